This is an optimization exercise on Yosys and OpenROAD, whose aim is small area and a short achievable clock period, not a production implementation.
At most, simulation tests tie the RTL to the original design; equivalence was not proved.
The runs stand in the order in which they began. Some may have run side by side, so a run need not build on the results above it, and the first need not be the original design.
Some runs may be left out. An edit can pass the tests and still lose a function that they never use.
Function not checked in runs 2 to 11, 13, 15 to 18, 22 to 27, 31, 32 and 35: the RTL went through the layout flow alone.

File: run.sh
#!/bin/bash
# synth_recipe.tcl (not shown) runs the flow's synth.tcl, then flattens the netlist and writes it again
# the make line also repeats each setting of config.mk as NAME=value (left out here)
make -C /OpenROAD-flow-scripts/flow DESIGN_CONFIG=/design/flow/config.mk WORK_HOME=/design/flow/orfs CLKGATE_MAP_FILE= SYNTH_SCRIPT=/design/flow/synth_recipe.tcl finish
File: config.mk
export PLATFORM = sky130hd
export DESIGN_NAME = I_PD
export DESIGN_NICKNAME = I_PD
export VERILOG_FILES = /design/flow/design.v
export SDC_FILE = /design/flow/constraint.sdc
export NUM_CORES = 4
export LEC_CHECK = 0
export CAP_MARGIN = 20
export CORE_MARGIN = 2
export CORE_UTILIZATION = 40
export PLACE_DENSITY = 0.6
export SLEW_MARGIN = 20
File: constraint.sdc
create_clock -name core_clock -period 20.0 [get_ports {clk}]
set_input_delay 4.0000 -clock core_clock [delete_from_list [all_inputs] [get_ports {clk}]]
set_output_delay 4.0000 -clock core_clock [all_outputs]
set_load 0.01 [all_outputs]
File: design.v
`timescale 1ns / 1ps
module Multiplicador #(parameter size=22, parameter sign=1)
	(
		input wire signed [size-1:0] A, B,
		output wire signed [size-1:0] Multi 
    );
reg signed[size*2-1:0] Multg;
always @ *
begin
	Multg=A*B;
	if (A=={size{1'b0}} | B=={size{1'b0}})
		Multg={(size*2){1'b0}};
	else
	begin
		if(A[size-1]==B[size-1]) 
		begin
			if(|Multg[size*2-1:size])
				Multg[size-1:0]={1'b0,{(size-1){1'b1}}};
		end
		else 
		begin
			if(~&Multg[size*2-1:size])
				Multg[size-1:0]={1'b1,{(size-1){1'b0}}};
		end
	end
end
assign Multi=Multg[size-1:0];
endmodule
`timescale 1ns / 1ps
module Sumador #(parameter size=22, parameter sign=1)
	(
		input wire signed [size-1:0] A,B,
		output wire signed [size-1:0] D
    );
reg signed [size-1:0] R;
always @ *
begin
	R=A+B;
	if(A[size-1]==1'b0 && B[size-1]==1'b0 && R[size-1]==1'b1) begin
		R={{sign{1'b0}},{(size-1){1'b1}}}; end
	else if (A[size-1]==1'b1 && B[size-1]==1'b1 && R[size-1]==1'b0) begin
		R={{sign{1'b1}},{(size-1){1'b0}}}; end
end
assign D=R;
endmodule
`timescale 1ns / 1ps
module Reg_n# (parameter size=19)
	(
		input wire [size-1:0] In,
		input wire rst, clk, EN,
		output wire [size-1:0] Out
    );
reg [size-1:0] Reg;
always @(posedge clk , posedge rst)
begin
	if (rst) begin      
		Reg <= {size{1'b0}};
	end
	else if (EN) begin     
		Reg <= In;
	end
end
assign Out=Reg;
endmodule
`timescale 1ns / 1ps
module Derivador #(parameter size=19)
	(
		input wire clk, rst, EN,
		input wire signed [size-1:0] yk,
		output wire signed [size-1:0] dk
    );
wire signed[size-1:0] NEG_yk;
wire signed[size-1:0] yk_yk1, yk1;
assign NEG_yk=-yk;
Reg_n #(size) Registro_yk1 (
    .In(NEG_yk), 
    .rst(rst), 
    .clk(clk), 
    .EN(EN), 
    .Out(yk1)
    );
Sumador #(size,1) Suma1
	(
		.A(yk),
		.B(yk1),
		.D(yk_yk1) 
    );
Multiplicador #(size,1) Mult_150 (
    .A(-19'sd150), 
    .B(yk_yk1), 
    .Multi(dk)
    );
endmodule
`timescale 1ns / 1ps
module Integrador #(parameter size=19)
	(
		input wire clk, rst, EN,
		input wire signed [size-1:0] yk, rk,
		output signed [size-1:0] ik
    );
wire signed [size-1:0] ek, ek_7, ik1;
wire signed[size-1:0] NEG_yk;
assign NEG_yk=-yk;
Sumador #(size,1) Error (
    .A(rk), 
    .B(NEG_yk), 
    .D(ek)
    );
Multiplicador #(size,1) Mult_7 (
    .A(19'd7), 
    .B(ek), 
    .Multi(ek_7)
    );
Sumador #(size,1) Suma_ik1 (
    .A(ek_7), 
    .B(ik1), 
    .D(ik)
    );
Reg_n #(size) Registro_ik1 (
    .In(ik), 
    .rst(rst), 
    .clk(clk), 
    .EN(EN), 
    .Out(ik1)
    );
endmodule
`timescale 1ns / 1ps
module Proporcional #(parameter size=13) 
	(
		input wire signed[size-1:0] yk,
		output wire signed[size-1:0] pk
    );
Multiplicador #(size,1) Mult_18 (
    .A(-19'sd18), 
    .B(yk), 
    .Multi(pk)
    );
endmodule
`timescale 1ns / 1ps
module I_PD #(parameter size=19) 
	(
		input wire clk, rst, EN,
		input wire signed [size-1:0] yk, rk,
		output wire signed[size-1:0] pidk
    );
wire signed[size-1:0] dk, ik, pk, ik_pk,Cpidk;
Derivador #(size) Derivador_k (
    .clk(clk), 
    .rst(rst), 
    .EN(EN), 
    .yk(yk), 
    .dk(dk)
    );
Integrador #(size) Integrador_k (
    .clk(clk), 
    .rst(rst), 
    .EN(EN), 
    .yk(yk), 
    .rk(rk), 
    .ik(ik)
    );
Proporcional #(size) Proporcional_k (
    .yk(yk), 
    .pk(pk)
    );
Sumador #(size,1) Restador_ik_pk (
    .A(dk), 
    .B(pk), 
    .D(ik_pk)
    );
Sumador #(size,1) Restador_pidk (
    .A(ik_pk), 
    .B(ik), 
    .D(Cpidk)
    );
Reg_n #(size) Registro_salida (
    .In(Cpidk), 
    .rst(rst), 
    .clk(clk), 
    .EN(EN), 
    .Out(pidk)
    );
endmodule
==> results of run 1 <==
==> layer usage <==
metal  vias up  GRT usage (%)  routed length, µm
met1      6498           27.0              19300
li1       6925              -                  -
met3        72           1.73               1200
met5         -              0                 43
met4         6           7.14               1290
met2       242           35.5              19700
==> area by class of cell <==
type / instances / area (µm²) / share of cell area (%)
tap: 525 / 657 / 3.72
multi-input combinational: 1579 / 13600 / 76.8
inverter: 277 / 1040 / 5.88
antenna: 3 / 7.51 / 0.0425
timing repair buffer: 67 / 646 / 3.65
sequential: 57 / 1430 / 8.07
clock buffer: 10 / 239 / 1.35
clock inverter: 6 / 90.1 / 0.510
==> cell usage after synthesis (all sizes together) (14+ instances only) <==
cell    number  area [µm²]
a31oi       26         169
o21bai      20         161
mux2        23         259
fa         114        2280
nand3       40         200
a21o        58         435
o211ai      14         110
inv        277        1040
xor2        50         438
nor2       105         394
xnor2       83         727
nand2      121         470
nor4        19         165
ha         310        3880
a21oi      149         764
o21a        30         226
dfrtp       57        1430
nand2b      21         131
clkbuf      34         128
and3        16         100
nor3        59         295
o21ai      110         551
a211oi      40         325
nor2b       20         125
==> flip-flops by register name (all words and copies together) (netlist names) <==
| signal | count |
|---|---|
| Derivador_k.Registro_yk1.Reg | 19 |
| Integrador_k.Registro_ik1.Reg | 19 |
| Registro_salida.Reg | 19 |
==> cells by family after synthesis <==
family                     count (synthesis)
buffers and inverters                    323
muxes                                     31
DFF                                       57
AOI/OAI and AO/OA                        532
and+or+nand+nor                          459
xor gates and xnor gates                 133
adders and majority gates                424
==> worst min-delay path, delay by kind of cell, from the launching register on <==
| kind | cells | cell delay [ps] |
|---|---|---|
| buffers and inverters | 1 | 50 |
| DFF | 1 | 370 |
| AOI/OAI and AO/OA | 1 | 60 |
==> worst min-delay path by stage <==
stage | from | slack [ps] | end
floorplan | Integrador_k.Registro_ik1.Reg[17] | 470 | Integrador_k.Registro_ik1.Reg[17]
global placement | Integrador_k.Registro_ik1.Reg[17] | 500 | Integrador_k.Registro_ik1.Reg[17]
detailed placement | Derivador_k.Registro_yk1.Reg[2] | 520 | Derivador_k.Registro_yk1.Reg[2]
CTS | Registro_salida.Reg[1] | 530 | Registro_salida.Reg[1]
global route | Registro_salida.Reg[1] | 540 | Registro_salida.Reg[1]
finish | Registro_salida.Reg[1] | 520 | Registro_salida.Reg[1]
==> placed cells by master, fill, tap and decap left out, types with 29 or more instances in the layout <==
master and n:
ha_1 310, inv_1 273, a21oi_1 146, nand2_1 120, fa_1 114, nor2_1 105
o21ai_0 97, xnor2_1 83, nor3_1 59, a21o_1 58, clkdlybuf4s50_1 58, dfrtp_1 57
xor2_1 50, nand3_1 40, a211oi_1 35, o21a_1 29
==> stage by stage <==
step	instance area [µm²]	instances	setup WS [ps]	hold WS (ps)	util, %
4_1_cts	17700	2521	1190	525	44.3
6_report	17700	2524	1520	521	44.3
3_5_place_dp	17300	2505	833	515	43.4
3_3_place_gp	17300	2505	1200	505	43.4
5_1_grt	17700	2522	128	540	44.3
2_1_floorplan	16200	1959	3550	474	-
==> results.tsv, run 1 <==
metric	value	unit
area_growth	8.78	%
antenna_found_initial	6	
clock-root-buffer	clkbuf_16	
synth-edff-count	0	
pin_count	60	
gp_congestion	0.920	
rows	73	
setup-violations-final	0	
overflow	0	
initial_core_util	40.7	%
synthAdderAreaFrac	37.9	%
slew_headroom	43.0	%
via_count	13700	
vias_per_cell	5.44	
grt_max_degree	78	
required	20190	ps
critical_path.max_stage_delay	610	ps
tightest_slew	856	ps
cp-startpoint	yk[1]	
synth_ff_type	dfrtp_1	
track_usage	20.6	%
start_kind	input pin	
cp_common_cell	ha_1	
synth.avg_cell_area	8.29	µm²
clkLatencyLatePin	350	ps
cp_max_fo	20	
cts_resized	0	
ctsHoldBuffers	0	
worstHoldPathCells	2	
postRouteAntennaNets	0	
die_w	206	µm
r2r_cells	50	
grt_pass1_vias	14100	
finalClockSkew	14.2	ps
final_hold_viol_count	0	
finalCritPeriodShare	92.4	%
final_max_slew_viol_count	0	
fmax	54.1	MHz
fin_setup_tns	0	ps
yosysWarnings	3	
coreArea	39900	µm²
die_h	206	µm
port_buffers	59	
drive_above_1_share	4.51	%
path_buf_inv	6	
path_depth	59	
cts_tree	done	
crit_arrival	18680	ps
crit_family	compound AO/OA/AOI/OAI gates	
syn-num-nets	2424	
clk_pin_slew	60	ps
finalCriticalPeriod	18480	ps
worst_setup_path_end_kind	register	
synth_mux_area_share	2.16	%
r2r-end	Registro_salida.Reg[16]	
dieArea	42300	µm²
grt_pass1_wl	70500	µm
firstDrtPassIters	6	
crit_type	input pin to register	
synth_seq_cells	57	
clock-sinks	57	
cts_setup_buffers	0	
cap_violations	0	
dp_hpwl	35800	µm
r2r_start	Derivador_k.Registro_yk1.Reg[0]	
detail_route.wl_per_cell	16.4	µm
wl	41500	µm
synth_simple_gate_area_share	14.3	%
syn_area	16200	µm²
ctsLongestPathBuffers	2	
nNetsFinal	2456	
hold_class	register to register	
endpoint	Registro_salida.Reg[16]	
yosysSeqAreaShare	8.78	%
drc	0	
syn_inst	1959	
synthXorXnorAreaFrac	7.17	%
synth_top_family_by_area	adder cells	
synth_compound_area_share	22.0	%
cts_made_buffers	9	
rsz0062_at_grt	false	
reg2reg_slack	5910	ps
status	no timing/DRC/antenna violations	
num-fill-cells	3952	
drtIter0Drc	575	
synth_cell_types	89	
cp_slowest_cell	a2111oi_4	
synthArstFlopShare	100	%
htree_levels	3	
Power of run 1 is left out: the tool's default activity adds up to more than one toggle a clock period on the data nets, which glitch-free logic cannot reach.
==> inputs of run 2 (changes only) <==
==> design.v (replaced) <==
`timescale 1ns / 1ps
module IPD_core
	(
		input wire [18:0] yk, rk, yk1, ik1,
		output wire [18:0] n_yk1, n_ik1, n_pidk
    );
localparam [18:0] MAX = 19'h3FFFF;
localparam [18:0] MIN = 19'h40000;
function [18:0] sat_add(input [18:0] a, input [18:0] b);
	reg [19:0] s;
	begin
		s = {a[18], a} + {b[18], b};
		sat_add = (s[19] != s[18]) ? (s[19] ? MIN : MAX) : s[18:0];
	end
endfunction
wire [18:0] neg_yk = -yk;
wire signed [19:0] t = $signed({yk[18], yk}) + $signed({yk1[18], yk1});
wire [18:0] t19 = t[18:0];
wire [18:0] d_w = (t19 << 1) - (t19 << 3) - (t19 << 4) - (t19 << 7);
wire [18:0] dk = (t >= 20'sd3496) ? MIN : (t <= -20'sd3496) ? MAX : d_w;
wire signed [18:0] ys = yk;
wire [18:0] p_w = -((yk << 4) + (yk << 1));
wire [18:0] pk = (ys >= 19'sd29128) ? MIN : (ys <= -19'sd29128) ? MAX : p_w;
wire signed [19:0] e = $signed({rk[18], rk}) + $signed({neg_yk[18], neg_yk});
wire [18:0] e19 = e[18:0];
wire [18:0] m_w = (e19 << 3) - e19;
wire [18:0] m7 = (e >= 20'sd74899) ? MAX : (e <= -20'sd74899) ? MIN : m_w;
wire [18:0] ik = sat_add(m7, ik1);
assign n_yk1 = neg_yk;
assign n_ik1 = ik;
assign n_pidk = sat_add(sat_add(dk, pk), ik);
endmodule
module I_PD #(parameter size=19)
	(
		input wire clk, rst, EN,
		input wire signed [size-1:0] yk, rk,
		output reg signed [size-1:0] pidk
    );
reg [18:0] yk1, ik1;
wire [18:0] n_yk1, n_ik1, n_pidk;
IPD_core core (.yk(yk), .rk(rk), .yk1(yk1), .ik1(ik1),
	.n_yk1(n_yk1), .n_ik1(n_ik1), .n_pidk(n_pidk));
always @(posedge clk or posedge rst)
begin
	if (rst) begin
		yk1 <= 19'd0;
		ik1 <= 19'd0;
		pidk <= 19'd0;
	end
	else if (EN) begin
		yk1 <= n_yk1;
		ik1 <= n_ik1;
		pidk <= n_pidk;
	end
end
endmodule
==> run 2 against run 1 <==
Count of clock-buffer cells in the layout unchanged; register-to-register slack better by 3700 ps; final area down 30%; critical path depth shrank 17; first-iteration DRC count grew 4.2%; area after synthesis is 32% lower; non-clock buffer count is the same; critical path type unchanged; largest cell class unchanged.
==> results.tsv, run 2 <==
metric	value	unit
ctsHoldBuffers	0	
synth_ff_type	dfrtp_1	
track_usage	21.6	%
finalCriticalPeriod	15600	ps
stdcell_count	1772	
ctsLongestPathBuffers	2	
rsz0062_at_grt	false	
antenna_found_initial	0	
layout_common_cells	ha_1, inv_1, a21oi_1, xnor2_1, o21ai_0	
cts_made_buffers	9	
drive_above_1_share	5.38	%
finalCritPeriodShare	78.0	%
coreArea	27000	µm²
drc	0	
syn-num-nets	1628	
overflow	0	
dieArea	28900	µm²
fin_setup_tns	0	ps
critical_path.max_stage_delay	610	ps
cts_setup_buffers	0	
clkLatencyLatePin	350	ps
final_hold_viol_count	0	
die_w	170	µm
syn_area	11000	µm²
vias_per_cell	5.70	
worst_setup_path_end_kind	register	
grt_max_degree	71	
clock-sinks	57	
mostFrequentLayoutCell	ha_1	
yosysSeqAreaShare	12.9	%
numPlacedInstances	1757	
start_kind	input pin	
hold_class	register to register	
cts_tree	done	
synth-edff-count	0	
synth_most_common_cell	ha_1	
wl	30600	µm
synth_cell_types	76	
required	20190	ps
pin_count	60	
crit_type	input pin to register	
status	no timing/DRC/antenna violations	
via_count	10100	
initial_core_util	40.9	%
port_buffers	59	
fmax	64.1	MHz
synthTopCellsByCount	ha_1, inv_1, a21oi_1	
synth_seq_cells	57	
cp_max_fo	20	
synth_top_cell_by_area	ha_1	
postRouteAntennaNets	0	
clk_pin_slew	60	ps
detail_route.wl_per_cell	17.3	µm
crit_family	compound AO/OA/AOI/OAI gates	
dp_hpwl	25000	µm
crit_arrival	15800	ps
grt_pass1_wl	50500	µm
clock-root-buffer	clkbuf_16	
yosysWarnings	2	
cap_violations	0	
area_growth	11.3	%
final_max_slew_viol_count	0	
nNetsFinal	1677	
gp_congestion	0.910	
rows	60	
top_regs	ik1: 19 flops, pidk: 19 flops, yk1: 19 flops	
grt_pass1_vias	9962	
ys_top_cells_by_area	ha_1, dfrtp_1, xnor2_1	
cp_slowest_cell	nand3_1	
drtIter0Drc	599	
syn_inst	1378	
synth.avg_cell_area	8.01	µm²
die_h	170	µm
firstDrtPassIters	5	
slew_headroom	42.1	%
path_buf_inv	3	
synthArstFlopShare	100	%
cts_resized	0	
finalClockSkew	8.55	ps
tightest_slew	869	ps
htree_levels	3	
setup-violations-final	0	
yosysTopAreaCellShare	21.4	%
antenna_cells	0	
[run 2: cell families after synthesis]
group	synth area share (%)
AO/OA/AOI/OAI	28.4
XOR/XNOR	11.2
adder cells (fa/ha/maj)	25.2
buffers and inverters	6.06
flip-flops	12.9
multiplexers	3.55
AND/OR/NAND/NOR	12.6
[run 2: metrics by stage]
step	cell area [µm²]	utilization (%)	setup slack, ps	hold slack [ps]
4_1_cts	12300	45.5	4410	493
2_1_floorplan	11000	-	6790	485
6_report	12300	45.5	4400	492
3_3_place_gp	12000	44.3	4480	472
3_5_place_dp	12000	44.3	4180	475
5_1_grt	12300	45.5	3320	512
[run 2: layer usage]
metal  wire length [µm]  track usage (%)  vias up
met4                457             4.91        0
met5                  0                0        -
met2              14200             36.5      180
li1                   -                -     5116
met3               1070             2.88       31
met1              14900             29.3     4769
[run 2: area by class of cell]
| class | instances | area (µm²) |
|---|---|---|
| multi-input combinational | 1150 | 8950 |
| sequential | 57 | 1430 |
| inverter | 142 | 533 |
| clock buffer | 10 | 229 |
| tap | 341 | 427 |
| timing repair buffer | 67 | 646 |
| clock inverter | 5 | 81.3 |
| fill | 2747 | 14700 |
[run 2: final timing paths]
kind,from,endpoint,slack (ps),depth (start not counted)
min,pidk[1],pidk[1],490,1
max in group asynchronous,rst,yk1[6],15290,3
min reg2reg,pidk[1],pidk[1],490,1
max reg2reg,yk1[0],pidk[17],9570,39
max,yk[1],pidk[17],4400,42
min in group asynchronous,rst,ik1[10],4200,3
Power of run 2 is left out for the same reason.
==> inputs of run 3 (changes only) <==
--- a/config.mk
+++ b/config.mk
@@ -7,2 +7,3 @@
 export LEC_CHECK = 0
+export ABC_CLOCK_PERIOD_IN_PS = 2000
 export CAP_MARGIN = 20
==> run 3 against run 2 <==
Die area unchanged; first-iteration DRC count unchanged; critical path depth unchanged; synthesized cell count unchanged; sequential share of layout area unchanged; worst setup slack unchanged; fmax unchanged; via count unchanged; final area unchanged; count of clock-buffer cells in the layout unchanged.
==> results.tsv, run 3 <==
metric	value	unit
finalCriticalPeriod	15600	ps
grt_max_degree	71	
pin_count	60	
nNetsFinal	1677	
rsz0062_at_grt	false	
port_buffers	59	
ctsLongestPathBuffers	2	
fin_setup_tns	0	ps
final_max_slew_viol_count	0	
dp_hpwl	25000	µm
hold_class	register to register	
worst_setup_path_end_kind	register	
synth_cell_types	76	
detail_route.wl_per_cell	17.3	µm
synth_seq_cells	57	
postRouteAntennaNets	0	
area_growth	11.3	%
setup-violations-final	0	
coreArea	27000	µm²
rows	60	
crit_type	input pin to register	
cts_made_buffers	9	
fmax	64.1	MHz
dr_wl_met2	14200	µm
via_count	10100	
routed.top_layer	met4	
met1_length	14900	µm
ys_top_cells_by_area	ha_1, dfrtp_1, xnor2_1	
top_regs	ik1: 19 flops, pidk: 19 flops, yk1: 19 flops	
cp_max_fo	20	
cts_resized	0	
synth_ff_type	dfrtp_1	
yosysSeqAreaShare	12.9	%
crit_family	compound AO/OA/AOI/OAI gates	
crit_arrival	15800	ps
antenna_cells	0	
start_kind	input pin	
path_buf_inv	3	
syn-num-nets	1628	
synth-edff-count	0	
htree_levels	3	
clock-sinks	57	
finalCritPeriodShare	78.0	%
synth.avg_cell_area	8.01	µm²
yosysTopAreaCellShare	21.4	%
slew_headroom	42.1	%
required	20190	ps
overflow	0	
reg2reg_slack	9570	ps
synthTopCellsByCount	ha_1, inv_1, a21oi_1	
critical_path.max_stage_delay	610	ps
final_hold_viol_count	0	
grt_pass1_wl	50500	µm
clk_pin_slew	60	ps
pre_cts_slack	4180	ps
yosysWarnings	2	
synth_top_cell_by_area	ha_1	
drtIter0Drc	599	
syn_area	11000	µm²
synthArstFlopShare	100	%
grt_pass1_vias	9962	
drc	0	
drive_above_1_share	5.38	%
clkLatencyLatePin	350	ps
cts_tree	done	
wl_met3	1070	µm
firstDrtPassIters	5	
mostFrequentLayoutCell	ha_1	
gp_congestion	0.910	
ctsHoldBuffers	0	
cp_slowest_cell	nand3_1	
layout_common_cells	ha_1, inv_1, a21oi_1, xnor2_1, o21ai_0	
die_w	170	µm
clock-root-buffer	clkbuf_16	
dieArea	28900	µm²
cap_violations	0	
synth_most_common_cell	ha_1	
fin_ws	4400	ps
antenna_found_initial	0	
wl	30600	µm
die_h	170	µm
initial_core_util	40.9	%
cts_setup_buffers	0	
tightest_slew	869	ps
track_usage	21.6	%
syn_inst	1378	
finalClockSkew	8.55	ps
status	no timing/DRC/antenna violations	
vias_per_cell	5.70	
[run 3: final timing paths]
check	cells past startpoint	from	end
worst max-delay path	42	yk[1]	pidk[17]
worst min-delay path	1	pidk[1]	pidk[1]
worst max register to register	39	yk1[0]	pidk[17]
worst min register to register	1	pidk[1]	pidk[1]
max in group asynchronous	3	rst	yk1[6]
min in group asynchronous	3	rst	ik1[10]
[run 3: cell type report]
class                      instances  area [µm²]
multi-input combinational       1150        8950
inverter                         142         533
sequential                        57        1430
timing repair buffer              67         646
tap                              341         427
clock inverter                     5        81.3
clock buffer                      10         229
fill                            2747       14700
[run 3: cell families after synthesis]
group                      count (synthesis)  synth area share [%]
adders and majority gates                211                  25.2
buffers and inverters                    171                  6.06
muxes                                     35                  3.55
AOI/OAI and AO/OA                        476                  28.4
and+or+nand+nor                          287                  12.6
DFF                                       57                  12.9
xor gates and xnor gates                 141                  11.2
[run 3: stage by stage]
| stage | std cells | utilization (%) | hold slack [ps] | area [µm²] |
|---|---|---|---|---|
| after global routing | 1772 | 45.5 | 512 | 12300 |
| final | 1772 | 45.5 | 492 | 12300 |
| after global placement | 1757 | 44.3 | 472 | 12000 |
| after detailed placement | 1757 | 44.3 | 475 | 12000 |
| after CTS | 1772 | 45.5 | 493 | 12300 |
| after floorplan | 1378 | - | 485 | 11000 |
[run 3: routing by layer]
layer  up-vias  global-route usage [%]
met5         -                       0
met1      4769                    29.3
li1       5116                       -
met4         0                    4.91
met2       180                    36.5
met3        31                    2.88
Power of run 3 is left out for the same reason.
==> inputs of run 4 (changes only) <==
--- a/config.mk
+++ b/config.mk
@@ -7,3 +7,3 @@
 export LEC_CHECK = 0
-export ABC_CLOCK_PERIOD_IN_PS = 2000
+export ABC_CLOCK_PERIOD_IN_PS = 5000
 export CAP_MARGIN = 20
==> run 4 against run 3 <==
Sequential share of layout area did not move; still clean; register-to-register slack hardly changed; critical path type unchanged; final area unchanged; sequential cell count unchanged; critical path depth is the same; critical endpoint unchanged; worst hold slack unchanged; first-iteration DRC count did not move; non-clock buffer count stayed put; synthesized cell count is the same.
==> results.tsv, run 4 <==
metric	value	unit
status	no timing/DRC/antenna violations	
synth.avg_cell_area	8.01	µm²
drc	0	
synth_seq_cells	57	
required	20190	ps
fin_setup_tns	0	ps
wl	30600	µm
coreArea	27000	µm²
layout_common_cells	ha_1, inv_1, a21oi_1, xnor2_1, o21ai_0	
firstDrtPassIters	5	
fmax	64.1	MHz
nNetsFinal	1677	
cp_max_fo	20	
cap_violations	0	
top_regs	ik1: 19 flops, pidk: 19 flops, yk1: 19 flops	
synth_top_cell_by_area	ha_1	
setup-violations-final	0	
clkLatencyLatePin	350	ps
port_buffers	59	
yosysSeqAreaShare	12.9	%
synthAdderAreaFrac	25.2	%
htree_levels	3	
postRouteAntennaNets	0	
clock-sinks	57	
worst_setup_path_end_kind	register	
finalCritPeriodShare	78.0	%
dieArea	28900	µm²
synth_most_common_cell	ha_1	
syn_inst	1378	
cts_tree	done	
cts_resized	0	
track_usage	21.6	%
die_w	170	µm
via_count	10100	
critical_path.max_stage_delay	610	ps
vias_per_cell	5.70	
antenna_found_initial	0	
yosysWarnings	2	
rows	60	
start_kind	input pin	
final_hold_viol_count	0	
grt_pass1_vias	9962	
synth_compound_area_share	28.4	%
synth_simple_gate_area_share	12.6	%
holdWs	492	ps
detail_route.wl_per_cell	17.3	µm
drive_above_1_share	5.38	%
synth_mux_area_share	3.55	%
yosysTopAreaCellShare	21.4	%
fin_ws	4400	ps
antenna_cells	0	
slew_headroom	42.1	%
synth_cell_types	76	
pin_count	60	
synthArstFlopShare	100	%
ys_top_cells_by_area	ha_1, dfrtp_1, xnor2_1	
grt_max_degree	71	
dp_hpwl	25000	µm
gp_congestion	0.910	
final_max_slew_viol_count	0	
hold_class	register to register	
overflow	0	
tightest_slew	869	ps
clock-root-buffer	clkbuf_16	
area_growth	11.3	%
synth-edff-count	0	
rsz0062_at_grt	false	
grt_pass1_wl	50500	µm
synth_top_family_by_area	compound AO/OA/AOI/OAI gates	
pre_cts_slack	4180	ps
drtIter0Drc	599	
synthTopCellsByCount	ha_1, inv_1, a21oi_1	
finalCriticalPeriod	15600	ps
cp_slowest_cell	nand3_1	
finalClockSkew	8.55	ps
cts_setup_buffers	0	
syn_area	11000	µm²
ctsHoldBuffers	0	
synth_ff_type	dfrtp_1	
ctsLongestPathBuffers	2	
initial_core_util	40.9	%
crit_type	input pin to register	
crit_arrival	15800	ps
die_h	170	µm
clk_pin_slew	60	ps
syn-num-nets	1628	
cts_made_buffers	9	
mostFrequentLayoutCell	ha_1	
synthXorXnorAreaFrac	11.2	%
[run 4: cell type report]
cell class / count / area (µm²)
sequential: 57 / 1430
timing repair buffer: 67 / 646
tap: 341 / 427
fill: 2747 / 14700
clock buffer: 10 / 229
clock inverter: 5 / 81.3
inverter: 142 / 533
multi-input combinational: 1150 / 8950
[run 4: path summary, 6_finish.rpt]
| path | depth (start not counted) | slack, ps | endpoint | from |
|---|---|---|---|---|
| max | 42 | 4400 | pidk[17] | yk[1] |
| min | 1 | 490 | pidk[1] | pidk[1] |
| max reg2reg | 39 | 9570 | pidk[17] | yk1[0] |
| min reg2reg | 1 | 490 | pidk[1] | pidk[1] |
| max in group asynchronous | 3 | 15290 | yk1[6] | rst |
| min in group asynchronous | 3 | 4200 | ik1[10] | rst |
[run 4: stage by stage]
step	std cells	util (%)	instance area (µm²)
6_report	1772	45.5	12300
5_1_grt	1772	45.5	12300
4_1_cts	1772	45.5	12300
3_5_place_dp	1757	44.3	12000
3_3_place_gp	1757	44.3	12000
2_1_floorplan	1378	-	11000
[run 4: cells by family after synthesis]
group           after synthesis
mux                          35
buf+inv                     171
fa+ha+maj                   211
xor+xnor                    141
compound gates              476
flops                        57
simple gates                287
[run 4: worst max-delay path, delay by kind of cell]
kind	cells	cell delay, ps
and+or+nand+nor	7	2260
xor gates and xnor gates	2	370
AOI/OAI and AO/OA	24	6330
adders and majority gates	6	1980
buffers and inverters	3	860
[run 4: layer usage]
metal | vias up | routed length [µm] | share of wire, % | GRT usage, %
met2 | 180 | 14200 | 46 | 36.5
met1 | 4769 | 14900 | 49 | 29.3
met5 | - | 0 | 0 | 0
met3 | 31 | 1070 | 3.5 | 2.88
met4 | 0 | 457 | 1.5 | 4.91
li1 | 5116 | - | - | -
Power of run 4 is left out for the same reason.
==> inputs of run 5 (changes only) <==
--- a/config.mk
+++ b/config.mk
@@ -7,3 +7,3 @@
 export LEC_CHECK = 0
-export ABC_CLOCK_PERIOD_IN_PS = 5000
+export ABC_AREA = 1
 export CAP_MARGIN = 20
==> run 5 against run 4 <==
Routed wire length increased by 26%; global-route usage grew 1.8 points; critical path depth increased by 9; critical path type unchanged; via count grew 31%; sequential cell count unchanged; non-clock buffer count shrank 4.
==> results.tsv, run 5 <==
metric	value	unit
hold_class	register to register	
syn_area	12800	µm²
overflow	0	
via_count	13200	
dp_hpwl	32800	µm
htree_levels	3	
synth_top_cell_by_area	ha_1	
wl	38700	µm
grt_pass1_vias	12700	
synth-edff-count	0	
firstDrtPassIters	6	
critical_path.max_stage_delay	600	ps
cp_common_cell	inv_1	
top_regs	ik1: 19 flops, pidk: 19 flops, yk1: 19 flops	
dieArea	33600	µm²
worst_setup_path_end_kind	register	
cts_setup_buffers	0	
gp_congestion	0.903	
cts_made_buffers	9	
crit_type	input pin to register	
synthArstFlopShare	100	%
synth.avg_cell_area	6.23	µm²
mostFrequentLayoutCell	nand2_1	
drtIter0Drc	881	
slew_headroom	37.4	%
fmax	71.8	MHz
cts_tree	done	
detail_route.wl_per_cell	15.4	µm
yosysWarnings	2	
tightest_slew	934	ps
nNetsFinal	2360	
cts_resized	0	
rows	65	
antenna_found_initial	1	
track_usage	23.4	%
finalCriticalPeriod	13930	ps
synth_ff_type	dfrtp_1	
ys_top_cells_by_area	ha_1, nand2_1, dfrtp_1	
initial_core_util	40.7	%
clkLatencyLatePin	350	ps
setup-violations-final	0	
synth_seq_cells	57	
syn_inst	2061	
yosysTopAreaCellShare	18.4	%
crit_arrival	14170	ps
fin_setup_tns	0	ps
required	20240	ps
die_w	183	µm
final_max_slew_viol_count	0	
coreArea	31600	µm²
clock-sinks	57	
grt_max_degree	58	
clock-root-buffer	clkbuf_16	
yosysSeqAreaShare	11.1	%
grt_pass1_wl	64100	µm
postRouteAntennaNets	0	
cp_slowest_cell	a21oi_2	
ctsLongestPathBuffers	2	
cp_max_fo	17	
finalCritPeriodShare	69.6	%
rsz0062_at_grt	false	
start_kind	input pin	
status	no timing/DRC/antenna violations	
area_growth	10.2	%
synthTopCellsByCount	nand2_1, inv_1, ha_1	
pin_count	60	
syn-num-nets	2311	
finalClockSkew	11.2	ps
port_buffers	59	
drc	0	
die_h	183	µm
drive_above_1_share	4.92	%
synth_cell_types	58	
clk_pin_slew	60	ps
cap_violations	0	
synth_most_common_cell	nand2_1	
final_hold_viol_count	0	
layout_common_cells	nand2_1, inv_1, ha_1, a21oi_1, nor2_1	
ctsHoldBuffers	0	
vias_per_cell	5.26	
-- run 5: cell count changes after synthesis, moves of 30 or more --
cell	previous run	this run
nand2_1	66	558
a21oi_1	137	178
nand3_1	26	116
a21o_1	57	6
mux2_2	33	0
o21a_1	39	4
o21ai_0	81	111
xor2_1	39	73
xnor2_1	102	37
nor2_1	74	141
inv_1	139	317
-- run 5: worst paths after layout --
| path | depth (start not counted) | endpoint | slack, ps | from |
|---|---|---|---|---|
| setup reg to reg | 48 | pidk[12] | 10600 | yk1[0] |
| max in group asynchronous | 3 | pidk[2] | 15240 | rst |
| hold reg to reg | 2 | yk1[2] | 470 | yk1[2] |
| min in group asynchronous | 3 | ik1[18] | 4230 | rst |
| setup / recovery | 51 | pidk[1] | 6070 | yk[0] |
| hold / removal | 2 | yk1[2] | 470 | yk1[2] |
-- run 5: metal layers --
metal	global-route usage, %	vias to the layer above	part of all wire, %
met4	4.67	0	1.3
met1	33.3	6073	50
met5	0	-	0
met3	2.20	41	4.5
li1	-	6835	-
met2	38.6	296	45
-- run 5: logic make-up (layout without fill, tap and decap cells) --
kind of cell	count (synthesis)	after routing	share of synthesized area, %
simple gates	957	957	32.2
buf+inv	350	404	10.7
other cells	0	1	0
fa+ha+maj	209	209	21.5
compound gates	372	372	16.1
flops	57	57	11.1
xor+xnor	116	116	8.35
-- run 5: cell type report --
| type | count | area (µm²) |
|---|---|---|
| Fill cell | 3428 | 17400 |
| Multi-Input combinational cell | 1654 | 10100 |
| Sequential cell | 57 | 1430 |
| Inverter | 325 | 1220 |
| Timing Repair Buffer | 63 | 621 |
| Tap cell | 402 | 503 |
| Clock buffer | 9 | 225 |
| Clock inverter | 7 | 103 |
| Antenna cell | 1 | 2.50 |
-- run 5: critical path: cells and delay by family --
kind	cells	cell delay, ps
AND/OR/NAND/NOR	23	3540
XOR/XNOR	4	910
buffers and inverters	9	1400
AO/OA/AOI/OAI	9	2010
adder cells (fa/ha/maj)	6	2290
-- run 5: metrics by stage --
stage	hold WS, ps	utilization (%)	instance area [µm²]	setup slack [ps]	instances
6_report	474	44.9	14200	6070	2518
5_1_grt	508	44.8	14200	5010	2517
4_1_cts	478	44.8	14200	6160	2517
3_5_place_dp	465	43.8	13800	5860	2501
3_3_place_gp	461	43.8	13800	5550	2501
2_1_floorplan	446	-	12800	8440	2061
Power of run 5 is left out for the same reason.
==> inputs of run 6 (changes only) <==
==> design.v (replaced) <==
`timescale 1ns / 1ps
module IPD_core
	(
		input wire [18:0] yk, rk,
		input wire [18:0] yp,       
		input wire [18:0] ik1,
		output wire [18:0] n_ik1, n_pidk
    );
localparam [18:0] MAX = 19'h3FFFF;
localparam [18:0] MIN = 19'h40000;
function [18:0] clamp20(input [19:0] s);
	clamp20 = (s[19] != s[18]) ? (s[19] ? MIN : MAX) : s[18:0];
endfunction
function [39:0] csa(input [19:0] a, input [19:0] b, input [19:0] c);
	csa = {((a & b) | (a & c) | (b & c)) << 1, a ^ b ^ c};
endfunction
wire ypmin = (yp == MIN);
wire ymin = (yk == MIN);
wire [19:0] t0 = {yk[18], yk} - {yp[18], yp};
wire [19:0] t = {t0[19] ^ ypmin, t0[18:0]};
wire signed [19:0] ts = t;
wire d_min = ts >= 20'sd3496;       
wire d_max = ts <= -20'sd3496;      
wire dsat = d_min | d_max;
wire d_wrap = (ts >= 20'sd1748) | (ts <= -20'sd1748);
wire [39:0] l1 = csa(~(t << 7), ~(t << 4), ~(t << 3));
wire [39:0] l2 = csa(l1[19:0], l1[39:20], t << 1);
wire [19:0] ds = dsat ? 20'd0 : l2[19:0];
wire [19:0] dc = dsat ? 20'd0 : l2[39:20];
wire signed [18:0] ys = yk;
wire p_min = ys >= 19'sd29128;      
wire p_max = ys <= -19'sd29128;     
wire psat = p_min | p_max;
wire p_wrap = (ys >= 19'sd14564) | (ys <= -19'sd14564);
wire [19:0] yc = psat ? 20'h20000 : {yk[18], yk};
wire [19:0] kd = d_min ? 20'hC0000 : d_max ? 20'h3FFFF : 20'd3;
wire [19:0] pr = kd - (yc << 4) - (yc << 1) - {19'd0, p_max};
wire [39:0] l3 = csa(ds, dc, pr);
wire [19:0] v = l3[19:0] + l3[39:20];
wire par_a = (dsat ? 1'b0 : d_wrap) ^ (psat ? p_max : p_wrap);
wire [18:0] a = clamp20({v[19] ^ par_a, v[18:0]});
wire [19:0] e0 = {rk[18], rk} - {yk[18], yk};
wire [19:0] e = {e0[19] ^ ymin, e0[18:0]};
wire signed [19:0] es = e;
wire m_max = es >= 20'sd74899;
wire m_min = es <= -20'sd74899;
wire msat = m_max | m_min;
wire m_wrap = (es >= 20'sd37450) | (es <= -20'sd37450);
wire [19:0] ec = msat ? 20'h40000 : e;
wire [19:0] q = (ec << 3) - ec + {ik1[18], ik1} - {19'd0, m_max};
wire par_q = msat ? m_max : m_wrap;
wire [18:0] ik = clamp20({q[19] ^ par_q, q[18:0]});
assign n_ik1 = ik;
assign n_pidk = clamp20({a[18], a} + {ik[18], ik});
endmodule
module I_PD #(parameter size=19)
	(
		input wire clk, rst, EN,
		input wire signed [size-1:0] yk, rk,
		output reg signed [size-1:0] pidk
    );
reg [18:0] yp, ik1;
wire [18:0] n_ik1, n_pidk;
IPD_core core (.yk(yk), .rk(rk), .yp(yp), .ik1(ik1),
	.n_ik1(n_ik1), .n_pidk(n_pidk));
always @(posedge clk or posedge rst)
begin
	if (rst) begin
		yp <= 19'd0;
		ik1 <= 19'd0;
		pidk <= 19'd0;
	end
	else if (EN) begin
		yp <= yk;
		ik1 <= n_ik1;
		pidk <= n_pidk;
	end
end
endmodule
--- a/config.mk
+++ b/config.mk
@@ -7,3 +7,2 @@
 export LEC_CHECK = 0
-export ABC_AREA = 1
 export CAP_MARGIN = 20
==> run 6 against run 5 <==
Fmax down 21%; critical path depth up 3; global-route usage decreased by 2.7 points; synthesized cell count fell by 30%; worst setup slack worse by 3800 ps; largest cell class unchanged.
==> results.tsv, run 6 <==
metric	value	unit
status	no timing/DRC/antenna violations	
start_kind	input pin	
synth_top_cell_by_area	ha_1	
wl	31200	µm
final_max_slew_viol_count	0	
reg2reg_slack	6640	ps
port_buffers	59	
detail_route.wl_per_cell	16.6	µm
vias_per_cell	5.35	
die_h	174	µm
synthTopCellsByCount	inv_1, ha_1, nand2_1	
cts_made_buffers	9	
clock-root-buffer	clkbuf_16	
postRouteAntennaNets	0	
r2r_cells	50	
clk_pin_slew	50	ps
grt_pass1_wl	50500	µm
area_growth	10.9	%
fin_setup_tns	0	ps
via_count	10100	
slew_headroom	31.8	%
hold-path-endpoint	pidk[3]	
worst_setup_path_end_kind	register	
grt_max_degree	81	
rows	62	
path_depth	54	
die_w	174	µm
track_usage	20.7	%
gp_congestion	0.936	
syn-num-nets	1728	
tightest_slew	1020	ps
ys_top_cells_by_area	ha_1, fa_1, dfrtp_1	
syn_area	11600	µm²
ctsHoldBuffers	0	
antenna_cells	0	
synth-edff-count	0	
fmax	56.5	MHz
synth_cell_types	81	
coreArea	28600	µm²
cp_slowest_cell	or2_1	
final_hold_viol_count	0	
layout_common_cells	inv_1, ha_1, nand2_1, nor2_1	
syn_inst	1451	
synth_seq_cells	57	
synthArstFlopShare	100	%
clock-sinks	57	
yosysWarnings	2	
crit_family	compound AO/OA/AOI/OAI gates	
path_buf_inv	6	
r2r_start	yp[0]	
finalCritPeriodShare	88.5	%
mostFrequentLayoutCell	inv_1	
top_regs	ik1: 19 flops, pidk: 19 flops, yp: 19 flops	
synth.avg_cell_area	8.01	µm²
yosysTopAreaCellShare	16.9	%
cts_resized	0	
clkLatencyLatePin	340	ps
hold_class	register to register	
nNetsFinal	1771	
overflow	0	
dieArea	30400	µm²
grt_pass1_vias	9679	
drc	0	
firstDrtPassIters	5	
crit_arrival	17890	ps
rsz0062_at_grt	false	
pin_count	60	
drtIter0Drc	623	
cap_violations	0	
drive_above_1_share	4.87	%
htree_levels	3	
yosysSeqAreaShare	12.3	%
min-delay-start	pidk[3]	
antenna_found_initial	0	
r2r-end	pidk[15]	
synth_ff_type	dfrtp_1	
setup-violations-final	0	
worstHoldPathCells	1	
finalClockSkew	7.67	ps
initial_core_util	40.6	%
ctsLongestPathBuffers	2	
crit_type	input pin to register	
cp_max_fo	34	
cts_setup_buffers	0	
dp_hpwl	26500	µm
critical_path.max_stage_delay	830	ps
cts_tree	done	
required	20190	ps
synth_most_common_cell	inv_1	
finalCriticalPeriod	17700	ps
==> run 6: cell count changes after synthesis, sizes merged, moves of 36 or more <==
cell / previous run / this run
inv: 324 / 227
nor2: 157 / 102
a21oi: 182 / 83
xor2: 78 / 34
nand3: 125 / 21
fa: 20 / 79
nand2: 586 / 113
o21ai: 121 / 85
==> run 6: metal layers <==
metal | wire length (µm) | share of wire [%] | track usage (%) | vias up
met5 | 0 | 0 | 0 | -
met3 | 811 | 2.6 | 1.57 | 49
met4 | 1190 | 3.8 | 7.91 | 0
met2 | 14600 | 47 | 33.9 | 201
li1 | - | - | - | 5074
met1 | 14600 | 47 | 28.4 | 4748
==> run 6: worst max path at each step <==
stage,from,endpoint,slack (ps)
6_report,yk[4],pidk[15],2300
5_1_grt,yk[4],pidk[15],780
4_1_cts,yk[4],pidk[15],2220
3_5_place_dp,yk[4],pidk[15],1900
3_3_place_gp,yk[4],pidk[15],2070
2_1_floorplan,yk[0],pidk[10],4570
==> run 6: area by class of cell <==
cell class                 instances  area, µm²
clock buffer                       9        225
clock inverter                     7       70.1
fill                            2859      15700
inverter                         228        857
multi-input combinational       1132       9190
sequential                        57       1430
tap                              384        480
timing repair buffer              66        638
==> run 6: logic make-up (layout without fill, tap and decap cells) <==
logic type | after synthesis | after routing | share of synthesized area (%)
multiplexers | 5 | 5 | 0.463
adder cells (fa/ha/maj) | 257 | 257 | 32.5
XOR/XNOR | 106 | 106 | 8.41
AND/OR/NAND/NOR | 402 | 402 | 16.7
flip-flops | 57 | 57 | 12.3
buffers and inverters | 262 | 310 | 8.66
AO/OA/AOI/OAI | 362 | 362 | 21.0
==> run 6: metrics by stage <==
stage / instances / setup slack, ps / area (µm²) / utilization [%] / hold WS [ps]
2_1_floorplan: 1451 / 4570 / 11600 / - / 481
3_3_place_gp: 1867 / 2070 / 12600 / 44.0 / 471
3_5_place_dp: 1867 / 1900 / 12600 / 44.0 / 478
4_1_cts: 1883 / 2220 / 12900 / 45.0 / 492
5_1_grt: 1883 / 780 / 12900 / 45.0 / 515
6_report: 1883 / 2300 / 12900 / 45.0 / 489
==> run 6: worst reg2reg max path: cells and delay by family, from the launching register on <==
kind / cells / cell delay [ps]
flops: 1 / 380
xor+xnor: 5 / 1930
compound gates: 27 / 6640
simple gates: 6 / 920
buf+inv: 4 / 400
fa+ha+maj: 8 / 2940
Power of run 6 is left out for the same reason.
==> inputs of run 7 (changes only) <==
--- a/config.mk
+++ b/config.mk
@@ -7,3 +7,3 @@
 export LEC_CHECK = 0
-export CAP_MARGIN = 20
+export CAP_MARGIN = 80
 export CORE_MARGIN = 2
@@ -11,2 +11,2 @@
 export PLACE_DENSITY = 0.6
-export SLEW_MARGIN = 20
+export SLEW_MARGIN = 80
==> run 7 against run 6 <==
Still clean on timing, DRC and antenna; via count up 2.8%; sequential cell count unchanged; non-clock buffer count up 57; fmax down 0.83%; register-to-register slack worse by 1000 ps; worst setup slack worse by 150 ps; die area unchanged; worst hold slack worse by 7.6 ps; critical path type unchanged; critical endpoint is now pidk[6].
==> results.tsv, run 7 <==
metric	value	unit
status	no timing/DRC/antenna violations	
antenna_cells	0	
cts_resized	0	
wl	32700	µm
numPlacedInstances	1916	
cp-startpoint	yk[0]	
synth_top_cell_by_area	ha_1	
rsz0062_at_grt	false	
die_h	174	µm
min-delay-start	pidk[4]	
syn_inst	1451	
path_buf_inv	17	
postRouteAntennaNets	0	
yosysSeqAreaShare	12.3	%
cp_max_fo	9	
grt_max_degree	36	
crit_family	compound AO/OA/AOI/OAI gates	
cts_made_buffers	9	
clock-sinks	57	
final_hold_viol_count	0	
ys_top_cells_by_area	ha_1, fa_1, dfrtp_1	
rows	62	
synth_most_common_cell	inv_1	
layout_common_cells	inv_1, ha_1, nand2_1, nor2_1, fa_1	
num-fill-cells	2680	
cp_slowest_cell	clkdlybuf4s50_1	
hold_class	register to register	
synth_ff_type	dfrtp_1	
ctsLongestPathBuffers	2	
detail_route.wl_per_cell	16.8	µm
drtIter0Drc	620	
cap_violations	0	
vias_per_cell	5.34	
critical_path.max_stage_delay	590	ps
final_max_slew_viol_count	0	
synth-edff-count	0	
crit_type	input pin to register	
via_count	10400	
die_w	174	µm
mostFrequentLayoutCell	inv_1	
reg2reg_slack	5630	ps
worst_setup_path_end_kind	register	
multi_input_area	10500	µm²
synthArstFlopShare	100	%
nNetsFinal	1828	
htree_levels	3	
grt_pass1_vias	10200	
clock-root-buffer	clkbuf_16	
yosysTopAreaCellShare	16.9	%
drc	0	
firstDrtPassIters	5	
synth_seq_cells	57	
gp_congestion	0.936	
top_regs	ik1: 19 flops, pidk: 19 flops, yp: 19 flops	
syn-num-nets	1728	
clkLatencyLatePin	340	ps
finalClockSkew	6.44	ps
area_growth	24.8	%
crit_arrival	18070	ps
dieArea	30400	µm²
overflow	0	
synth_cell_types	81	
stdcell_count	1940	
slew_headroom	79.6	%
r2r_start	yp[0]	
clk_pin_slew	60	ps
cts_tree	done	
cts_setup_buffers	0	
synth.avg_cell_area	8.01	µm²
synthTopCellsByCount	inv_1, ha_1, nand2_1	
fmax	56.0	MHz
antenna_found_initial	0	
initial_core_util	40.6	%
grt_pass1_wl	52200	µm
syn_area	11600	µm²
port_buffers	59	
track_usage	21.3	%
setup-violations-final	0	
fin_setup_tns	0	ps
tightest_slew	307	ps
drive_above_1_share	18.0	%
regArea	1430	µm²
coreArea	28600	µm²
required	20230	ps
pin_count	60	
ctsHoldBuffers	0	
dp_hpwl	27700	µm
start_kind	input pin	
finalCriticalPeriod	17840	ps
finalCritPeriodShare	89.2	%
cp_common_cell	buf_2	
yosysWarnings	2	
run 7: cell count changes in the layout (fill, tap and decap cells not counted), moves of 15 or more:
| cell | before | now |
|---|---|---|
| a21oi_1 | 83 | 65 |
| a21oi_2 | 0 | 17 |
| buf_1 | 0 | 18 |
| buf_2 | 1 | 32 |
| ha_1 | 157 | 141 |
| ha_2 | 0 | 16 |
| o21ai_0 | 83 | 66 |
| xnor2_1 | 67 | 43 |
| xnor2_2 | 4 | 22 |
| xor2_1 | 34 | 19 |
run 7: cell type report:
cell class / count / area share, %
sequential: 57 / 9.84
clock buffer: 10 / 1.65
multi-input combinational: 1132 / 72.1
clock inverter: 6 / 0.293
inverter: 228 / 5.93
tap: 384 / 3.31
timing repair buffer: 123 / 6.87
run 7: final timing paths:
check,to,depth (start not counted)
setup / recovery,pidk[6],64
hold / removal,pidk[4],2
setup reg to reg,pidk[6],62
hold reg to reg,pidk[4],2
max in group asynchronous,ik1[17],4
min in group asynchronous,pidk[13],3
run 7: tightest hold or removal path: stages, from the launching register on:
cell,delay [ps]
dfrtp_1,340
nand2_1,50
o21ai_0,60
run 7: logic make-up (layout without fill, tap and decap cells):
group / Yosys count / in the layout / share of synthesized area, %
muxes: 5 / 5 / 0.463
DFF: 57 / 57 / 12.3
xor gates and xnor gates: 106 / 106 / 8.41
buffers and inverters: 262 / 367 / 8.66
AOI/OAI and AO/OA: 362 / 362 / 21.0
adders and majority gates: 257 / 257 / 32.5
and+or+nand+nor: 402 / 402 / 16.7
run 7: through the flow:
stage          util, %  hold slack (ps)  cell area (µm²)  setup slack (ps)
3_3_place_gp      44.0              471            12600              2070
3_5_place_dp      48.0              473            13700              1860
6_report          50.6              482            14500              2160
4_1_cts           49.0              487            14000              2140
2_1_floorplan        -              481            11600              4570
5_1_grt           50.6              506            14500              1420
run 7: routing by layer:
layer	wire length [µm]	track usage (%)
met1	14900	28.4
met2	15600	35.7
met3	883	1.75
met4	1270	8.75
met5	0	0
Power of run 7 is left out for the same reason.
==> inputs of run 8 (changes only) <==
--- a/config.mk
+++ b/config.mk
@@ -11,2 +11,3 @@
 export PLACE_DENSITY = 0.6
+export SETUP_SLACK_MARGIN = 5
 export SLEW_MARGIN = 80
==> run 8 against run 7 <==
Still clean on timing, DRC and antenna; global-route usage shrank 0.33 points; die area is the same; critical path depth shrank 3; final cell count grew 3.5%; via count grew 5.5%; worst hold slack gained 3.9 ps; count of clock-buffer cells in the layout shrank 1; first-iteration DRC count grew 21%; highest routed layer unchanged.
==> results.tsv, run 8 <==
metric	value	unit
grt_pass1_vias	10600	
ys_top_cells_by_area	ha_1, fa_1, dfrtp_1	
yosysTopAreaCellShare	16.9	%
initial_core_util	40.6	%
cp_common_cell	xnor2_2	
syn_area	11600	µm²
area_growth	33.2	%
synth_most_common_cell	inv_1	
synth_cell_types	81	
finalClockSkew	6.39	ps
critical_path.max_stage_delay	520	ps
postRouteAntennaNets	0	
detail_route.wl_per_cell	16.5	µm
pin_count	60	
cts_tree	done	
final_hold_viol_count	0	
grt_max_degree	40	
crit_arrival	14890	ps
synth-edff-count	0	
die_w	174	µm
dp_hpwl	25900	µm
synth_seq_cells	57	
hold_class	register to register	
top_regs	ik1: 19 flops, pidk: 19 flops, yp: 19 flops	
finalCriticalPeriod	14660	ps
rows	62	
yosysWarnings	2	
syn_inst	1451	
tightest_slew	319	ps
coreArea	28600	µm²
clk_pin_slew	60	ps
crit_type	input pin to register	
die_h	174	µm
port_buffers	59	
drive_above_1_share	25.3	%
antenna_found_initial	0	
final_max_slew_viol_count	0	
htree_levels	3	
firstDrtPassIters	5	
slew_headroom	78.6	%
start_kind	input pin	
layout_common_cells	inv_1, ha_1, nand2_1, nor2_1, fa_1	
min-delay-start	pidk[13]	
multi_input_area	10800	µm²
worst_setup_path_end_kind	register	
via_count	10900	
status	no timing/DRC/antenna violations	
gp_congestion	0.898	
finalCritPeriodShare	73.3	%
clkLatencyLatePin	350	ps
cp_slowest_cell	fa_1	
grt_pass1_wl	52200	µm
antenna_cells	0	
synth_ff_type	dfrtp_1	
dieArea	30400	µm²
num-fill-cells	2552	
drtIter0Drc	750	
nNetsFinal	1896	
cts_made_buffers	9	
track_usage	21.0	%
clock-sinks	57	
synthTopCellsByCount	inv_1, ha_1, nand2_1	
yosysSeqAreaShare	12.3	%
mostFrequentLayoutCell	inv_1	
cp_max_fo	7	
ctsLongestPathBuffers	2	
fmax	68.2	MHz
fin_setup_tns	0	ps
setup-violations-final	0	
cap_violations	0	
overflow	0	
rsz0062_at_grt	true	
synth.avg_cell_area	8.01	µm²
vias_per_cell	5.44	
synthArstFlopShare	100	%
cp-startpoint	yk[0]	
syn-num-nets	1728	
regArea	1430	µm²
synth_top_cell_by_area	ha_1	
clock-root-buffer	clkbuf_16	
r2r_start	yp[3]	
wl	33100	µm
drc	0	
required	20240	ps
==> run 8: timing repair <==
item                       CTS  global route
setup buffers               27            42
cloned                       0             1
hold buffers                 0             0
pin swaps                   25            74
setup endpoints to repair   19            19
resized for setup           59           129
==> run 8: layout make-up <==
type	instances	share of cell area, %
clock buffer	9	1.46
clock inverter	6	0.598
inverter	228	5.71
multi-input combinational	1132	69.6
sequential	57	9.22
tap	384	3.11
timing repair buffer	191	10.3
==> run 8: worst paths after layout <==
kind / slack (ps) / cells past startpoint / end
min in group asynchronous: 3940 / 3 / pidk[13]
worst min register to register: 490 / 1 / pidk[13]
worst min-delay path: 490 / 1 / pidk[13]
max in group asynchronous: 15500 / 5 / yp[14]
worst max-delay path: 5340 / 61 / pidk[6]
worst max register to register: 8660 / 60 / pidk[6]
==> run 8: logic make-up (layout without fill, tap and decap cells) <==
kind of cell    after synthesis  count (layout)  synth area share (%)
buf+inv                     262             434                  8.66
xor+xnor                    106             106                  8.41
compound gates              362             362                  21.0
fa+ha+maj                   257             257                  32.5
mux                           5               5                 0.463
flops                        57              57                  12.3
simple gates                402             402                  16.7
==> run 8: per-layer routing <==
metal / GRT usage, % / share of wire, % / up-vias
met1: 27.2 / 44 / 5348
met5: 0 / 0 / -
met2: 35.7 / 50 / 219
met4: 6.23 / 2.0 / 0
met3: 3.72 / 4.4 / 48
li1: - / - / 5307
==> run 8: metrics by stage <==
stage	cell area [µm²]	instances	util, %	setup WS (ps)	hold slack (ps)
2_1_floorplan	11600	1451	-	5050	481
3_3_place_gp	12600	1866	44.0	2720	476
3_5_place_dp	13700	1916	47.8	2770	477
4_1_cts	14400	1958	50.3	5000	491
5_1_grt	15500	2007	54.1	4850	506
6_report	15500	2007	54.1	5340	485
==> run 8: worst max-delay path, delay by kind of cell <==
family / cells / cell delay (ps)
xor+xnor: 8 / 1350
simple gates: 6 / 770
buf+inv: 12 / 1270
fa+ha+maj: 9 / 2700
mux: 1 / 260
compound gates: 25 / 4530
Power of run 8 is left out for the same reason.
==> inputs of run 9 (changes only) <==
--- a/design.v
+++ b/design.v
@@ -6,3 +6,3 @@
 		input wire [18:0] ik1,
-		output wire [18:0] n_ik1, n_pidk
+		output wire [18:0] n_ik1, n_a
     );
@@ -53,3 +53,3 @@
 assign n_ik1 = ik;
-assign n_pidk = clamp20({a[18], a} + {ik[18], ik});
+assign n_a = a;
 endmodule
@@ -59,8 +59,10 @@
 		input wire signed [size-1:0] yk, rk,
-		output reg signed [size-1:0] pidk
+		output wire signed [size-1:0] pidk
     );
-reg [18:0] yp, ik1;
-wire [18:0] n_ik1, n_pidk;
+reg [18:0] yp, ik1, a1;
+wire [18:0] n_ik1, n_a;
+wire [19:0] sum = {a1[18], a1} + {ik1[18], ik1};
 IPD_core core (.yk(yk), .rk(rk), .yp(yp), .ik1(ik1),
-	.n_ik1(n_ik1), .n_pidk(n_pidk));
+	.n_ik1(n_ik1), .n_a(n_a));
+assign pidk = (sum[19] != sum[18]) ? {sum[19], {18{~sum[19]}}} : sum[18:0];
 always @(posedge clk or posedge rst)
@@ -70,3 +72,3 @@
 		ik1 <= 19'd0;
-		pidk <= 19'd0;
+		a1 <= 19'd0;
 	end
@@ -75,3 +77,3 @@
 		ik1 <= n_ik1;
-		pidk <= n_pidk;
+		a1 <= n_a;
 	end
--- a/config.mk
+++ b/config.mk
@@ -7,3 +7,3 @@
 export LEC_CHECK = 0
-export CAP_MARGIN = 80
+export CAP_MARGIN = 20
 export CORE_MARGIN = 2
@@ -11,3 +11,2 @@
 export PLACE_DENSITY = 0.6
-export SETUP_SLACK_MARGIN = 5
-export SLEW_MARGIN = 80
+export SLEW_MARGIN = 20
==> run 9 against run 8 <==
Final cell count down 4.3%; core utilization down 9.4 points; first-iteration DRC count down 6.0%; count of clock-buffer cells in the layout up 1; largest cell class unchanged; via count down 3.1%.
==> results.tsv, run 9 <==
metric	value	unit
detail_route.wl_per_cell	16.7	µm
min-delay-start	a1[18]	
finalCriticalPeriod	13610	ps
layout_common_cells	inv_1, ha_1, a21oi_1, o21ai_0, nand2_1	
pin_count	60	
clock-root-buffer	clkbuf_16	
crit_arrival	13790	ps
grt_max_degree	90	
grt.busiest_layer	met2	
num-fill-cells	3045	
met2_usage	34.3	%
area_growth	10.4	%
synthArstFlopShare	100	%
postRouteAntennaNets	0	
mostFrequentLayoutCell	inv_1	
coreArea	29500	µm²
cp_common_cell	inv_1	
critical_path.max_stage_delay	540	ps
ys_top_cells_by_area	ha_1, fa_1, dfrtp_1	
required	20180	ps
ctsHoldBuffers	0	
antenna_cells	0	
ctsLongestPathBuffers	2	
syn_inst	1485	
hold_class	register to register	
synth_top_cell_by_area	ha_1	
rsz0062_at_grt	false	
cts_tree	done	
synth_ff_type	dfrtp_1	
cap_violations	0	
via_count	10600	
gp_congestion	0.917	
firstDrtPassIters	5	
clk_pin_slew	60	ps
antenna_found_initial	0	
cp_max_fo	28	
dp_hpwl	27100	µm
yosysSeqAreaShare	12.0	%
cts_made_buffers	9	
final_max_slew_viol_count	0	
vias_per_cell	5.51	
status	no timing/DRC/antenna violations	
setup-violations-final	0	
grt_use_met3	2.30	%
nNetsFinal	1800	
syn-num-nets	1760	
fmax	73.5	MHz
die_w	177	µm
synth-edff-count	0	
fin_setup_tns	0	ps
grtUsageMet1	29.0	%
cp_slowest_cell	clkdlybuf4s50_1	
dieArea	31200	µm²
tightest_slew	962	ps
finalCritPeriodShare	68.0	%
r2r_start	yp[0]	
grt_pass1_wl	52100	µm
drc	0	
synth_seq_cells	57	
track_usage	20.8	%
yosysTopAreaCellShare	16.3	%
htree_levels	3	
cts_setup_buffers	0	
grt_pass1_vias	10200	
drtIter0Drc	705	
top_regs	a1: 19 flops, ik1: 19 flops, yp: 19 flops	
synth_cell_types	82	
drive_above_1_share	4.71	%
cp-startpoint	yk[0]	
port_buffers	59	
die_h	177	µm
finalClockSkew	9.01	ps
crit_type	input pin to register	
worst_setup_path_end_kind	register	
initial_core_util	40.5	%
slew_headroom	35.9	%
synthTopCellsByCount	inv_1, ha_1, a21oi_1	
synth.avg_cell_area	8.04	µm²
clkLatencyLatePin	340	ps
clock-sinks	57	
final_hold_viol_count	0	
start_kind	input pin	
rows	63	
cts_resized	0	
synth_most_common_cell	inv_1	
wl	32100	µm
yosysWarnings	2	
overflow	0	
syn_area	11900	µm²
[run 9: final cells by class]
cell class | instances | area [µm²] | share of cell area (%)
clock inverter | 6 | 42.5 | 0.323
multi-input combinational | 1148 | 9430 | 71.6
timing repair buffer | 65 | 631 | 4.79
tap | 390 | 488 | 3.71
inverter | 244 | 916 | 6.95
sequential | 57 | 1430 | 10.8
clock buffer | 10 | 239 | 1.81
[run 9: metrics by stage]
stage          hold slack [ps]  cells  instance area, µm²  worst slack, ps  utilization, %
2_1_floorplan              499   1485               11900             7520               -
3_3_place_gp               516   1904               12900             6360            43.7
3_5_place_dp               527   1904               12900             6120            43.7
4_1_cts                    538   1920               13200             6440            44.7
5_1_grt                    563   1920               13200             5600            44.7
6_report                   534   1920               13200             6390            44.7
[run 9: cells by family after synthesis]
| family | synth area share, % |
|---|---|
| and+or+nand+nor | 16.4 |
| DFF | 12.0 |
| xor gates and xnor gates | 7.25 |
| adders and majority gates | 31.1 |
| buffers and inverters | 9.04 |
| AOI/OAI and AO/OA | 22.2 |
| muxes | 2.06 |
[run 9: path summary, 6_finish.rpt]
kind / slack (ps) / depth (start not counted) / to
max in group asynchronous: 15260 / 3 / yp[9]
min in group asynchronous: 4210 / 3 / ik1[9]
max: 6390 / 44 / a1[16]
max reg2reg: 10300 / 42 / a1[16]
min reg2reg: 530 / 2 / a1[18]
min: 530 / 2 / a1[18]
[run 9: worst max-delay path, delay by kind of cell]
family	cells	cell delay [ps]
AOI/OAI and AO/OA	22	4660
xor gates and xnor gates	4	1060
buffers and inverters	7	1320
adders and majority gates	6	1980
and+or+nand+nor	5	770
[run 9: per-layer routing]
metal	share of wire (%)	wire length, µm
met5	0	0
met2	46	14800
met3	4.8	1550
met4	1.9	625
met1	47	15100
Power of run 9 is not shown: the default activity estimate is doubtful for this run.
==> inputs of run 10 (changes only) <==
--- a/design.v
+++ b/design.v
@@ -26,5 +26,5 @@
 wire [39:0] l1 = csa(~(t << 7), ~(t << 4), ~(t << 3));
-wire [39:0] l2 = csa(l1[19:0], l1[39:20], t << 1);
-wire [19:0] ds = dsat ? 20'd0 : l2[19:0];
-wire [19:0] dc = dsat ? 20'd0 : l2[39:20];
+wire [39:0] l2 = csa(l1[19:0], {l1[39:21], 1'b1}, {t[18:0], 1'b1});
+wire [19:0] ds = d_min ? 20'hC0000 : d_max ? 20'h3FFFF : l2[19:0];
+wire [19:0] dc = dsat ? 20'd0 : {l2[39:21], 1'b1};
 wire signed [18:0] ys = yk;
@@ -35,6 +35,5 @@
 wire [19:0] yc = psat ? 20'h20000 : {yk[18], yk};
-wire [19:0] kd = d_min ? 20'hC0000 : d_max ? 20'h3FFFF : 20'd3;
-wire [19:0] pr = kd - (yc << 4) - (yc << 1) - {19'd0, p_max};
-wire [39:0] l3 = csa(ds, dc, pr);
-wire [19:0] v = l3[19:0] + l3[39:20];
+wire [19:0] m18 = (yc << 4) + (yc << 1);
+wire [39:0] l3 = csa(ds, dc, ~m18);
+wire [19:0] v = l3[19:0] + {l3[39:21], ~p_max};
 wire par_a = (dsat ? 1'b0 : d_wrap) ^ (psat ? p_max : p_wrap);
@@ -49,3 +48,4 @@
 wire [19:0] ec = msat ? 20'h40000 : e;
-wire [19:0] q = (ec << 3) - ec + {ik1[18], ik1} - {19'd0, m_max};
+wire [39:0] lq = csa(ec << 3, ~ec, {ik1[18], ik1});
+wire [19:0] q = lq[19:0] + {lq[39:21], ~m_max};
 wire par_q = msat ? m_max : m_wrap;
@@ -54,2 +54,10 @@
 assign n_a = a;
+endmodule
+module IPD_out
+	(
+		input wire [18:0] a1, ik1,
+		output wire [18:0] pidk
+    );
+wire [19:0] sum = {a1[18], a1} + {ik1[18], ik1};
+assign pidk = (sum[19] != sum[18]) ? {sum[19], {18{~sum[19]}}} : sum[18:0];
 endmodule
@@ -63,6 +71,5 @@
 wire [18:0] n_ik1, n_a;
-wire [19:0] sum = {a1[18], a1} + {ik1[18], ik1};
 IPD_core core (.yk(yk), .rk(rk), .yp(yp), .ik1(ik1),
 	.n_ik1(n_ik1), .n_a(n_a));
-assign pidk = (sum[19] != sum[18]) ? {sum[19], {18{~sum[19]}}} : sum[18:0];
+IPD_out out (.a1(a1), .ik1(ik1), .pidk(pidk));
 always @(posedge clk or posedge rst)
==> run 10 against run 9 <==
Still clean; sequential share of layout area is 1.1 points higher; fmax rose by 8.7%; final area decreased by 9.0%; critical path depth decreased by 7; sequential cell count unchanged; count of clock-buffer cells in the layout up 2; worst setup slack better by 1100 ps; synthesized cell count decreased by 7.9%; first-iteration DRC count grew 7.1%; critical endpoint unchanged; highest routed layer unchanged.
==> results.tsv, run 10 <==
metric	value	unit
via_count	9929	
synth_ff_type	dfrtp_1	
ctsHoldBuffers	0	
clk_pin_slew	60	ps
top_regs	a1: 19 flops, ik1: 19 flops, yp: 19 flops	
synth_top_cell_by_area	ha_1	
die_w	168	µm
setup-violations-final	0	
cts_tree	done	
cap_violations	0	
fmax	79.9	MHz
cp_slowest_cell	a211oi_4	
reg2reg_slack	11550	ps
finalCriticalPeriod	12520	ps
cts_setup_buffers	0	
hold_class	register to register	
wl	31000	µm
track_usage	22.4	%
synthTopCellsByCount	inv_1, ha_1, a21oi_1	
ys_top_cells_by_area	ha_1, dfrtp_1, fa_1	
cp_max_fo	24	
crit_type	input pin to register	
pin_count	60	
worst_setup_path_end_kind	register	
synth.avg_cell_area	7.86	µm²
grt_pass1_wl	51100	µm
synth_most_common_cell	inv_1	
antenna_found_initial	1	
overflow	0	
r2r_start	yp[1]	
syn-num-nets	1595	
htree_levels	3	
rsz0062_at_grt	false	
synth_seq_cells	57	
postRouteAntennaNets	0	
tightest_slew	960	ps
firstDrtPassIters	5	
clkLatencyLatePin	350	ps
rows	60	
endpoint	a1[16]	
final_hold_viol_count	0	
yosysWarnings	2	
cts_made_buffers	9	
cp_common_cell	o21ai_0	
grt_max_degree	72	
synthArstFlopShare	100	%
initial_core_util	40.4	%
finalClockSkew	11.2	ps
yosysTopAreaCellShare	14.1	%
slew_headroom	35.8	%
area_growth	11.5	%
clock-sinks	57	
syn_inst	1368	
synth-edff-count	0	
coreArea	26700	µm²
drc	0	
vias_per_cell	5.64	
min-delay-start	a1[14]	
critical_path.max_stage_delay	800	ps
nNetsFinal	1640	
finalCritPeriodShare	62.6	%
synth_cell_types	90	
die_h	168	µm
r2r_cells	32	
final_max_slew_viol_count	0	
grt_pass1_vias	9668	
fin_setup_tns	0	ps
required	20260	ps
port_buffers	59	
syn_area	10800	µm²
dp_hpwl	25500	µm
layout_common_cells	inv_1, ha_1, a21oi_1, nand2_1, nor2_1	
clock-root-buffer	clkbuf_16	
drive_above_1_share	4.23	%
yosysSeqAreaShare	13.3	%
cts_resized	0	
ctsLongestPathBuffers	2	
r2r-end	a1[16]	
final_util	45.0	%
gp_congestion	0.930	
status	no timing/DRC/antenna violations	
start_kind	input pin	
crit_arrival	12780	ps
num-fill-cells	2627	
detail_route.wl_per_cell	17.6	µm
drtIter0Drc	755	
dieArea	28200	µm²
cp-startpoint	yk[1]	
mostFrequentLayoutCell	inv_1	
==> run 10: cell count changes after synthesis, moves of 16 or more <==
cell	previous run	this run
a21oi_1	96	112
a21o_1	44	24
mux2i_1	20	3
maj3_1	19	1
ha_1	155	121
and2_1	6	23
inv_1	243	195
nand2b_1	38	22
==> run 10: metrics by stage <==
| stage | hold slack (ps) | std cells | cell area (µm²) | setup slack [ps] |
|---|---|---|---|---|
| floorplan | 461 | 1368 | 10800 | 9360 |
| global placement | 493 | 1743 | 11700 | 7170 |
| detailed placement | 494 | 1743 | 11700 | 7140 |
| CTS | 511 | 1759 | 12000 | 7470 |
| global route | 533 | 1759 | 12000 | 6690 |
| finish | 506 | 1760 | 12000 | 7480 |
==> run 10: worst min path at each step <==
stage	end	slack, ps	cells after the start
6_report	a1[14]	510	1
4_1_cts	a1[6]	510	1
2_1_floorplan	a1[0]	460	1
3_5_place_dp	a1[6]	490	1
5_1_grt	a1[16]	530	1
3_3_place_gp	a1[6]	490	1
==> run 10: final cells by class <==
type / instances / area, µm² / area share [%]
multi-input combinational: 1083 / 8450 / 70.5
sequential: 57 / 1430 / 11.9
inverter: 196 / 736 / 6.14
timing repair buffer: 66 / 638 / 5.32
tap: 341 / 427 / 3.56
clock buffer: 12 / 256 / 2.14
clock inverter: 4 / 51.3 / 0.428
antenna: 1 / 2.50 / 0.0209
==> run 10: per-layer routing <==
metal / wire length [µm] / part of all wire (%) / GRT usage, %
met5: 0 / 0 / 0
met4: 587 / 1.9 / 5.48
met3: 1220 / 3.9 / 2.84
met2: 14600 / 47 / 37.9
met1: 14500 / 47 / 30.3
==> run 10: cell families (layout without fill, tap and decap cells) <==
group                    count (synthesis)  after routing  share of synthesized area, %
AO/OA/AOI/OAI                          430            430                          27.0
AND/OR/NAND/NOR                        375            375                          17.6
buffers and inverters                  228            278                          8.21
adder cells (fa/ha/maj)                187            187                          26.3
XOR/XNOR                                85             85                          7.06
flip-flops                              57             57                          13.3
multiplexers                             6              6                         0.593
other                                    0              1                             0
==> run 10: worst max-delay path, delay by kind of cell <==
family	cells	cell delay, ps
buf+inv	4	870
xor+xnor	2	280
simple gates	8	1200
fa+ha+maj	4	1340
compound gates	19	5050
Power of run 10 is not shown: the default activity estimate is doubtful for this run.
==> inputs of run 11 (changes only) <==
--- a/design.v
+++ b/design.v
@@ -1 +1,29 @@
+`timescale 1ns / 1ps
+module addbk #(parameter W = 20)
+	(
+		input wire [W-1:0] a, b,
+		input wire cin,
+		output wire [W-1:0] s
+    );
+localparam L = $clog2(W);
+reg [W-1:0] g, p;
+integer k, i;
+always @* begin
+	p = a ^ b;
+	g = (a & b) | {{(W-1){1'b0}}, p[0] & cin};
+	for (k = 0; k < L; k = k + 1) begin
+		for (i = (2 << k) - 1; i < W; i = i + (2 << k)) begin
+			g[i] = g[i] | (p[i] & g[i - (1 << k)]);
+			p[i] = p[i] & p[i - (1 << k)];
+		end
+	end
+	for (k = L - 2; k >= 0; k = k - 1) begin
+		for (i = 3 * (1 << k) - 1; i < W; i = i + (2 << k)) begin
+			g[i] = g[i] | (p[i] & g[i - (1 << k)]);
+			p[i] = p[i] & p[i - (1 << k)];
+		end
+	end
+end
+assign s = a ^ b ^ {g[W-2:0], cin};
+endmodule
 `timescale 1ns / 1ps
@@ -6,3 +34,4 @@
 		input wire [18:0] ik1,
-		output wire [18:0] n_ik1, n_a
+		output wire [18:0] n_ik1,
+		output wire [19:0] n_a
     );
@@ -18,3 +47,4 @@
 wire ymin = (yk == MIN);
-wire [19:0] t0 = {yk[18], yk} - {yp[18], yp};
+wire [19:0] t0;
+addbk #(20) add_t (.a({yk[18], yk}), .b(~{yp[18], yp}), .cin(1'b1), .s(t0));
 wire [19:0] t = {t0[19] ^ ypmin, t0[18:0]};
@@ -35,8 +65,10 @@
 wire [19:0] yc = psat ? 20'h20000 : {yk[18], yk};
-wire [19:0] m18 = (yc << 4) + (yc << 1);
-wire [39:0] l3 = csa(ds, dc, ~m18);
-wire [19:0] v = l3[19:0] + {l3[39:21], ~p_max};
+wire [39:0] l3 = csa(ds, dc, ~(yc << 4));
+wire [39:0] l4 = csa(l3[19:0], {l3[39:21], 1'b1}, ~(yc << 1));
+wire [19:0] v;
+addbk #(20) add_v (.a(l4[19:0]), .b({l4[39:21], 1'b0}), .cin(~p_max), .s(v));
 wire par_a = (dsat ? 1'b0 : d_wrap) ^ (psat ? p_max : p_wrap);
-wire [18:0] a = clamp20({v[19] ^ par_a, v[18:0]});
-wire [19:0] e0 = {rk[18], rk} - {yk[18], yk};
+wire [19:0] a = {v[19] ^ par_a, v[18:0]};    
+wire [19:0] e0;
+addbk #(20) add_e (.a({rk[18], rk}), .b(~{yk[18], yk}), .cin(1'b1), .s(e0));
 wire [19:0] e = {e0[19] ^ ymin, e0[18:0]};
@@ -49,3 +81,4 @@
 wire [39:0] lq = csa(ec << 3, ~ec, {ik1[18], ik1});
-wire [19:0] q = lq[19:0] + {lq[39:21], ~m_max};
+wire [19:0] q;
+addbk #(20) add_q (.a(lq[19:0]), .b({lq[39:21], 1'b0}), .cin(~m_max), .s(q));
 wire par_q = msat ? m_max : m_wrap;
@@ -57,6 +90,11 @@
 	(
-		input wire [18:0] a1, ik1,
+		input wire [19:0] a1,      
+		input wire [18:0] ik1,
 		output wire [18:0] pidk
     );
-wire [19:0] sum = {a1[18], a1} + {ik1[18], ik1};
+localparam [18:0] MAX = 19'h3FFFF;
+localparam [18:0] MIN = 19'h40000;
+wire [18:0] a = (a1[19] != a1[18]) ? (a1[19] ? MIN : MAX) : a1[18:0];
+wire [19:0] sum;
+addbk #(20) add_o (.a({a[18], a}), .b({ik1[18], ik1}), .cin(1'b0), .s(sum));
 assign pidk = (sum[19] != sum[18]) ? {sum[19], {18{~sum[19]}}} : sum[18:0];
@@ -69,4 +107,6 @@
     );
-reg [18:0] yp, ik1, a1;
-wire [18:0] n_ik1, n_a;
+reg [18:0] yp, ik1;
+reg [19:0] a1;
+wire [18:0] n_ik1;
+wire [19:0] n_a;
 IPD_core core (.yk(yk), .rk(rk), .yp(yp), .ik1(ik1),
@@ -79,3 +119,3 @@
 		ik1 <= 19'd0;
-		a1 <= 19'd0;
+		a1 <= 20'd0;
 	end
==> run 11 against run 10 <==
Critical path type unchanged; clock skew grew 2.0 ps; via count down 16%; die area decreased by 4.5%; worst hold slack better by 9.7 ps; highest routed layer unchanged; critical path depth grew 1.
==> results.tsv, run 11 <==
metric	value	unit
status	no timing/DRC/antenna violations	
synth_compound_area_share	14.3	%
grt_pass1_wl	44200	µm
dieArea	27000	µm²
stdcell_count	1546	
cts_setup_buffers	0	
cp-startpoint	yk[0]	
clk_pin_slew	50	ps
yosysTopAreaCellShare	23.8	%
final_util	45.5	%
reg2reg_slack	10520	ps
detail_route.wl_per_cell	17.6	µm
yosysSeqAreaShare	14.1	%
dr_wl_met2	13200	µm
clock-root-buffer	clkbuf_16	
area_growth	11.6	%
dp_hpwl	22400	µm
drc	0	
cp_common_cell	inv_1	
synth.avg_cell_area	8.71	µm²
overflow	0	
synthArstFlopShare	100	%
final_hold_viol_count	0	
final_max_slew_viol_count	0	
syn-num-nets	1445	
synth_top_family_by_area	adder cells	
required	20200	ps
ys_top_cells_by_area	fa_1, dfrtp_1, ha_1	
r2r-end	a1[19]	
synth_ff_type	dfrtp_1	
mostFrequentLayoutCell	inv_1	
crit_type	input pin to register	
cts_resized	0	
setup-violations-final	0	
clkLatencyLatePin	340	ps
postRouteAntennaNets	0	
largest_reg_flops	20	
r2r_cells	36	
syn_inst	1178	
cts_tree	done	
synthXorXnorAreaFrac	5.24	%
yosysWarnings	3	
hold_class	register to register	
routed.top_layer	met4	
largest_register	a1	
tightest_slew	930	ps
pin_count	60	
fmax	74.4	MHz
wl_met3	1150	µm
grt_max_degree	123	
coreArea	25200	µm²
layout_common_cells	inv_1, fa_1, ha_1, nand2_1, nor2_1	
r2r_start	yp[0]	
die_h	164	µm
nNetsFinal	1478	
finalCritPeriodShare	67.2	%
cp_max_fo	23	
finalCriticalPeriod	13450	ps
initial_core_util	40.7	%
synthTopCellsByCount	inv_1, fa_1, ha_1	
die_w	164	µm
worstHoldPathCells	1	
synth_mux_area_share	1.95	%
ctsLongestPathBuffers	2	
drive_above_1_share	5.26	%
synth_cell_types	65	
rsz0062_at_grt	false	
gp_congestion	0.868	
grt_pass1_vias	8311	
fin_setup_tns	0	ps
endpoint	a1[19]	
critical_path.max_stage_delay	790	ps
ctsHoldBuffers	0	
top_regs	a1: 20 flops, ik1: 19 flops, yp: 19 flops	
antenna_found_initial	0	
synthAdderAreaFrac	38.4	%
port_buffers	59	
cp_slowest_cell	a311oi_1	
rows	58	
track_usage	21.0	%
met1_length	12400	µm
cap_violations	0	
synth_most_common_cell	inv_1	
cts_made_buffers	9	
via_count	8311	
syn_area	10300	µm²
synth_simple_gate_area_share	17.6	%
synth_top_cell_by_area	fa_1	
drtIter0Drc	597	
crit_arrival	13650	ps
htree_levels	3	
numPlacedInstances	1530	
start_kind	input pin	
finalClockSkew	13.2	ps
wl	27200	µm
firstDrtPassIters	5	
synth_seq_cells	58	
slew_headroom	38.0	%
synth-edff-count	0	
vias_per_cell	5.38	
clock-sinks	58	
antenna_cells	0	
worst_setup_path_end_kind	register	
-- run 11: cell count changes in the layout (fill, tap and decap cells not counted), moves of 17 or more --
cell	delta
a21oi_1	-69
maj3_1	+19
xnor2_1	-21
fa_1	+57
ha_1	-17
-- run 11: final cells by class --
type | count | area (µm²)
tap | 330 | 413
multi-input combinational | 898 | 7950
sequential | 58 | 1450
fill | 2445 | 13700
clock inverter | 4 | 73.8
inverter | 181 | 679
timing repair buffer | 63 | 622
clock buffer | 12 | 256
-- run 11: critical path, delay by kind of cell --
family	cells	cell delay [ps]
buffers and inverters	7	1830
XOR/XNOR	2	620
adder cells (fa/ha/maj)	7	2330
AND/OR/NAND/NOR	6	1070
AO/OA/AOI/OAI	16	3770
-- run 11: logic make-up after synthesis --
kind of cell,count (synthesis)
AOI/OAI and AO/OA,219
xor gates and xnor gates,55
adders and majority gates,246
buffers and inverters,222
DFF,58
muxes,18
and+or+nand+nor,360
-- run 11: worst min path at each step --
stage	startpoint	to	slack [ps]
final	a1[11]	a1[11]	520
after global routing	a1[11]	a1[11]	530
after floorplan	a1[5]	a1[5]	480
after CTS	a1[11]	a1[11]	510
after detailed placement	a1[11]	a1[11]	500
after global placement	a1[11]	a1[11]	490
-- run 11: routing by layer --
layer | vias to the layer above | global-route usage, %
li1 | 4022 | -
met1 | 4046 | 28.9
met2 | 208 | 35.3
met3 | 35 | 2.78
met4 | 0 | 4.55
met5 | - | 0
-- run 11: through the flow --
step	hold WS, ps	setup slack, ps	area (µm²)
floorplan	481	8440	10300
global placement	494	6570	11100
detailed placement	501	6260	11100
CTS	515	6560	11400
global route	528	5580	11400
finish	515	6550	11400
Power of run 11 is not shown: the default activity estimate is doubtful for this run.
==> inputs of run 12 (changes only) <==
--- a/design.v
+++ b/design.v
@@ -1,29 +1 @@
-`timescale 1ns / 1ps
-module addbk #(parameter W = 20)
-	(
-		input wire [W-1:0] a, b,
-		input wire cin,
-		output wire [W-1:0] s
-    );
-localparam L = $clog2(W);
-reg [W-1:0] g, p;
-integer k, i;
-always @* begin
-	p = a ^ b;
-	g = (a & b) | {{(W-1){1'b0}}, p[0] & cin};
-	for (k = 0; k < L; k = k + 1) begin
-		for (i = (2 << k) - 1; i < W; i = i + (2 << k)) begin
-			g[i] = g[i] | (p[i] & g[i - (1 << k)]);
-			p[i] = p[i] & p[i - (1 << k)];
-		end
-	end
-	for (k = L - 2; k >= 0; k = k - 1) begin
-		for (i = 3 * (1 << k) - 1; i < W; i = i + (2 << k)) begin
-			g[i] = g[i] | (p[i] & g[i - (1 << k)]);
-			p[i] = p[i] & p[i - (1 << k)];
-		end
-	end
-end
-assign s = a ^ b ^ {g[W-2:0], cin};
-endmodule
 `timescale 1ns / 1ps
@@ -47,4 +19,3 @@
 wire ymin = (yk == MIN);
-wire [19:0] t0;
-addbk #(20) add_t (.a({yk[18], yk}), .b(~{yp[18], yp}), .cin(1'b1), .s(t0));
+wire [19:0] t0 = {yk[18], yk} - {yp[18], yp};
 wire [19:0] t = {t0[19] ^ ypmin, t0[18:0]};
@@ -67,8 +38,6 @@
 wire [39:0] l4 = csa(l3[19:0], {l3[39:21], 1'b1}, ~(yc << 1));
-wire [19:0] v;
-addbk #(20) add_v (.a(l4[19:0]), .b({l4[39:21], 1'b0}), .cin(~p_max), .s(v));
+wire [19:0] v = l4[19:0] + {l4[39:21], ~p_max};
 wire par_a = (dsat ? 1'b0 : d_wrap) ^ (psat ? p_max : p_wrap);
 wire [19:0] a = {v[19] ^ par_a, v[18:0]};    
-wire [19:0] e0;
-addbk #(20) add_e (.a({rk[18], rk}), .b(~{yk[18], yk}), .cin(1'b1), .s(e0));
+wire [19:0] e0 = {rk[18], rk} - {yk[18], yk};
 wire [19:0] e = {e0[19] ^ ymin, e0[18:0]};
@@ -81,4 +50,3 @@
 wire [39:0] lq = csa(ec << 3, ~ec, {ik1[18], ik1});
-wire [19:0] q;
-addbk #(20) add_q (.a(lq[19:0]), .b({lq[39:21], 1'b0}), .cin(~m_max), .s(q));
+wire [19:0] q = lq[19:0] + {lq[39:21], ~m_max};
 wire par_q = msat ? m_max : m_wrap;
@@ -97,4 +65,3 @@
 wire [18:0] a = (a1[19] != a1[18]) ? (a1[19] ? MIN : MAX) : a1[18:0];
-wire [19:0] sum;
-addbk #(20) add_o (.a({a[18], a}), .b({ik1[18], ik1}), .cin(1'b0), .s(sum));
+wire [19:0] sum = {a[18], a} + {ik1[18], ik1};
 assign pidk = (sum[19] != sum[18]) ? {sum[19], {18{~sum[19]}}} : sum[18:0];
==> run 12 against run 11 <==
Still clean; critical path depth shrank 7; register-to-register slack gained 1500 ps; non-clock buffer count grew 2.
==> results.tsv, run 12 <==
metric	value	unit
status	no timing/DRC/antenna violations	
drc	0	
die_w	170	µm
min-delay-start	a1[6]	
clk_pin_slew	60	ps
synth_seq_cells	58	
syn_area	11000	µm²
pin_count	60	
r2r_start	yp[0]	
rsz0062_at_grt	false	
yosysTopAreaCellShare	14.3	%
initial_core_util	40.9	%
reg2reg_slack	11980	ps
synth.avg_cell_area	7.90	µm²
tightest_slew	930	ps
htree_levels	3	
crit_family	simple AND/OR/NAND/NOR gates	
vias_per_cell	5.48	
final_max_slew_viol_count	0	
start_kind	input pin	
mostFrequentLayoutCell	inv_1	
num-fill-cells	2737	
cp_max_fo	22	
grt_pass1_vias	9583	
r2r_cells	29	
fmax	83.7	MHz
nNetsFinal	1663	
syn_inst	1398	
synth-edff-count	0	
wl	30000	µm
port_buffers	59	
syn-num-nets	1628	
grt_pass1_wl	49300	µm
finalCriticalPeriod	11950	ps
cp_slowest_cell	nor2b_1	
yosysSeqAreaShare	13.1	%
finalCritPeriodShare	59.7	%
worst_setup_path_end_kind	register	
coreArea	27000	µm²
layout_common_cells	inv_1, nor2_1, ha_1, nand2_1, a21oi_1	
ys_top_cells_by_area	fa_1, dfrtp_1, ha_1	
yosysWarnings	2	
crit_type	input pin to register	
crit_arrival	12160	ps
synth_top_cell_by_area	fa_1	
die_h	170	µm
regArea	1450	µm²
antenna_found_initial	2	
top_regs	a1: 20 flops, ik1: 19 flops, yp: 19 flops	
hold-path-endpoint	a1[6]	
placed_area	11900	µm²
gp_congestion	0.906	
via_count	9759	
postRouteAntennaNets	0	
cts_setup_buffers	0	
cts_made_buffers	9	
synthTopCellsByCount	inv_1, nor2_1, ha_1	
r2r-end	a1[19]	
multi_input_area	8640	µm²
fin_setup_tns	0	ps
firstDrtPassIters	5	
synth_ff_type	dfrtp_1	
cts_tree	done	
detail_route.wl_per_cell	16.8	µm
ctsHoldBuffers	0	
critical_path.max_stage_delay	670	ps
hold_class	register to register	
synth_cell_types	87	
ctsLongestPathBuffers	2	
final_cell_area	12200	µm²
clkLatencyLatePin	350	ps
worstHoldPathCells	2	
largest_reg_flops	20	
cts_resized	0	
finalClockSkew	7.80	ps
track_usage	21.4	%
required	20210	ps
overflow	0	
synthArstFlopShare	100	%
grt_max_degree	81	
path_buf_inv	5	
area_growth	10.8	%
largest_register	a1	
slew_headroom	37.4	%
setup-violations-final	0	
dieArea	28900	µm²
rows	60	
clock-sinks	58	
drtIter0Drc	614	
synth_most_common_cell	inv_1	
dp_hpwl	25100	µm
cap_violations	0	
final_hold_viol_count	0	
clock-root-buffer	clkbuf_16	
drive_above_1_share	6.40	%
==> run 12: cells by family after synthesis <==
family | count (synthesis) | share of synthesized area (%)
compound gates | 345 | 21.0
flops | 58 | 13.1
mux | 31 | 3.31
buf+inv | 254 | 8.86
fa+ha+maj | 205 | 28.3
simple gates | 425 | 18.8
xor+xnor | 80 | 6.61
==> run 12: through the flow <==
stage	hold slack, ps	instances	setup slack [ps]	utilization [%]
finish	507	1780	8050	45.3
floorplan	447	1398	9250	-
detailed placement	481	1763	7750	44.1
CTS	503	1779	8070	45.2
global placement	476	1763	7820	44.1
global route	520	1779	7350	45.2
==> run 12: tightest hold or removal path, stage by stage, from the launching register on <==
cell     delay (ps)
dfrtp_1         350
nand2_1          70
o31ai_1          60
==> run 12: how the worst max path moves through the flow <==
stage                     slack [ps]  cells after the start   from  endpoint
after detailed placement        7750                     31  yk[0]    a1[19]
after CTS                       8070                     31  yk[0]    a1[19]
after global routing            7350                     31  yk[0]    a1[19]
final                           8050                     31  yk[0]    a1[19]
after floorplan                 9250                     31  rk[0]    ik1[2]
after global placement          7820                     31  yk[0]    a1[19]
==> run 12: final cells by class <==
cell class / count / area share (%)
clock inverters: 6 / 0.338
multi-input cells: 1086 / 70.6
inverters: 213 / 6.54
flip-flops and latches: 58 / 11.9
repair buffers: 65 / 5.16
clock buffers: 10 / 1.95
well taps: 341 / 3.49
diodes: 1 / 0.0205
==> run 12: per-layer routing <==
layer  track usage [%]  part of all wire, %  vias up
met5                 0                0.043        -
met4              7.17                  2.8        2
met3              2.84                  3.6       48
met2              35.9                   47      217
met1              28.4                   47     4581
li1                  -                    -     4911
Power of run 12 is not shown: the default activity estimate is doubtful for this run.
==> inputs of run 13 (changes only) <==
--- a/design.v
+++ b/design.v
@@ -5,5 +5,5 @@
 		input wire [18:0] yp,       
-		input wire [18:0] ik1,
-		output wire [18:0] n_ik1,
-		output wire [19:0] n_a
+		input wire [18:0] ik1,      
+		output wire [19:0] n_vs, n_vc,    
+		output wire [19:0] n_qs, n_qc     
     );
@@ -11,5 +11,2 @@
 localparam [18:0] MIN = 19'h40000;
-function [18:0] clamp20(input [19:0] s);
-	clamp20 = (s[19] != s[18]) ? (s[19] ? MIN : MAX) : s[18:0];
-endfunction
 function [39:0] csa(input [19:0] a, input [19:0] b, input [19:0] c);
@@ -38,5 +35,5 @@
 wire [39:0] l4 = csa(l3[19:0], {l3[39:21], 1'b1}, ~(yc << 1));
-wire [19:0] v = l4[19:0] + {l4[39:21], ~p_max};
 wire par_a = (dsat ? 1'b0 : d_wrap) ^ (psat ? p_max : p_wrap);
-wire [19:0] a = {v[19] ^ par_a, v[18:0]};    
+assign n_vs = {l4[19] ^ par_a, l4[18:0]};
+assign n_vc = {l4[39:21], ~p_max};
 wire [19:0] e0 = {rk[18], rk} - {yk[18], yk};
@@ -50,19 +47,13 @@
 wire [39:0] lq = csa(ec << 3, ~ec, {ik1[18], ik1});
-wire [19:0] q = lq[19:0] + {lq[39:21], ~m_max};
 wire par_q = msat ? m_max : m_wrap;
-wire [18:0] ik = clamp20({q[19] ^ par_q, q[18:0]});
-assign n_ik1 = ik;
-assign n_a = a;
+assign n_qs = {lq[19] ^ par_q, lq[18:0]};
+assign n_qc = {lq[39:21], ~m_max};
 endmodule
-module IPD_out
+module IPD_clamp
 	(
-		input wire [19:0] a1,      
-		input wire [18:0] ik1,
-		output wire [18:0] pidk
+		input wire [19:0] s, c,
+		output wire [18:0] y
     );
-localparam [18:0] MAX = 19'h3FFFF;
-localparam [18:0] MIN = 19'h40000;
-wire [18:0] a = (a1[19] != a1[18]) ? (a1[19] ? MIN : MAX) : a1[18:0];
-wire [19:0] sum = {a[18], a} + {ik1[18], ik1};
-assign pidk = (sum[19] != sum[18]) ? {sum[19], {18{~sum[19]}}} : sum[18:0];
+wire [19:0] r = s + c;
+assign y = (r[19] != r[18]) ? {r[19], {18{~r[19]}}} : r[18:0];
 endmodule
@@ -74,9 +65,11 @@
     );
-reg [18:0] yp, ik1;
-reg [19:0] a1;
-wire [18:0] n_ik1;
-wire [19:0] n_a;
+reg [18:0] yp;
+reg [19:0] vs, vc, qs, qc;
+wire [19:0] n_vs, n_vc, n_qs, n_qc;
+wire [18:0] a1, ik1;
+IPD_clamp clamp_a (.s(vs), .c(vc), .y(a1));
+IPD_clamp clamp_i (.s(qs), .c(qc), .y(ik1));
 IPD_core core (.yk(yk), .rk(rk), .yp(yp), .ik1(ik1),
-	.n_ik1(n_ik1), .n_a(n_a));
-IPD_out out (.a1(a1), .ik1(ik1), .pidk(pidk));
+	.n_vs(n_vs), .n_vc(n_vc), .n_qs(n_qs), .n_qc(n_qc));
+IPD_clamp clamp_o (.s({a1[18], a1}), .c({ik1[18], ik1}), .y(pidk));
 always @(posedge clk or posedge rst)
@@ -85,4 +78,6 @@
 		yp <= 19'd0;
-		ik1 <= 19'd0;
-		a1 <= 20'd0;
+		vs <= 20'd0;
+		vc <= 20'd0;
+		qs <= 20'd0;
+		qc <= 20'd0;
 	end
@@ -90,4 +85,6 @@
 		yp <= yk;
-		ik1 <= n_ik1;
-		a1 <= n_a;
+		vs <= n_vs;
+		vc <= n_vc;
+		qs <= n_qs;
+		qc <= n_qc;
 	end
==> run 13 against run 12 <==
First-iteration DRC count is 13% higher; core utilization down 0.58 points; via count rose by 1.1%; clock skew up 6.1 ps; routed wire length is 4.5% higher; still clean on timing, DRC and antenna; area after synthesis is 7.8% higher; count of clock-buffer cells in the layout shrank 1; global-route usage fell by 0.57 points; final area increased by 7.7%; worst setup slack improved by 110 ps.
==> results.tsv, run 13 <==
metric	value	unit
fin_setup_tns	0	ps
antenna_found_initial	0	
die_h	177	µm
crit_type	register to output pin	
grt_pass1_wl	51100	µm
coreArea	29500	µm²
crit_family	compound AO/OA/AOI/OAI gates	
cts_made_buffers	9	
syn-num-nets	1579	
path_depth	27	
cts_setup_buffers	0	
final_util	44.7	%
syn_inst	1348	
synthArstFlopShare	100	%
fmax	84.5	MHz
clock-root-buffer	clkbuf_16	
yosysTopAreaCellShare	20.8	%
dp_hpwl	25700	µm
drive_above_1_share	9.35	%
ctsLongestPathBuffers	2	
wl	31300	µm
nNetsFinal	1617	
worstHoldPathCells	1	
crit_arrival	7840	ps
dieArea	31200	µm²
gp_congestion	0.912	
r2r_cells	16	
synth_seq_cells	99	
ctsHoldBuffers	0	
synth_most_common_cell	inv_1	
pin_count	60	
grt_max_degree	77	
initial_core_util	40.4	%
cp_max_fo	20	
yosysSeqAreaShare	20.8	%
setup-violations-final	0	
synth-edff-count	0	
cts_resized	0	
finalClockSkew	13.9	ps
syn_area	11900	µm²
rsz0062_at_grt	false	
cap_violations	0	
clock-sinks	99	
cp_common_cell	a21oi_1	
rows	63	
synth.avg_cell_area	8.83	µm²
htree_levels	3	
finalCritPeriodShare	59.2	%
postRouteAntennaNets	0	
detail_route.wl_per_cell	17.6	µm
synth_cell_types	85	
worst_setup_path_end_kind	output pin	
antenna_cells	0	
overflow	0	
drc	0	
via_count	9867	
clkLatencyLatePin	360	ps
port_buffers	59	
die_w	177	µm
vias_per_cell	5.54	
required	16000	ps
tightest_slew	1100	ps
critical_path.max_stage_delay	700	ps
cts_tree	done	
final_max_slew_viol_count	0	
status	no timing/DRC/antenna violations	
grt_pass1_vias	9609	
yosysWarnings	2	
track_usage	20.8	%
drtIter0Drc	691	
synth_top_cell_by_area	dfrtp_1	
final_hold_viol_count	0	
cp_slowest_cell	nor2_1	
firstDrtPassIters	5	
slew_headroom	26.7	%
start_kind	register	
hold_class	register to register	
path_buf_inv	2	
finalCriticalPeriod	11840	ps
mostFrequentLayoutCell	inv_1	
clk_pin_slew	80	ps
layout_common_cells	inv_1, nand2_1, a21oi_1, ha_1, dfrtp_1	
synthTopCellsByCount	inv_1, nand2_1, a21oi_1	
ys_top_cells_by_area	dfrtp_1, fa_1, ha_1	
area_growth	10.6	%
synth_ff_type	dfrtp_1	
run 13: area by class of cell:
class | count | area (µm²)
Tap cell | 390 | 488
Inverter | 139 | 524
Clock inverter | 7 | 62.6
Sequential cell | 99 | 2480
Multi-Input combinational cell | 1073 | 8770
Clock buffer | 9 | 225
Fill cell | 2940 | 16300
Timing Repair Buffer | 64 | 626
run 13: worst paths after layout:
kind | from | end | slack [ps]
min reg2reg | vs[8] | vs[8] | 510
max | qc[1] | pidk[13] | 8160
max reg2reg | yp[0] | vs[16] | 13900
max in group asynchronous | rst | vs[5] | 14720
min in group asynchronous | rst | qs[13] | 4030
min | vs[8] | vs[8] | 510
run 13: cell families (layout without fill, tap and decap cells):
group,count (synthesis),after routing,share of synthesized area (%)
adder cells (fa/ha/maj),196,196,25.5
buffers and inverters,176,219,5.66
AO/OA/AOI/OAI,352,352,19.4
flip-flops,99,99,20.8
XOR/XNOR,89,89,6.61
multiplexers,83,83,7.78
AND/OR/NAND/NOR,353,353,14.3
run 13: per-stage QoR:
step                      std cells  hold slack (ps)  instance area [µm²]  setup WS [ps]
final                          1781              514                13200           8160
after global routing           1781              530                13200           7440
after CTS                      1781              519                13200           8190
after detailed placement       1765              502                12900           8650
after global placement         1765              493                12900           8900
after floorplan                1348              481                11900          10190
run 13: per-layer routing:
| metal | part of all wire [%] | vias to the layer above | global-route usage (%) |
|---|---|---|---|
| li1 | - | 4769 | - |
| met1 | 50 | 4825 | 31.4 |
| met2 | 44 | 255 | 31.8 |
| met3 | 5.5 | 18 | 3.51 |
| met4 | 0.88 | 0 | 3.00 |
| met5 | 0 | - | 0 |
Power of run 13 is not shown: default switching activity piles up to over one toggle a cycle in this logic, so the estimate is an artifact.
==> inputs of run 14 (changes only) <==
==> design.v: back to that of run 12 <==
==> flow/run.sh (new file) <==
#!/bin/bash
# Standard ORFS layout, except that the port buffers are buf_2 cells
# instead of the delay cells buffer_ports picks by default.
set -euo pipefail
export BUFFER_PORTS_ARGS="-buffer_cell sky130_fd_sc_hd__buf_2"
bash standard.sh finish > standard_flow.log 2>&1
==> standard.sh (new file) <==
#!/bin/bash
# synth_recipe.tcl (not shown) runs the flow's synth.tcl, then flattens the netlist and writes it again
# the make line also repeats each setting of config.mk as NAME=value (left out here)
make -C /OpenROAD-flow-scripts/flow DESIGN_CONFIG=/design/flow/config.mk WORK_HOME=/design/flow/orfs CLKGATE_MAP_FILE= SYNTH_SCRIPT=/design/flow/synth_recipe.tcl "${@:-finish}"
removed: run.sh
==> run 14 against run 13 <==
Core utilization fell by 0.33 points; first-iteration DRC count fell by 8.4%; die area fell by 7.1%.
==> results.tsv, run 14 <==
metric	value	unit
status	no timing/DRC/antenna violations	
setup-violations-final	0	
r2r_cells	29	
dp_hpwl	24900	µm
nNetsFinal	1664	
clkLatencyLatePin	340	ps
antenna_cells	0	
cp_max_fo	22	
wl	29900	µm
grt_pass1_vias	9420	
grt_pass1_wl	48600	µm
crit_arrival	11810	ps
pin_count	60	
cts_resized	0	
worstHoldPathCells	2	
gp_congestion	0.946	
tightest_slew	1070	ps
area_growth	8.53	%
cp_slowest_cell	nor2b_1	
cap_violations	0	
yosysTopAreaCellShare	14.3	%
numPlacedInstances	1763	
drive_above_1_share	10.4	%
port_buffers	59	
synthTopCellsByCount	inv_1, nor2_1, ha_1	
crit_type	input pin to register	
cts_tree	done	
final_max_slew_viol_count	0	
htree_levels	3	
critical_path.max_stage_delay	660	ps
finalCriticalPeriod	11600	ps
synth_seq_cells	58	
dieArea	28900	µm²
firstDrtPassIters	5	
yosysWarnings	2	
coreArea	27000	µm²
clk_pin_slew	60	ps
drtIter0Drc	633	
crit_family	simple AND/OR/NAND/NOR gates	
mostFrequentLayoutCell	inv_1	
largest_register	a1	
postRouteAntennaNets	0	
ctsHoldBuffers	0	
vias_per_cell	5.52	
cts_made_buffers	9	
path_buf_inv	5	
hold-path-endpoint	a1[4]	
layout_common_cells	inv_1, nor2_1, ha_1, nand2_1, a21oi_1	
initial_core_util	40.9	%
track_usage	21.0	%
overflow	0	
synth_cell_types	87	
hold_class	register to register	
start_kind	input pin	
reg2reg_slack	11810	ps
synthArstFlopShare	100	%
synth-edff-count	0	
finalCritPeriodShare	58.0	%
synth_ff_type	dfrtp_1	
worst_setup_path_end_kind	register	
final_hold_viol_count	0	
synth_top_cell_by_area	fa_1	
rsz0062_at_grt	false	
detail_route.wl_per_cell	16.8	µm
fin_setup_tns	0	ps
finalClockSkew	14.2	ps
cts_setup_buffers	0	
clock-root-buffer	clkbuf_16	
syn_area	11000	µm²
syn_inst	1398	
holdWs	497	ps
via_count	9833	
top_regs	a1: 20 flops, ik1: 19 flops, yp: 19 flops	
grt_max_degree	81	
rows	60	
synth_most_common_cell	inv_1	
min-delay-start	a1[4]	
slew_headroom	28.4	%
r2r-end	a1[19]	
clock-sinks	58	
syn-num-nets	1628	
required	20210	ps
yosysSeqAreaShare	13.1	%
synth.avg_cell_area	7.90	µm²
ctsLongestPathBuffers	2	
stdcell_count	1780	
drc	0	
antenna_found_initial	4	
r2r_start	yp[1]	
ys_top_cells_by_area	fa_1, dfrtp_1, ha_1	
largest_reg_flops	20	
cp-startpoint	yk[0]	
die_h	170	µm
die_w	170	µm
fmax	86.2	MHz
[run 14: kinds of logic (layout without fill, tap and decap cells)]
logic type                 after synthesis  in the layout  share of synthesized area, %
AOI/OAI and AO/OA                      345            345                          21.0
DFF                                     58             58                          13.1
adders and majority gates              205            205                          28.3
and+or+nand+nor                        425            425                          18.8
xor gates and xnor gates                80             80                          6.61
muxes                                   31             31                          3.31
buffers and inverters                  254            295                          8.86
[run 14: metrics by stage]
step / util [%] / setup WS, ps / cell area, µm²
2_1_floorplan: - / 9250 / 11000
3_3_place_gp: 43.1 / 8110 / 11600
3_5_place_dp: 43.1 / 8070 / 11600
4_1_cts: 44.3 / 8410 / 12000
5_1_grt: 44.3 / 7680 / 12000
6_report: 44.3 / 8400 / 12000
[run 14: worst max-delay path by stage]
stage / slack [ps] / depth (start not counted) / end
after global routing: 7680 / 32 / a1[18]
after detailed placement: 8070 / 31 / a1[19]
final: 8400 / 31 / a1[19]
after floorplan: 9250 / 31 / ik1[2]
after global placement: 8110 / 31 / a1[19]
after CTS: 8410 / 31 / a1[19]
[run 14: area by class of cell]
cell class	count	area, µm²
inverters	213	800
fillers	2780	15000
flip-flops and latches	58	1450
repair buffers	66	352
clock buffers	12	256
clock inverters	4	73.8
multi-input cells	1086	8620
well taps	341	427
[run 14: tightest hold or removal path: cells and delay by family, from the launching register on]
family,cells,cell delay (ps)
AOI/OAI and AO/OA,1,50
DFF,1,350
and+or+nand+nor,1,60
[run 14: layer usage]
metal  global-route usage, %  vias to the layer above  routed length [µm]
li1                        -                     4909                   -
met1                    28.2                     4630               14000
met2                    35.3                      231               14000
met3                    2.51                       55                1160
met4                    6.13                        8                 669
met5                       0                        -                  52
Power of run 14 is left out for the same reason.
==> inputs of run 15 (changes only) <==
--- a/design.v
+++ b/design.v
@@ -5,5 +5,5 @@
 		input wire [18:0] yp,       
-		input wire [18:0] ik1,
-		output wire [18:0] n_ik1,
-		output wire [19:0] n_a
+		input wire [18:0] ik1,      
+		output wire [19:0] n_vs, n_vc,    
+		output wire [19:0] n_qs, n_qc     
     );
@@ -11,5 +11,2 @@
 localparam [18:0] MIN = 19'h40000;
-function [18:0] clamp20(input [19:0] s);
-	clamp20 = (s[19] != s[18]) ? (s[19] ? MIN : MAX) : s[18:0];
-endfunction
 function [39:0] csa(input [19:0] a, input [19:0] b, input [19:0] c);
@@ -38,5 +35,5 @@
 wire [39:0] l4 = csa(l3[19:0], {l3[39:21], 1'b1}, ~(yc << 1));
-wire [19:0] v = l4[19:0] + {l4[39:21], ~p_max};
 wire par_a = (dsat ? 1'b0 : d_wrap) ^ (psat ? p_max : p_wrap);
-wire [19:0] a = {v[19] ^ par_a, v[18:0]};    
+assign n_vs = {l4[19] ^ par_a, l4[18:0]};
+assign n_vc = {l4[39:21], ~p_max};
 wire [19:0] e0 = {rk[18], rk} - {yk[18], yk};
@@ -50,7 +47,5 @@
 wire [39:0] lq = csa(ec << 3, ~ec, {ik1[18], ik1});
-wire [19:0] q = lq[19:0] + {lq[39:21], ~m_max};
 wire par_q = msat ? m_max : m_wrap;
-wire [18:0] ik = clamp20({q[19] ^ par_q, q[18:0]});
-assign n_ik1 = ik;
-assign n_a = a;
+assign n_qs = {lq[19] ^ par_q, lq[18:0]};
+assign n_qc = {lq[39:21], ~m_max};
 endmodule
@@ -58,4 +53,4 @@
 	(
-		input wire [19:0] a1,      
-		input wire [18:0] ik1,
+		input wire [19:0] vs, vc, qs, qc,
+		output wire [18:0] ik1,
 		output wire [18:0] pidk
@@ -64,5 +59,22 @@
 localparam [18:0] MIN = 19'h40000;
-wire [18:0] a = (a1[19] != a1[18]) ? (a1[19] ? MIN : MAX) : a1[18:0];
-wire [19:0] sum = {a[18], a} + {ik1[18], ik1};
-assign pidk = (sum[19] != sum[18]) ? {sum[19], {18{~sum[19]}}} : sum[18:0];
+function [18:0] clamp20(input [19:0] s);
+	clamp20 = (s[19] != s[18]) ? (s[19] ? MIN : MAX) : s[18:0];
+endfunction
+function [39:0] csa(input [19:0] a, input [19:0] b, input [19:0] c);
+	csa = {((a & b) | (a & c) | (b & c)) << 1, a ^ b ^ c};
+endfunction
+wire [19:0] vr = vs + vc;
+wire [19:0] qr = qs + qc;
+wire ova = vr[19] ^ vr[18];
+wire ovi = qr[19] ^ qr[18];
+wire [18:0] a = clamp20(vr);
+assign ik1 = clamp20(qr);
+wire [39:0] l1 = csa(vs, vc, qs);
+wire [39:0] l2 = csa(l1[19:0], l1[39:20], qc);
+wire [19:0] sr = l2[19:0] + l2[39:20];
+wire s_max = ova ? ~vr[19] : ~qr[19];
+wire [18:0] x = ova ? ik1 : a;
+wire [18:0] x_dec = {1'b0, x[17:0]} + 19'h7FFFF;    
+wire [18:0] o_sat = s_max ? (x[18] ? x_dec : MAX) : (x[18] ? MIN : {1'b1, x[17:0]});
+assign pidk = (ova | ovi) ? o_sat : clamp20(sr);
 endmodule
@@ -74,9 +86,9 @@
     );
-reg [18:0] yp, ik1;
-reg [19:0] a1;
-wire [18:0] n_ik1;
-wire [19:0] n_a;
+reg [18:0] yp;
+reg [19:0] vs, vc, qs, qc;
+wire [19:0] n_vs, n_vc, n_qs, n_qc;
+wire [18:0] ik1;
+IPD_out out (.vs(vs), .vc(vc), .qs(qs), .qc(qc), .ik1(ik1), .pidk(pidk));
 IPD_core core (.yk(yk), .rk(rk), .yp(yp), .ik1(ik1),
-	.n_ik1(n_ik1), .n_a(n_a));
-IPD_out out (.a1(a1), .ik1(ik1), .pidk(pidk));
+	.n_vs(n_vs), .n_vc(n_vc), .n_qs(n_qs), .n_qc(n_qc));
 always @(posedge clk or posedge rst)
@@ -85,4 +97,6 @@
 		yp <= 19'd0;
-		ik1 <= 19'd0;
-		a1 <= 20'd0;
+		vs <= 20'd0;
+		vc <= 20'd0;
+		qs <= 20'd0;
+		qc <= 20'd0;
 	end
@@ -90,4 +104,6 @@
 		yp <= yk;
-		ik1 <= n_ik1;
-		a1 <= n_a;
+		vs <= n_vs;
+		vc <= n_vc;
+		qs <= n_qs;
+		qc <= n_qc;
 	end
==> run 15 against run 14 <==
Critical path depth is 14 lower; worst hold slack better by 45 ps; via count is 39% higher; die area is 33% higher; routed wire length is 59% higher; final cell count is 27% higher; register-to-register slack better by 2000 ps; final area is 32% higher.
==> results.tsv, run 15 <==
metric	value	unit
drtIter0Drc	1145	
synth_top_cell_by_area	dfrtp_1	
hold_class	register to register	
track_usage	25.2	%
synth_compound_area_share	24.2	%
synth_cell_types	99	
syn_inst	1758	
status	no timing/DRC/antenna violations	
htree_levels	3	
grt_pass1_vias	13300	
clk_pin_slew	100	ps
ys_top_cells_by_area	dfrtp_1, fa_1, ha_1	
regArea	2480	µm²
cts_tree	done	
syn_area	14800	µm²
slew_headroom	37.8	%
detail_route.wl_per_cell	21.0	µm
rows	70	
vias_per_cell	6.06	
grt_pass1_wl	75900	µm
ctsHoldBuffers	0	
syn-num-nets	2028	
finalClockSkew	25.5	ps
drive_above_1_share	10.1	%
coreArea	36500	µm²
synth_simple_gate_area_share	18.1	%
final_hold_viol_count	0	
fmax	99.1	MHz
clock-sinks	99	
worst_setup_path_end_kind	output pin	
cts_made_buffers	9	
cp_max_fo	13	
tightest_slew	927	ps
synthAdderAreaFrac	26.4	%
firstDrtPassIters	5	
overflow	0	
synth_mux_area_share	4.42	%
synth_most_common_cell	nand2_1	
synth_ff_type	dfrtp_1	
crit_arrival	6090	ps
finalCritPeriodShare	50.4	%
dp_hpwl	39400	µm
die_w	196	µm
synth_seq_cells	99	
yosysWarnings	3	
synthTopCellsByCount	nand2_1, inv_1, fa_1	
via_count	13700	
setup-violations-final	0	
final_max_slew_viol_count	0	
synth_top_family_by_area	adder cells	
yosysTopAreaCellShare	16.8	%
rsz0062_at_grt	false	
finalCriticalPeriod	10090	ps
wl	47500	µm
cts_setup_buffers	0	
synth.avg_cell_area	8.40	µm²
gp_congestion	0.922	
layout_common_cells	nand2_1, inv_1, fa_1, o21ai_0, nor2_1	
grt_max_degree	69	
ctsLongestPathBuffers	2	
postRouteAntennaNets	0	
start_kind	register	
antenna_found_initial	1	
synthXorXnorAreaFrac	4.62	%
initial_core_util	40.4	%
port_buffers	59	
multi_input_area	11500	µm²
pin_count	60	
required	16000	ps
cts_resized	0	
yosysSeqAreaShare	16.8	%
dieArea	38500	µm²
area_growth	7.39	%
drc	0	
crit_type	register to output pin	
die_h	196	µm
clock-root-buffer	clkbuf_16	
num-fill-cells	3686	
mostFrequentLayoutCell	nand2_1	
fin_setup_tns	0	ps
synthArstFlopShare	100	%
cap_violations	0	
nNetsFinal	2054	
synth-edff-count	0	
clkLatencyLatePin	390	ps
## run 15: worst max-delay path: stages (launching register included)
cell,delay [ps]
dfrtp_1,460
fa_1,520
fa_1,520
ha_1,160
inv_1,50
fa_1,370
nor2b_1,150
o21ai_0,110
a21o_1,230
a211o_1,410
a211o_1,310
nor4bb_1,150
a311oi_1,750
nand2_1,360
nand2_1,450
o21ai_0,160
nor3_1,310
buf_2,210
## run 15: logic make-up (layout without fill, tap and decap cells)
| group | after synthesis | after routing |
|---|---|---|
| other | 0 | 1 |
| buffers and inverters | 211 | 242 |
| AO/OA/AOI/OAI | 521 | 521 |
| flip-flops | 99 | 99 |
| adder cells (fa/ha/maj) | 245 | 245 |
| multiplexers | 59 | 59 |
| AND/OR/NAND/NOR | 546 | 546 |
| XOR/XNOR | 77 | 77 |
## run 15: worst paths after layout
path                       slack [ps]  endpoint  cells past startpoint  startpoint
hold reg to reg                   540    qc[19]                      2      qc[19]
min in group asynchronous        3660    qs[17]                      2         rst
hold / removal                    540    qc[19]                      2      qc[19]
setup reg to reg                13850     vs[6]                     18       yp[0]
setup / recovery                 9910  pidk[15]                     17       qs[1]
max in group asynchronous       15100     yp[0]                      3         rst
## run 15: routing by layer
metal / GRT usage [%] / up-vias / part of all wire [%]
li1: - / 6392 / -
met1: 35.6 / 6732 / 46
met2: 40.7 / 490 / 45
met3: 3.66 / 63 / 6.2
met4: 6.20 / 0 / 2.1
met5: 0 / - / 0
## run 15: stage by stage
stage | setup slack [ps] | std cells | utilization (%) | cell area [µm²] | hold WS, ps
after detailed placement | 9740 | 2241 | 42.5 | 15500 | 525
after CTS | 9960 | 2257 | 43.4 | 15900 | 544
after floorplan | 11250 | 1758 | - | 14800 | 473
after global placement | 10040 | 2241 | 42.5 | 15500 | 504
final | 9910 | 2258 | 43.4 | 15900 | 542
after global routing | 9600 | 2258 | 43.4 | 15900 | 580
## run 15: cell type report
class                      count  area share, %
inverter                     155           3.69
antenna                        1         0.0158
sequential                    99           15.6
multi-input combinational   1448           72.5
timing repair buffer          71           2.45
clock inverter                 7          0.592
clock buffer                   9           1.42
tap                          468           3.69
Power of run 15 is left out for the same reason.
==> inputs of run 16 (changes only) <==
==> design.v (replaced) <==
`timescale 1ns / 1ps
module addbk #(parameter W = 20)
	(
		input wire [W-1:0] a, b,
		input wire cin,
		output wire [W-1:0] s
    );
localparam L = $clog2(W);
reg [W-1:0] g, p;
integer k, i;
always @* begin
	p = a ^ b;
	g = (a & b) | {{(W-1){1'b0}}, p[0] & cin};
	for (k = 0; k < L; k = k + 1) begin
		for (i = (2 << k) - 1; i < W; i = i + (2 << k)) begin
			g[i] = g[i] | (p[i] & g[i - (1 << k)]);
			p[i] = p[i] & p[i - (1 << k)];
		end
	end
	for (k = L - 2; k >= 0; k = k - 1) begin
		for (i = 3 * (1 << k) - 1; i < W; i = i + (2 << k)) begin
			g[i] = g[i] | (p[i] & g[i - (1 << k)]);
			p[i] = p[i] & p[i - (1 << k)];
		end
	end
end
assign s = a ^ b ^ {g[W-2:0], cin};
endmodule
`timescale 1ns / 1ps
module IPD_core
	(
		input wire [18:0] yk, rk,
		input wire [18:0] yp,       
		input wire [18:0] ik1,
		output wire [18:0] n_ik1,
		output wire [19:0] n_a
    );
localparam [18:0] MAX = 19'h3FFFF;
localparam [18:0] MIN = 19'h40000;
function [18:0] clamp20(input [19:0] s);
	clamp20 = (s[19] != s[18]) ? (s[19] ? MIN : MAX) : s[18:0];
endfunction
function [39:0] csa(input [19:0] a, input [19:0] b, input [19:0] c);
	csa = {((a & b) | (a & c) | (b & c)) << 1, a ^ b ^ c};
endfunction
wire ypmin = (yp == MIN);
wire ymin = (yk == MIN);
wire [19:0] t0 = {yk[18], yk} - {yp[18], yp};
wire [19:0] t = {t0[19] ^ ypmin, t0[18:0]};
wire signed [19:0] ts = t;
wire d_min = ts >= 20'sd3496;       
wire d_max = ts <= -20'sd3496;      
wire dsat = d_min | d_max;
wire d_wrap = (ts >= 20'sd1748) | (ts <= -20'sd1748);
wire [39:0] l1 = csa(~(t << 7), ~(t << 4), ~(t << 3));
wire [39:0] l2 = csa(l1[19:0], {l1[39:21], 1'b1}, {t[18:0], 1'b1});
wire [19:0] ds = d_min ? 20'hC0000 : d_max ? 20'h3FFFF : l2[19:0];
wire [19:0] dc = dsat ? 20'd0 : {l2[39:21], 1'b1};
wire signed [18:0] ys = yk;
wire p_min = ys >= 19'sd29128;      
wire p_max = ys <= -19'sd29128;     
wire psat = p_min | p_max;
wire p_wrap = (ys >= 19'sd14564) | (ys <= -19'sd14564);
wire [19:0] yw = {yk[18], yk};
wire [19:0] p18;
addbk #(20) add_p (.a(~(yw << 4)), .b(~(yw << 1)), .cin(1'b1), .s(p18));
wire [19:0] pm1 = p_min ? 20'hBFFFF : p_max ? 20'hBFFFE : p18;
wire [39:0] l3 = csa(ds, dc, pm1);
wire [19:0] v = l3[19:0] + {l3[39:21], 1'b1};
wire par_a = (dsat ? 1'b0 : d_wrap) ^ (psat ? p_max : p_wrap);
wire [19:0] a = {v[19] ^ par_a, v[18:0]};    
wire [19:0] e0 = {rk[18], rk} - {yk[18], yk};
wire [19:0] e = {e0[19] ^ ymin, e0[18:0]};
wire signed [19:0] es = e;
wire m_max = es >= 20'sd74899;
wire m_min = es <= -20'sd74899;
wire msat = m_max | m_min;
wire m_wrap = (es >= 20'sd37450) | (es <= -20'sd37450);
wire [39:0] lq = csa(e << 3, ~e, {ik1[18], ik1});
wire [19:0] q = lq[19:0] + {lq[39:21], 1'b1};
wire [18:0] ik_w = clamp20({q[19] ^ m_wrap, q[18:0]});
wire [18:0] ik1_dec = {1'b0, ik1[17:0]} + 19'h7FFFF;
wire [18:0] ik_max = ik1[18] ? ik1_dec : MAX;
wire [18:0] ik_min = ik1[18] ? MIN : {1'b1, ik1[17:0]};
wire [18:0] ik = m_max ? ik_max : m_min ? ik_min : ik_w;
assign n_ik1 = ik;
assign n_a = a;
endmodule
module IPD_out
	(
		input wire [19:0] a1,      
		input wire [18:0] ik1,
		output wire [18:0] pidk
    );
localparam [18:0] MAX = 19'h3FFFF;
localparam [18:0] MIN = 19'h40000;
wire [18:0] a = (a1[19] != a1[18]) ? (a1[19] ? MIN : MAX) : a1[18:0];
wire [19:0] sum;
addbk #(20) add_o (.a({a[18], a}), .b({ik1[18], ik1}), .cin(1'b0), .s(sum));
assign pidk = (sum[19] != sum[18]) ? {sum[19], {18{~sum[19]}}} : sum[18:0];
endmodule
module I_PD #(parameter size=19)
	(
		input wire clk, rst, EN,
		input wire signed [size-1:0] yk, rk,
		output wire signed [size-1:0] pidk
    );
reg [18:0] yp, ik1;
reg [19:0] a1;
wire [18:0] n_ik1;
wire [19:0] n_a;
IPD_core core (.yk(yk), .rk(rk), .yp(yp), .ik1(ik1),
	.n_ik1(n_ik1), .n_a(n_a));
IPD_out out (.a1(a1), .ik1(ik1), .pidk(pidk));
always @(posedge clk or posedge rst)
begin
	if (rst) begin
		yp <= 19'd0;
		ik1 <= 19'd0;
		a1 <= 20'd0;
	end
	else if (EN) begin
		yp <= yk;
		ik1 <= n_ik1;
		a1 <= n_a;
	end
end
endmodule
==> run 16 against run 15 <==
Global-route usage down 3.0 points; register-to-register slack worse by 1800 ps; fmax down 11%; non-clock buffer count down 8; critical path depth up 12; count of clock-buffer cells in the layout up 2; largest cell class unchanged.
==> results.tsv, run 16 <==
metric	value	unit
syn_inst	1387	
setup-violations-final	0	
wl	31600	µm
pin_count	60	
ys_top_cells_by_area	fa_1, ha_1, dfrtp_1	
detail_route.wl_per_cell	17.6	µm
ctsLongestPathBuffers	2	
die_h	172	µm
port_buffers	59	
fmax	88.2	MHz
synth_ff_type	dfrtp_1	
rows	61	
clk_pin_slew	60	ps
synth_compound_area_share	24.3	%
track_usage	22.2	%
hold_class	register to register	
synthTopCellsByCount	inv_1, ha_1, nand2_1	
finalCritPeriodShare	56.7	%
overflow	0	
synth_seq_cells	58	
finalClockSkew	9.06	ps
firstDrtPassIters	5	
die_w	172	µm
cap_violations	0	
largest_register	a1	
grt_pass1_vias	9552	
synth_cell_types	95	
layout_common_cells	inv_1, ha_1, nand2_1, a21oi_1, fa_1	
gp_congestion	0.933	
drtIter0Drc	668	
crit_type	input pin to register	
grt_pass1_wl	51500	µm
synth_top_cell_by_area	fa_1	
slew_headroom	29.3	%
finalCriticalPeriod	11330	ps
grtUsageMet1	32.8	%
yosysTopAreaCellShare	14.5	%
dp_hpwl	26100	µm
via_count	10000	
synthArstFlopShare	100	%
crit_arrival	11550	ps
start_kind	input pin	
cts_tree	done	
postRouteAntennaNets	0	
largest_reg_flops	20	
syn_area	11300	µm²
grt.busiest_layer	met2	
vias_per_cell	5.56	
synth_mux_area_share	1.95	%
status	no timing/DRC/antenna violations	
grt_use_met3	3.43	%
yosysWarnings	3	
antenna_found_initial	0	
clock-sinks	58	
nNetsFinal	1661	
yosysSeqAreaShare	12.8	%
worst_setup_path_end_kind	register	
rsz0062_at_grt	false	
synth_most_common_cell	inv_1	
tightest_slew	1060	ps
cts_resized	0	
holdWs	515	ps
ctsHoldBuffers	0	
cts_made_buffers	9	
syn-num-nets	1629	
final_max_slew_viol_count	0	
dieArea	29600	µm²
fin_setup_tns	0	ps
antenna_cells	0	
mostFrequentLayoutCell	inv_1	
htree_levels	3	
clock-root-buffer	clkbuf_16	
required	20220	ps
synth_simple_gate_area_share	17.5	%
critical_path.max_stage_delay	680	ps
cts_setup_buffers	0	
synthAdderAreaFrac	29.5	%
synthXorXnorAreaFrac	6.18	%
top_regs	a1: 20 flops, ik1: 19 flops, yp: 19 flops	
area_growth	8.25	%
final_hold_viol_count	0	
cp_common_cell	a21oi_1	
num-fill-cells	2836	
cp_slowest_cell	and2b_1	
synth.avg_cell_area	8.14	µm²
synth-edff-count	0	
cp_max_fo	23	
grt_max_degree	67	
drc	0	
initial_core_util	40.7	%
met2_usage	34.2	%
synth_top_family_by_area	adder cells	
coreArea	27800	µm²
clkLatencyLatePin	340	ps
drive_above_1_share	9.84	%
-- run 16: per-layer routing --
layer | up-vias | wire (µm)
met1 | 4761 | 15600
met4 | 0 | 527
met2 | 295 | 13600
met5 | - | 0
met3 | 29 | 1850
li1 | 4929 | -
-- run 16: worst max-delay path, delay by kind of cell --
family,cells,cell delay (ps)
AO/OA/AOI/OAI,14,3090
buffers and inverters,3,510
AND/OR/NAND/NOR,5,1600
XOR/XNOR,2,640
multiplexers,1,260
adder cells (fa/ha/maj),4,1440
-- run 16: path summary, 6_finish.rpt --
kind,startpoint,endpoint,slack [ps],cells after the start
max reg2reg,yp[1],a1[16],12080,28
min,a1[7],a1[7],510,1
max in group asynchronous,rst,yp[8],15560,3
max,yk[0],a1[16],8670,29
min in group asynchronous,rst,ik1[15],3890,3
min reg2reg,a1[7],a1[7],510,1
-- run 16: logic make-up after synthesis --
kind of cell,after synthesis
other cells,1
buf+inv,230
xor+xnor,78
compound gates,396
fa+ha+maj,221
mux,20
simple gates,383
flops,58
-- run 16: per-stage QoR --
step / std cells / area [µm²] / utilization [%] / setup WS [ps]
after global placement: 1786 / 11900 / 42.9 / 8570
final: 1801 / 12200 / 44.0 / 8670
after floorplan: 1387 / 11300 / - / 9490
after detailed placement: 1786 / 11900 / 42.9 / 8360
after CTS: 1801 / 12200 / 44.0 / 8670
after global routing: 1801 / 12200 / 44.0 / 8070
-- run 16: area by class of cell --
class,count,area (µm²),area share (%)
Clock inverter,4,51.3,0.419
Timing Repair Buffer,63,325,2.66
Tap cell,378,473,3.87
Multi-Input combinational cell,1099,8970,73.3
Inverter,188,706,5.77
Sequential cell,58,1450,11.9
Clock buffer,11,253,2.07
Power of run 16 is not shown: the default activity estimate is doubtful for this run.
==> inputs of run 17 (changes only) <==
--- a/design.v
+++ b/design.v
@@ -1,29 +1 @@
-`timescale 1ns / 1ps
-module addbk #(parameter W = 20)
-	(
-		input wire [W-1:0] a, b,
-		input wire cin,
-		output wire [W-1:0] s
-    );
-localparam L = $clog2(W);
-reg [W-1:0] g, p;
-integer k, i;
-always @* begin
-	p = a ^ b;
-	g = (a & b) | {{(W-1){1'b0}}, p[0] & cin};
-	for (k = 0; k < L; k = k + 1) begin
-		for (i = (2 << k) - 1; i < W; i = i + (2 << k)) begin
-			g[i] = g[i] | (p[i] & g[i - (1 << k)]);
-			p[i] = p[i] & p[i - (1 << k)];
-		end
-	end
-	for (k = L - 2; k >= 0; k = k - 1) begin
-		for (i = 3 * (1 << k) - 1; i < W; i = i + (2 << k)) begin
-			g[i] = g[i] | (p[i] & g[i - (1 << k)]);
-			p[i] = p[i] & p[i - (1 << k)];
-		end
-	end
-end
-assign s = a ^ b ^ {g[W-2:0], cin};
-endmodule
 `timescale 1ns / 1ps
@@ -64,5 +36,4 @@
 wire [19:0] yw = {yk[18], yk};
-wire [19:0] p18;
-addbk #(20) add_p (.a(~(yw << 4)), .b(~(yw << 1)), .cin(1'b1), .s(p18));
-wire [19:0] pm1 = p_min ? 20'hBFFFF : p_max ? 20'hBFFFE : p18;
+wire [19:0] p18 = (yw << 4) + (yw << 1);
+wire [19:0] pm1 = p_min ? 20'hBFFFF : p_max ? 20'hBFFFE : ~p18;
 wire [39:0] l3 = csa(ds, dc, pm1);
@@ -97,4 +68,3 @@
 wire [18:0] a = (a1[19] != a1[18]) ? (a1[19] ? MIN : MAX) : a1[18:0];
-wire [19:0] sum;
-addbk #(20) add_o (.a({a[18], a}), .b({ik1[18], ik1}), .cin(1'b0), .s(sum));
+wire [19:0] sum = {a[18], a} + {ik1[18], ik1};
 assign pidk = (sum[19] != sum[18]) ? {sum[19], {18{~sum[19]}}} : sum[18:0];
--- a/config.mk
+++ b/config.mk
@@ -9,4 +9,4 @@
 export CORE_MARGIN = 2
-export CORE_UTILIZATION = 40
-export PLACE_DENSITY = 0.6
+export CORE_UTILIZATION = 70
+export PLACE_DENSITY = 0.8
 export SLEW_MARGIN = 20
==> run 17 against run 16 <==
Register-to-register slack lost 140 ps; worst hold slack lost 1.8 ps; critical path depth grew 1; sequential share of layout area grew 0.26 points; largest cell class unchanged; highest routed layer unchanged.
==> results.tsv, run 17 <==
metric	value	unit
required	20220	ps
syn_inst	1383	
synth_compound_area_share	25.5	%
wl	30200	µm
grt_max_degree	64	
start_kind	input pin	
largest_reg_flops	20	
synth_mux_area_share	1.94	%
die_h	130	µm
crit_family	compound AO/OA/AOI/OAI gates	
synthArstFlopShare	100	%
endpoint	a1[16]	
fin_setup_tns	0	ps
clk_pin_slew	50	ps
placed_area	11700	µm²
routed.top_layer	met4	
ctsLongestPathBuffers	2	
mostFrequentLayoutCell	inv_1	
rows	46	
setup-violations-final	0	
rsz0062_at_grt	false	
worst_setup_path_end_kind	register	
area_growth	7.05	%
cp-startpoint	yk[2]	
crit_arrival	11700	ps
pin_count	60	
fmax	87.2	MHz
detail_route.wl_per_cell	18.3	µm
synth_cell_types	94	
antenna_cells	0	
r2r-end	a1[16]	
r2r_start	yp[1]	
overflow	0	
syn_area	11200	µm²
die_w	130	µm
cp_slowest_cell	nor2b_1	
cts_resized	0	
cap_violations	0	
path_depth	30	
tightest_slew	987	ps
clkLatencyLatePin	340	ps
synth_top_cell_by_area	ha_1	
dieArea	17000	µm²
finalClockSkew	4.91	ps
finalCriticalPeriod	11470	ps
finalCritPeriodShare	57.4	%
cts_tree	done	
layout_common_cells	inv_1, ha_1, a21oi_1, nand2_1, nor2_1	
via_count	10400	
final_hold_viol_count	0	
final_cell_area	12000	µm²
reg2reg_slack	11940	ps
antenna_found_initial	0	
synth_most_common_cell	inv_1	
dr_wl_met2	13800	µm
dp_hpwl	24300	µm
synth.avg_cell_area	8.08	µm²
multi_input_area	8900	µm²
hold_class	register to register	
yosysTopAreaCellShare	13.7	%
synth-edff-count	0	
num-fill-cells	1262	
final_max_slew_viol_count	0	
fin_ws	8530	ps
drc	0	
track_usage	36.6	%
yosysWarnings	2	
synthTopCellsByCount	inv_1, ha_1, a21oi_1	
grt_pass1_wl	48600	µm
clock-sinks	58	
htree_levels	3	
synth_ff_type	dfrtp_1	
nNetsFinal	1654	
cp_max_fo	22	
drtIter0Drc	919	
crit_type	input pin to register	
postRouteAntennaNets	0	
synthAdderAreaFrac	26.8	%
initial_core_util	70.9	%
path_buf_inv	4	
final_util	75.9	%
critical_path.max_stage_delay	840	ps
met1_length	13400	µm
synth_seq_cells	58	
largest_register	a1	
wl_met3	2380	µm
yosysSeqAreaShare	13.0	%
drive_above_1_share	9.79	%
regArea	1450	µm²
gp_congestion	0.996	
top_regs	a1: 20 flops, ik1: 19 flops, yp: 19 flops	
grt_pass1_vias	9799	
cts_made_buffers	9	
port_buffers	59	
vias_per_cell	6.34	
synthXorXnorAreaFrac	7.79	%
ys_top_cells_by_area	ha_1, dfrtp_1, fa_1	
status	no timing/DRC/antenna violations	
clock-root-buffer	clkbuf_16	
syn-num-nets	1612	
slew_headroom	34.1	%
synth_top_family_by_area	adder cells	
synth_simple_gate_area_share	17.6	%
ctsHoldBuffers	0	
coreArea	15800	µm²
r2r_cells	30	
firstDrtPassIters	5	
pre_cts_slack	8310	ps
cts_setup_buffers	0	
## run 17: cell count changes in the layout (fill, tap and decap cells not counted), sizes merged, moves of 15 or more
cell	delta
a21oi	+22
and2	-15
fa	-16
nand2	-15
o2bb2ai	+15
or3	+17
xnor2	+22
## run 17: layout make-up
| cell class | count | share of cell area, % |
|---|---|---|
| clock inverters | 4 | 0.418 |
| repair buffers | 66 | 2.91 |
| well taps | 216 | 2.26 |
| inverters | 182 | 5.71 |
| clock buffers | 12 | 2.14 |
| flip-flops and latches | 58 | 12.1 |
| multi-input cells | 1108 | 74.4 |
## run 17: worst min path at each step
stage	startpoint	to	slack, ps	depth (start not counted)
3_3_place_gp	a1[7]	a1[7]	500	1
3_5_place_dp	a1[10]	a1[10]	510	1
5_1_grt	a1[7]	a1[7]	540	1
6_report	a1[10]	a1[10]	510	1
4_1_cts	a1[10]	a1[10]	520	1
2_1_floorplan	a1[17]	a1[17]	470	2
## run 17: logic make-up (layout without fill, tap and decap cells)
logic type                 Yosys count  in the layout
muxes                               19             19
DFF                                 58             58
AOI/OAI and AO/OA                  412            412
adders and majority gates          203            203
and+or+nand+nor                    380            380
xor gates and xnor gates            94             94
buffers and inverters              217            264
## run 17: metal layers
layer  vias up  track usage (%)
met5         -                0
met4         0             10.6
met3        51             5.74
met2       418             58.9
met1      4958             51.2
li1       5002                -
## run 17: stage by stage
step	hold slack (ps)	cells
final	513	1646
after global routing	543	1646
after CTS	517	1646
after detailed placement	505	1630
after global placement	500	1630
after floorplan	472	1383
Power of run 17 is not shown: the default activity estimate is doubtful for this run.
==> inputs of run 18 (changes only) <==
--- a/config.mk
+++ b/config.mk
@@ -9,4 +9,4 @@
 export CORE_MARGIN = 2
-export CORE_UTILIZATION = 70
-export PLACE_DENSITY = 0.8
+export CORE_UTILIZATION = 40
+export PLACE_DENSITY = 0.6
 export SLEW_MARGIN = 20
==> run 18 against run 17 <==
Sequential cell count unchanged; final cell count is 10% higher; synthesized cell count unchanged; non-clock buffer count grew 2; final area up 2.2%; worst setup slack better by 140 ps; routed wire length increased by 5.1%; worst hold slack gained 1.4 ps; core utilization fell by 32 points; clock skew increased by 9.7 ps; critical path type unchanged.
==> results.tsv, run 18 <==
metric	value	unit
nNetsFinal	1656	
detail_route.wl_per_cell	17.5	µm
tightest_slew	1010	ps
yosysSeqAreaShare	13.0	%
synth_ff_type	dfrtp_1	
rows	61	
cp_max_fo	22	
hold_class	register to register	
track_usage	22.2	%
pin_count	60	
grt_pass1_wl	51400	µm
largest_reg_flops	20	
worst_setup_path_end_kind	register	
r2r_start	yp[1]	
crit_arrival	11540	ps
synth_top_cell_by_area	ha_1	
drive_above_1_share	9.92	%
area_growth	9.37	%
status	no timing/DRC/antenna violations	
cts_setup_buffers	0	
die_w	171	µm
finalCriticalPeriod	11330	ps
syn_inst	1383	
final_util	44.2	%
grt_pass1_vias	9665	
cap_violations	0	
final_hold_viol_count	0	
ctsLongestPathBuffers	2	
clock-root-buffer	clkbuf_16	
cts_resized	0	
via_count	10000	
clk_pin_slew	70	ps
fmax	88.3	MHz
hold-path-endpoint	a1[3]	
antenna_cells	0	
syn_area	11200	µm²
drtIter0Drc	770	
yosysTopAreaCellShare	13.7	%
setup-violations-final	0	
grt_max_degree	64	
crit_type	input pin to register	
finalClockSkew	14.6	ps
synth-edff-count	0	
largest_register	a1	
clock-sinks	58	
dp_hpwl	26000	µm
numPlacedInstances	1794	
synthArstFlopShare	100	%
coreArea	27600	µm²
required	20220	ps
final_max_slew_viol_count	0	
firstDrtPassIters	5	
synth_cell_types	94	
htree_levels	3	
antenna_found_initial	0	
r2r_cells	30	
port_buffers	59	
wl	31700	µm
synth_most_common_cell	inv_1	
finalCritPeriodShare	56.6	%
ys_top_cells_by_area	ha_1, dfrtp_1, fa_1	
final_cell_area	12200	µm²
die_h	171	µm
dieArea	29300	µm²
clkLatencyLatePin	340	ps
postRouteAntennaNets	0	
syn-num-nets	1612	
layout_common_cells	inv_1, ha_1, a21oi_1, nand2_1, nor2_1	
top_regs	a1: 20 flops, ik1: 19 flops, yp: 19 flops	
synth.avg_cell_area	8.08	µm²
vias_per_cell	5.54	
rsz0062_at_grt	false	
gp_congestion	0.949	
synthTopCellsByCount	inv_1, ha_1, a21oi_1	
fin_setup_tns	0	ps
ctsHoldBuffers	0	
slew_headroom	32.1	%
start_kind	input pin	
placed_area	11900	µm²
synth_seq_cells	58	
drc	0	
stdcell_count	1810	
cts_made_buffers	9	
yosysWarnings	2	
mostFrequentLayoutCell	inv_1	
reg2reg_slack	12120	ps
min-delay-start	a1[3]	
r2r-end	a1[16]	
overflow	0	
initial_core_util	40.4	%
worstHoldPathCells	1	
cts_tree	done	
run 18: layout make-up:
| type | instances | area (µm²) |
|---|---|---|
| flip-flops and latches | 58 | 1450 |
| fillers | 2810 | 15400 |
| well taps | 378 | 473 |
| clock buffers | 9 | 225 |
| clock inverters | 7 | 125 |
| multi-input cells | 1108 | 8900 |
| inverters | 182 | 683 |
| repair buffers | 68 | 363 |
run 18: layer usage:
metal  up-vias  routed length [µm]  global-route usage (%)
met5         -                   0                       0
met4         0                 462                    5.01
met3        24                1400                    2.52
met2       259               14400                    36.4
met1      4737               15500                    31.3
li1       5008                   -                       -
run 18: cells by family after synthesis:
kind of cell | synth area share (%)
xor+xnor | 7.79
fa+ha+maj | 26.8
simple gates | 17.6
compound gates | 25.5
buf+inv | 7.36
flops | 13.0
mux | 1.94
run 18: worst max-delay path: stages:
cell and delay [ps]:
buf_2 160, inv_1 80, ha_1 220, fa_1 400
nand2b_1 180, a211o_1 330, a221oi_1 820, a211o_1 230
a211oi_1 70, o41a_2 680, nor2b_1 860, inv_1 240
fa_1 590, inv_1 40, ha_1 340, a21o_1 180
a21oi_1 210, o21bai_1 90, a21oi_1 230, o21bai_1 90
a21oi_1 220, nor2b_1 80, o21a_1 180, o41a_1 360
nand4_1 140, nand3b_1 100, xor2_1 150, mux2_2 260
run 18: per-stage QoR:
stage                     hold slack, ps  setup slack, ps
after global placement               498             8600
after CTS                            518             8700
final                                514             8670
after detailed placement             503             8370
after floorplan                      472             9620
after global routing                 529             8030
run 18: worst max-delay path by stage:
stage                     startpoint     end  slack [ps]
after global routing           yk[2]  a1[14]        8030
after detailed placement       yk[2]  a1[16]        8370
after floorplan                yk[0]  a1[14]        9620
after global placement         yk[2]  a1[14]        8600
after CTS                      yk[2]  a1[16]        8700
final                          yk[0]  a1[16]        8670
Power of run 18 is not shown: the default activity estimate is doubtful for this run.
==> inputs of run 19 (changes only) <==
--- a/design.v
+++ b/design.v
@@ -35,5 +35,4 @@
 wire p_wrap = (ys >= 19'sd14564) | (ys <= -19'sd14564);
-wire [19:0] yw = {yk[18], yk};
-wire [19:0] p18 = (yw << 4) + (yw << 1);
-wire [19:0] pm1 = p_min ? 20'hBFFFF : p_max ? 20'hBFFFE : ~p18;
+wire [19:0] yc = psat ? 20'h20000 : {yk[18], yk};
+wire [19:0] pm1 = ~(yc << 4) + ~(yc << 1) + {19'd0, ~p_max};
 wire [39:0] l3 = csa(ds, dc, pm1);
==> run 19 against run 18 <==
Highest routed layer unchanged; area after synthesis is 1.1% higher; core utilization hardly changed; sequential share of layout area is 0.058 points lower; final cell count is 3.6% higher; critical endpoint is now a1[18].
==> results.tsv, run 19 <==
metric	value	unit
finalCriticalPeriod	10910	ps
crit_type	input pin to register	
vias_per_cell	5.57	
ctsHoldBuffers	0	
initial_core_util	40.7	%
clk_pin_slew	50	ps
port_buffers	59	
dp_hpwl	26200	µm
dieArea	29600	µm²
antenna_found_initial	0	
antenna_cells	0	
rsz0062_at_grt	false	
critical_path.max_stage_delay	560	ps
synth-edff-count	0	
cp_slowest_cell	a31o_2	
mostFrequentLayoutCell	inv_1	
drc	0	
synth_mux_area_share	2.33	%
crit_arrival	11100	ps
die_h	172	µm
htree_levels	3	
tightest_slew	945	ps
setup-violations-final	0	
cp_common_cell	o21ai_0	
synth_ff_type	dfrtp_1	
synth_most_common_cell	inv_1	
yosysTopAreaCellShare	13.5	%
worst_setup_path_end_kind	register	
synth_cell_types	95	
finalCritPeriodShare	54.5	%
start_kind	input pin	
yosysWarnings	2	
final_hold_viol_count	0	
synth_compound_area_share	24.9	%
synth_top_cell_by_area	ha_1	
clock-sinks	58	
fin_setup_tns	0	ps
slew_headroom	36.8	%
nNetsFinal	1721	
synth_simple_gate_area_share	19.7	%
clock-root-buffer	clkbuf_16	
cts_made_buffers	9	
largest_reg_flops	20	
syn_inst	1450	
rows	61	
grt_pass1_vias	9657	
clkLatencyLatePin	350	ps
via_count	10400	
multi_input_area	8980	µm²
grt_pass1_wl	51600	µm
coreArea	27800	µm²
ctsLongestPathBuffers	2	
crit_family	compound AO/OA/AOI/OAI gates	
final_max_slew_viol_count	0	
gp_congestion	0.904	
firstDrtPassIters	5	
top_regs	a1: 20 flops, ik1: 19 flops, yp: 19 flops	
synthXorXnorAreaFrac	7.05	%
syn_area	11300	µm²
synth_seq_cells	58	
finalClockSkew	11.8	ps
overflow	0	
track_usage	22.1	%
area_growth	8.75	%
status	no timing/DRC/antenna violations	
synthArstFlopShare	100	%
hold_class	register to register	
detail_route.wl_per_cell	17.3	µm
synth.avg_cell_area	7.79	µm²
path_buf_inv	3	
met2_usage	34.3	%
cts_setup_buffers	0	
fmax	91.7	MHz
grt_max_degree	73	
yosysSeqAreaShare	12.9	%
cap_violations	0	
grt.busiest_layer	met2	
synth_top_family_by_area	adder cells	
drtIter0Drc	707	
largest_register	a1	
required	20200	ps
grt_use_met3	2.86	%
cts_tree	done	
die_w	172	µm
drive_above_1_share	9.62	%
synthAdderAreaFrac	25.5	%
cts_resized	0	
layout_common_cells	inv_1, nand2_1, ha_1, nor2_1, a21oi_1	
postRouteAntennaNets	0	
num-fill-cells	2866	
grtUsageMet1	31.9	%
ys_top_cells_by_area	ha_1, dfrtp_1, fa_1	
regArea	1450	µm²
wl	32400	µm
syn-num-nets	1679	
cp_max_fo	31	
synthTopCellsByCount	inv_1, nand2_1, ha_1	
pin_count	60	
## run 19: per-layer routing
metal  vias to the layer above  routed length [µm]
met5                         -                   0
met4                         0                 709
met3                        36                1680
met2                       300               14300
met1                      4886               15700
li1                       5214                   -
## run 19: through the flow
step                setup slack, ps  area (µm²)  std cells  hold WS (ps)  utilization [%]
floorplan                     10130       11300       1450           481                -
global placement               8740       12000       1859           493             43.1
detailed placement             8690       12000       1859           500             43.1
CTS                            9060       12300       1875           514             44.2
global route                   8500       12300       1875           531             44.2
finish                         9090       12300       1875           510             44.2
## run 19: cells by family (layout without fill, tap and decap cells)
group / count (synthesis) / after routing
simple gates: 449 / 449
mux: 24 / 24
xor+xnor: 86 / 86
buf+inv: 229 / 276
compound gates: 413 / 413
fa+ha+maj: 191 / 191
flops: 58 / 58
## run 19: worst paths after layout
kind	startpoint	end	slack [ps]	cells past startpoint
setup / recovery	yk[2]	a1[18]	9090	29
hold / removal	a1[12]	a1[12]	510	1
setup reg to reg	yp[2]	a1[18]	12550	29
hold reg to reg	a1[12]	a1[12]	510	1
max in group asynchronous	rst	yp[15]	15590	3
min in group asynchronous	rst	ik1[5]	3890	3
## run 19: final cells by class
class	count	area share, %
Tap cell	378	3.85
Clock buffer	10	1.95
Timing Repair Buffer	66	2.83
Clock inverter	6	0.530
Sequential cell	58	11.8
Multi-Input combinational cell	1163	73.1
Inverter	194	5.93
## run 19: worst reg2reg max path: cells and delay by family, from the launching register on
| family | cells | cell delay (ps) |
|---|---|---|
| mux | 1 | 110 |
| flops | 1 | 380 |
| simple gates | 4 | 740 |
| compound gates | 15 | 3340 |
| fa+ha+maj | 4 | 1320 |
| xor+xnor | 2 | 760 |
| buf+inv | 3 | 640 |
Power of run 19 is not shown: the default activity estimate is doubtful for this run.
==> inputs of run 20 (changes only) <==
--- a/config.mk
+++ b/config.mk
@@ -7,2 +7,3 @@
 export LEC_CHECK = 0
+export ABC_AREA = 1
 export CAP_MARGIN = 20
==> run 20 against run 19 <==
Fmax increased by 8.0%; worst setup slack improved by 800 ps; via count increased by 20%; area after synthesis increased by 10%; critical path type unchanged; critical endpoint is now a1[14].
==> results.tsv, run 20 <==
metric	value	unit
path_buf_inv	7	
cts_tree	done	
drc	0	
clk_pin_slew	50	ps
final_max_slew_viol_count	0	
finalClockSkew	11.9	ps
htree_levels	3	
worstHoldPathCells	2	
synthTopCellsByCount	nand2_1, inv_1, nor2_1	
drtIter0Drc	908	
area_growth	7.76	%
num-fill-cells	3363	
cts_setup_buffers	0	
dieArea	32500	µm²
largest_register	a1	
crit_family	simple AND/OR/NAND/NOR gates	
grt_pass1_vias	11900	
rows	64	
track_usage	22.3	%
mostFrequentLayoutCell	nand2_1	
finalCritPeriodShare	50.5	%
critical_path.max_stage_delay	590	ps
fin_setup_tns	0	ps
yosysWarnings	2	
syn_inst	2003	
crit_arrival	10310	ps
detail_route.wl_per_cell	14.9	µm
nNetsFinal	2275	
ys_top_cells_by_area	nand2_1, ha_1, dfrtp_1	
start_kind	input pin	
overflow	0	
r2r_start	yp[0]	
rsz0062_at_grt	false	
antenna_cells	0	
die_h	180	µm
syn-num-nets	2232	
postRouteAntennaNets	0	
port_buffers	59	
grt_use_met3	2.47	%
clock-root-buffer	clkbuf_16	
worst_setup_path_end_kind	register	
grt.busiest_layer	met2	
pin_count	60	
dp_hpwl	30700	µm
wl	36400	µm
multi_input_area	9430	µm²
synth-edff-count	0	
cp_common_cell	nand2_1	
hold-path-endpoint	a1[3]	
slew_headroom	45.8	%
grtUsageMet1	30.8	%
ctsHoldBuffers	0	
ctsLongestPathBuffers	2	
status	no timing/DRC/antenna violations	
crit_type	input pin to register	
finalCriticalPeriod	10100	ps
final_hold_viol_count	0	
vias_per_cell	5.13	
yosysTopAreaCellShare	15.4	%
grt_pass1_wl	59600	µm
cap_violations	0	
hold_class	register to register	
synth_cell_types	59	
cp_slowest_cell	xor2_1	
top_regs	a1: 20 flops, ik1: 19 flops, yp: 19 flops	
largest_reg_flops	20	
setup-violations-final	0	
tightest_slew	813	ps
yosysSeqAreaShare	11.7	%
cp_max_fo	20	
reg2reg_slack	13420	ps
synthArstFlopShare	100	%
clock-sinks	58	
antenna_found_initial	2	
layout_common_cells	nand2_1, inv_1, nor2_1, a21oi_1, ha_1	
cts_resized	0	
coreArea	30600	µm²
die_w	180	µm
cts_made_buffers	9	
grt_max_degree	63	
clkLatencyLatePin	350	ps
synth_top_cell_by_area	nand2_1	
required	20210	ps
min-delay-start	a1[3]	
r2r-end	a1[14]	
fmax	99.0	MHz
syn_area	12400	µm²
synth_ff_type	dfrtp_1	
synth.avg_cell_area	6.20	µm²
initial_core_util	40.6	%
drive_above_1_share	7.61	%
gp_congestion	0.963	
via_count	12600	
r2r_cells	32	
met2_usage	38.2	%
synth_most_common_cell	nand2_1	
firstDrtPassIters	5	
holdWs	483	ps
regArea	1450	µm²
synth_seq_cells	58	
[run 20: cells by family (layout without fill, tap and decap cells)]
| kind of cell | Yosys count | in the layout | share of synthesized area [%] |
|---|---|---|---|
| and+or+nand+nor | 967 | 967 | 33.5 |
| buffers and inverters | 399 | 447 | 12.5 |
| xor gates and xnor gates | 54 | 54 | 4.32 |
| AOI/OAI and AO/OA | 337 | 337 | 15.1 |
| adders and majority gates | 188 | 188 | 22.9 |
| DFF | 58 | 58 | 11.7 |
[run 20: final cells by class]
type	count	share of cell area, %
flip-flops and latches	58	10.8
repair buffers	62	2.37
clock buffers	12	1.92
inverters	369	10.4
clock inverters	4	0.374
well taps	396	3.70
multi-input cells	1546	70.4
[run 20: per-stage QoR]
| stage | instances | util, % | instance area, µm² | setup slack (ps) |
|---|---|---|---|---|
| 6_report | 2447 | 43.8 | 13400 | 9900 |
| 5_1_grt | 2447 | 43.8 | 13400 | 9190 |
| 4_1_cts | 2447 | 43.8 | 13400 | 9880 |
| 3_5_place_dp | 2431 | 42.8 | 13100 | 9530 |
| 3_3_place_gp | 2431 | 42.8 | 13100 | 9780 |
| 2_1_floorplan | 2003 | - | 12400 | 10930 |
[run 20: metal layers]
| layer | up-vias | part of all wire [%] |
|---|---|---|
| met5 | - | 0.055 |
| met4 | 4 | 1.1 |
| met3 | 38 | 3.9 |
| met2 | 263 | 47 |
| met1 | 5766 | 48 |
| li1 | 6482 | - |
[run 20: worst max path at each step]
stage / from / end / cells after the start
final: yk[0] / a1[14] / 34
after floorplan: yk[0] / a1[14] / 35
after detailed placement: yk[0] / a1[14] / 34
after CTS: yk[0] / a1[14] / 34
after global routing: yk[0] / a1[14] / 34
after global placement: yk[0] / a1[14] / 34
[run 20: tightest hold or removal path, stage by stage, from the launching register on]
cell     delay, ps
dfrtp_1        330
nand2_1         50
o21ai_0         60
Power of run 20 is not shown: the default activity estimate is doubtful for this run.
==> inputs of run 21 (changes only) <==
--- a/design.v
+++ b/design.v
@@ -74,7 +74,6 @@
 		input wire signed [size-1:0] yk, rk,
-		output wire signed [size-1:0] pidk
+		output reg signed [size-1:0] pidk
     );
 reg [18:0] yp, ik1;
-reg [19:0] a1;
-wire [18:0] n_ik1;
+wire [18:0] n_ik1, n_pidk;
 wire [19:0] n_a;
@@ -82,3 +81,3 @@
 	.n_ik1(n_ik1), .n_a(n_a));
-IPD_out out (.a1(a1), .ik1(ik1), .pidk(pidk));
+IPD_out out (.a1(n_a), .ik1(n_ik1), .pidk(n_pidk));
 always @(posedge clk or posedge rst)
@@ -88,3 +87,3 @@
 		ik1 <= 19'd0;
-		a1 <= 20'd0;
+		pidk <= 19'd0;
 	end
@@ -93,3 +92,3 @@
 		ik1 <= n_ik1;
-		a1 <= n_a;
+		pidk <= n_pidk;
 	end
--- a/config.mk
+++ b/config.mk
@@ -7,3 +7,2 @@
 export LEC_CHECK = 0
-export ABC_AREA = 1
 export CAP_MARGIN = 20
==> run 21 against run 20 <==
Sequential cell count is 1 lower; area after synthesis down 5.1%; worst hold slack better by 17 ps; non-clock buffer count is 8 higher; routed wire length down 4.7%; clock skew shrank 2.6 ps; global-route usage grew 0.36 points; critical path type unchanged; critical endpoint is now pidk[8]; largest cell class unchanged.
==> results.tsv, run 21 <==
metric	value	unit
status	no timing/DRC/antenna violations	
cts_resized	0	
nNetsFinal	1780	
synth_cell_types	99	
vias_per_cell	5.70	
final_max_slew_viol_count	0	
hold_class	register to register	
synthArstFlopShare	100	%
path_buf_inv	2	
final_hold_viol_count	0	
cp_max_fo	32	
rows	62	
ctsLongestPathBuffers	2	
crit_type	input pin to register	
die_w	176	µm
initial_core_util	40.8	%
top_regs	ik1: 19 flops, pidk: 19 flops, yp: 19 flops	
htree_levels	3	
synth.avg_cell_area	7.77	µm²
synth-edff-count	0	
layout_common_cells	inv_1, nand2_1, ha_1, o21ai_0, a21oi_1	
holdWs	500	ps
syn_area	11800	µm²
final_cell_area	12700	µm²
slew_headroom	30.8	%
finalClockSkew	9.30	ps
finalCritPeriodShare	76.0	%
cts_tree	done	
pin_count	60	
clock-root-buffer	clkbuf_16	
antenna_found_initial	2	
drive_above_1_share	10.0	%
dp_hpwl	28500	µm
cp_slowest_cell	o21bai_2	
clk_pin_slew	60	ps
cts_setup_buffers	0	
required	20230	ps
synth_most_common_cell	inv_1	
start_kind	input pin	
grt_pass1_vias	10800	
coreArea	28900	µm²
placed_area	12400	µm²
drtIter0Drc	572	
fmax	65.8	MHz
overflow	0	
area_growth	8.14	%
ys_top_cells_by_area	ha_1, dfrtp_1, fa_1	
crit_arrival	15430	ps
setup-violations-final	0	
clkLatencyLatePin	350	ps
gp_congestion	0.915	
clock-sinks	57	
via_count	11100	
drc	0	
wl	34700	µm
postRouteAntennaNets	0	
cts_made_buffers	9	
yosysSeqAreaShare	12.1	%
tightest_slew	1030	ps
fin_setup_tns	0	ps
yosysTopAreaCellShare	12.8	%
synthTopCellsByCount	inv_1, nand2_1, ha_1	
dieArea	30900	µm²
track_usage	22.7	%
cap_violations	0	
syn-num-nets	1745	
syn_inst	1517	
firstDrtPassIters	5	
worst_setup_path_end_kind	register	
ctsHoldBuffers	0	
synth_top_cell_by_area	ha_1	
yosysWarnings	2	
final_util	44.2	%
detail_route.wl_per_cell	17.9	µm
grt_pass1_wl	56100	µm
finalCriticalPeriod	15200	ps
rsz0062_at_grt	false	
mostFrequentLayoutCell	inv_1	
synth_seq_cells	57	
synth_ff_type	dfrtp_1	
die_h	176	µm
critical_path.max_stage_delay	760	ps
crit_family	compound AO/OA/AOI/OAI gates	
grt_max_degree	70	
port_buffers	59	
run 21: cell count changes in the layout (fill, tap and decap cells not counted), sizes merged, moves of 22 or more:
cell	previous run	this run
a21o	9	33
a21oi	179	99
inv	369	193
maj3	0	26
mux2	0	24
nand2	526	150
nand2b	0	23
nand3	110	31
nand4	33	11
nor2	226	79
nor2b	0	22
xnor2	18	53
run 21: layout make-up:
type,instances,area [µm²]
clock buffer,9,225
inverter,193,724
fill,3039,16100
timing repair buffer,70,378
tap,384,480
antenna,1,2.50
clock inverter,7,70.1
sequential,57,1430
multi-input combinational,1221,9440
run 21: stage by stage:
step	worst slack, ps	cells
5_1_grt	3680	1941
3_3_place_gp	4890	1925
4_1_cts	4870	1941
2_1_floorplan	6240	1517
3_5_place_dp	4560	1925
6_report	4800	1942
run 21: layer usage:
layer	vias to the layer above	GRT usage, %	part of all wire [%]
met5	-	0	0.037
li1	5445	-	-
met1	5259	30.6	46
met2	310	38.2	47
met3	59	2.84	4.7
met4	2	6.34	2.5
run 21: cells by family after synthesis:
kind of cell             after synthesis  share of synthesized area [%]
adder cells (fa/ha/maj)              213                           26.3
AO/OA/AOI/OAI                        442                           25.5
XOR/XNOR                              91                           7.01
multiplexers                          28                           2.63
flip-flops                            57                           12.1
AND/OR/NAND/NOR                      447                           18.6
buffers and inverters                239                           7.84
run 21: final timing paths:
kind                            to  cells past startpoint  startpoint  slack, ps
setup / recovery           pidk[8]                     44       yk[0]       4800
hold / removal             pidk[8]                      1     pidk[8]        500
setup reg to reg           pidk[8]                     42       yp[0]       8270
hold reg to reg            pidk[8]                      1     pidk[8]        500
max in group asynchronous   yp[12]                      3         rst      15600
min in group asynchronous   ik1[5]                      3         rst       3880
run 21: worst reg2reg max path: cells and delay by family (launching register included):
kind | cells | cell delay, ps
AO/OA/AOI/OAI | 26 | 6200
adder cells (fa/ha/maj) | 6 | 2150
AND/OR/NAND/NOR | 8 | 2050
XOR/XNOR | 1 | 530
flip-flops | 1 | 400
multiplexers | 1 | 270
Power of run 21 is not shown: default switching activity piles up to over one toggle a cycle in this logic, so the estimate is an artifact.
==> inputs of run 22 (changes only) <==
--- a/design.v
+++ b/design.v
@@ -28,4 +28,2 @@
 wire [39:0] l2 = csa(l1[19:0], {l1[39:21], 1'b1}, {t[18:0], 1'b1});
-wire [19:0] ds = d_min ? 20'hC0000 : d_max ? 20'h3FFFF : l2[19:0];
-wire [19:0] dc = dsat ? 20'd0 : {l2[39:21], 1'b1};
 wire signed [18:0] ys = yk;
@@ -35,8 +33,15 @@
 wire p_wrap = (ys >= 19'sd14564) | (ys <= -19'sd14564);
-wire [19:0] yc = psat ? 20'h20000 : {yk[18], yk};
-wire [19:0] pm1 = ~(yc << 4) + ~(yc << 1) + {19'd0, ~p_max};
-wire [39:0] l3 = csa(ds, dc, pm1);
+wire par_p = psat ? p_max : p_wrap;
+wire [19:0] yw = {yk[18], yk};
+wire [19:0] p18 = (yw << 4) + (yw << 1);
+wire [19:0] n18 = 20'd0 - p18;
+wire [19:0] pk0 = p_min ? 20'hC0000 : p_max ? 20'hBFFFF : n18;
+wire [19:0] pm1 = p_min ? 20'hBFFFF : p_max ? 20'hBFFFE : ~p18;
+wire [39:0] l3 = csa(l2[19:0], {l2[39:21], 1'b1}, pm1);
 wire [19:0] v = l3[19:0] + {l3[39:21], 1'b1};
-wire par_a = (dsat ? 1'b0 : d_wrap) ^ (psat ? p_max : p_wrap);
-wire [19:0] a = {v[19] ^ par_a, v[18:0]};    
+wire [19:0] a_w = {v[19] ^ d_wrap ^ par_p, v[18:0]};
+wire [19:0] pd = d_max ? pm1 : pk0;
+wire [1:0] pd_hi = pd[19:18] + 2'b11;
+wire [19:0] a_s = {pd_hi[1] ^ d_max ^ par_p, pd_hi[0], pd[17:0]};
+wire [19:0] a = dsat ? a_s : a_w;            
 wire [19:0] e0 = {rk[18], rk} - {yk[18], yk};
@@ -74,6 +79,7 @@
 		input wire signed [size-1:0] yk, rk,
-		output reg signed [size-1:0] pidk
+		output wire signed [size-1:0] pidk
     );
 reg [18:0] yp, ik1;
-wire [18:0] n_ik1, n_pidk;
+reg [19:0] a1;
+wire [18:0] n_ik1;
 wire [19:0] n_a;
@@ -81,3 +87,3 @@
 	.n_ik1(n_ik1), .n_a(n_a));
-IPD_out out (.a1(n_a), .ik1(n_ik1), .pidk(n_pidk));
+IPD_out out (.a1(a1), .ik1(ik1), .pidk(pidk));
 always @(posedge clk or posedge rst)
@@ -87,3 +93,3 @@
 		ik1 <= 19'd0;
-		pidk <= 19'd0;
+		a1 <= 20'd0;
 	end
@@ -92,3 +98,3 @@
 		ik1 <= n_ik1;
-		pidk <= n_pidk;
+		a1 <= n_a;
 	end
==> run 22 against run 21 <==
Highest routed layer is now met4; first-iteration DRC count grew 39%; final cell count grew 2.2%; routed wire length grew 0.54%; still clean; fmax grew 46%; worst setup slack gained 4800 ps; worst hold slack gained 17 ps; global-route usage grew 0.17 points; register-to-register slack gained 5300 ps.
==> results.tsv, run 22 <==
metric	value	unit
fin_setup_tns	0	ps
syn_inst	1563	
tightest_slew	1030	ps
final_max_slew_viol_count	0	
rsz0062_at_grt	false	
top_regs	a1: 20 flops, ik1: 19 flops, yp: 19 flops	
clk_pin_slew	60	ps
finalCriticalPeriod	10420	ps
syn_area	11800	µm²
slew_headroom	31.4	%
synthTopCellsByCount	inv_1, nor2_1, a21oi_1	
yosysSeqAreaShare	12.3	%
mostFrequentLayoutCell	inv_1	
synth.avg_cell_area	7.54	µm²
worst_setup_path_end_kind	register	
syn-num-nets	1789	
antenna_found_initial	0	
grt_pass1_vias	10600	
wl	34900	µm
coreArea	28900	µm²
drtIter0Drc	797	
ctsLongestPathBuffers	2	
crit_arrival	10700	ps
synth_top_cell_by_area	ha_1	
pin_count	60	
placed_area	12400	µm²
synth_seq_cells	58	
clkLatencyLatePin	350	ps
final_cell_area	12800	µm²
grt_pass1_wl	56500	µm
nNetsFinal	1821	
hold_class	register to register	
htree_levels	3	
yosysWarnings	2	
final_util	44.3	%
cp-startpoint	yk[1]	
layout_common_cells	inv_1, nor2_1, a21oi_1, ha_1, nand2_1	
synth_ff_type	dfrtp_1	
critical_path.max_stage_delay	640	ps
postRouteAntennaNets	0	
synth-edff-count	0	
r2r_start	yp[4]	
ctsHoldBuffers	0	
firstDrtPassIters	5	
port_buffers	59	
min-delay-start	a1[1]	
overflow	0	
required	20280	ps
yosysTopAreaCellShare	14.1	%
fmax	96.0	MHz
synthArstFlopShare	100	%
synth_most_common_cell	inv_1	
cts_tree	done	
drive_above_1_share	8.13	%
largest_register	a1	
crit_type	input pin to register	
antenna_cells	0	
initial_core_util	40.8	%
detail_route.wl_per_cell	17.6	µm
cap_violations	0	
setup-violations-final	0	
synth_cell_types	96	
start_kind	input pin	
dieArea	30800	µm²
drc	0	
crit_chain	buf_2, inv_1, fa_1, a21o_1, a21oi_2, o21ai_1, a211oi_1, nor3_1, nor2_1, fa_1, ha_1, or4_1, a211oi_1, nor4_1, nor2_1, o31ai_1, a211o_1, a31o_2, xor2_1, ha_1, or4b_1, mux2i_2, a221o_1	
ys_top_cells_by_area	ha_1, dfrtp_1, fa_1	
finalClockSkew	20.1	ps
status	no timing/DRC/antenna violations	
via_count	11400	
clock-root-buffer	clkbuf_16	
dp_hpwl	28300	µm
die_w	176	µm
grt_max_degree	85	
finalCritPeriodShare	52.1	%
clock-sinks	58	
gp_congestion	0.893	
die_h	176	µm
cts_setup_buffers	0	
cp_max_fo	14	
cts_made_buffers	9	
area_growth	8.53	%
cp_slowest_cell	mux2i_2	
vias_per_cell	5.75	
rows	62	
final_hold_viol_count	0	
cts_resized	0	
track_usage	22.8	%
largest_reg_flops	20	
[run 22: cell types whose count changed in the layout (fill, tap and decap cells not counted), sizes merged, moves of 18 or more]
cell and change:
a21oi +37, inv -22, mux2 -22, maj3 -20, o21ai -18, nor2 +87, nand2 -55
[run 22: area by class of cell]
type | instances | area, µm²
flip-flops and latches | 58 | 1450
fillers | 2996 | 16100
inverters | 172 | 646
repair buffers | 65 | 340
well taps | 384 | 480
clock buffers | 9 | 225
clock inverters | 7 | 125
multi-input cells | 1289 | 9520
[run 22: worst paths after layout]
check | endpoint | depth (start not counted) | slack [ps]
max in group asynchronous | yp[6] | 3 | 15600
min in group asynchronous | a1[9] | 3 | 3870
hold / removal | a1[1] | 2 | 520
hold reg to reg | a1[1] | 2 | 520
setup / recovery | ik1[3] | 23 | 9580
setup reg to reg | a1[19] | 23 | 13590
[run 22: per-stage QoR]
step	hold WS (ps)	setup WS, ps	std cells
floorplan	460	10240	1563
global placement	494	9480	1968
detailed placement	503	9300	1968
CTS	516	9640	1984
global route	538	9180	1984
finish	516	9580	1984
[run 22: kinds of logic after synthesis]
family                   share of synthesized area, %
AO/OA/AOI/OAI                                    25.4
multiplexers                                     1.18
AND/OR/NAND/NOR                                  22.0
adder cells (fa/ha/maj)                          23.5
buffers and inverters                            6.99
XOR/XNOR                                         8.64
flip-flops                                       12.3
[run 22: metal layers]
metal | GRT usage [%] | up-vias | wire (µm)
met1 | 34.6 | 5426 | 17900
met4 | 4.79 | 0 | 438
met5 | 0 | - | 0
met3 | 3.61 | 27 | 1820
met2 | 33.9 | 287 | 14700
li1 | - | 5670 | -
[run 22: critical path, delay by kind of cell]
kind | cells | cell delay, ps
and+or+nand+nor | 6 | 1810
AOI/OAI and AO/OA | 9 | 2040
muxes | 1 | 640
buffers and inverters | 2 | 380
adders and majority gates | 4 | 1640
xor gates and xnor gates | 1 | 160
Power of run 22 is not shown: the default activity estimate is doubtful for this run.
==> inputs of run 23 (changes only) <==
--- a/config.mk
+++ b/config.mk
@@ -7,2 +7,3 @@
 export LEC_CHECK = 0
+export ABC_AREA = 1
 export CAP_MARGIN = 20
==> run 23 against run 22 <==
Still clean; synthesized cell count increased by 44%; clock skew decreased by 9.9 ps; routed wire length increased by 28%; worst setup slack improved by 950 ps; via count increased by 27%; count of clock-buffer cells in the layout unchanged; area after synthesis increased by 13%; worst hold slack got worse by 12 ps; final cell count increased by 38%; critical path type unchanged.
==> results.tsv, run 23 <==
metric	value	unit
cp_common_cell	nand2_1	
detail_route.wl_per_cell	16.3	µm
grt_pass1_vias	14100	
synth.avg_cell_area	5.95	µm²
ys_top_cells_by_area	nand2_1, ha_1, dfrtp_1	
cp_max_fo	7	
largest_reg_flops	20	
grt_use_met3	2.03	%
yosysWarnings	2	
nNetsFinal	2513	
yosysTopAreaCellShare	17.3	%
area_growth	7.60	%
syn_area	13300	µm²
rsz0062_at_grt	false	
finalCritPeriodShare	47.3	%
synthTopCellsByCount	nand2_1, inv_1, nor2_1	
hold_class	register to register	
critical_path.max_stage_delay	480	ps
grt_pass1_wl	72800	µm
layout_common_cells	nand2_1, inv_1, nor2_1, a21oi_1, nand3_1	
ctsHoldBuffers	0	
synth_cell_types	57	
dp_hpwl	37100	µm
overflow	0	
drtIter0Drc	1033	
synth_top_cell_by_area	nand2_1	
grtUsageMet1	32.9	%
finalClockSkew	10.2	ps
clk_pin_slew	60	ps
setup-violations-final	0	
cts_setup_buffers	0	
coreArea	32700	µm²
cts_resized	0	
drc	0	
die_h	187	µm
htree_levels	3	
r2r-end	a1[19]	
mostFrequentLayoutCell	nand2_1	
crit_arrival	9700	ps
final_cell_area	14400	µm²
required	20240	ps
grt_max_degree	64	
vias_per_cell	5.32	
syn-num-nets	2469	
fin_setup_tns	0	ps
cp-startpoint	yk[0]	
finalCriticalPeriod	9460	ps
synth_most_common_cell	nand2_1	
firstDrtPassIters	8	
worst_setup_path_end_kind	register	
cts_made_buffers	9	
pin_count	60	
ctsLongestPathBuffers	2	
crit_type	input pin to register	
fmax	106	MHz
final_hold_viol_count	0	
cp_slowest_cell	fa_1	
synthArstFlopShare	100	%
synth_ff_type	dfrtp_1	
final_max_slew_viol_count	0	
r2r_start	yp[0]	
min-delay-start	a1[17]	
clock-sinks	58	
track_usage	25.7	%
syn_inst	2243	
final_util	43.9	%
synth-edff-count	0	
r2r_cells	32	
antenna_found_initial	0	
grt.busiest_layer	met2	
drive_above_1_share	7.33	%
dieArea	34800	µm²
postRouteAntennaNets	0	
cap_violations	0	
port_buffers	59	
worstHoldPathCells	2	
tightest_slew	1080	ps
wl	44600	µm
cts_tree	done	
rows	66	
via_count	14500	
synth_seq_cells	58	
status	no timing/DRC/antenna violations	
slew_headroom	27.6	%
top_regs	a1: 20 flops, ik1: 19 flops, yp: 19 flops	
start_kind	input pin	
met2_usage	46.2	%
reg2reg_slack	14170	ps
hold-path-endpoint	a1[17]	
placed_area	14100	µm²
largest_register	a1	
die_w	187	µm
clock-root-buffer	clkbuf_16	
gp_congestion	0.973	
antenna_cells	0	
yosysSeqAreaShare	10.9	%
initial_core_util	40.8	%
clkLatencyLatePin	350	ps
[run 23: cell types whose count changed in the layout (fill, tap and decap cells not counted), moves of 19 or more]
cell,before,now
nand2_1,95,614
inv_1,167,373
nand3_1,34,135
nor2_1,165,242
a21oi_1,134,197
xnor2_1,65,13
nand4_1,16,46
nand2b_1,29,0
nand2_2,0,25
a21o_1,28,7
nor2b_1,19,0
[run 23: per-stage QoR]
| step | hold slack (ps) | worst slack (ps) | instances |
|---|---|---|---|
| 5_1_grt | 523 | 9990 | 2734 |
| 3_3_place_gp | 495 | 10280 | 2718 |
| 4_1_cts | 511 | 10590 | 2734 |
| 6_report | 504 | 10540 | 2734 |
| 2_1_floorplan | 475 | 11310 | 2243 |
| 3_5_place_dp | 498 | 10240 | 2718 |
[run 23: layer usage]
metal / vias up / wire length [µm]
li1: 7317 / -
met1: 6725 / 19800
met2: 426 / 21700
met3: 71 / 1930
met4: 0 / 1140
met5: - / 0
[run 23: final cells by class]
class	count	area, µm²
well taps	442	553
repair buffers	62	318
clock inverters	7	70.1
clock buffers	9	225
flip-flops and latches	58	1450
multi-input cells	1769	10300
fillers	3623	18400
inverters	387	1460
[run 23: worst max path at each step]
stage,to,slack [ps]
4_1_cts,a1[19],10590
3_3_place_gp,a1[19],10280
2_1_floorplan,a1[19],11310
5_1_grt,a1[14],9990
6_report,a1[19],10540
3_5_place_dp,a1[19],10240
[run 23: worst max-delay path, delay by kind of cell]
family                   cells  cell delay, ps
XOR/XNOR                     2             330
AO/OA/AOI/OAI                5            1020
AND/OR/NAND/NOR             16            1760
buffers and inverters        6             780
adder cells (fa/ha/maj)      5            1780
[run 23: logic make-up (layout without fill, tap and decap cells)]
kind of cell	after synthesis	after routing	share of synthesized area, %
fa+ha+maj	185	185	20.3
buf+inv	416	465	12.1
simple gates	1153	1153	37.0
xor+xnor	61	61	4.40
compound gates	370	370	15.4
flops	58	58	10.9
Power of run 23 is not shown: the default activity estimate is doubtful for this run.
==> inputs of run 24 (changes only) <==
--- a/config.mk
+++ b/config.mk
@@ -7,7 +7,6 @@
 export LEC_CHECK = 0
-export ABC_AREA = 1
 export CAP_MARGIN = 20
 export CORE_MARGIN = 2
-export CORE_UTILIZATION = 40
-export PLACE_DENSITY = 0.6
+export CORE_UTILIZATION = 60
+export PLACE_DENSITY = 0.75
 export SLEW_MARGIN = 20
==> run 24 against run 23 <==
Synthesized cell count decreased by 30%; final area decreased by 12%; final cell count decreased by 32%; worst hold slack improved by 10 ps; sequential share of layout area increased by 1.4 points; core utilization increased by 21 points.
==> results.tsv, run 24 <==
metric	value	unit
worst_setup_path_end_kind	register	
postRouteAntennaNets	0	
mostFrequentLayoutCell	inv_1	
clock-root-buffer	clkbuf_16	
wl	33600	µm
initial_core_util	60.9	%
yosysTopAreaCellShare	14.1	%
synthArstFlopShare	100	%
nNetsFinal	1821	
track_usage	32.7	%
finalCritPeriodShare	52.5	%
synth_seq_cells	58	
ctsHoldBuffers	0	
syn-num-nets	1789	
tightest_slew	992	ps
synthXorXnorAreaFrac	8.64	%
overflow	0	
fin_setup_tns	0	ps
synth.avg_cell_area	7.54	µm²
die_w	144	µm
crit_arrival	10800	ps
yosysWarnings	2	
clkLatencyLatePin	360	ps
synth_top_cell_by_area	ha_1	
synth_most_common_cell	inv_1	
r2r_start	yp[3]	
r2r-end	a1[19]	
coreArea	19300	µm²
drive_above_1_share	8.06	%
synth_cell_types	96	
cts_setup_buffers	0	
cp-startpoint	yk[0]	
grt_pass1_vias	10600	
final_hold_viol_count	0	
die_h	144	µm
antenna_found_initial	1	
cts_resized	0	
drtIter0Drc	1024	
min-delay-start	a1[10]	
fmax	95.2	MHz
detail_route.wl_per_cell	18.0	µm
area_growth	6.83	%
rsz0062_at_grt	false	
start_kind	input pin	
synth_compound_area_share	25.4	%
dp_hpwl	26900	µm
finalClockSkew	21.2	ps
syn_inst	1563	
synth_simple_gate_area_share	22.0	%
cp_common_cell	ha_1	
crit_type	input pin to register	
htree_levels	3	
dieArea	20800	µm²
grt_max_degree	85	
synth-edff-count	0	
synthTopCellsByCount	inv_1, nor2_1, a21oi_1	
grt_pass1_wl	53800	µm
regArea	1450	µm²
largest_register	a1	
final_max_slew_viol_count	0	
setup-violations-final	0	
synth_top_family_by_area	compound AO/OA/AOI/OAI gates	
largest_reg_flops	20	
synthAdderAreaFrac	23.5	%
hold_class	register to register	
gp_congestion	0.955	
vias_per_cell	6.22	
status	no timing/DRC/antenna violations	
cp_slowest_cell	mux2i_2	
endpoint	ik1[3]	
cp_max_fo	14	
yosysSeqAreaShare	12.3	%
top_regs	a1: 20 flops, ik1: 19 flops, yp: 19 flops	
ctsLongestPathBuffers	2	
critical_path.max_stage_delay	600	ps
clk_pin_slew	60	ps
holdWs	515	ps
clock-sinks	58	
required	20290	ps
drc	0	
via_count	11600	
finalCriticalPeriod	10510	ps
cap_violations	0	
syn_area	11800	µm²
rows	51	
pin_count	60	
ys_top_cells_by_area	ha_1, dfrtp_1, fa_1	
slew_headroom	33.6	%
port_buffers	59	
multi_input_area	9520	µm²
r2r_cells	25	
reg2reg_slack	13560	ps
cts_made_buffers	9	
num-fill-cells	1798	
synth_mux_area_share	1.18	%
synth_ff_type	dfrtp_1	
layout_common_cells	inv_1, nor2_1, a21oi_1, ha_1, nand2_1	
firstDrtPassIters	5	
crit_chain	buf_2, ha_1, inv_1, fa_1, a21o_1, a21oi_2, o21ai_1, a211oi_1, nor3_1, nor2_1, fa_1, ha_1, or4_1, a211oi_1, nor4_1, nor2_1, o31ai_1, a211o_1, a31o_2, xor2_1, ha_1, or4b_1, mux2i_2, a221o_1	
cts_tree	done	
## run 24: logic make-up after synthesis
group | count (synthesis)
buffers and inverters | 216
xor gates and xnor gates | 113
muxes | 12
and+or+nand+nor | 517
adders and majority gates | 191
AOI/OAI and AO/OA | 456
DFF | 58
## run 24: cell type report
cell class | instances | area share [%]
flip-flops and latches | 58 | 11.5
multi-input cells | 1289 | 75.6
inverters | 172 | 5.13
repair buffers | 65 | 2.70
clock inverters | 5 | 0.428
clock buffers | 11 | 1.93
diodes | 1 | 0.0199
well taps | 265 | 2.63
## run 24: how the worst min path moves through the flow
stage                     endpoint  depth (start not counted)
after floorplan              a1[1]                          2
after global placement       a1[1]                          2
after detailed placement     a1[9]                          2
after CTS                   a1[10]                          2
after global routing         a1[1]                          2
final                       a1[10]                          2
## run 24: worst max-delay path, delay by kind of cell
| family | cells | cell delay (ps) |
|---|---|---|
| compound gates | 9 | 2100 |
| xor+xnor | 1 | 160 |
| fa+ha+maj | 5 | 1850 |
| buf+inv | 2 | 260 |
| simple gates | 6 | 1830 |
| mux | 1 | 600 |
## run 24: stage by stage
stage	setup WS, ps	util [%]	cells	instance area (µm²)
6_report	9490	65.1	1866	12600
3_5_place_dp	9260	63.5	1849	12300
5_1_grt	9050	65.1	1866	12600
4_1_cts	9600	65.0	1865	12600
3_3_place_gp	9420	63.5	1849	12300
2_1_floorplan	10240	-	1563	11800
## run 24: metal layers
metal	global-route usage (%)	routed length (µm)	share of wire, %	vias to the layer above
met5	0	0	0	-
met4	10.5	958	2.8	0
met3	4.60	2230	6.6	60
met2	54.6	15600	46	435
met1	43.7	14900	44	5452
li1	-	-	-	5658
Power of run 24 is not shown: the default activity estimate is doubtful for this run.
==> inputs of run 25 (changes only) <==
--- a/design.v
+++ b/design.v
@@ -6,3 +6,3 @@
 		input wire [18:0] ik1,
-		output wire [18:0] n_ik1,
+		output wire [19:0] n_ik,      
 		output wire [19:0] n_a
@@ -11,5 +11,2 @@
 localparam [18:0] MIN = 19'h40000;
-function [18:0] clamp20(input [19:0] s);
-	clamp20 = (s[19] != s[18]) ? (s[19] ? MIN : MAX) : s[18:0];
-endfunction
 function [39:0] csa(input [19:0] a, input [19:0] b, input [19:0] c);
@@ -55,3 +52,3 @@
 wire [19:0] q = lq[19:0] + {lq[39:21], 1'b1};
-wire [18:0] ik_w = clamp20({q[19] ^ m_wrap, q[18:0]});
+wire [19:0] ik_w = {q[19] ^ m_wrap, q[18:0]};
 wire [18:0] ik1_dec = {1'b0, ik1[17:0]} + 19'h7FFFF;
@@ -59,4 +56,4 @@
 wire [18:0] ik_min = ik1[18] ? MIN : {1'b1, ik1[17:0]};
-wire [18:0] ik = m_max ? ik_max : m_min ? ik_min : ik_w;
-assign n_ik1 = ik;
+wire [19:0] ik = m_max ? {ik_max[18], ik_max} : m_min ? {ik_min[18], ik_min} : ik_w;
+assign n_ik = ik;
 assign n_a = a;
@@ -81,8 +78,9 @@
     );
-reg [18:0] yp, ik1;
-reg [19:0] a1;
-wire [18:0] n_ik1;
+reg [18:0] yp;
+reg [19:0] a1, ir;
+wire [19:0] n_ik;
+wire [18:0] ik1 = (ir[19] != ir[18]) ? {ir[19], {18{~ir[19]}}} : ir[18:0];
 wire [19:0] n_a;
 IPD_core core (.yk(yk), .rk(rk), .yp(yp), .ik1(ik1),
-	.n_ik1(n_ik1), .n_a(n_a));
+	.n_ik(n_ik), .n_a(n_a));
 IPD_out out (.a1(a1), .ik1(ik1), .pidk(pidk));
@@ -92,3 +90,3 @@
 		yp <= 19'd0;
-		ik1 <= 19'd0;
+		ir <= 20'd0;
 		a1 <= 20'd0;
@@ -97,3 +95,3 @@
 		yp <= yk;
-		ik1 <= n_ik1;
+		ir <= n_ik;
 		a1 <= n_a;
--- a/config.mk
+++ b/config.mk
@@ -9,4 +9,4 @@
 export CORE_MARGIN = 2
-export CORE_UTILIZATION = 60
-export PLACE_DENSITY = 0.75
+export CORE_UTILIZATION = 40
+export PLACE_DENSITY = 0.6
 export SLEW_MARGIN = 20
==> run 25 against run 24 <==
Synthesized cell count is 1.9% higher; routed wire length up 6.2%; worst hold slack about the same.
==> results.tsv, run 25 <==
metric	value	unit
status	no timing/DRC/antenna violations	
overflow	0	
pin_count	60	
ctsHoldBuffers	0	
initial_core_util	40.4	%
area_growth	8.49	%
holdWs	515	ps
final_max_slew_viol_count	0	
synth.avg_cell_area	7.50	µm²
synth_most_common_cell	inv_1	
fin_setup_tns	0	ps
track_usage	22.9	%
setup-violations-final	0	
antenna_cells	0	
cts_tree	done	
placed_area	12600	µm²
clkLatencyLatePin	340	ps
final_hold_viol_count	0	
top_regs	a1: 20 flops, ir: 20 flops, yp: 19 flops	
drc	0	
worst_setup_path_end_kind	output pin	
hold_class	register to register	
rows	63	
synthTopCellsByCount	inv_1, a21oi_1, ha_1	
cts_made_buffers	9	
mostFrequentLayoutCell	inv_1	
synth_seq_cells	59	
cts_resized	0	
wl	35700	µm
synthArstFlopShare	100	%
final_cell_area	13000	µm²
antenna_found_initial	0	
yosysWarnings	2	
syn-num-nets	1821	
finalClockSkew	11.6	ps
gp_congestion	0.936	
syn_area	11900	µm²
dp_hpwl	28600	µm
tightest_slew	918	ps
synth_cell_types	90	
yosysSeqAreaShare	12.4	%
drive_above_1_share	8.16	%
cp_max_fo	21	
layout_common_cells	inv_1, a21oi_1, ha_1, nand2_1	
clk_pin_slew	50	ps
fin_ws	9560	ps
dieArea	31300	µm²
rsz0062_at_grt	false	
via_count	11600	
ctsLongestPathBuffers	2	
postRouteAntennaNets	0	
vias_per_cell	5.74	
detail_route.wl_per_cell	17.7	µm
start_kind	register	
finalCriticalPeriod	10440	ps
pre_cts_slack	9980	ps
syn_inst	1592	
synth_top_cell_by_area	ha_1	
cp-startpoint	ir[19]	
synth-edff-count	0	
drtIter0Drc	895	
ys_top_cells_by_area	ha_1, dfrtp_1, fa_1	
crit_arrival	6440	ps
r2r_start	ir[19]	
htree_levels	3	
grt_max_degree	60	
grt_pass1_wl	57100	µm
die_h	177	µm
finalCritPeriodShare	52.2	%
cap_violations	0	
required	16000	ps
port_buffers	59	
clock-root-buffer	clkbuf_16	
slew_headroom	38.1	%
crit_type	register to output pin	
grt_pass1_vias	11100	
min-delay-start	a1[1]	
die_w	177	µm
fmax	95.8	MHz
coreArea	29600	µm²
yosysTopAreaCellShare	14.2	%
cts_setup_buffers	0	
firstDrtPassIters	6	
num-fill-cells	3053	
nNetsFinal	1854	
clock-sinks	59	
synth_ff_type	dfrtp_1	
[run 25: path summary, 6_finish.rpt]
check	to	slack [ps]	depth (start not counted)
worst max-delay path	pidk[17]	9560	21
worst min-delay path	a1[1]	510	1
worst max register to register	ir[19]	13770	21
worst min register to register	a1[1]	510	1
max in group asynchronous	yp[14]	15550	3
min in group asynchronous	ir[1]	3900	3
[run 25: per-layer routing]
metal	part of all wire (%)	vias up	global-route usage (%)
li1	-	5692	-
met1	45	5497	30.1
met2	48	339	39.1
met3	4.8	61	3.20
met4	2.5	0	6.34
met5	0	-	0
[run 25: layout make-up]
cell class              instances  area (µm²)  area share (%)
flip-flops and latches         59        1480            11.4
repair buffers                 72         393            3.03
multi-input cells            1274        9490            73.2
well taps                     390         488            3.77
inverters                     209         785            6.05
clock inverters                 4        73.8           0.570
clock buffers                  11         253            1.95
[run 25: per-stage QoR]
step / utilization [%] / instances
after floorplan: - / 1592
after global placement: 42.7 / 2004
after detailed placement: 42.7 / 2004
after CTS: 43.8 / 2019
after global routing: 43.8 / 2019
final: 43.8 / 2019
[run 25: kinds of logic (layout without fill, tap and decap cells)]
family	after synthesis	count (layout)	synth area share, %
AO/OA/AOI/OAI	497	497	27.1
AND/OR/NAND/NOR	445	445	18.2
buffers and inverters	259	296	8.30
adder cells (fa/ha/maj)	190	190	23.1
XOR/XNOR	136	136	10.4
flip-flops	59	59	12.4
multiplexers	6	6	0.534
[run 25: worst max-delay path, stage by stage, from the launching register on]
cell and delay, ps:
dfrtp_1 440, ha_1 710, inv_1 360, nand2_1 370, o21ai_0 230, inv_1 200
ha_1 260, a21o_1 170, a21oi_1 220, o21bai_1 90, a21oi_1 240, o21bai_1 90
a21oi_1 290, o21ai_1 170, or4_1 450, a311o_1 320, a21o_1 190, a21oi_1 230
o221a_2 260, and2_1 450, o21ai_0 190, buf_2 170
Power of run 25 is left out: the tool's default activity adds up to more than one toggle a clock period on the data nets, which glitch-free logic cannot reach.
==> inputs of run 26 (changes only) <==
--- a/design.v
+++ b/design.v
@@ -33,4 +33,2 @@
 wire [19:0] p18 = (yw << 4) + (yw << 1);
-wire [19:0] n18 = 20'd0 - p18;
-wire [19:0] pk0 = p_min ? 20'hC0000 : p_max ? 20'hBFFFF : n18;
 wire [19:0] pm1 = p_min ? 20'hBFFFF : p_max ? 20'hBFFFE : ~p18;
@@ -39,3 +37,3 @@
 wire [19:0] a_w = {v[19] ^ d_wrap ^ par_p, v[18:0]};
-wire [19:0] pd = d_max ? pm1 : pk0;
+wire [19:0] pd = pm1 + {19'd0, ~d_max};
 wire [1:0] pd_hi = pd[19:18] + 2'b11;
==> run 26 against run 25 <==
Via count fell by 4.1%; still clean; fmax grew 3.3%; die area shrank 0.24%; sequential share of layout area up 0.079 points; final area shrank 0.69%; sequential cell count is the same; synthesized cell count fell by 3.3%; core utilization fell by 0.18 points.
==> results.tsv, run 26 <==
metric	value	unit
yosysTopAreaCellShare	14.4	%
firstDrtPassIters	7	
ys_top_cells_by_area	ha_1, dfrtp_1, fa_1	
crit_type	register to output pin	
clock-root-buffer	clkbuf_16	
drc	0	
synth-edff-count	0	
cts_tree	done	
required	16000	ps
syn_inst	1539	
ctsLongestPathBuffers	2	
hold_class	register to register	
drive_above_1_share	9.06	%
antenna_cells	0	
synth_top_cell_by_area	ha_1	
wl	35200	µm
layout_common_cells	inv_1, a21oi_1, ha_1, nand2_1, nor2_1	
grt_pass1_wl	56800	µm
cts_setup_buffers	0	
synthTopCellsByCount	inv_1, a21oi_1, ha_1	
synthArstFlopShare	100	%
crit_arrival	6110	ps
grt.busiest_layer	met2	
die_h	177	µm
htree_levels	3	
nNetsFinal	1804	
synth_ff_type	dfrtp_1	
final_max_slew_viol_count	0	
status	no timing/DRC/antenna violations	
grt_max_degree	94	
synth.avg_cell_area	7.74	µm²
dieArea	31200	µm²
grt_use_met3	2.52	%
area_growth	8.00	%
synth_most_common_cell	inv_1	
drtIter0Drc	771	
track_usage	23.0	%
cap_violations	0	
grtUsageMet1	31.1	%
mostFrequentLayoutCell	inv_1	
cp_max_fo	18	
ctsHoldBuffers	0	
rows	63	
cp_common_cell	o21ai_0	
top_regs	a1: 20 flops, ir: 20 flops, yp: 19 flops	
syn_area	11900	µm²
met2_usage	38.8	%
overflow	0	
grt_pass1_vias	10600	
critical_path.max_stage_delay	690	ps
yosysWarnings	2	
synth_seq_cells	59	
rsz0062_at_grt	false	
yosysSeqAreaShare	12.4	%
cts_made_buffers	9	
port_buffers	59	
clkLatencyLatePin	350	ps
cp_slowest_cell	nor2_1	
cts_resized	0	
gp_congestion	0.890	
vias_per_cell	5.64	
finalCriticalPeriod	10110	ps
worst_setup_path_end_kind	output pin	
via_count	11100	
tightest_slew	930	ps
start_kind	register	
syn-num-nets	1769	
antenna_found_initial	0	
slew_headroom	38.0	%
crit_chain	ha_1, inv_1, nand2_1, o21a_1, ha_1, a21o_1, a21o_1, a21oi_1, o21bai_1, a21oi_1, o21ai_0, a41oi_1, o21ai_0, nand2_1, a31oi_1, nor2_1, o21ai_0, buf_2	
final_hold_viol_count	0	
dp_hpwl	28700	µm
setup-violations-final	0	
finalClockSkew	16.1	ps
fmax	98.9	MHz
fin_setup_tns	0	ps
synth_cell_types	101	
die_w	177	µm
pin_count	60	
clk_pin_slew	60	ps
finalCritPeriodShare	50.6	%
clock-sinks	59	
detail_route.wl_per_cell	17.9	µm
initial_core_util	40.4	%
postRouteAntennaNets	0	
coreArea	29500	µm²
==> run 26: cell count changes after synthesis, moves of 10 or more <==
cell / change
clkbuf_1: -10
inv_1: -16
nand2b_1: -10
nor3_1: -19
o21ai_0: -25
==> run 26: worst paths after layout <==
check                       start  endpoint  slack, ps  cells past startpoint
max                        ir[19]  pidk[10]       9890                     18
min                         a1[0]     a1[0]        510                      1
max in group asynchronous     rst     yp[8]      15520                      3
max reg2reg                 yp[4]    a1[19]      13660                     24
min reg2reg                 a1[0]     a1[0]        510                      1
min in group asynchronous     rst     ir[0]       3890                      3
==> run 26: per-layer routing <==
metal / up-vias / wire length, µm
li1: 5528 / -
met4: 0 / 821
met3: 46 / 1650
met5: - / 0
met2: 306 / 16800
met1: 5229 / 16000
==> run 26: cell type report <==
cell class	count	area, µm²
inverter	192	721
fill	3037	16600
multi-input combinational	1246	9550
sequential	59	1480
tap	390	488
clock buffer	11	253
clock inverter	5	36.3
timing repair buffer	66	348
==> run 26: critical path, delay by kind of cell, from the launching register on <==
| kind | cells | cell delay (ps) |
|---|---|---|
| compound gates | 11 | 2440 |
| simple gates | 3 | 1320 |
| fa+ha+maj | 2 | 940 |
| buf+inv | 2 | 600 |
| flops | 1 | 440 |
==> run 26: kinds of logic (layout without fill, tap and decap cells) <==
logic type               after synthesis  count (layout)  synth area share [%]
AO/OA/AOI/OAI                        497             497                  28.1
AND/OR/NAND/NOR                      399             399                  16.3
buffers and inverters                234             274                  7.55
XOR/XNOR                             142             142                  10.9
adder cells (fa/ha/maj)              191             191                  23.3
flip-flops                            59              59                  12.4
multiplexers                          17              17                  1.51
==> run 26: through the flow <==
stage | util [%] | area [µm²] | hold slack (ps) | cells | worst slack [ps]
after detailed placement | 42.7 | 12600 | 498 | 1953 | 9940
after floorplan | - | 11900 | 475 | 1539 | 10920
after global routing | 43.7 | 12900 | 520 | 1969 | 9280
after global placement | 42.7 | 12600 | 487 | 1953 | 10090
after CTS | 43.7 | 12900 | 513 | 1969 | 9930
final | 43.7 | 12900 | 507 | 1969 | 9890
Power of run 26 is left out for the same reason.
==> inputs of run 27 (changes only) <==
--- a/design.v
+++ b/design.v
@@ -33,2 +33,4 @@
 wire [19:0] p18 = (yw << 4) + (yw << 1);
+wire [19:0] n18 = 20'd0 - p18;
+wire [19:0] pk0 = p_min ? 20'hC0000 : p_max ? 20'hBFFFF : n18;
 wire [19:0] pm1 = p_min ? 20'hBFFFF : p_max ? 20'hBFFFE : ~p18;
@@ -37,3 +39,3 @@
 wire [19:0] a_w = {v[19] ^ d_wrap ^ par_p, v[18:0]};
-wire [19:0] pd = pm1 + {19'd0, ~d_max};
+wire [19:0] pd = d_max ? pm1 : pk0;
 wire [1:0] pd_hi = pd[19:18] + 2'b11;
--- a/config.mk
+++ b/config.mk
@@ -12 +12,2 @@
 export SLEW_MARGIN = 20
+export SYNTH_HIERARCHICAL = 1
==> run 27 against run 26 <==
Via count grew 4.9%; critical path depth grew 5; register-to-register slack worse by 50 ps; core utilization grew 0.18 points; first-iteration DRC count grew 21%; sequential share of layout area shrank 0.49 points; worst setup slack better by 330 ps; highest routed layer unchanged.
==> results.tsv, run 27 <==
metric	value	unit
status	no timing/DRC/antenna violations	
cap_violations	0	
detail_route.wl_per_cell	18.8	µm
coreArea	30700	µm²
synth_seq_cells	59	
synth_top_cell_by_area	ha_1	
grt_pass1_wl	60400	µm
layout_common_cells	inv_1, ha_1, a21oi_1, nor2_1, nand2_1	
clk_pin_slew	70	ps
postRouteAntennaNets	0	
crit_arrival	10030	ps
grt_use_met3	2.74	%
synthXorXnorAreaFrac	7.22	%
crit_type	input pin to register	
fin_setup_tns	0	ps
multi_input_area	10000	µm²
ys_top_cells_by_area	ha_1, dfrtp_1, fa_1	
required	20250	ps
cts_setup_buffers	0	
synthAdderAreaFrac	23.8	%
rsz0062_at_grt	false	
port_buffers	59	
mostFrequentLayoutCell	inv_1	
antenna_found_initial	1	
htree_levels	3	
finalCritPeriodShare	48.9	%
fmax	102	MHz
drive_above_1_share	11.0	%
die_w	181	µm
grt_pass1_vias	11300	
grtUsageMet1	30.9	%
cp_slowest_cell	fa_1	
cts_made_buffers	9	
synthTopCellsByCount	inv_1, ha_1, a21oi_1	
grt_max_degree	60	
clkLatencyLatePin	360	ps
dieArea	32700	µm²
tightest_slew	1030	ps
synth.avg_cell_area	8.03	µm²
synth_cell_types	86	
top_regs	a1: 20 flops, ir: 20 flops, yp: 19 flops	
rows	64	
synth_mux_area_share	7.21	%
cts_tree	done	
syn_inst	1557	
regArea	1480	µm²
synth_ff_type	dfrtp_1	
firstDrtPassIters	6	
final_max_slew_viol_count	0	
yosysTopAreaCellShare	13.7	%
clock-sinks	59	
pin_count	60	
track_usage	22.9	%
ctsLongestPathBuffers	2	
finalClockSkew	18.6	ps
area_growth	7.49	%
synth-edff-count	0	
gp_congestion	0.939	
synth_top_family_by_area	compound AO/OA/AOI/OAI gates	
clock-root-buffer	clkbuf_16	
yosysWarnings	8	
finalCriticalPeriod	9780	ps
met2_usage	37.5	%
num-fill-cells	3106	
drtIter0Drc	932	
initial_core_util	40.8	%
overflow	0	
worst_setup_path_end_kind	register	
cts_resized	0	
setup-violations-final	0	
final_hold_viol_count	0	
synthArstFlopShare	100	%
drc	0	
critical_path.max_stage_delay	560	ps
nNetsFinal	1827	
start_kind	input pin	
dp_hpwl	30400	µm
synth_compound_area_share	25.6	%
grt.busiest_layer	met2	
crit_chain	buf_2, inv_1, ha_1, nand2b_1, a21oi_1, o21ai_0, a211o_1, xnor2_1, inv_1, fa_1, ha_1, xnor2_1, fa_1, inv_1, ha_1, a21o_1, a21oi_1, a21oi_1, o31ai_1, a2111oi_0, o41ai_1, o21ai_0, mux2_4	
slew_headroom	31.6	%
via_count	11700	
hold_class	register to register	
synth_simple_gate_area_share	16.2	%
syn_area	12500	µm²
cp_max_fo	7	
yosysSeqAreaShare	11.8	%
syn-num-nets	1787	
wl	37600	µm
ctsHoldBuffers	0	
vias_per_cell	5.83	
synth_most_common_cell	inv_1	
die_h	181	µm
-- run 27: cell types whose count changed after synthesis, moves of 9 or more --
cell,change
a21oi_1,-19
maj3_1,+20
mux2_4,+58
nand2_1,-19
nor2_1,-13
nor3_1,+18
o21ai_1,-9
o221ai_1,+17
or3_1,+10
xnor2_1,-36
-- run 27: kinds of logic (layout without fill, tap and decap cells) --
logic type | Yosys count | count (layout)
XOR/XNOR | 100 | 100
buffers and inverters | 239 | 283
AND/OR/NAND/NOR | 403 | 403
AO/OA/AOI/OAI | 484 | 484
multiplexers | 61 | 61
adder cells (fa/ha/maj) | 211 | 211
flip-flops | 59 | 59
other | 0 | 1
-- run 27: layout make-up --
cell class | count | area share [%]
inverter | 199 | 5.56
sequential | 59 | 11.0
antenna | 1 | 0.0186
tap | 396 | 3.69
clock buffer | 11 | 1.88
timing repair buffer | 69 | 2.77
clock inverter | 4 | 0.549
multi-input combinational | 1259 | 74.6
-- run 27: path summary, 6_finish.rpt --
path                            endpoint    from  slack, ps  cells after the start
max in group asynchronous         yp[10]     rst      15560                      3
worst min register to register    ir[15]  ir[15]        510                      1
worst max register to register    a1[18]   yp[1]      13610                     22
worst min-delay path              ir[15]  ir[15]        510                      1
worst max-delay path              a1[18]   yk[0]      10220                     23
min in group asynchronous         a1[19]     rst       3870                      3
-- run 27: per-stage QoR --
stage / hold WS, ps / util, % / instances / instance area [µm²] / worst slack [ps]
6_report: 509 / 43.8 / 1998 / 13400 / 10220
5_1_grt: 521 / 43.8 / 1998 / 13400 / 9830
4_1_cts: 511 / 43.8 / 1997 / 13400 / 10310
3_5_place_dp: 493 / 42.7 / 1982 / 13100 / 9920
3_3_place_gp: 496 / 42.7 / 1982 / 13100 / 10050
2_1_floorplan: 480 / - / 1557 / 12500 / 10770
-- run 27: critical path, delay by kind of cell --
family	cells	cell delay [ps]
compound gates	10	2380
mux	1	270
simple gates	1	170
xor+xnor	2	600
fa+ha+maj	5	1990
buf+inv	4	600
-- run 27: modules after synthesis, one instance, submodules excluded --
module	cell area [µm²]	flip-flops and latches	cells inside
IPD_core	8500	0	1221
IPD_out	1310	0	183
I_PD	2700	59	153
-- run 27: routing by layer --
| layer | part of all wire (%) | vias up | wire [µm] |
|---|---|---|---|
| met3 | 4.7 | 63 | 1760 |
| met5 | 0 | - | 0 |
| met4 | 3.2 | 0 | 1200 |
| li1 | - | 5713 | - |
| met1 | 46 | 5544 | 17200 |
| met2 | 46 | 336 | 17500 |
Power of run 27 is left out for the same reason.
==> inputs of run 28 (changes only) <==
--- a/design.v
+++ b/design.v
@@ -6,3 +6,3 @@
 		input wire [18:0] ik1,
-		output wire [19:0] n_ik,      
+		output wire [18:0] n_ik1,
 		output wire [19:0] n_a
@@ -11,2 +11,5 @@
 localparam [18:0] MIN = 19'h40000;
+function [18:0] clamp20(input [19:0] s);
+	clamp20 = (s[19] != s[18]) ? (s[19] ? MIN : MAX) : s[18:0];
+endfunction
 function [39:0] csa(input [19:0] a, input [19:0] b, input [19:0] c);
@@ -33,4 +36,2 @@
 wire [19:0] p18 = (yw << 4) + (yw << 1);
-wire [19:0] n18 = 20'd0 - p18;
-wire [19:0] pk0 = p_min ? 20'hC0000 : p_max ? 20'hBFFFF : n18;
 wire [19:0] pm1 = p_min ? 20'hBFFFF : p_max ? 20'hBFFFE : ~p18;
@@ -39,3 +40,3 @@
 wire [19:0] a_w = {v[19] ^ d_wrap ^ par_p, v[18:0]};
-wire [19:0] pd = d_max ? pm1 : pk0;
+wire [19:0] pd = pm1 + {19'd0, ~d_max};
 wire [1:0] pd_hi = pd[19:18] + 2'b11;
@@ -52,3 +53,3 @@
 wire [19:0] q = lq[19:0] + {lq[39:21], 1'b1};
-wire [19:0] ik_w = {q[19] ^ m_wrap, q[18:0]};
+wire [18:0] ik_w = clamp20({q[19] ^ m_wrap, q[18:0]});
 wire [18:0] ik1_dec = {1'b0, ik1[17:0]} + 19'h7FFFF;
@@ -56,4 +57,4 @@
 wire [18:0] ik_min = ik1[18] ? MIN : {1'b1, ik1[17:0]};
-wire [19:0] ik = m_max ? {ik_max[18], ik_max} : m_min ? {ik_min[18], ik_min} : ik_w;
-assign n_ik = ik;
+wire [18:0] ik = m_max ? ik_max : m_min ? ik_min : ik_w;
+assign n_ik1 = ik;
 assign n_a = a;
@@ -78,9 +79,8 @@
     );
-reg [18:0] yp;
-reg [19:0] a1, ir;
-wire [19:0] n_ik;
-wire [18:0] ik1 = (ir[19] != ir[18]) ? {ir[19], {18{~ir[19]}}} : ir[18:0];
+reg [18:0] yp, ik1;
+reg [19:0] a1;
+wire [18:0] n_ik1;
 wire [19:0] n_a;
 IPD_core core (.yk(yk), .rk(rk), .yp(yp), .ik1(ik1),
-	.n_ik(n_ik), .n_a(n_a));
+	.n_ik1(n_ik1), .n_a(n_a));
 IPD_out out (.a1(a1), .ik1(ik1), .pidk(pidk));
@@ -90,3 +90,3 @@
 		yp <= 19'd0;
-		ir <= 20'd0;
+		ik1 <= 19'd0;
 		a1 <= 20'd0;
@@ -95,3 +95,3 @@
 		yp <= yk;
-		ir <= n_ik;
+		ik1 <= n_ik1;
 		a1 <= n_a;
--- a/config.mk
+++ b/config.mk
@@ -12,2 +12 @@
 export SLEW_MARGIN = 20
-export SYNTH_HIERARCHICAL = 1
==> run 28 against run 27 <==
Final cell count decreased by 3.5%; critical path type unchanged; core utilization increased by 0.55 points; area after synthesis decreased by 8.4%; non-clock buffer count decreased by 4; still clean on timing, DRC and antenna; routed wire length decreased by 10%; largest cell class unchanged; die area decreased by 8.2%; worst setup slack got worse by 350 ps; fmax decreased by 3.4%; count of clock-buffer cells in the layout increased by 1.
==> results.tsv, run 28 <==
metric	value	unit
fin_setup_tns	0	ps
final_max_slew_viol_count	0	
nNetsFinal	1773	
cap_violations	0	
drc	0	
clkLatencyLatePin	350	ps
rows	61	
top_regs	a1: 20 flops, ik1: 19 flops, yp: 19 flops	
syn_area	11500	µm²
via_count	10900	
clock-sinks	58	
yosysWarnings	2	
synth_ff_type	dfrtp_1	
synth-edff-count	0	
grt_max_degree	82	
port_buffers	59	
yosysTopAreaCellShare	14.6	%
mostFrequentLayoutCell	inv_1	
worst_setup_path_end_kind	register	
largest_reg_flops	20	
gp_congestion	0.912	
die_h	173	µm
drtIter0Drc	733	
synthArstFlopShare	100	%
fin_ws	9870	ps
area_growth	8.49	%
clock-root-buffer	clkbuf_16	
grt_pass1_vias	10400	
pin_count	60	
required	20230	ps
antenna_found_initial	0	
antenna_cells	0	
synth_top_cell_by_area	ha_1	
synthTopCellsByCount	inv_1, nand2_1, ha_1	
drive_above_1_share	7.41	%
tightest_slew	855	ps
cts_setup_buffers	0	
rsz0062_at_grt	false	
layout_common_cells	inv_1, nand2_1, ha_1, nor2_1, o21ai_0	
regArea	1450	µm²
postRouteAntennaNets	0	
synth_most_common_cell	inv_1	
synth_cell_types	81	
overflow	0	
coreArea	28000	µm²
syn-num-nets	1740	
final_cell_area	12400	µm²
track_usage	22.1	%
hold_class	register to register	
initial_core_util	40.9	%
cts_tree	done	
start_kind	input pin	
crit_type	input pin to register	
grt_pass1_wl	54100	µm
crit_arrival	10360	ps
dieArea	30000	µm²
die_w	173	µm
finalClockSkew	10.3	ps
finalCritPeriodShare	50.6	%
cp_max_fo	19	
final_hold_viol_count	0	
status	no timing/DRC/antenna violations	
ctsHoldBuffers	0	
detail_route.wl_per_cell	17.5	µm
cts_resized	0	
wl	33800	µm
placed_area	12100	µm²
dp_hpwl	27400	µm
num-fill-cells	2925	
cts_made_buffers	9	
slew_headroom	41.4	%
setup-violations-final	0	
ctsLongestPathBuffers	2	
synth.avg_cell_area	7.57	µm²
synth_seq_cells	58	
multi_input_area	9220	µm²
finalCriticalPeriod	10130	ps
fmax	98.7	MHz
syn_inst	1513	
clk_pin_slew	60	ps
largest_register	a1	
firstDrtPassIters	5	
pre_cts_slack	9610	ps
vias_per_cell	5.66	
yosysSeqAreaShare	12.7	%
htree_levels	3	
ys_top_cells_by_area	ha_1, dfrtp_1, fa_1	
-- run 28: cell families after synthesis --
family / count (synthesis) / share of synthesized area [%]
flops: 58 / 12.7
compound gates: 443 / 25.7
simple gates: 479 / 19.7
xor+xnor: 110 / 8.65
mux: 19 / 1.75
buf+inv: 207 / 6.92
fa+ha+maj: 197 / 24.7
-- run 28: worst paths after layout --
path,cells past startpoint,startpoint,slack [ps],to
worst max-delay path,20,yk[4],9870,ik1[15]
worst min-delay path,1,a1[7],510,a1[7]
max in group asynchronous,3,rst,15570,yp[16]
worst min register to register,1,a1[7],510,a1[7]
worst max register to register,23,yp[3],13710,a1[19]
min in group asynchronous,3,rst,3880,ik1[4]
-- run 28: layout make-up --
class | count | share of cell area, %
multi-input cells | 1248 | 74.2
flip-flops and latches | 58 | 11.7
inverters | 164 | 4.95
well taps | 378 | 3.81
repair buffers | 65 | 2.74
clock buffers | 12 | 2.06
clock inverters | 4 | 0.594
-- run 28: worst max-delay path: stages --
cell	delay, ps
buf_2	250
inv_1	80
ha_1	370
a2111o_1	490
o21bai_4	210
a21oi_1	190
xor2_1	530
fa_1	530
ha_1	340
a21o_1	200
a21oi_1	220
a21boi_0	120
a31oi_1	240
o221ai_1	170
o41ai_1	460
o21ai_0	170
xnor3_1	460
ha_1	550
o211a_4	420
a221o_1	330
-- run 28: per-layer routing --
| layer | track usage, % | routed length, µm | up-vias |
|---|---|---|---|
| met3 | 2.48 | 1450 | 43 |
| met5 | 0 | 0 | - |
| met1 | 29.6 | 15700 | 5141 |
| met4 | 5.58 | 699 | 0 |
| met2 | 38.1 | 16000 | 272 |
| li1 | - | - | 5467 |
-- run 28: through the flow --
step	utilization, %	cells	hold slack, ps
floorplan	-	1513	481
global placement	43.2	1913	497
detailed placement	43.2	1913	502
CTS	44.4	1929	513
global route	44.4	1929	533
finish	44.4	1929	507
Power of run 28 is not shown: the default activity estimate is doubtful for this run.
==> inputs of run 29 (changes only) <==
--- a/config.mk
+++ b/config.mk
@@ -10,3 +10,5 @@
 export CORE_UTILIZATION = 40
+export CTS_BUF_LIST = sky130_fd_sc_hd__clkbuf_8
 export PLACE_DENSITY = 0.6
 export SLEW_MARGIN = 20
+export SYNTH_HIERARCHICAL = 1
==> run 29 against run 28 <==
Critical path depth grew 6; first-iteration DRC count grew 8.9%; worst setup slack gained 55 ps; routed wire length grew 6.1%; via count grew 1.4%; area after synthesis grew 7.2%; still clean on timing, DRC and antenna.
==> results.tsv, run 29 <==
metric	value	unit
status	no timing/DRC/antenna violations	
dr_wl_met2	17000	µm
synth_ff_type	dfrtp_1	
synth_cell_types	99	
mostFrequentLayoutCell	inv_1	
routed.top_layer	met4	
syn-num-nets	1711	
clock-root-buffer	clkbuf_8	
yosysTopAreaCellShare	13.8	%
rows	64	
ctsLongestPathBuffers	2	
regArea	1450	µm²
finalCriticalPeriod	10070	ps
layout_common_cells	inv_1, ha_1, a21oi_1, nand2_1, o21ai_0	
synth_top_family_by_area	compound AO/OA/AOI/OAI gates	
min-delay-start	a1[13]	
pin_count	60	
cts_tree	done	
r2r_start	yp[0]	
rsz0062_at_grt	false	
grt_pass1_vias	10600	
port_buffers	59	
synthXorXnorAreaFrac	9.03	%
required	20240	ps
nNetsFinal	1753	
finalCritPeriodShare	50.4	%
final_hold_viol_count	0	
syn_area	12300	µm²
initial_core_util	40.4	%
drive_above_1_share	14.1	%
yosysWarnings	8	
overflow	0	
fin_setup_tns	0	ps
ctsHoldBuffers	0	
final_max_slew_viol_count	0	
largest_reg_flops	20	
cts_resized	0	
synthTopCellsByCount	inv_1, ha_1, a21oi_1	
detail_route.wl_per_cell	18.6	µm
firstDrtPassIters	5	
clkLatencyLatePin	370	ps
yosysSeqAreaShare	11.8	%
worst_setup_path_end_kind	register	
fmax	99.3	MHz
cts_made_buffers	9	
cts_setup_buffers	0	
largest_register	a1	
postRouteAntennaNets	0	
placed_area	12900	µm²
cap_violations	0	
area_growth	6.73	%
synth_most_common_cell	inv_1	
slew_headroom	27.2	%
grt_pass1_wl	57000	µm
synthAdderAreaFrac	24.0	%
met1_length	16200	µm
clock-sinks	58	
synth-edff-count	0	
dieArea	32100	µm²
wl_met3	1640	µm
wl	35900	µm
synthArstFlopShare	100	%
cp_max_fo	10	
htree_levels	3	
vias_per_cell	5.74	
hold_class	register to register	
antenna_found_initial	1	
crit_type	input pin to register	
synth_top_cell_by_area	ha_1	
top_regs	a1: 20 flops, ik1: 19 flops, yp: 19 flops	
clk_pin_slew	60	ps
cp-startpoint	yk[0]	
crit_arrival	10310	ps
via_count	11100	
gp_congestion	0.938	
coreArea	30400	µm²
synth_simple_gate_area_share	16.8	%
num-fill-cells	3089	
syn_inst	1483	
finalClockSkew	19.9	ps
dp_hpwl	29200	µm
grt_max_degree	59	
synth_mux_area_share	6.70	%
multi_input_area	9970	µm²
drtIter0Drc	798	
die_h	179	µm
track_usage	22.7	%
synth_compound_area_share	24.7	%
start_kind	input pin	
setup-violations-final	0	
final_cell_area	13100	µm²
synth.avg_cell_area	8.28	µm²
drc	0	
synth_seq_cells	58	
tightest_slew	1090	ps
ys_top_cells_by_area	ha_1, dfrtp_1, fa_1	
die_w	179	µm
run 29: critical path, stage by stage:
cell and delay, ps:
buf_2 220, inv_1 70, ha_1 230, fa_1 430, nor2b_1 190, o311ai_1 200
a2bb2oi_2 410, xor2_1 720, inv_1 220, fa_1 510, ha_1 320, xnor2_1 240
fa_1 430, ha_1 350, inv_1 80, o21bai_1 70, a21oi_1 190, nor2_1 70
nor2_1 100, o31ai_1 90, nor4_1 340, o31ai_1 160, xnor2_1 150, mux2i_1 100
xnor2_1 150, mux2_2 260
run 29: worst paths after layout:
kind                          end  slack (ps)  cells past startpoint
hold / removal             a1[13]         510                      1
setup reg to reg           a1[19]       13470                     24
min in group asynchronous  a1[17]        3840                      3
setup / recovery           a1[19]        9930                     26
hold reg to reg            a1[13]         510                      1
max in group asynchronous  yp[13]       15590                      3
run 29: metal layers:
metal  GRT usage (%)  up-vias
met5               0        -
met4            7.76        0
met3            2.50       44
met2            38.3      288
met1            30.1     5287
li1                -     5457
run 29: layout make-up:
cell class,instances,share of cell area (%)
multi-input cells,1221,76.1
flip-flops and latches,58,11.1
inverters,170,4.87
well taps,396,3.78
repair buffers,65,2.60
clock buffers,11,1.15
clock inverters,5,0.410
diodes,2,0.0382
run 29: Yosys stat by module, one instance, submodules excluded:
module    area, µm²  cells  flops+latches  copies in the design
IPD_core       8640   1179              0                     1
IPD_out        1420    181              0                     1
I_PD           2230    123             58                     1
run 29: metrics by stage:
stage	hold slack [ps]	utilization [%]	std cells	setup WS, ps
6_report	513	43.1	1928	9930
3_3_place_gp	494	42.4	1910	9810
5_1_grt	537	43.1	1927	9380
3_5_place_dp	501	42.4	1910	9660
4_1_cts	519	43.1	1926	10040
2_1_floorplan	479	-	1483	10660
run 29: cells by family (layout without fill, tap and decap cells):
group,Yosys count,after routing
adder cells (fa/ha/maj),209,209
multiplexers,66,66
buffers and inverters,204,251
flip-flops,58,58
XOR/XNOR,122,122
other,0,2
AND/OR/NAND/NOR,396,396
AO/OA/AOI/OAI,428,428
Power of run 29 is not shown: the default activity estimate is doubtful for this run.
==> inputs of run 30 (changes only) <==
--- a/config.mk
+++ b/config.mk
@@ -11,4 +11,5 @@
 export CTS_BUF_LIST = sky130_fd_sc_hd__clkbuf_8
+export CTS_CLUSTER_DIAMETER = 200
+export CTS_CLUSTER_SIZE = 40
 export PLACE_DENSITY = 0.6
 export SLEW_MARGIN = 20
-export SYNTH_HIERARCHICAL = 1
==> run 30 against run 29 <==
Count of clock-buffer cells in the layout did not move; fmax fell by 0.22%; critical path depth fell by 6; sequential cell count did not move; register-to-register slack improved by 230 ps; non-clock buffer count did not move; critical path type unchanged; critical endpoint is now ik1[2]; largest cell class unchanged.
==> results.tsv, run 30 <==
metric	value	unit
status	no timing/DRC/antenna violations	
port_buffers	59	
synthTopCellsByCount	inv_1, nand2_1, ha_1	
grt_max_degree	82	
synth_most_common_cell	inv_1	
required	20260	ps
finalClockSkew	19.7	ps
synth_cell_types	81	
grt_pass1_wl	53900	µm
syn_area	11500	µm²
reg2reg_slack	13700	ps
die_w	173	µm
syn-num-nets	1740	
fin_setup_tns	0	ps
layout_common_cells	inv_1, nand2_1, ha_1, nor2_1, o21ai_0	
via_count	11000	
cap_violations	0	
cp_max_fo	19	
grt_use_met3	2.59	%
syn_inst	1513	
ys_top_cells_by_area	ha_1, dfrtp_1, fa_1	
cts_setup_buffers	0	
vias_per_cell	5.68	
wl	33700	µm
cp_slowest_cell	ha_1	
r2r_cells	23	
largest_reg_flops	20	
die_h	173	µm
finalCriticalPeriod	10100	ps
drc	0	
drive_above_1_share	7.41	%
start_kind	input pin	
gp_congestion	0.912	
finalCritPeriodShare	50.5	%
cts_tree	done	
hold_class	register to register	
rows	61	
setup-violations-final	0	
largest_register	a1	
overflow	0	
dieArea	30000	µm²
min-delay-start	a1[7]	
postRouteAntennaNets	0	
grt_pass1_vias	10400	
coreArea	28000	µm²
tightest_slew	855	ps
crit_arrival	10350	ps
clkLatencyLatePin	370	ps
antenna_found_initial	0	
critical_path.max_stage_delay	550	ps
worst_setup_path_end_kind	register	
synthArstFlopShare	100	%
dp_hpwl	27400	µm
final_hold_viol_count	0	
synth-edff-count	0	
detail_route.wl_per_cell	17.5	µm
cp_common_cell	ha_1	
yosysSeqAreaShare	12.7	%
crit_type	input pin to register	
cts_resized	0	
synth.avg_cell_area	7.57	µm²
synth_ff_type	dfrtp_1	
drtIter0Drc	752	
slew_headroom	41.4	%
antenna_cells	0	
mostFrequentLayoutCell	inv_1	
fmax	99.0	MHz
area_growth	7.60	%
clock-root-buffer	clkbuf_8	
worstHoldPathCells	1	
synth_seq_cells	58	
r2r-end	a1[19]	
r2r_start	yp[3]	
ctsLongestPathBuffers	2	
firstDrtPassIters	6	
clk_pin_slew	80	ps
final_max_slew_viol_count	0	
top_regs	a1: 20 flops, ik1: 19 flops, yp: 19 flops	
met2_usage	37.9	%
rsz0062_at_grt	false	
track_usage	22.1	%
clock-sinks	58	
htree_levels	3	
cts_made_buffers	9	
synth_top_cell_by_area	ha_1	
ctsHoldBuffers	0	
yosysWarnings	2	
pin_count	60	
crit_chain	buf_2, inv_1, ha_1, a2111o_1, o21bai_4, a21oi_1, xor2_1, fa_1, ha_1, a21o_1, a21oi_1, a21boi_0, a31oi_1, o221ai_1, o41ai_1, o21ai_0, xnor3_1, ha_1, o211a_4, a221o_1	
grtUsageMet1	29.5	%
nNetsFinal	1773	
yosysTopAreaCellShare	14.6	%
initial_core_util	40.9	%
grt.busiest_layer	met2	
hold-path-endpoint	a1[7]	
[run 30: cell types whose count changed after synthesis, moves of 9 or more]
cell      change
nor2_1       +50
nand2_1      +48
o21ai_0      +38
mux2_2       -32
clkbuf_1     +22
mux2_4       -20
o21ai_2      -12
maj3_1       -11
xor2_1       -11
a32o_1       +10
a31oi_1       +9
buf_2         -9
nand3_1       +9
nor2b_1       +9
[run 30: how the worst max path moves through the flow]
stage / start / endpoint / slack (ps) / cells past startpoint
after floorplan: yk[2] / ik1[10] / 10590 / 22
after global placement: yk[4] / ik1[2] / 9780 / 20
after detailed placement: yk[4] / ik1[15] / 9610 / 20
after CTS: yk[4] / ik1[2] / 10000 / 20
after global routing: yk[4] / ik1[1] / 9450 / 20
final: yk[4] / ik1[2] / 9900 / 20
[run 30: layout make-up]
class	instances	area, µm²
Timing Repair Buffer	65	340
Clock inverter	5	77.6
Inverter	164	616
Sequential cell	58	1450
Tap cell	378	473
Clock buffer	11	151
Multi-Input combinational cell	1248	9220
Fill cell	2938	15700
[run 30: routing by layer]
metal  vias to the layer above  routed length (µm)
met5                         -                   0
met4                         0                 710
met3                        49                1410
met2                       275               15900
met1                      5170               15700
li1                       5472                   -
[run 30: cells by family after synthesis]
family | Yosys count | share of synthesized area [%]
compound gates | 443 | 25.7
xor+xnor | 110 | 8.65
fa+ha+maj | 197 | 24.7
buf+inv | 207 | 6.92
flops | 58 | 12.7
mux | 19 | 1.75
simple gates | 479 | 19.7
[run 30: critical path: cells and delay by family]
kind / cells / cell delay (ps)
XOR/XNOR: 2 / 990
adder cells (fa/ha/maj): 4 / 1790
AO/OA/AOI/OAI: 12 / 3220
buffers and inverters: 2 / 330
[run 30: through the flow]
stage	cells	cell area (µm²)	worst slack [ps]	hold slack [ps]	utilization, %
CTS	1929	12300	10000	516	44.0
finish	1929	12300	9900	510	44.0
floorplan	1513	11500	10590	481	-
global placement	1913	12100	9780	497	43.2
detailed placement	1913	12100	9610	502	43.2
global route	1929	12300	9450	537	44.0
Power of run 30 is not shown: the default activity estimate is doubtful for this run.
==> inputs of run 31 (changes only) <==
--- a/design.v
+++ b/design.v
@@ -1 +1,29 @@
+`timescale 1ns / 1ps
+module addbk #(parameter W = 20)
+	(
+		input wire [W-1:0] a, b,
+		input wire cin,
+		output wire [W-1:0] s
+    );
+localparam L = $clog2(W);
+reg [W-1:0] g, p;
+integer k, i;
+always @* begin
+	p = a ^ b;
+	g = (a & b) | {{(W-1){1'b0}}, p[0] & cin};
+	for (k = 0; k < L; k = k + 1) begin
+		for (i = (2 << k) - 1; i < W; i = i + (2 << k)) begin
+			g[i] = g[i] | (p[i] & g[i - (1 << k)]);
+			p[i] = p[i] & p[i - (1 << k)];
+		end
+	end
+	for (k = L - 2; k >= 0; k = k - 1) begin
+		for (i = 3 * (1 << k) - 1; i < W; i = i + (2 << k)) begin
+			g[i] = g[i] | (p[i] & g[i - (1 << k)]);
+			p[i] = p[i] & p[i - (1 << k)];
+		end
+	end
+end
+assign s = a ^ b ^ {g[W-2:0], cin};
+endmodule
 `timescale 1ns / 1ps
@@ -35,3 +63,4 @@
 wire [19:0] yw = {yk[18], yk};
-wire [19:0] p18 = (yw << 4) + (yw << 1);
+wire [19:0] p18;
+addbk #(20) add_p (.a(yw << 4), .b(yw << 1), .cin(1'b0), .s(p18));
 wire [19:0] pm1 = p_min ? 20'hBFFFF : p_max ? 20'hBFFFE : ~p18;
--- a/config.mk
+++ b/config.mk
@@ -11,4 +11,2 @@
 export CTS_BUF_LIST = sky130_fd_sc_hd__clkbuf_8
-export CTS_CLUSTER_DIAMETER = 200
-export CTS_CLUSTER_SIZE = 40
 export PLACE_DENSITY = 0.6
==> run 31 against run 30 <==
Die area increased by 1.5%; global-route usage is 0.89 points higher; still clean; final area is 1.9% higher.
==> results.tsv, run 31 <==
metric	value	unit
status	no timing/DRC/antenna violations	
clock-root-buffer	clkbuf_8	
grtUsageMet1	31.5	%
yosysWarnings	3	
drtIter0Drc	872	
final_hold_viol_count	0	
synthTopCellsByCount	inv_1, ha_1, nor2_1	
ctsLongestPathBuffers	2	
layout_common_cells	inv_1, ha_1, nor2_1, nand2_1, o21ai_0	
ys_top_cells_by_area	ha_1, dfrtp_1, fa_1	
synth_seq_cells	58	
die_w	175	µm
vias_per_cell	5.75	
grt_pass1_wl	56100	µm
track_usage	23.0	%
port_buffers	59	
largest_reg_flops	20	
area_growth	8.04	%
final_max_slew_viol_count	0	
synth_top_cell_by_area	ha_1	
min-delay-start	a1[0]	
finalCritPeriodShare	51.8	%
firstDrtPassIters	5	
nNetsFinal	1778	
grt_max_degree	84	
largest_register	a1	
rsz0062_at_grt	false	
cts_tree	done	
clock-sinks	58	
clkLatencyLatePin	370	ps
mostFrequentLayoutCell	inv_1	
critical_path.max_stage_delay	760	ps
reg2reg_slack	13410	ps
rows	62	
coreArea	28700	µm²
num-fill-cells	2907	
antenna_found_initial	2	
dieArea	30500	µm²
setup-violations-final	0	
grt_pass1_vias	10700	
crit_arrival	10620	ps
htree_levels	3	
cts_resized	0	
synth_cell_types	93	
fin_setup_tns	0	ps
r2r_start	yp[0]	
cap_violations	0	
detail_route.wl_per_cell	17.9	µm
required	20250	ps
cp_max_fo	12	
yosysTopAreaCellShare	14.3	%
yosysSeqAreaShare	12.5	%
crit_chain	buf_2, inv_1, ha_1, nor2b_1, o2111ai_1, nand3_1, a31oi_1, xor2_1, fa_1, inv_1, ha_1, a21o_1, a21oi_1, nand2_1, a211oi_1, o31ai_1, a31oi_1, xor2_1, ha_1, and2_1, and4_1, nor2_1, o211ai_1, or3b_1	
synth-edff-count	0	
grt_use_met3	2.91	%
drc	0	
cts_made_buffers	9	
syn-num-nets	1737	
overflow	0	
die_h	175	µm
wl	34600	µm
drive_above_1_share	9.03	%
clk_pin_slew	80	ps
hold-path-endpoint	a1[0]	
synth_ff_type	dfrtp_1	
worst_setup_path_end_kind	register	
syn_area	11600	µm²
crit_type	input pin to register	
cts_setup_buffers	0	
synth.avg_cell_area	7.73	µm²
slew_headroom	32.8	%
pin_count	60	
synthArstFlopShare	100	%
via_count	11100	
dp_hpwl	28300	µm
syn_inst	1504	
cp_slowest_cell	nor2_1	
postRouteAntennaNets	0	
tightest_slew	1000	ps
synth_most_common_cell	inv_1	
start_kind	input pin	
cp_common_cell	ha_1	
r2r_cells	23	
multi_input_area	9380	µm²
worstHoldPathCells	1	
fmax	96.4	MHz
gp_congestion	0.926	
met2_usage	37.3	%
finalClockSkew	14.2	ps
ctsHoldBuffers	0	
regArea	1450	µm²
finalCriticalPeriod	10370	ps
top_regs	a1: 20 flops, ik1: 19 flops, yp: 19 flops	
initial_core_util	40.5	%
grt.busiest_layer	met2	
r2r-end	a1[18]	
hold_class	register to register	
==> run 31: cell types whose count changed in the layout (fill, tap and decap cells not counted), sizes merged, moves of 8 or more <==
cell / before / now
nand2: 148 / 105
nor2b: 18 / 32
a32o: 11 / 0
maj3: 11 / 1
o211ai: 8 / 17
or2: 8 / 17
a21oi: 106 / 98
o21a: 13 / 21
o21ai: 119 / 111
==> run 31: area by class of cell <==
cell class              count  share of cell area (%)
diodes                      1                  0.0199
clock buffers               9                   0.986
clock inverters             7                   0.996
inverters                 171                    5.11
multi-input cells        1238                    74.7
flip-flops and latches     58                    11.6
well taps                 384                    3.82
repair buffers             67                    2.83
==> run 31: critical path, delay by kind of cell <==
family,cells,cell delay [ps]
compound gates,8,2100
xor+xnor,2,820
fa+ha+maj,4,1290
buf+inv,3,390
simple gates,7,2020
==> run 31: worst max-delay path by stage <==
stage | startpoint | endpoint | slack [ps] | cells after the start
2_1_floorplan | yk[1] | a1[18] | 10520 | 21
3_3_place_gp | yk[1] | ik1[2] | 9640 | 27
3_5_place_dp | yk[0] | ik1[2] | 9330 | 25
4_1_cts | yk[0] | ik1[2] | 9710 | 25
5_1_grt | yk[1] | ik1[14] | 9080 | 24
6_report | yk[1] | ik1[2] | 9630 | 24
==> run 31: logic make-up after synthesis <==
kind of cell	synth area share (%)
buf+inv	6.83
simple gates	20.9
compound gates	24.5
xor+xnor	8.60
flops	12.5
mux	2.17
fa+ha+maj	24.6
==> run 31: metrics by stage <==
stage	instance area [µm²]	cells	utilization, %	hold slack (ps)	worst slack (ps)
finish	12600	1935	43.8	526	9630
global route	12600	1934	43.8	545	9080
CTS	12600	1934	43.8	525	9710
detailed placement	12300	1918	42.9	503	9330
global placement	12300	1918	42.9	496	9640
floorplan	11600	1504	-	481	10520
==> run 31: layer usage <==
layer  routed length, µm  part of all wire (%)  vias up
li1                    -                     -     5449
met1               15800                    46     5221
met2               15700                    45      384
met3                1980                   5.7       77
met4                1150                   3.3        2
met5                  11                 0.032        -
Power of run 31 is not shown: the default activity estimate is doubtful for this run.
==> inputs of run 32 (changes only) <==
--- a/design.v
+++ b/design.v
@@ -99,3 +99,4 @@
 wire [18:0] a = (a1[19] != a1[18]) ? (a1[19] ? MIN : MAX) : a1[18:0];
-wire [19:0] sum = {a[18], a} + {ik1[18], ik1};
+wire [19:0] sum;
+addbk #(20) add_o (.a({a[18], a}), .b({ik1[18], ik1}), .cin(1'b0), .s(sum));
 assign pidk = (sum[19] != sum[18]) ? {sum[19], {18{~sum[19]}}} : sum[18:0];
==> run 32 against run 31 <==
Via count down 2.9%; worst hold slack worse by 4.2 ps; core utilization down 0.11 points; final cell count down 1.9%; worst setup slack better by 230 ps; register-to-register slack better by 220 ps; synthesized cell count down 1.3%; fmax up 2.2%; area after synthesis up 1.2%; highest routed layer is now met4.
==> results.tsv, run 32 <==
metric	value	unit
clk_pin_slew	70	ps
wl_met3	1660	µm
synth.avg_cell_area	7.93	µm²
synth_top_family_by_area	adder cells	
wl	34800	µm
port_buffers	59	
pin_count	60	
overflow	0	
numPlacedInstances	1882	
start_kind	register	
crit_arrival	6140	ps
antenna_found_initial	0	
clock-sinks	58	
yosysSeqAreaShare	12.3	%
cts_setup_buffers	0	
dr_wl_met2	16200	µm
vias_per_cell	5.70	
cp_common_cell	a21o_1	
drtIter0Drc	714	
hold_class	register to register	
synth_cell_types	95	
final_hold_viol_count	0	
reg2reg_slack	13630	ps
synth_ff_type	dfrtp_1	
regArea	1450	µm²
cts_tree	done	
drc	0	
final_max_slew_viol_count	0	
grt_pass1_wl	56300	µm
critical_path.max_stage_delay	890	ps
stdcell_count	1898	
final_util	43.7	%
syn_area	11800	µm²
worst_setup_path_end_kind	output pin	
yosysTopAreaCellShare	13.8	%
drive_above_1_share	8.78	%
coreArea	28900	µm²
grt_max_degree	82	
top_regs	a1: 20 flops, ik1: 19 flops, yp: 19 flops	
track_usage	23.0	%
required	16000	ps
cap_violations	0	
ys_top_cells_by_area	ha_1, dfrtp_1, fa_1	
area_growth	7.07	%
slew_headroom	33.7	%
via_count	10800	
cp_slowest_cell	fa_1	
synth_simple_gate_area_share	17.5	%
syn-num-nets	1723	
ctsHoldBuffers	0	
initial_core_util	40.8	%
nNetsFinal	1748	
num-fill-cells	2964	
syn_inst	1484	
fin_ws	9860	ps
synthArstFlopShare	100	%
synth-edff-count	0	
antenna_cells	0	
die_h	176	µm
dieArea	30800	µm²
fmax	98.6	MHz
synth_most_common_cell	inv_1	
dp_hpwl	28400	µm
pre_cts_slack	9560	ps
synthAdderAreaFrac	27.9	%
cts_resized	0	
detail_route.wl_per_cell	18.3	µm
gp_congestion	0.938	
synth_mux_area_share	0.797	%
finalCritPeriodShare	50.7	%
crit_chain	inv_1, maj3_1, ha_1, fa_1, a21o_1, a21oi_1, o21bai_1, a21oi_1, o21bai_1, a21o_1, a21o_1, a311o_1, a31oi_1, nor2b_1, o21a_1, o41a_1, fa_1, maj3_1, buf_2	
tightest_slew	987	ps
crit_type	register to output pin	
multi_input_area	9410	µm²
met1_length	16000	µm
fin_setup_tns	0	ps
ctsLongestPathBuffers	2	
setup-violations-final	0	
die_w	176	µm
clkLatencyLatePin	370	ps
cp_max_fo	18	
cts_made_buffers	9	
synth_top_cell_by_area	ha_1	
largest_reg_flops	20	
routed.top_layer	met4	
synth_compound_area_share	25.9	%
largest_register	a1	
finalClockSkew	6.18	ps
synthTopCellsByCount	inv_1, ha_1, nand2_1	
finalCriticalPeriod	10140	ps
layout_common_cells	inv_1, ha_1, nand2_1, a21oi_1, nor2_1	
clock-root-buffer	clkbuf_8	
rows	62	
status	no timing/DRC/antenna violations	
mostFrequentLayoutCell	inv_1	
htree_levels	3	
firstDrtPassIters	7	
synth_seq_cells	58	
synthXorXnorAreaFrac	7.93	%
rsz0062_at_grt	false	
grt_pass1_vias	10300	
postRouteAntennaNets	0	
yosysWarnings	3	
-- run 32: worst paths after layout --
kind                       startpoint       to  cells past startpoint
setup / recovery               a1[19]  pidk[0]                     19
hold / removal                  a1[0]    a1[0]                      1
setup reg to reg                yp[1]   a1[19]                     22
hold reg to reg                 a1[0]    a1[0]                      1
max in group asynchronous         rst    yp[7]                      3
min in group asynchronous         rst   ik1[6]                      3
-- run 32: cell families after synthesis --
group | count (synthesis)
buffers and inverters | 236
AO/OA/AOI/OAI | 441
adder cells (fa/ha/maj) | 227
flip-flops | 58
multiplexers | 9
AND/OR/NAND/NOR | 408
XOR/XNOR | 105
-- run 32: per-layer routing --
metal | global-route usage [%] | vias to the layer above
met5 | 0 | -
met4 | 6.47 | 0
met3 | 2.58 | 52
met2 | 38.4 | 321
met1 | 31.4 | 5127
li1 | - | 5315
-- run 32: area by class of cell --
cell class,count,area share (%)
clock buffer,11,1.20
clock inverter,5,0.616
inverter,186,5.54
multi-input combinational,1190,74.7
sequential,58,11.5
tap,384,3.81
timing repair buffer,64,2.64
-- run 32: through the flow --
| step | cell area, µm² | hold WS (ps) |
|---|---|---|
| floorplan | 11800 | 477 |
| global placement | 12400 | 497 |
| detailed placement | 12400 | 509 |
| CTS | 12600 | 524 |
| global route | 12600 | 555 |
| finish | 12600 | 522 |
-- run 32: worst max-delay path, delay by kind of cell (launching register included) --
| kind | cells | cell delay [ps] |
|---|---|---|
| AO/OA/AOI/OAI | 11 | 2460 |
| adder cells (fa/ha/maj) | 5 | 2220 |
| buffers and inverters | 2 | 450 |
| flip-flops | 1 | 560 |
| AND/OR/NAND/NOR | 1 | 80 |
Power of run 32 is not shown: the default activity estimate is doubtful for this run.
==> inputs of run 33 (changes only) <==
--- a/design.v
+++ b/design.v
@@ -1,29 +1 @@
-`timescale 1ns / 1ps
-module addbk #(parameter W = 20)
-	(
-		input wire [W-1:0] a, b,
-		input wire cin,
-		output wire [W-1:0] s
-    );
-localparam L = $clog2(W);
-reg [W-1:0] g, p;
-integer k, i;
-always @* begin
-	p = a ^ b;
-	g = (a & b) | {{(W-1){1'b0}}, p[0] & cin};
-	for (k = 0; k < L; k = k + 1) begin
-		for (i = (2 << k) - 1; i < W; i = i + (2 << k)) begin
-			g[i] = g[i] | (p[i] & g[i - (1 << k)]);
-			p[i] = p[i] & p[i - (1 << k)];
-		end
-	end
-	for (k = L - 2; k >= 0; k = k - 1) begin
-		for (i = 3 * (1 << k) - 1; i < W; i = i + (2 << k)) begin
-			g[i] = g[i] | (p[i] & g[i - (1 << k)]);
-			p[i] = p[i] & p[i - (1 << k)];
-		end
-	end
-end
-assign s = a ^ b ^ {g[W-2:0], cin};
-endmodule
 `timescale 1ns / 1ps
@@ -63,4 +35,3 @@
 wire [19:0] yw = {yk[18], yk};
-wire [19:0] p18;
-addbk #(20) add_p (.a(yw << 4), .b(yw << 1), .cin(1'b0), .s(p18));
+wire [19:0] p18 = (yw << 4) + (yw << 1);
 wire [19:0] pm1 = p_min ? 20'hBFFFF : p_max ? 20'hBFFFE : ~p18;
@@ -99,4 +70,3 @@
 wire [18:0] a = (a1[19] != a1[18]) ? (a1[19] ? MIN : MAX) : a1[18:0];
-wire [19:0] sum;
-addbk #(20) add_o (.a({a[18], a}), .b({ik1[18], ik1}), .cin(1'b0), .s(sum));
+wire [19:0] sum = {a[18], a} + {ik1[18], ik1};
 assign pidk = (sum[19] != sum[18]) ? {sum[19], {18{~sum[19]}}} : sum[18:0];
==> run 33 against run 32 <==
Still clean; global-route usage is 0.91 points lower; area after synthesis is 2.6% lower; clock skew is 13 ps higher; sequential cell count stayed put; synthesized cell count is 2.0% higher; fmax is 0.45% higher; routed wire length is 3.2% lower; critical path type is now input pin to register; critical endpoint is now ik1[2]; highest routed layer unchanged.
==> results.tsv, run 33 <==
metric	value	unit
status	no timing/DRC/antenna violations	
regArea	1450	µm²
largest_register	a1	
detail_route.wl_per_cell	17.5	µm
drive_above_1_share	7.41	%
multi_input_area	9220	µm²
worst_setup_path_end_kind	register	
synthArstFlopShare	100	%
port_buffers	59	
fmax	99.0	MHz
reg2reg_slack	13700	ps
dp_hpwl	27400	µm
yosysWarnings	2	
num-fill-cells	2938	
worstHoldPathCells	1	
htree_levels	3	
vias_per_cell	5.68	
grt_max_degree	82	
ctsLongestPathBuffers	2	
min-delay-start	a1[7]	
finalCriticalPeriod	10100	ps
r2r-end	a1[19]	
initial_core_util	40.9	%
cap_violations	0	
pre_cts_slack	9610	ps
hold_class	register to register	
crit_type	input pin to register	
area_growth	7.60	%
synthTopCellsByCount	inv_1, nand2_1, ha_1	
synth.avg_cell_area	7.57	µm²
r2r_cells	23	
mostFrequentLayoutCell	inv_1	
hold-path-endpoint	a1[7]	
slew_headroom	41.4	%
clock-root-buffer	clkbuf_8	
grt_pass1_vias	10400	
layout_common_cells	inv_1, nand2_1, ha_1, nor2_1, o21ai_0	
top_regs	a1: 20 flops, ik1: 19 flops, yp: 19 flops	
die_w	173	µm
postRouteAntennaNets	0	
rsz0062_at_grt	false	
clk_pin_slew	80	ps
antenna_cells	0	
synth_top_cell_by_area	ha_1	
cp_slowest_cell	ha_1	
r2r_start	yp[3]	
crit_chain	buf_2, inv_1, ha_1, a2111o_1, o21bai_4, a21oi_1, xor2_1, fa_1, ha_1, a21o_1, a21oi_1, a21boi_0, a31oi_1, o221ai_1, o41ai_1, o21ai_0, xnor3_1, ha_1, o211a_4, a221o_1	
cts_setup_buffers	0	
antenna_found_initial	0	
firstDrtPassIters	6	
ctsHoldBuffers	0	
track_usage	22.1	%
coreArea	28000	µm²
setup-violations-final	0	
finalClockSkew	19.7	ps
crit_family	compound AO/OA/AOI/OAI gates	
gp_congestion	0.912	
final_max_slew_viol_count	0	
numPlacedInstances	1913	
syn_area	11500	µm²
cp_common_cell	ha_1	
yosysTopAreaCellShare	14.6	%
drtIter0Drc	752	
cts_resized	0	
dieArea	30000	µm²
die_h	173	µm
pin_count	60	
drc	0	
nNetsFinal	1773	
syn_inst	1513	
crit_arrival	10350	ps
synth_cell_types	81	
cts_tree	done	
yosysSeqAreaShare	12.7	%
rows	61	
syn-num-nets	1740	
start_kind	input pin	
clock-sinks	58	
largest_reg_flops	20	
required	20260	ps
tightest_slew	855	ps
synth_most_common_cell	inv_1	
cts_made_buffers	9	
grt_pass1_wl	53900	µm
via_count	11000	
synth_seq_cells	58	
final_hold_viol_count	0	
critical_path.max_stage_delay	550	ps
finalCritPeriodShare	50.5	%
path_buf_inv	2	
ys_top_cells_by_area	ha_1, dfrtp_1, fa_1	
fin_ws	9900	ps
synth_ff_type	dfrtp_1	
synth-edff-count	0	
fin_setup_tns	0	ps
wl	33700	µm
overflow	0	
cp_max_fo	19	
clkLatencyLatePin	370	ps
stdcell_count	1929	
## run 33: cell count changes in the layout (fill, tap and decap cells not counted), moves of 16 or more
cell / previous run / this run
inv_1: 182 / 162
nand2_1: 109 / 148
maj3_1: 29 / 11
nor2_1: 91 / 127
o21ai_0: 78 / 117
fa_1: 68 / 52
o21a_1: 36 / 13
## run 33: worst max path at each step
stage | cells after the start | start | slack [ps] | to
floorplan | 22 | yk[2] | 10590 | ik1[10]
finish | 20 | yk[4] | 9900 | ik1[2]
global route | 20 | yk[4] | 9450 | ik1[1]
detailed placement | 20 | yk[4] | 9610 | ik1[15]
CTS | 20 | yk[4] | 10000 | ik1[2]
global placement | 20 | yk[4] | 9780 | ik1[2]
## run 33: cell type report
cell class              instances  area share [%]
flip-flops and latches         58            11.8
multi-input cells            1248            74.8
clock inverters                 5           0.629
inverters                     164            4.99
repair buffers                 65            2.76
clock buffers                  11            1.23
well taps                     378            3.84
## run 33: per-layer routing
layer | vias to the layer above | GRT usage [%] | wire length (µm)
met3 | 49 | 2.59 | 1410
li1 | 5472 | - | -
met1 | 5170 | 29.5 | 15700
met4 | 0 | 5.44 | 710
met5 | - | 0 | 0
met2 | 275 | 37.9 | 15900
## run 33: metrics by stage
| step | util, % | instance area (µm²) | hold WS [ps] |
|---|---|---|---|
| after floorplan | - | 11500 | 481 |
| after global placement | 43.2 | 12100 | 497 |
| after detailed placement | 43.2 | 12100 | 502 |
| after CTS | 44.0 | 12300 | 516 |
| after global routing | 44.0 | 12300 | 537 |
| final | 44.0 | 12300 | 510 |
## run 33: kinds of logic after synthesis
| family | share of synthesized area (%) |
|---|---|
| multiplexers | 1.75 |
| AND/OR/NAND/NOR | 19.7 |
| buffers and inverters | 6.92 |
| flip-flops | 12.7 |
| XOR/XNOR | 8.65 |
| adder cells (fa/ha/maj) | 24.7 |
| AO/OA/AOI/OAI | 25.7 |
Power of run 33 is not shown: the default activity estimate is doubtful for this run.
==> inputs of run 34 (changes only) <==
==> flow/run.sh (replaced) <==
#!/bin/bash
# Standard ORFS layout, except that the port buffers are buf_2 cells
# instead of the delay cells buffer_ports picks by default, and synthesis
# leaves full and half adders to ABC instead of extracting them first.
set -euo pipefail
export BUFFER_PORTS_ARGS="-buffer_cell sky130_fd_sc_hd__buf_2"
bash standard.sh ADDER_MAP_FILE= finish > standard_flow.log 2>&1
==> run 34 against run 33 <==
Still clean; fmax decreased by 2.1%; core utilization decreased by 1.8 points; first-iteration DRC count increased by 73%; final cell count increased by 26%; clock skew decreased by 4.4 ps; synthesized cell count increased by 33%; worst hold slack improved by 14 ps; die area increased by 21%; area after synthesis increased by 21%; sequential cell count unchanged; critical endpoint is now pidk[4].
==> results.tsv, run 34 <==
metric	value	unit
status	no timing/DRC/antenna violations	
port_buffers	59	
clock-root-buffer	clkbuf_8	
critical_path.max_stage_delay	690	ps
nNetsFinal	2019	
syn_inst	2017	
final_hold_viol_count	0	
wl	48600	µm
die_h	190	µm
top_regs	a1: 20 flops, ik1: 19 flops, yp: 19 flops	
cts_setup_buffers	0	
area_growth	4.56	%
required	16000	ps
hold_class	register to register	
postRouteAntennaNets	0	
finalCritPeriodShare	51.6	%
dp_hpwl	38000	µm
rsz0062_at_grt	false	
rows	68	
ctsLongestPathBuffers	2	
worst_setup_path_end_kind	output pin	
slew_headroom	33.9	%
crit_arrival	6310	ps
synthTopCellsByCount	xnor2_1, nor2_1, nand2_1	
drc	0	
cp_max_fo	16	
stdcell_count	2440	
mostFrequentLayoutCell	xnor2_1	
cts_made_buffers	9	
final_util	42.2	%
antenna_found_initial	2	
synth.avg_cell_area	6.88	µm²
synth-edff-count	0	
vias_per_cell	6.23	
coreArea	34400	µm²
synth_top_cell_by_area	xnor2_1	
synth_seq_cells	58	
dieArea	36200	µm²
overflow	0	
via_count	15200	
grt_max_degree	67	
detail_route.wl_per_cell	19.9	µm
die_w	190	µm
synthArstFlopShare	100	%
clkLatencyLatePin	390	ps
synth_most_common_cell	xnor2_1	
yosysTopAreaCellShare	13.7	%
largest_reg_flops	20	
drive_above_1_share	7.16	%
tightest_slew	984	ps
ctsHoldBuffers	0	
yosysSeqAreaShare	10.5	%
cap_violations	0	
cp_common_cell	maj3_1	
clk_pin_slew	90	ps
drtIter0Drc	1302	
syn_area	13900	µm²
cts_resized	0	
crit_chain	inv_1, maj3_1, o211ai_1, o211ai_1, a211oi_1, maj3_1, o221ai_1, nand3_1, maj3_1, a21oi_1, maj3_1, maj3_1, maj3_1, nor2_1, a21oi_1, nor2_1, o21ai_0, buf_2	
syn-num-nets	2058	
start_kind	register	
final_max_slew_viol_count	0	
largest_register	a1	
yosysWarnings	2	
cts_tree	done	
holdWs	523	ps
synth_cell_types	99	
grt_pass1_wl	76200	µm
gp_congestion	0.955	
initial_core_util	40.4	%
finalCriticalPeriod	10310	ps
setup-violations-final	0	
layout_common_cells	xnor2_1, nor2_1, nand2_1, o21ai_0, a21oi_1	
grt_pass1_vias	14000	
finalClockSkew	15.2	ps
crit_type	register to output pin	
synth_ff_type	dfrtp_1	
track_usage	26.4	%
clock-sinks	58	
htree_levels	3	
pin_count	60	
fin_setup_tns	0	ps
ys_top_cells_by_area	xnor2_1, dfrtp_1, nor2_1	
firstDrtPassIters	6	
cp_slowest_cell	nor2_1	
fmax	97.0	MHz
numPlacedInstances	2422	
## run 34: final timing paths
path	startpoint	to	slack, ps	cells past startpoint
min in group asynchronous	rst	yp[16]	3860	3
max in group asynchronous	rst	a1[7]	15570	3
worst min register to register	a1[3]	a1[3]	520	1
worst max-delay path	a1[19]	pidk[4]	9690	18
worst max register to register	yp[0]	a1[18]	13810	17
worst min-delay path	a1[3]	a1[3]	520	1
## run 34: metrics by stage
stage / area (µm²) / worst slack [ps]
after floorplan: 13900 / 11190
after global placement: 14300 / 10050
after detailed placement: 14300 / 9810
after CTS: 14500 / 9690
after global routing: 14500 / 9180
final: 14500 / 9690
## run 34: final cells by class
class / instances / area [µm²]
clock buffer: 9 / 124
antenna: 2 / 5.00
timing repair buffer: 67 / 355
tap: 455 / 569
sequential: 58 / 1450
multi-input combinational: 1787 / 11700
clock inverter: 7 / 71.3
inverter: 55 / 206
fill: 3644 / 19900
## run 34: per-layer routing
layer	wire length (µm)	vias to the layer above	track usage [%]
li1	-	7328	-
met1	20800	7193	33.4
met2	22900	562	45.2
met3	2990	115	3.13
met4	2020	0	11.8
met5	0	-	0
## run 34: cell families (layout without fill, tap and decap cells)
kind of cell	after synthesis	count (layout)	share of synthesized area, %
and+or+nand+nor	750	750	26.1
AOI/OAI and AO/OA	657	657	31.7
xor gates and xnor gates	282	282	19.4
buffers and inverters	172	138	5.03
adders and majority gates	62	62	4.47
DFF	58	58	10.5
muxes	36	36	2.75
other	0	2	0
## run 34: worst max-delay path: cells and delay by family (launching register included)
kind | cells | cell delay (ps)
DFF | 1 | 560
and+or+nand+nor | 3 | 1060
buffers and inverters | 2 | 580
AOI/OAI and AO/OA | 7 | 1430
adders and majority gates | 6 | 2250
Power of run 34 is not shown: the default activity estimate is doubtful for this run.
==> inputs of run 35 (changes only) <==
--- a/design.v
+++ b/design.v
@@ -19,11 +19,13 @@
 wire ymin = (yk == MIN);
-wire [19:0] t0 = {yk[18], yk} - {yp[18], yp};
-wire [19:0] t = {t0[19] ^ ypmin, t0[18:0]};
-wire signed [19:0] ts = t;
-wire d_min = ts >= 20'sd3496;       
-wire d_max = ts <= -20'sd3496;      
+wire [19:0] nt0 = {yp[18], yp} - {yk[18], yk};
+wire [19:0] nt = {nt0[19] ^ ypmin, nt0[18:0]};
+wire signed [19:0] nts = nt;
+wire nt_top = ymin & ypmin;
+wire d_min = (nts <= -20'sd3496) & ~nt_top;     
+wire d_max = (nts >= 20'sd3496) | nt_top;       
 wire dsat = d_min | d_max;
-wire d_wrap = (ts >= 20'sd1748) | (ts <= -20'sd1748);
-wire [39:0] l1 = csa(~(t << 7), ~(t << 4), ~(t << 3));
-wire [39:0] l2 = csa(l1[19:0], {l1[39:21], 1'b1}, {t[18:0], 1'b1});
+wire d_wrap = (nts >= 20'sd1748) | (nts <= -20'sd1748);
+wire [12:0] u = {~nt[12], nt[11:0]};
+wire [39:0] l1 = csa({u, 7'd0}, {1'b0, 2'b11, u, 4'd0}, {4'b0001, u, 2'd0});
+wire [39:0] l2 = csa(l1[19:0], l1[39:20], {6'd0, u, 1'b0});
 wire signed [18:0] ys = yk;
@@ -35,8 +37,11 @@
 wire [19:0] yw = {yk[18], yk};
-wire [19:0] p18 = (yw << 4) + (yw << 1);
-wire [19:0] pm1 = p_min ? 20'hBFFFF : p_max ? 20'hBFFFE : ~p18;
-wire [39:0] l3 = csa(l2[19:0], {l2[39:21], 1'b1}, pm1);
+wire [39:0] lp = csa(yw << 4, yw << 1, 20'hFE000);
+wire [19:0] p18 = lp[19:0] + lp[39:20];         
+wire [19:0] pm1 = p_min ? 20'hC1FFF : p_max ? 20'hC1FFE : ~p18;
+wire [39:0] l3 = csa(l2[19:0], l2[39:20], pm1);
 wire [19:0] v = l3[19:0] + {l3[39:21], 1'b1};
 wire [19:0] a_w = {v[19] ^ d_wrap ^ par_p, v[18:0]};
-wire [19:0] pd = pm1 + {19'd0, ~d_max};
+wire [19:0] pdi = pm1 + {19'd0, ~d_max};
+wire [6:0] pdh = pdi[19:13] - 7'd1;               
+wire [19:0] pd = {pdh, pdi[12:0]};
 wire [1:0] pd_hi = pd[19:18] + 2'b11;
==> flow/run.sh (replaced) <==
#!/bin/bash
# Standard ORFS layout, except that the port buffers are buf_2 cells
# instead of the delay cells buffer_ports picks by default.
set -euo pipefail
export BUFFER_PORTS_ARGS="-buffer_cell sky130_fd_sc_hd__buf_2"
bash standard.sh finish > standard_flow.log 2>&1
==> run 35 against run 34 <==
Area after synthesis is 13% lower; routed wire length fell by 24%; final area decreased by 10%; sequential cell count unchanged; die area shrank 13%.
==> results.tsv, run 35 <==
metric	value	unit
rows	63	
antenna_cells	0	
ctsHoldBuffers	0	
syn_area	12100	µm²
met1_length	16900	µm
fin_setup_tns	0	ps
clk_pin_slew	70	ps
numPlacedInstances	1960	
wl_met3	1860	µm
cts_made_buffers	9	
crit_type	input pin to register	
finalCriticalPeriod	10500	ps
drc	0	
cts_setup_buffers	0	
tightest_slew	1020	ps
status	no timing/DRC/antenna violations	
synthTopCellsByCount	inv_1, ha_1, nor2_1	
ys_top_cells_by_area	ha_1, dfrtp_1, fa_1	
firstDrtPassIters	5	
synth_ff_type	dfrtp_1	
die_w	178	µm
synth_compound_area_share	25.4	%
finalClockSkew	18.8	ps
dieArea	31600	µm²
path_buf_inv	5	
synth_mux_area_share	3.99	%
nNetsFinal	1827	
clkLatencyLatePin	380	ps
top_regs	a1: 20 flops, ik1: 19 flops, yp: 19 flops	
layout_common_cells	inv_1, ha_1, nor2_1, a21oi_1, nand2_1	
yosysTopAreaCellShare	15.7	%
synth_seq_cells	58	
gp_congestion	0.945	
port_buffers	59	
clock-root-buffer	clkbuf_8	
setup-violations-final	0	
rsz0062_at_grt	false	
crit_arrival	10750	ps
htree_levels	3	
dp_hpwl	30300	µm
drtIter0Drc	994	
synth_most_common_cell	inv_1	
yosysSeqAreaShare	12.0	%
mostFrequentLayoutCell	inv_1	
grt_pass1_wl	58800	µm
worst_setup_path_end_kind	register	
antenna_found_initial	0	
yosysWarnings	2	
drive_above_1_share	8.95	%
overflow	0	
routed.top_layer	met4	
die_h	178	µm
synth-edff-count	0	
stdcell_count	1976	
largest_register	a1	
crit_family	adder cells	
vias_per_cell	5.89	
syn-num-nets	1788	
track_usage	23.6	%
final_hold_viol_count	0	
synth.avg_cell_area	7.82	µm²
synth_top_cell_by_area	ha_1	
syn_inst	1542	
required	20250	ps
postRouteAntennaNets	0	
final_cell_area	13000	µm²
largest_reg_flops	20	
wl	36900	µm
synth_cell_types	92	
critical_path.max_stage_delay	650	ps
dr_wl_met2	17300	µm
detail_route.wl_per_cell	18.7	µm
ctsLongestPathBuffers	2	
area_growth	7.60	%
cts_tree	done	
slew_headroom	30.0	%
final_max_slew_viol_count	0	
finalCritPeriodShare	52.5	%
synthAdderAreaFrac	25.0	%
cp_slowest_cell	nor4_1	
synthArstFlopShare	100	%
cts_resized	0	
grt_pass1_vias	10900	
synthXorXnorAreaFrac	6.97	%
clock-sinks	58	
cap_violations	0	
hold_class	register to register	
fmax	95.3	MHz
synth_simple_gate_area_share	19.4	%
grt_max_degree	66	
via_count	11600	
start_kind	input pin	
holdWs	499	ps
synth_top_family_by_area	compound AO/OA/AOI/OAI gates	
coreArea	29600	µm²
cp_max_fo	21	
initial_core_util	40.7	%
placed_area	12700	µm²
pin_count	60	
## run 35: cell count changes in the layout (fill, tap and decap cells not counted), sizes merged, moves of 81 or more
cell and delta:
xnor2 -152, ha +151, inv +134, nand2 -99
o21ai -83, nor2 -81
## run 35: cell families after synthesis
logic type                 after synthesis
AOI/OAI and AO/OA                      442
adders and majority gates              210
and+or+nand+nor                        464
muxes                                   45
DFF                                     58
xor gates and xnor gates                96
buffers and inverters                  227
## run 35: metal layers
metal	vias to the layer above	global-route usage, %
met4	0	6.49
met5	-	0
met3	53	2.31
met2	376	39.5
li1	5643	-
met1	5573	32.3
## run 35: path summary, 6_finish.rpt
path	start	to	slack [ps]	cells past startpoint
worst max-delay path	yk[0]	ik1[1]	9500	25
worst max register to register	yp[0]	a1[19]	13220	27
min in group asynchronous	rst	a1[12]	3860	3
max in group asynchronous	rst	yp[4]	15590	3
worst min register to register	a1[10]	a1[10]	500	2
worst min-delay path	a1[10]	a1[10]	500	2
## run 35: final cells by class
class,count,area [µm²]
fill,3033,16700
multi-input combinational,1257,9750
sequential,58,1450
inverter,186,698
tap,390,488
timing repair buffer,69,370
clock buffer,11,151
clock inverter,5,77.6
## run 35: metrics by stage
stage,setup WS [ps],utilization (%)
CTS,9610,43.8
floorplan,10460,-
detailed placement,9200,43.0
global route,8930,43.8
finish,9500,43.8
global placement,9320,43.0
## run 35: worst register-to-register path, delay by kind of cell, from the launching register on
| family | cells | cell delay (ps) |
|---|---|---|
| AOI/OAI and AO/OA | 9 | 2400 |
| adders and majority gates | 5 | 1550 |
| buffers and inverters | 2 | 160 |
| muxes | 1 | 250 |
| and+or+nand+nor | 7 | 1410 |
| xor gates and xnor gates | 3 | 510 |
| DFF | 1 | 390 |
Power of run 35 is not shown: the default activity estimate is doubtful for this run.
==> inputs of run 36 (changes only) <==
--- a/design.v
+++ b/design.v
@@ -27,5 +27,4 @@
 wire d_wrap = (nts >= 20'sd1748) | (nts <= -20'sd1748);
-wire [12:0] u = {~nt[12], nt[11:0]};
-wire [39:0] l1 = csa({u, 7'd0}, {1'b0, 2'b11, u, 4'd0}, {4'b0001, u, 2'd0});
-wire [39:0] l2 = csa(l1[19:0], l1[39:20], {6'd0, u, 1'b0});
+wire [39:0] l1 = csa(nt << 7, nt << 4, nt << 2);
+wire [39:0] l2 = csa(l1[19:0], l1[39:20], nt << 1);
 wire signed [18:0] ys = yk;
@@ -37,5 +36,4 @@
 wire [19:0] yw = {yk[18], yk};
-wire [39:0] lp = csa(yw << 4, yw << 1, 20'hFE000);
-wire [19:0] p18 = lp[19:0] + lp[39:20];         
-wire [19:0] pm1 = p_min ? 20'hC1FFF : p_max ? 20'hC1FFE : ~p18;
+wire [19:0] p18 = (yw << 4) + (yw << 1);
+wire [19:0] pm1 = p_min ? 20'hBFFFF : p_max ? 20'hBFFFE : ~p18;
 wire [39:0] l3 = csa(l2[19:0], l2[39:20], pm1);
@@ -43,5 +41,3 @@
 wire [19:0] a_w = {v[19] ^ d_wrap ^ par_p, v[18:0]};
-wire [19:0] pdi = pm1 + {19'd0, ~d_max};
-wire [6:0] pdh = pdi[19:13] - 7'd1;               
-wire [19:0] pd = {pdh, pdi[12:0]};
+wire [19:0] pd = pm1 + {19'd0, ~d_max};
 wire [1:0] pd_hi = pd[19:18] + 2'b11;
==> run 36 against run 35 <==
Still clean; worst setup slack better by 410 ps; worst hold slack better by 13 ps; first-iteration DRC count down 17%; sequential cell count unchanged.
==> results.tsv, run 36 <==
metric	value	unit
wl	33300	µm
overflow	0	
largest_register	a1	
antenna_found_initial	2	
r2r_start	yp[0]	
htree_levels	3	
syn_area	11300	µm²
initial_core_util	40.7	%
grt_max_degree	67	
reg2reg_slack	13340	ps
clk_pin_slew	90	ps
finalCriticalPeriod	10090	ps
tightest_slew	1090	ps
synthArstFlopShare	100	%
syn_inst	1412	
r2r_cells	25	
worst_setup_path_end_kind	register	
placed_area	12000	µm²
ys_top_cells_by_area	ha_1, dfrtp_1, fa_1	
cts_tree	done	
synth_mux_area_share	2.71	%
final_cell_area	12200	µm²
rows	61	
num-fill-cells	2866	
dp_hpwl	27500	µm
postRouteAntennaNets	0	
synth_most_common_cell	inv_1	
synth_top_cell_by_area	ha_1	
drtIter0Drc	822	
fmax	99.1	MHz
setup-violations-final	0	
grt_pass1_vias	9695	
area_growth	7.67	%
cp_slowest_cell	xor2_1	
cp-startpoint	yk[4]	
vias_per_cell	5.77	
port_buffers	59	
synth_ff_type	dfrtp_1	
die_w	172	µm
yosysWarnings	2	
via_count	10600	
synth_top_family_by_area	compound AO/OA/AOI/OAI gates	
grt.busiest_layer	met2	
mostFrequentLayoutCell	inv_1	
cap_violations	0	
yosysSeqAreaShare	12.8	%
start_kind	input pin	
grt_pass1_wl	52600	µm
status	no timing/DRC/antenna violations	
syn-num-nets	1634	
cts_setup_buffers	0	
grtUsageMet1	31.9	%
crit_arrival	10370	ps
synthAdderAreaFrac	24.9	%
slew_headroom	27.2	%
final_max_slew_viol_count	0	
hold_class	register to register	
finalClockSkew	25.0	ps
firstDrtPassIters	6	
top_regs	a1: 20 flops, ik1: 19 flops, yp: 19 flops	
drc	0	
clock-root-buffer	clkbuf_8	
finalCritPeriodShare	50.4	%
coreArea	27800	µm²
drive_above_1_share	10.1	%
pin_count	60	
synth-edff-count	0	
dieArea	29600	µm²
synth_cell_types	92	
grt_use_met3	2.98	%
cts_resized	0	
yosysTopAreaCellShare	14.2	%
synth.avg_cell_area	8.01	µm²
hold-path-endpoint	a1[3]	
clock-sinks	58	
required	20290	ps
final_hold_viol_count	0	
critical_path.max_stage_delay	850	ps
min-delay-start	a1[3]	
synthXorXnorAreaFrac	10.8	%
synth_simple_gate_area_share	16.8	%
track_usage	22.7	%
worstHoldPathCells	2	
die_h	172	µm
synthTopCellsByCount	inv_1, ha_1, a21oi_1	
rsz0062_at_grt	false	
detail_route.wl_per_cell	18.1	µm
ctsHoldBuffers	0	
final_util	43.8	%
nNetsFinal	1674	
synth_seq_cells	58	
holdWs	511	ps
fin_setup_tns	0	ps
cts_made_buffers	9	
largest_reg_flops	20	
ctsLongestPathBuffers	2	
clkLatencyLatePin	380	ps
gp_congestion	0.917	
r2r-end	a1[19]	
crit_type	input pin to register	
synth_compound_area_share	25.8	%
met2_usage	37.4	%
cp_max_fo	12	
layout_common_cells	inv_1, ha_1, a21oi_1, nor2_1, xnor2_1	
==> run 36: cell types whose count changed in the layout (fill, tap and decap cells not counted), moves of 11 or more <==
cell / before / now
a21oi_1: 103 / 127
ha_1: 151 / 128
inv_1: 184 / 138
mux2i_1: 20 / 7
nand2_1: 92 / 81
nor2_1: 134 / 120
nor3_1: 49 / 31
o21a_1: 39 / 22
xnor2_1: 65 / 83
==> run 36: final cells by class <==
type                       instances  area (µm²)  share of cell area [%]
multi-input combinational       1174        9160                    75.3
sequential                        58        1450                    11.9
inverter                         145         546                    4.48
tap                              378         473                    3.89
timing repair buffer              64         333                    2.73
clock buffer                      11         151                    1.24
clock inverter                     5        53.8                   0.442
antenna                            1        2.50                  0.0206
==> run 36: critical path: cells and delay by family <==
| family | cells | cell delay, ps |
|---|---|---|
| fa+ha+maj | 3 | 1260 |
| xor+xnor | 2 | 990 |
| buf+inv | 4 | 610 |
| mux | 1 | 250 |
| compound gates | 8 | 1660 |
| simple gates | 7 | 1580 |
==> run 36: cells by family (layout without fill, tap and decap cells) <==
| group | Yosys count | after routing |
|---|---|---|
| buf+inv | 180 | 225 |
| fa+ha+maj | 196 | 196 |
| simple gates | 387 | 387 |
| other cells | 0 | 1 |
| mux | 28 | 28 |
| xor+xnor | 130 | 130 |
| compound gates | 433 | 433 |
| flops | 58 | 58 |
==> run 36: routing by layer <==
layer  up-vias  routed length (µm)
met1      5065               15900
li1       5163                   -
met3        42                1660
met4         0                 585
met5         -                   0
met2       319               15200
==> run 36: per-stage QoR <==
stage          cells  worst slack (ps)
6_report        1836              9910
5_1_grt         1835              9280
4_1_cts         1835             10000
3_5_place_dp    1819              9610
3_3_place_gp    1819              9690
2_1_floorplan   1412             10470
==> run 36: how the worst max path moves through the flow <==
stage / to / slack (ps) / depth (start not counted)
CTS: a1[19] / 10000 / 25
finish: a1[19] / 9910 / 25
floorplan: ik1[7] / 10470 / 29
global placement: a1[18] / 9690 / 21
detailed placement: a1[19] / 9610 / 25
global route: a1[19] / 9280 / 25
Power of run 36 is left out: the tool's default activity adds up to more than one toggle a clock period on the data nets, which glitch-free logic cannot reach.
==> inputs of run 37 (changes only) <==
==> flow/run.sh (replaced) <==
#!/bin/bash
# Standard ORFS layout, except that the port buffers are buf_2 cells
# instead of the delay cells buffer_ports picks by default, and half-adder
# cells are not used (their logic is left to ABC).
set -euo pipefail
export BUFFER_PORTS_ARGS="-buffer_cell sky130_fd_sc_hd__buf_2"
export DONT_USE_CELLS="sky130_fd_sc_hd__ha_1 sky130_fd_sc_hd__ha_2 sky130_fd_sc_hd__ha_4"
bash standard.sh finish > standard_flow.log 2>&1
==> run 37 against run 36 <==
Critical path depth did not move; register-to-register slack barely moved; fmax did not move; synthesized cell count did not move; worst hold slack did not move; final cell count did not move; still clean on timing, DRC and antenna; area after synthesis did not move; first-iteration DRC count did not move; worst setup slack did not move; sequential cell count did not move; final area did not move; critical endpoint unchanged; via count did not move.
==> results.tsv, run 37 <==
metric	value	unit
status	no timing/DRC/antenna violations	
initial_core_util	40.7	%
synth-edff-count	0	
rsz0062_at_grt	false	
required	20290	ps
ctsHoldBuffers	0	
largest_reg_flops	20	
finalCriticalPeriod	10090	ps
critical_path.max_stage_delay	850	ps
clk_pin_slew	90	ps
vias_per_cell	5.77	
drc	0	
drive_above_1_share	10.1	%
cap_violations	0	
die_h	172	µm
worst_setup_path_end_kind	register	
pin_count	60	
ctsLongestPathBuffers	2	
clkLatencyLatePin	380	ps
synth_seq_cells	58	
coreArea	27800	µm²
syn-num-nets	1634	
dieArea	29600	µm²
layout_common_cells	inv_1, ha_1, a21oi_1, nor2_1, xnor2_1	
crit_arrival	10370	ps
synth_ff_type	dfrtp_1	
firstDrtPassIters	6	
synth_top_cell_by_area	ha_1	
detail_route.wl_per_cell	18.1	µm
syn_inst	1412	
cts_setup_buffers	0	
die_w	172	µm
htree_levels	3	
yosysSeqAreaShare	12.8	%
final_max_slew_viol_count	0	
cp_slowest_cell	xor2_1	
hold_class	register to register	
cts_made_buffers	9	
fmax	99.1	MHz
drtIter0Drc	822	
top_regs	a1: 20 flops, ik1: 19 flops, yp: 19 flops	
gp_congestion	0.917	
tightest_slew	1090	ps
final_util	43.8	%
clock-root-buffer	clkbuf_8	
port_buffers	59	
via_count	10600	
finalCritPeriodShare	50.4	%
area_growth	7.67	%
final_hold_viol_count	0	
ys_top_cells_by_area	ha_1, dfrtp_1, fa_1	
rows	61	
yosysTopAreaCellShare	14.2	%
cts_resized	0	
fin_setup_tns	0	ps
cp_max_fo	12	
overflow	0	
synthTopCellsByCount	inv_1, ha_1, a21oi_1	
mostFrequentLayoutCell	inv_1	
yosysWarnings	2	
syn_area	11300	µm²
slew_headroom	27.2	%
crit_type	input pin to register	
cts_tree	done	
grt_pass1_wl	52600	µm
setup-violations-final	0	
clock-sinks	58	
nNetsFinal	1674	
grt_max_degree	67	
grt_pass1_vias	9695	
start_kind	input pin	
postRouteAntennaNets	0	
dp_hpwl	27500	µm
antenna_found_initial	2	
finalClockSkew	25.0	ps
synth_most_common_cell	inv_1	
track_usage	22.7	%
synthArstFlopShare	100	%
largest_register	a1	
synth_cell_types	92	
wl	33300	µm
synth.avg_cell_area	8.01	µm²
## run 37: cells by family after synthesis
| logic type | synth area share (%) |
|---|---|
| adders and majority gates | 24.9 |
| buffers and inverters | 6.12 |
| DFF | 12.8 |
| muxes | 2.71 |
| AOI/OAI and AO/OA | 25.8 |
| xor gates and xnor gates | 10.8 |
| and+or+nand+nor | 16.8 |
## run 37: path summary, 6_finish.rpt
| kind | slack (ps) | endpoint | from | cells after the start |
|---|---|---|---|---|
| max | 9910 | a1[19] | yk[4] | 25 |
| min | 510 | a1[3] | a1[3] | 2 |
| max reg2reg | 13340 | a1[19] | yp[0] | 25 |
| min reg2reg | 510 | a1[3] | a1[3] | 2 |
| max in group asynchronous | 15600 | yp[5] | rst | 3 |
| min in group asynchronous | 3850 | ik1[4] | rst | 3 |
## run 37: layout make-up
type | instances | area [µm²]
Tap cell | 378 | 473
Timing Repair Buffer | 64 | 333
Clock buffer | 11 | 151
Sequential cell | 58 | 1450
Inverter | 145 | 546
Clock inverter | 5 | 53.8
Multi-Input combinational cell | 1174 | 9160
Fill cell | 2866 | 15600
Antenna cell | 1 | 2.50
## run 37: critical path: cells and delay by family
| family | cells | cell delay (ps) |
|---|---|---|
| buffers and inverters | 4 | 610 |
| xor gates and xnor gates | 2 | 990 |
| adders and majority gates | 3 | 1260 |
| and+or+nand+nor | 7 | 1580 |
| muxes | 1 | 250 |
| AOI/OAI and AO/OA | 8 | 1660 |
## run 37: layer usage
metal  up-vias  GRT usage (%)  wire length [µm]
met5         -              0                 0
met4         0           4.75               585
met3        42           2.98              1660
met2       319           37.4             15200
met1      5065           31.9             15900
li1       5163              -                 -
## run 37: through the flow
step | hold slack, ps | instances | area [µm²] | worst slack [ps]
6_report | 511 | 1836 | 12200 | 9910
5_1_grt | 541 | 1835 | 12200 | 9280
4_1_cts | 507 | 1835 | 12200 | 10000
3_5_place_dp | 489 | 1819 | 12000 | 9610
3_3_place_gp | 491 | 1819 | 12000 | 9690
2_1_floorplan | 466 | 1412 | 11300 | 10470
Power of run 37 is left out for the same reason.
==> inputs of run 38 (changes only) <==
==> flow/run.sh (replaced) <==
#!/bin/bash
# Standard ORFS layout, except that the port buffers are buf_2 cells
# instead of the delay cells buffer_ports picks by default, and half-adder
# cells are added to the platform's don't-use list (ABC maps their logic).
set -euo pipefail
export BUFFER_PORTS_ARGS="-buffer_cell sky130_fd_sc_hd__buf_2"
DONT_USE="sky130_fd_sc_hd__probe_p_8 sky130_fd_sc_hd__probec_p_8 sky130_fd_sc_hd__lpflow_bleeder_1 sky130_fd_sc_hd__lpflow_clkbufkapwr_1 sky130_fd_sc_hd__lpflow_clkbufkapwr_16 sky130_fd_sc_hd__lpflow_clkbufkapwr_2 sky130_fd_sc_hd__lpflow_clkbufkapwr_4 sky130_fd_sc_hd__lpflow_clkbufkapwr_8 sky130_fd_sc_hd__lpflow_clkinvkapwr_1 sky130_fd_sc_hd__lpflow_clkinvkapwr_16 sky130_fd_sc_hd__lpflow_clkinvkapwr_2 sky130_fd_sc_hd__lpflow_clkinvkapwr_4 sky130_fd_sc_hd__lpflow_clkinvkapwr_8 sky130_fd_sc_hd__lpflow_decapkapwr_12 sky130_fd_sc_hd__lpflow_decapkapwr_3 sky130_fd_sc_hd__lpflow_decapkapwr_4 sky130_fd_sc_hd__lpflow_decapkapwr_6 sky130_fd_sc_hd__lpflow_decapkapwr_8 sky130_fd_sc_hd__lpflow_inputiso0n_1 sky130_fd_sc_hd__lpflow_inputiso0p_1 sky130_fd_sc_hd__lpflow_inputiso1n_1 sky130_fd_sc_hd__lpflow_inputiso1p_1 sky130_fd_sc_hd__lpflow_inputisolatch_1 sky130_fd_sc_hd__lpflow_isobufsrc_1 sky130_fd_sc_hd__lpflow_isobufsrc_16 sky130_fd_sc_hd__lpflow_isobufsrc_2 sky130_fd_sc_hd__lpflow_isobufsrc_4 sky130_fd_sc_hd__lpflow_isobufsrc_8 sky130_fd_sc_hd__lpflow_isobufsrckapwr_16 sky130_fd_sc_hd__lpflow_lsbuf_lh_hl_isowell_tap_1 sky130_fd_sc_hd__lpflow_lsbuf_lh_hl_isowell_tap_2 sky130_fd_sc_hd__lpflow_lsbuf_lh_hl_isowell_tap_4 sky130_fd_sc_hd__lpflow_lsbuf_lh_isowell_4 sky130_fd_sc_hd__lpflow_lsbuf_lh_isowell_tap_1 sky130_fd_sc_hd__lpflow_lsbuf_lh_isowell_tap_2 sky130_fd_sc_hd__lpflow_lsbuf_lh_isowell_tap_4 sky130_fd_sc_hd__ha_1 sky130_fd_sc_hd__ha_2 sky130_fd_sc_hd__ha_4"
bash standard.sh "DONT_USE_CELLS=$DONT_USE" finish > standard_flow.log 2>&1
==> run 38 against run 37 <==
Worst hold slack gained 20 ps; non-clock buffer count grew 3; clock skew decreased by 11 ps; final area is 1.7% higher; area after synthesis up 3.3%; sequential share of layout area shrank 0.20 points; global-route usage rose by 0.42 points; routed wire length rose by 6.3%; worst setup slack gained 6.4 ps; count of clock-buffer cells in the layout shrank 2; critical path depth stayed put.
==> results.tsv, run 38 <==
metric	value	unit
nNetsFinal	1692	
clock-root-buffer	clkbuf_8	
cp_max_fo	17	
cap_violations	0	
r2r_cells	24	
cts_tree	done	
largest_reg_flops	20	
cts_setup_buffers	0	
area_growth	6.01	%
cts_made_buffers	9	
finalClockSkew	13.9	ps
cp-startpoint	yk[0]	
finalCritPeriodShare	50.4	%
syn_inst	1596	
final_max_slew_viol_count	0	
pin_count	60	
path_depth	25	
cp_slowest_cell	xor2_1	
grt_max_degree	70	
drc	0	
clk_pin_slew	70	ps
dp_hpwl	28400	µm
ctsLongestPathBuffers	2	
syn-num-nets	1690	
yosysSeqAreaShare	12.4	%
drtIter0Drc	869	
critical_path.max_stage_delay	730	ps
rows	62	
clock-sinks	58	
yosysTopAreaCellShare	12.4	%
dieArea	30600	µm²
drive_above_1_share	9.86	%
synth_top_cell_by_area	dfrtp_1	
synth-edff-count	0	
crit_family	adder cells	
coreArea	28700	µm²
crit_arrival	10300	ps
via_count	11400	
synth_seq_cells	58	
wl	35400	µm
ys_top_cells_by_area	dfrtp_1, xnor2_1, fa_1	
hold_class	register to register	
firstDrtPassIters	6	
clkLatencyLatePin	380	ps
overflow	0	
synth_cell_types	99	
tightest_slew	1020	ps
fin_setup_tns	0	ps
status	no timing/DRC/antenna violations	
synthArstFlopShare	100	%
gp_congestion	0.892	
detail_route.wl_per_cell	17.8	µm
initial_core_util	40.7	%
synthTopCellsByCount	nor2_1, nand2_1, xnor2_1	
fmax	99.2	MHz
postRouteAntennaNets	0	
rsz0062_at_grt	false	
vias_per_cell	5.71	
ctsHoldBuffers	0	
largest_register	a1	
antenna_cells	0	
worst_setup_path_end_kind	register	
num-fill-cells	3056	
r2r_start	yp[0]	
start_kind	input pin	
grt_pass1_wl	57100	µm
endpoint	a1[19]	
track_usage	23.1	%
required	20220	ps
path_buf_inv	2	
slew_headroom	31.7	%
syn_area	11700	µm²
synth_most_common_cell	nor2_1	
mostFrequentLayoutCell	nor2_1	
grt_pass1_vias	10500	
r2r-end	a1[19]	
die_h	175	µm
synth.avg_cell_area	7.31	µm²
yosysWarnings	2	
crit_type	input pin to register	
die_w	175	µm
synth_ff_type	dfrtp_1	
top_regs	a1: 20 flops, ik1: 19 flops, yp: 19 flops	
port_buffers	59	
htree_levels	3	
final_hold_viol_count	0	
layout_common_cells	nor2_1, xnor2_1, nand2_1, a21oi_1, inv_1	
cts_resized	0	
reg2reg_slack	13270	ps
setup-violations-final	0	
finalCriticalPeriod	10080	ps
antenna_found_initial	1	
## run 38: logic make-up (layout without fill, tap and decap cells)
group	Yosys count	count (layout)	synth area share (%)
xor gates and xnor gates	210	210	16.1
and+or+nand+nor	561	561	23.2
buffers and inverters	189	196	6.50
DFF	58	58	12.4
adders and majority gates	112	112	14.3
muxes	20	20	2.08
AOI/OAI and AO/OA	446	446	25.4
## run 38: worst min-delay path by stage
stage / depth (start not counted) / to / start
after floorplan: 2 / a1[8] / a1[8]
after global placement: 2 / a1[9] / a1[9]
after detailed placement: 2 / a1[9] / a1[9]
after CTS: 2 / a1[9] / a1[9]
after global routing: 2 / a1[12] / a1[12]
final: 2 / a1[9] / a1[9]
## run 38: layout make-up
cell class                      count  area (µm²)  area share, %
Inverter                          113         424           3.43
Tap cell                          384         480           3.88
Clock inverter                      7        68.8          0.556
Timing Repair Buffer               67         355           2.87
Multi-Input combinational cell   1349        9470           76.5
Sequential cell                    58        1450           11.7
Clock buffer                        9         124           1.00
## run 38: through the flow
step           utilization [%]  cells  worst slack (ps)  hold WS (ps)  instance area [µm²]
5_1_grt                   43.1   1987              9470           557                12400
4_1_cts                   43.1   1987              9970           529                12400
3_5_place_dp              42.4   1971              9580           513                12200
3_3_place_gp              42.4   1971              9790           509                12200
2_1_floorplan                -   1596             10360           481                11700
6_report                  43.1   1987              9920           532                12400
## run 38: tightest hold or removal path, cell delays in order, from the launching register on
cell and delay (ps):
dfrtp_1 360, nor2_1 50, nor2_1 90
## run 38: metal layers
metal / routed length [µm] / vias to the layer above / track usage [%]
li1: - / 5617 / -
met1: 16500 / 5354 / 32.2
met2: 16000 / 324 / 37.3
met3: 1880 / 57 / 3.22
met4: 1030 / 2 / 7.01
met5: 16 / - / 0
Power of run 38 is not shown: the default activity estimate is doubtful for this run.
==> inputs of run 39 (changes only) <==
--- a/design.v
+++ b/design.v
@@ -78,7 +78,6 @@
 		input wire signed [size-1:0] yk, rk,
-		output wire signed [size-1:0] pidk
+		output reg signed [size-1:0] pidk
     );
 reg [18:0] yp, ik1;
-reg [19:0] a1;
-wire [18:0] n_ik1;
+wire [18:0] n_ik1, n_pidk;
 wire [19:0] n_a;
@@ -86,3 +85,3 @@
 	.n_ik1(n_ik1), .n_a(n_a));
-IPD_out out (.a1(a1), .ik1(ik1), .pidk(pidk));
+IPD_out out (.a1(n_a), .ik1(n_ik1), .pidk(n_pidk));
 always @(posedge clk or posedge rst)
@@ -92,3 +91,3 @@
 		ik1 <= 19'd0;
-		a1 <= 20'd0;
+		pidk <= 19'd0;
 	end
@@ -97,3 +96,3 @@
 		ik1 <= n_ik1;
-		a1 <= n_a;
+		pidk <= n_pidk;
 	end
==> flow/run.sh (replaced) <==
#!/bin/bash
# Standard ORFS layout, except that the port buffers are buf_2 cells
# instead of the delay cells buffer_ports picks by default.
set -euo pipefail
export BUFFER_PORTS_ARGS="-buffer_cell sky130_fd_sc_hd__buf_2"
bash standard.sh finish > standard_flow.log 2>&1
==> run 39 against run 38 <==
Non-clock buffer count up 6; sequential share of layout area shrank 0.84 points; sequential cell count down 1; area after synthesis is 4.8% higher; still clean; core utilization grew 0.065 points; register-to-register slack worse by 3500 ps; via count up 3.3%.
==> results.tsv, run 39 <==
metric	value	unit
die_w	179	µm
via_count	11700	
r2r_cells	40	
status	no timing/DRC/antenna violations	
wl	37800	µm
critical_path.max_stage_delay	570	ps
synth_mux_area_share	4.09	%
firstDrtPassIters	6	
grt_pass1_wl	60500	µm
synth.avg_cell_area	7.92	µm²
ctsLongestPathBuffers	2	
clock-sinks	57	
synth-edff-count	0	
synth_simple_gate_area_share	18.1	%
start_kind	input pin	
grt_max_degree	75	
syn_inst	1544	
top_regs	ik1: 19 flops, pidk: 19 flops, yp: 19 flops	
r2r-end	pidk[0]	
setup-violations-final	0	
synth_cell_types	94	
ys_top_cells_by_area	ha_1, dfrtp_1, fa_1	
fin_setup_tns	0	ps
die_h	179	µm
pin_count	60	
tightest_slew	1000	ps
track_usage	24.0	%
grt_pass1_vias	11200	
synth_top_cell_by_area	ha_1	
synth_seq_cells	57	
reg2reg_slack	9780	ps
synthAdderAreaFrac	24.7	%
rsz0062_at_grt	false	
synthXorXnorAreaFrac	9.19	%
crit_type	input pin to register	
initial_core_util	40.3	%
final_max_slew_viol_count	0	
endpoint	pidk[0]	
antenna_found_initial	0	
synth_top_family_by_area	compound AO/OA/AOI/OAI gates	
cts_setup_buffers	0	
crit_arrival	14080	ps
nNetsFinal	1802	
dp_hpwl	31200	µm
cp-startpoint	yk[2]	
hold_class	register to register	
coreArea	30300	µm²
path_buf_inv	5	
layout_common_cells	inv_1, ha_1, nand2_1, a21oi_1, nor2_1	
regArea	1430	µm²
cts_made_buffers	9	
drc	0	
cp_max_fo	19	
worst_setup_path_end_kind	register	
multi_input_area	10000	µm²
yosysWarnings	2	
htree_levels	3	
rows	64	
finalCriticalPeriod	13830	ps
required	20250	ps
port_buffers	59	
clock-root-buffer	clkbuf_8	
finalClockSkew	18.9	ps
syn-num-nets	1765	
cts_resized	0	
yosysTopAreaCellShare	13.0	%
clk_pin_slew	80	ps
finalCritPeriodShare	69.1	%
synthArstFlopShare	100	%
synthTopCellsByCount	inv_1, ha_1, nand2_1	
fmax	72.3	MHz
final_hold_viol_count	0	
cp_slowest_cell	fa_1	
drive_above_1_share	10.7	%
overflow	0	
crit_family	adder cells	
synth_ff_type	dfrtp_1	
dieArea	32000	µm²
path_depth	40	
yosysSeqAreaShare	11.7	%
clkLatencyLatePin	370	ps
postRouteAntennaNets	0	
area_growth	7.16	%
gp_congestion	0.943	
mostFrequentLayoutCell	inv_1	
syn_area	12200	µm²
cts_tree	done	
synth_most_common_cell	inv_1	
r2r_start	yp[0]	
detail_route.wl_per_cell	19.1	µm
synth_compound_area_share	26.0	%
drtIter0Drc	793	
num-fill-cells	3069	
slew_headroom	32.0	%
vias_per_cell	5.91	
cap_violations	0	
ctsHoldBuffers	0	
==> run 39: cell types whose count changed in the layout (fill, tap and decap cells not counted), sizes merged, moves of 34 or more <==
| cell | before | now |
|---|---|---|
| ha | 0 | 127 |
| nor2 | 167 | 93 |
| xnor2 | 143 | 86 |
| inv | 111 | 151 |
| o21ai | 116 | 79 |
| xor2 | 67 | 33 |
==> run 39: cell type report <==
type | instances | share of cell area [%]
tap | 396 | 3.78
inverter | 151 | 4.33
antenna | 3 | 0.0573
sequential | 57 | 10.9
clock inverter | 7 | 0.363
timing repair buffer | 73 | 3.06
clock buffer | 9 | 0.945
multi-input combinational | 1289 | 76.6
==> run 39: worst reg2reg max path: cells and delay by family, from the launching register on <==
family | cells | cell delay [ps]
compound gates | 17 | 3270
xor+xnor | 3 | 680
fa+ha+maj | 10 | 3790
buf+inv | 4 | 370
flops | 1 | 370
mux | 1 | 270
simple gates | 5 | 1370
==> run 39: how the worst min path moves through the flow <==
stage                        start  endpoint  cells after the start
after floorplan             yp[18]    yp[18]                      1
after CTS                 pidk[12]  pidk[12]                      1
after detailed placement  pidk[12]  pidk[12]                      1
after global routing      pidk[12]  pidk[12]                      1
after global placement     pidk[9]   pidk[9]                      1
final                     pidk[12]  pidk[12]                      1
==> run 39: routing by layer <==
layer | wire length (µm) | share of wire, % | global-route usage, % | up-vias
met2 | 18200 | 48 | 40.3 | 294
li1 | - | - | - | 5741
met4 | 1010 | 2.7 | 8.23 | 0
met3 | 1430 | 3.8 | 1.70 | 55
met5 | 0 | 0 | 0 | -
met1 | 17200 | 46 | 32.6 | 5636
==> run 39: cell families (layout without fill, tap and decap cells) <==
| group | Yosys count | after routing |
|---|---|---|
| AOI/OAI and AO/OA | 457 | 457 |
| other | 0 | 3 |
| DFF | 57 | 57 |
| adders and majority gates | 216 | 216 |
| xor gates and xnor gates | 121 | 121 |
| and+or+nand+nor | 450 | 450 |
| buffers and inverters | 198 | 240 |
| muxes | 45 | 45 |
==> run 39: metrics by stage <==
stage          utilization (%)  instance area [µm²]  hold WS [ps]  setup WS (ps)  cells
2_1_floorplan                -                12200           499           6550   1544
3_3_place_gp              42.6                12900           488           6130   1966
3_5_place_dp              42.6                12900           495           5890   1966
4_1_cts                   43.1                13100           512           6250   1982
5_1_grt                   43.1                13100           537           5550   1982
6_report                  43.2                13100           510           6170   1985
Power of run 39 is left out: the tool's default activity adds up to more than one toggle a clock period on the data nets, which glitch-free logic cannot reach.

separate check: timing with driven ports:
How much do the figures lean on ideal ports? The routed layouts below were timed once more, with nothing changed but the port constraints.
Step 1 assumes that a clkbuf_16 drives the clock port and a buf_2 every other input.
Step 2 moves the port delays by t, midway between the first and last clock arrival at a register: inputs arrive t later, outputs are due t later. That takes back most of the time a late clock gives input paths.
Three values: ideal ports, drivers, drivers and shift; two values: the first two.
run	shift t [ns]	slack for setup (ns)	worst setup path at the end	pins driven straight from the clock port
run 1	0.382	1.516 / 1.496 / 1.114	input to register	1
run 2	0.388	4.396 / 4.419 / 4.031	input to register	1
run 3	0.388	4.396 / 4.419 / 4.031	input to register	1
run 4	0.388	4.396 / 4.419 / 4.031	input to register	1
run 5	0.392	6.075 / 6.104 / 5.713	input to register	1
run 6	0.373	2.304 / 2.313 / 1.940	input to register	1
run 7	0.379	2.157 / 2.175 / 1.796	input to register	1
run 8	0.391	5.344 / 5.339 / 4.948	input to register	1
run 9	0.387	6.391 / 6.418 / 6.032	input to register	1
run 10	0.389	7.482 / 7.457 / 7.068	input to register	1
run 11	0.377	6.554 / 6.572 / 6.196	input to register	1
run 12	0.388	8.051 / 8.022 / 7.635	input to register	1
run 13	0.405	8.162 / 8.115 / 8.520	register to output	1
run 14	0.376	8.396 / 8.381 / 8.005	input to register	1
run 15	0.426	9.913 / 9.865 / 9.969	input to register	1
run 16	0.379	8.668 / 8.689 / 8.310	input to register	1
run 17	0.386	8.529 / 8.537 / 8.151	input to register	1
run 18	0.390	8.673 / 8.704 / 8.314	input to register	1
run 19	0.390	9.094 / 9.118 / 8.728	input to register	1
run 20	0.389	9.897 / 9.920 / 9.531	input to register	1
run 21	0.391	4.800 / 4.778 / 4.387	input to register	1
run 22	0.389	9.583 / 9.572 / 9.183	input to register	1
run 23	0.392	10.537 / 10.559 / 10.167	input to register	1
run 24	0.393	9.490 / 9.517 / 9.124	input to register	1
run 25	0.385	9.558 / 9.512 / 9.896	register to output	1
run 26	0.395	9.890 / 9.842 / 9.846	input to register	1
run 27	0.396	10.216 / 10.204 / 9.808	input to register	1
run 28	0.388	9.870 / 9.889 / 9.501	input to register	1
run 29	0.405	9.926 / 9.911 / 9.506	input to register	1
run 30	0.405	9.904 / 9.919 / 9.514	input to register	1
run 31	0.407	9.632 / 9.608 / 9.201	input to register	1
run 32	0.411	9.859 / 9.812 / 9.454	input to register	1
run 33	0.405	9.904 / 9.919 / 9.514	input to register	1
run 34	0.429	9.689 / 9.642 / 9.739	input to register	1
run 35	0.408	9.504 / 9.470 / 9.062	input to register	1
run 36	0.416	9.911 / 9.900 / 9.483	input to register	1
run 37	0.416	9.911 / 9.900 / 9.483	input to register	1
run 38	0.420	9.918 / 9.909 / 9.488	input to register	1
run 39	0.401	6.172 / 6.151 / 5.749	input to register	1
After both steps every run listed still meets setup and hold. For run 35, which loses most, drivers alone change the setup slack by -0.034 ns; drivers and shift together by -0.442 ns.
